Source: an optimization exercise on an open RTL-to-GDS flow (aim: small area). Production flows keep margins and buffers that such runs may drop.
Function was checked by simulation only, so behaviour that the tests miss may differ from the original.
Runs are listed by start time; runs that overlapped did not see each other's results, and the first one shown may already differ from the original design.
The series may have gaps, and a smaller design here may also do less where the tests do not look.
No activity file was given, so power comes from the tool's default toggle rates.

===== flow/run.sh =====
#!/bin/bash
# synth_recipe.tcl (not shown) runs the flow's synth.tcl, then flattens the netlist and writes it again
# the make line also repeats each setting of config.mk as NAME=value (left out here)
make -C /OpenROAD-flow-scripts/flow DESIGN_CONFIG=/design/flow/config.mk WORK_HOME=/design/flow/orfs CLKGATE_MAP_FILE= SYNTH_SCRIPT=/design/flow/synth_recipe.tcl finish

===== flow/config.mk =====
export PLATFORM = sky130hd
export DESIGN_NAME = b14
export DESIGN_NICKNAME = b14
export VERILOG_FILES = /design/flow/design.v
export SDC_FILE = /design/flow/constraint.sdc
export NUM_CORES = 4
export LEC_CHECK = 0
export CAP_MARGIN = 20
export CORE_MARGIN = 2
export CORE_UTILIZATION = 40
export SLEW_MARGIN = 20

===== flow/constraint.sdc =====
create_clock -name core_clock -period 11.0 [get_ports {clock}]
set_input_delay 2.2000 -clock core_clock [delete_from_list [all_inputs] [get_ports {clock}]]
set_output_delay 2.2000 -clock core_clock [all_outputs]
set_load 0.01 [all_outputs]

===== flow/design.v =====
`timescale 1 ns / 1 ns  
module b14 (
   clock,
   reset,
   addr,
   datai,
   datao,
   rd,
   wr);
input   clock; 
input   reset; 
output   [31:0] addr; 
input   [31:0] datai; 
output   [31:0] datao; 
output   rd; 
output   wr; 
reg     [31:0] addr; 
reg     [31:0] datao; 
reg     rd; 
reg     wr; 
parameter FETCH = 0; 
parameter EXEC = 1; 
integer  reg0; 
integer  reg1; 
integer  reg2; 
integer  reg3; 
reg      B; 
reg     [31:0]  MAR; 
integer  MBR; 
reg     [1:0]  mf; 
reg     [2:0]  df; 
reg      cf; 
reg     [3:0]  ff; 
reg     [31:0]  tail; 
integer  IR; 
reg      state; 
integer  r; 
integer  m; 
integer  t; 
integer  d; 
integer  temp; 
reg     [1:0]  s; 
always @ (posedge clock)
   begin : process_1
   if (reset == 1'b 1)
      begin
      MAR = 0;   
      MBR = 0;   
      IR = 0;   
      d = 0;   
      r = 0;   
      m = 0;   
      s = 0;   
      temp = 0;   
      mf = 0;   
      df = 0;   
      ff = 0;   
      cf = 0;   
      tail = 0;   
      B = 1'b 0;   
      reg0 = 0;   
      reg1 = 0;   
      reg2 = 0;   
      reg3 = 0;   
      addr <= 0;   
      rd <= 1'b0;   
      wr <= 1'b0;   
      datao <= 0;   
      state = FETCH;   
      end
   else
      begin
      rd <= 1'b0;   
      wr <= 1'b0;   
      case (state)
      FETCH:
         begin
         MAR = reg3 %    2**20;   
         addr <= MAR;   
         rd <= 1'b1;   
         MBR = datai;   
         IR = MBR;   
         state = EXEC;   
         end
      EXEC:
         begin
         if (IR < 0)
            begin
            IR = -IR;   
            end
		/*verilator lint_off WIDTH*/
         mf = IR / (2**27) % 4;   
         df = IR / (2**24) % (2**3);
         ff = IR / (2**19) % (2**4);   
         cf = IR / (2**23) % 2;   
         tail = IR % 2**20;   
         reg3 = reg3 % (2**29) + 8;   
         s = IR / (2**29) % 4;   
		 /*verilator lint_off WIDTH*/
         case (s)
         0:
            begin
            r = reg0;   
            end
         1:
            begin
            r = reg1;   
            end
         2:
            begin
            r = reg2;   
            end
         3:
            begin
            r = reg3;   
            end
         endcase
         case (cf)
         1:
            begin
            case (mf)
            0:
               begin
               m = tail;   
               end
            1:
               begin
               m = datai;   
               addr <= tail;   
               rd <= 1'b1;   
               end
            2:
               begin
               addr <= (tail + reg1) % 2**20;   
               rd <= 1'b1;   
               m = datai;   
               end
            3:
               begin
               addr <= (tail + reg2) % 2**20;   
               rd <= 1'b1;   
               m = datai;   
               end
            endcase
            case (ff)
            0:
               begin
               if (r < m)
                  begin
                  B = 1'b 1;   
                  end
               else
                  begin
                  B = 1'b 0;   
                  end
               end
            1:
               begin
               if (~(r < m))
                  begin
                  B = 1'b 1;   
                  end
               else
                  begin
                  B = 1'b 0;   
                  end
               end
            2:
               begin
               if (r === m)
                  begin
                  B = 1'b 1;   
                  end
               else
                  begin
                  B = 1'b 0;   
                  end
               end
            3:
               begin
               if (~(r === m))
                  begin
                  B = 1'b 1;   
                  end
               else
                  begin
                  B = 1'b 0;   
                  end
               end
            4:
               begin
               if (~(r > m))
                  begin
                  B = 1'b 1;   
                  end
               else
                  begin
                  B = 1'b 0;   
                  end
               end
            5:
               begin
               if (r > m)
                  begin
                  B = 1'b 1;   
                  end
               else
                  begin
                  B = 1'b 0;   
                  end
               end
            6:
               begin
               if (r > (2**30) - 1)
                  begin
                  r = r - (2**30);   
                  end
               if (r < m)
                  begin
                  B = 1'b 1;   
                  end
               else
                  begin
                  B = 1'b 0;   
                  end
               end
            7:
               begin
               if (r > (2**30) - 1)
                  begin
                  r = r - (2**30);   
                  end
               if (~(r < m))
                  begin
                  B = 1'b 1;   
                  end
               else
                  begin
                  B = 1'b 0;   
                  end
               end
            8:
               begin
               if (r < m | B === 1'b 1)
                  begin
                  B = 1'b 1;   
                  end
               else
                  begin
                  B = 1'b 0;   
                  end
               end
            9:
               begin
               if (~(r < m) | B === 1'b 1)
                  begin
                  B = 1'b 1;   
                  end
               else
                  begin
                  B = 1'b 0;   
                  end
               end
            10:
               begin
               if (r === m | B === 1'b 1)
                  begin
                  B = 1'b 1;   
                  end
               else
                  begin
                  B = 1'b 0;   
                  end
               end
            11:
               begin
               if (~(r === m) | B === 1'b 1)
                  begin
                  B = 1'b 1;   
                  end
               else
                  begin
                  B = 1'b 0;   
                  end
               end
            12:
               begin
               if (~(r > m) | B === 1'b 1)
                  begin
                  B = 1'b 1;   
                  end
               else
                  begin
                  B = 1'b 0;   
                  end
               end
            13:
               begin
               if (r > m | B === 1'b 1)
                  begin
                  B = 1'b 1;   
                  end
               else
                  begin
                  B = 1'b 0;   
                  end
               end
            14:
               begin
               if (r > (2**30) - 1)
                  begin
                  r = r - (2**30);   
                  end
               if (r < m | B === 1'b 1)
                  begin
                  B = 1'b 1;   
                  end
               else
                  begin
                  B = 1'b 0;   
                  end
               end
            15:
               begin
               if (r > (2**30) - 1)
                  begin
                  r = r - (2**30);   
                  end
               if (~(r < m) | B === 1'b 1)
                  begin
                  B = 1'b 1;   
                  end
               else
                  begin
                  B = 1'b 0;   
                  end
               end
            endcase
            end
         0:
            begin
            if (~(df === 7))
               begin
               if (df === 5)
                  begin
                  if (~B === 1'b 1)
                     begin
                     d = 3;   
                     end
                  end
               else if (df === 4 )
                  begin
                  if (B === 1'b 1)
                     begin
                     d = 3;   
                     end
                  end
               else if (df === 3 )
                  begin
                  d = 3;   
                  end
               else if (df === 2 )
                  begin
                  d = 2;   
                  end
               else if (df === 1 )
                  begin
                  d = 1;   
                  end
               else if (df === 0 )
                  begin
                  d = 0;   
                  end
               case (ff)
               0:
                  begin
                  case (mf)
                  0:
                     begin
                     m = tail;   
                     end
                  1:
                     begin
                     m = datai;   
                     addr <= tail;   
                     rd <= 1'b 1;   
                     end
                  2:
                     begin
                     addr <= (tail + reg1) % 2**20;   
                     rd <= 1'b 1;   
                     m = datai;   
                     end
                  3:
                     begin
                     addr <= (tail + reg2) %  2**20;   
                     rd <= 1'b 1;   
                     m = datai;   
                     end
                  endcase
                  t = 0;   
                  case (d)
                  0:
                     begin
                     reg0 = t - m;   
                     end
                  1:
                     begin
                     reg1 = t - m;   
                     end
                  2:
                     begin
                     reg2 = t - m;   
                     end
                  3:
                     begin
                     reg3 = t - m;   
                     end
                  default:
                     ;
                  endcase
                  end
               1:
                  begin
                  case (mf)
                  0:
                     begin
                     m = tail;   
                     end
                  1:
                     begin
                     m = datai;   
                     addr <= tail;   
                     rd <= 1'b 1;   
                     end
                  2:
                     begin
                     addr <= (tail + reg1) %  2**20;   
                     rd <= 1'b 1;   
                     m = datai;   
                     end
                  3:
                     begin
                     addr <= (tail + reg2) %  2**20;   
                     rd <= 1'b 1;   
                     m = datai;   
                     end
                  endcase
                  reg2 = reg3;   
                  reg3 = m;   
                  end
               2:
                  begin
                  case (mf)
                  0:
                     begin
                     m = tail;   
                     end
                  1:
                     begin
                     m = datai;   
                     addr <= tail;   
                     rd <= 1'b 1;   
                     end
                  2:
                     begin
                     addr <= (tail + reg1) % 2**20;   
                     rd <= 1'b 1;   
                     m = datai;   
                     end
                  3:
                     begin
                     addr <= (tail + reg2) % 2**20;   
                     rd <= 1'b 1;   
                     m = datai;   
                     end
                  endcase
                  case (d)
                  0:
                     begin
                     reg0 = m;   
                     end
                  1:
                     begin
                     reg1 = m;   
                     end
                  2:
                     begin
                     reg2 = m;   
                     end
                  3:
                     begin
                     reg3 = m;   
                     end
                  default:
                     ;
                  endcase
                  end
               3:
                  begin
                  case (mf)
                  0:
                     begin
                     m = tail;   
                     end
                  1:
                     begin
                     m = datai;   
                     addr <= tail;   
                     rd <= 1'b 1;   
                     end
                  2:
                     begin
                     addr <= (tail + reg1) % 2**20;   
                     rd <= 1'b 1;   
                     m = datai;   
                     end
                  3:
                     begin
                     addr <= (tail + reg2) % 2**20;   
                     rd <= 1'b 1;   
                     m = datai;   
                     end
                  endcase
                  case (d)
                  0:
                     begin
                     reg0 = m;   
                     end
                  1:
                     begin
                     reg1 = m;   
                     end
                  2:
                     begin
                     reg2 = m;   
                     end
                  3:
                     begin
                     reg3 = m;   
                     end
                  default:
                     ;
                  endcase
                  end
               4:
                  begin
                  case (mf)
                  0:
                     begin
                     m = tail;   
                     end
                  1:
                     begin
                     m = datai;   
                     addr <= tail;   
                     rd <= 1'b 1;   
                     end
                  2:
                     begin
                     addr <= (tail + reg1) % 2**20;   
                     rd <= 1'b 1;   
                     m = datai;   
                     end
                  3:
                     begin
                     addr <= (tail + reg2) % 2**20;   
                     rd <= 1'b 1;   
                     m = datai;   
                     end
                  endcase
                  case (d)
                  0:
                     begin
                     reg0 = (r + m) % (2**30);   
                     end
                  1:
                     begin
                     reg1 = (r + m) % (2**30);   
                     end
                  2:
                     begin
                     reg2 = (r + m) % (2**30);   
                     end
                  3:
                     begin
                     reg3 = (r + m) % (2**30);   
                     end
                  default:
                     ;
                  endcase
                  end
               5:
                  begin
                  case (mf)
                  0:
                     begin
                     m = tail;   
                     end
                  1:
                     begin
                     m = datai;   
                     addr <= tail;   
                     rd <= 1'b 1;   
                     end
                  2:
                     begin
                     addr <= (tail + reg1) % 2**20;   
                     rd <= 1'b 1;   
                     m = datai;   
                     end
                  3:
                     begin
                     addr <= (tail + reg2) % 2**20;   
                     rd <= 1'b 1;   
                     m = datai;   
                     end
                  endcase
                  case (d)
                  0:
                     begin
                     reg0 = (r + m) % (2**30);   
                     end
                  1:
                     begin
                     reg1 = (r + m) % (2**30);   
                     end
                  2:
                     begin
                     reg2 = (r + m) %    (2**30);   
                     end
                  3:
                     begin
                     reg3 = (r + m) %    (2**30);   
                     end
                  default:
                     ;
                  endcase
                  end
               6:
                  begin
                  case (mf)
                  0:
                     begin
                     m = tail;   
                     end
                  1:
                     begin
                     m = datai;   
                     addr <= tail;   
                     rd <= 1'b 1;   
                     end
                  2:
                     begin
                     addr <= (tail + reg1) %    2**20;   
                     rd <= 1'b 1;   
                     m = datai;   
                     end
                  3:
                     begin
                     addr <= (tail + reg2) %    2**20;   
                     rd <= 1'b 1;   
                     m = datai;   
                     end
                  endcase
                  case (d)
                  0:
                     begin
                     reg0 = (r - m) %    (2**30);   
                     end
                  1:
                     begin
                     reg1 = (r - m) %    (2**30);   
                     end
                  2:
                     begin
                     reg2 = (r - m) %    (2**30);   
                     end
                  3:
                     begin
                     reg3 = (r - m) %    (2**30);   
                     end
                  default:
                     ;
                  endcase
                  end
               7:
                  begin
                  case (mf)
                  0:
                     begin
                     m = tail;   
                     end
                  1:
                     begin
                     m = datai;   
                     addr <= tail;   
                     rd <= 1'b 1;   
                     end
                  2:
                     begin
                     addr <= (tail + reg1) %    2**20;   
                     rd <= 1'b 1;   
                     m = datai;   
                     end
                  3:
                     begin
                     addr <= (tail + reg2) %    2**20;   
                     rd <= 1'b 1;   
                     m = datai;   
                     end
                  endcase
                  case (d)
                  0:
                     begin
                     reg0 = (r - m) %    (2**30);   
                     end
                  1:
                     begin
                     reg1 = (r - m) %    (2**30);   
                     end
                  2:
                     begin
                     reg2 = (r - m) %    (2**30);   
                     end
                  3:
                     begin
                     reg3 = (r - m) %    (2**30);   
                     end
                  default:
                     ;
                  endcase
                  end
               8:
                  begin
                  case (mf)
                  0:
                     begin
                     m = tail;   
                     end
                  1:
                     begin
                     m = datai;   
                     addr <= tail;   
                     rd <= 1'b 1;   
                     end
                  2:
                     begin
                     addr <= (tail + reg1) %    2**20;   
                     rd <= 1'b 1;   
                     m = datai;   
                     end
                  3:
                     begin
                     addr <= (tail + reg2) %    2**20;   
                     rd <= 1'b 1;   
                     m = datai;   
                     end
                  endcase
                  case (d)
                  0:
                     begin
                     reg0 = (r + m) %    (2**30);   
                     end
                  1:
                     begin
                     reg1 = (r + m) %    (2**30);   
                     end
                  2:
                     begin
                     reg2 = (r + m) %    (2**30);   
                     end
                  3:
                     begin
                     reg3 = (r + m) %    (2**30);   
                     end
                  default:
                     ;
                  endcase
                  end
               9:
                  begin
                  case (mf)
                  0:
                     begin
                     m = tail;   
                     end
                  1:
                     begin
                     m = datai;   
                     addr <= tail;   
                     rd <= 1'b 1;   
                     end
                  2:
                     begin
                     addr <= (tail + reg1) %    2**20;   
                     rd <= 1'b 1;   
                     m = datai;   
                     end
                  3:
                     begin
                     addr <= (tail + reg2) %    2**20;   
                     rd <= 1'b 1;   
                     m = datai;   
                     end
                  endcase
                  case (d)
                  0:
                     begin
                     reg0 = (r - m) %    (2**30);   
                     end
                  1:
                     begin
                     reg1 = (r - m) %    (2**30);   
                     end
                  2:
                     begin
                     reg2 = (r - m) %    (2**30);   
                     end
                  3:
                     begin
                     reg3 = (r - m) %    (2**30);   
                     end
                  default:
                     ;
                  endcase
                  end
               10:
                  begin
                  case (mf)
                  0:
                     begin
                     m = tail;   
                     end
                  1:
                     begin
                     m = datai;   
                     addr <= tail;   
                     rd <= 1'b 1;   
                     end
                  2:
                     begin
                     addr <= (tail + reg1) %    2**20;   
                     rd <= 1'b 1;   
                     m = datai;   
                     end
                  3:
                     begin
                     addr <= (tail + reg2) %    2**20;   
                     rd <= 1'b 1;   
                     m = datai;   
                     end
                  endcase
                  case (d)
                  0:
                     begin
                     reg0 = (r + m) %    (2**30);   
                     end
                  1:
                     begin
                     reg1 = (r + m) %    (2**30);   
                     end
                  2:
                     begin
                     reg2 = (r + m) %    (2**30);   
                     end
                  3:
                     begin
                     reg3 = (r + m) %    (2**30);   
                     end
                  default:
                     ;
                  endcase
                  end
               11:
                  begin
                  case (mf)
                  0:
                     begin
                     m = tail;   
                     end
                  1:
                     begin
                     m = datai;   
                     addr <= tail;   
                     rd <= 1'b 1;   
                     end
                  2:
                     begin
                     addr <= (tail + reg1) %    2**20;   
                     rd <= 1'b 1;   
                     m = datai;   
                     end
                  3:
                     begin
                     addr <= (tail + reg2) %    2**20;   
                     rd <= 1'b 1;   
                     m = datai;   
                     end
                  endcase
                  case (d)
                  0:
                     begin
                     reg0 = (r - m) %    (2**30);   
                     end
                  1:
                     begin
                     reg1 = (r - m) %    (2**30);   
                     end
                  2:
                     begin
                     reg2 = (r - m) %    (2**30);   
                     end
                  3:
                     begin
                     reg3 = (r - m) %    (2**30);   
                     end
                  default:
                     ;
                  endcase
                  end
               12:
                  begin
                  case (mf)
                  0:
                     begin
                     t = r / 2;   
                     end
                  1:
                     begin
                     t = r / 2;   
                     if (B === 1'b 1)
                        begin
                        t = t %    (2**29);   
                        end
                     end
                  2:
                     begin
                     t = r %    (2**29) * 2;   
                     end
                  3:
                     begin
                     t = r %    (2**29) * 2;   
                     if (t >    (2**30) - 1)
                        begin
                        B = 1'b 1;   
                        end
                     else
                        begin
                        B = 1'b 0;   
                        end
                     end
                  default:
                     ;
                  endcase
                  case (d)
                  0:
                     begin
                     reg0 = t;   
                     end
                  1:
                     begin
                     reg1 = t;   
                     end
                  2:
                     begin
                     reg2 = t;   
                     end
                  3:
                     begin
                     reg3 = t;   
                     end
                  default:
                     ;
                  endcase
                  end
               13,
               14,
               15:
                  ;
               endcase
               end
            else if (df === 7 )
               begin
               case (mf)
               0:
                  begin
                  m = tail;   
                  end
               1:
                  begin
                  m = tail;   
                  end
               2:
                  begin
                  m = (reg1 % 2**20) + (tail % 2**20);   
                  end
               3:
                  begin
                  m = (reg2 % 2**20) + (tail % 2**20);   
                  end
               endcase
               addr <= m % 2**20;   
               wr <= 1'b 1;   
               datao <= r;   
               end
            end
         endcase
         state = FETCH;   
         end
      endcase
      end
   end
endmodule  

==> results of run 1 <==
-- final cells by class --
cell class	count	area [um^2]
sequential	258	5166
fill	5731	30400
inverter	139	521.8
clock buffer	46	967.2
clock inverter	14	197.7
multi-input combinational	2528	16150
tap	756	945.9
timing repair buffer	210	1823
-- worst min-delay path by stage --
stage                         start   endpoint  slack (ns)  cells past startpoint
after global routing       datao[8]   datao[8]        0.48                      2
after CTS                  reg1[20]   reg1[20]        0.46                      2
after global placement     reg1[21]   reg1[21]        0.44                      2
after floorplan            reg2[28]   reg2[28]        0.43                      2
final                     datao[15]  datao[15]        0.45                      2
after detailed placement       d[9]       d[9]        0.45                      1
-- per-layer routing --
metal	share of wire	track usage
met3	0.11	0.07766
met1	0.41	0.4859
met4	0.061	0.1855
met2	0.42	0.5402
met5	0.00015	0
-- synth_stat cells, types with 42 or more instances --
library cell,count,area share
nand3_1,85,0.019
a21oi_1,238,0.053
nor3_1,124,0.027
xnor2_1,111,0.043
clkbuf_1,182,0.030
and2_1,44,0.012
o21ai_0,175,0.039
nor2_1,392,0.065
inv_1,132,0.022
dfxtp_1,258,0.23
a211oi_1,89,0.029
ha_1,97,0.054
nand2_1,319,0.053
mux2i_1,42,0.019
xor2_1,50,0.019
-- logic make-up after synthesis --
logic type,after synthesis
AND/OR/NAND/NOR,1240
AO/OA/AOI/OAI,937
XOR/XNOR,161
adder cells (fa/ha/maj),100
buffers and inverters,364
multiplexers,90
flip-flops,258
-- placed cells by master, fill, tap and decap left out, drive strengths merged, types with 97 or more instances in the layout --
| cell type | synthesis | layout |
|---|---|---|
| buf | 43 | 112 |
| inv | 137 | 139 |
| clkdlybuf4s50 | 0 | 98 |
| nor3 | 125 | 125 |
| nand2 | 320 | 320 |
| dfxtp | 258 | 258 |
| a21oi | 241 | 241 |
| o21ai | 195 | 195 |
| nor2 | 395 | 395 |
| ha | 97 | 97 |
| xnor2 | 111 | 111 |
-- registers in the layout (all words and copies together), names as in the netlist --
| signal | flops |
|---|---|
| IR | 32 |
| addr | 32 |
| d | 32 |
| datao | 32 |
| reg0 | 32 |
| reg1 | 32 |
| reg2 | 32 |
| reg3 | 30 |
| B | 1 |
| rd | 1 |
| state | 1 |
| wr | 1 |
-- worst register-to-register path: cells and delay by family (launching register included) --
family	cells	cell delay, ns
simple gates	11	4.01
compound gates	13	4.00
fa+ha+maj	2	0.92
mux	2	0.92
flops	1	0.39
buf+inv	1	0.08
-- stage by stage --
step           instance area, um^2  utilization  std cells  power [mW]  setup slack [ns]
2_1_floorplan                22680            -       3150       2.313             2.046
3_3_place_gp                 24570       0.4375       3890       3.027            0.7053
3_5_place_dp                 24570       0.4375       3890       3.030            0.4389
4_1_cts                      25740       0.4582       3950       4.225            0.3737
5_1_grt                      25770       0.4588       3951       4.468           0.01725
6_report                     25770       0.4588       3951       4.318            0.5068
-- power breakdown --
part           leakage, nW  switching, mW  internal (mW)
logic                 7.03           1.39          0.650
clock network        0.569          0.485          0.715
registers             2.10         0.0732          0.999
-- repair_timing --
action,in CTS,in global routing
hold endpoints to repair,0,0
hold buffers,0,0
gates resized for setup,0,4
endpoints found under the setup margin,0,27
==> run_results.csv, run 1 <==
group,metric,value,unit
logic_synthesis,seq_area_frac_synth,0.2278,
worst_setup_path,cp_common_cell,"or4_1",
routing,num_vias,26200,
sta,slew_violations,0,
logic_synthesis,postSynthCellCount,3150,
global_route,grt_pass1_wl,160.5,mm
power,leakagePower,9.695,nW
global_route,antenna_found_initial,0,
worst_setup_path,end_kind,"register",
global_route,grtUsageTotal,0.3606,
logic_synthesis,yosysWarnings,1,
sta,max_freq,95.30,MHz
global_route,grt_overflow,0,
layout,drive_gt1_frac,0.09077,
place,post-dp-hpwl,84.29,mm
power,vdd_drop_max,0.1134,mV
floorplanning,die_height,242.1,um
sta,relSlewSlack,0.1930,
clock_network,cts_buffers,34,
place,place.gp.congestion,1.031,
logic_synthesis,synth-xor-area-share,0.06218,
global_route,grt_pass1_vias,23880,
clock_network,worstSkewPairLatency,0.57,ns
worst_setup_path,path_buf_inv,1,
global_route,grt_max_degree,94,
hold_path,worstHoldPathType,"reg2reg",
sta,whs,0.4540,ns
routing,vias_per_cell,6.630,
sta,fin_crit,10.49,ns
clock_network,clkTransAtPathRegs,0.06,ns
logic_synthesis,synth_simple_gate_area_frac,0.2628,
worst_setup_path,critPathLaunch,"IR[18]",
sta,fin_crit_sh,0.9539,
logic_synthesis,yosys_register_bits,258,
worst_setup_path,r2r_end,"reg1[31]",
sta,finalSetupTns,0,ns
worst_setup_path,rrSetupSlack,0.51,ns
layout,layout.nets,3305,
job,drv_cap,0,
logic_synthesis,synth_top_family_by_area,"compound AO/OA/AOI/OAI gates",
clock_network,htree_levels,2,
clock_network,cts_sinks,258,
floorplanning,fp-row-count,87,
worst_setup_path,rr_startpoint,"IR[18]",
floorplanning,die_x,242.1,um
routing,ant_nets,0,
routing,wl,110.7,mm
worst_setup_path,start_kind,"register",
clock_network,cts_tree,"done",
clock_network,cts_buffer_depth,3,
routing,wire_per_inst,28.03,um
routing,dr.pass1.iters,7,
logic_synthesis,syn_avg_cell_area,7.199,um^2
worst_setup_path,worst-setup-path-type,"reg2reg",
worst_setup_path,critical_path_arrival,10.88,ns
logic_synthesis,synth-edff-count,0,
clock_network,postCtsSetupRepairBufs,0,
worst_setup_path,critPathTopFamily,"simple AND/OR/NAND/NOR gates",
logic_synthesis,synthFlopType,"dfxtp_1",
sta,tightest_slew,1.210,ns
sta,hold_viol,0,
status,run_status,"complete, no violations",
worst_setup_path,reg2regPathDepth,29,
routing,drc_errors,0,
sta,rsz0062_at_grt,"false",
worst_setup_path,crit_slowest_cell,"or4_1",
logic_synthesis,netlist_area,22680,um^2
floorplanning,core,56170,um^2
layout,synthToLayoutAreaGrowth,13.63,%
logic_synthesis,synthesis.nets,3284,
logic_synthesis,synth_compound_area_frac,0.2730,
floorplanning,pin_count,100,
logic_synthesis,ys_async_sr_fraction,0,
logic_synthesis,synth_mux_area_frac,0.05429,
power,powerDensity,167.6,nW/um^2
sta,skew,0.03602,ns
floorplanning,initial_core_util,0.4037,
routing,drt-initial-drc-count,3931,
logic_synthesis,synth_fa_ha_area_frac,0.05617,
clock_network,root_buffer,"clkbuf_16",
sta,setup_viol,0,
worst_setup_path,max_stage_delay,0.70,ns
worst_setup_path,required,11.39,ns
worst_setup_path,crit_fanout,21,
floorplanning,dieArea,58610,um^2
logic_synthesis,synth_cell_types,103,
worst_setup_path,endpoint,"reg1[31]",
layout,insertedDiodeCount,0,
place,port-buffer-count,99,
worst_setup_path,critical_path_depth,29,
==> run 2: changes to the inputs <==
==> flow/design.v (replaced) <==
module b14 (clock, reset, addr, datai, datao, rd, wr);
input         clock;
input         reset;
output [31:0] addr;
input  [31:0] datai;
output [31:0] datao;
output        rd;
output        wr;
reg  [31:0] datao;
reg         rd;
reg         wr;
reg  [31:0] reg0, reg1, reg2, reg3;
reg         B;
reg  [1:0]  d;
reg         state;           
reg  [30:0] ir;              
reg  [19:0] addr_lo;
reg         addr_hi;         
assign addr = {{12{addr_hi}}, addr_lo};
wire [1:0]  s    = ir[30:29];
wire [1:0]  mf   = ir[28:27];
wire [2:0]  df   = ir[26:24];
wire        cf   = ir[23];
wire [3:0]  ff   = ir[22:19];
wire [19:0] tail = ir[19:0];
wire fetch = ~state;
wire exec  = state;
wire [30:0] absd = datai[31] ? (~datai[30:0] + 31'd1) : datai[30:0];
wire [1:0]  rsel = s | {2{fetch}};
reg  [31:0] r;
always @* begin
  case (rsel)
    2'd0: r = reg0;
    2'd1: r = reg1;
    2'd2: r = reg2;
    default: r = reg3;
  endcase
end
wire [31:0] m = (mf == 2'd0) ? {12'd0, tail} : datai;
wire alu_w   = ~cf & (df != 3'd7);            
wire st      = ~cf & (df == 3'd7);            
wire ff12    = (ff == 4'd12);
wire alu     = exec & alu_w;
wire f_neg   = alu & (ff == 4'd0);
wire f_mov   = alu & (ff[3:2] == 2'b00) & (ff[1:0] != 2'b00);    
wire f_arith = alu & ((ff[3:2] == 2'b01) | (ff[3:2] == 2'b10));  
wire f_sub   = ff[3] ? ff[0] : ff[1];
wire f_shr   = alu & ff12 & ~mf[1];
wire f_shl   = alu & ff12 & mf[1];
wire adj     = exec & cf & (ff[2:1] == 2'b11);   
wire        mask29 = fetch | f_shl;
wire        nz29   = |r[28:0];
wire        sx29   = r[31] & nz29;
wire [31:0] a_r;
assign a_r[28:0]  = r[28:0];
assign a_r[29]    = mask29 ? sx29 : r[29];
assign a_r[30]    = mask29 ? sx29 : (r[30] & ~(adj & ~r[31]));
assign a_r[31]    = mask29 ? sx29 : r[31];
wire        zero_a = exec & (f_neg | f_mov);
wire [31:0] a      = zero_a ? 32'd0 : a_r;
wire        use_m  = exec & ~(f_shr | f_shl);
wire        inv_b  = (exec & cf) | f_neg | (f_arith & f_sub);
wire [31:0] b      = ({32{use_m}} & m) ^ {32{inv_b}} | {28'd0, fetch, 3'd0};
wire        cin    = inv_b | (f_shr & r[31]);
wire [32:0] sum    = {a[31], a} + {b[31], b} + {32'd0, cin};
wire lt = sum[32];
wire eq = (sum[31:0] == 32'd0);
wire cmp = (ff[2:1] == 2'b01) ? eq : (ff[2:1] == 2'b10) ? (lt | eq) : lt;
wire b_cmp = (cmp ^ ff[0]) | (ff[3] & B);
wire [31:0] sh_r = {sum[31], sum[31:1]};
wire        sx29t = sh_r[31] & (|sh_r[28:0]);
wire [31:0] t_r  = (mf[0] & B) ? {{3{sx29t}}, sh_r[28:0]} : sh_r;
wire        sx30 = sum[31] & (|sum[29:0]);
reg  [31:0] w;
always @* begin
  if (f_shl)        w = {sum[30:0], 1'b0};
  else if (f_shr)   w = t_r;
  else if (f_arith) w = {{2{sx30}}, sum[29:0]};
  else              w = sum[31:0];
end
reg [1:0] dn;
always @* begin
  dn = d;
  if (alu) begin
    case (df)
      3'd4: if (B)  dn = 2'd3;
      3'd5: if (~B) dn = 2'd3;
      3'd6: ;
      default: dn = df[1:0];
    endcase
  end
end
wire wr_d   = alu & ~(ff == 4'd1) & ~(ff[3:2] == 2'b11 & ff[1:0] != 2'b00);
wire mv23   = alu & (ff == 4'd1);
wire we0 = wr_d & (dn == 2'd0);
wire we1 = wr_d & (dn == 2'd1);
wire we2 = wr_d & (dn == 2'd2);
wire we3 = (wr_d & (dn == 2'd3)) | mv23 | fetch;
wire memop = cf | (alu_w & ~(ff[3:2] == 2'b11));
wire ld    = memop & (mf != 2'd0);
wire [19:0] xoff = mf[1] ? (mf[0] ? reg2[19:0] : reg1[19:0]) : 20'd0;
wire [19:0] ea   = tail + xoff;
always @(posedge clock) begin
  if (reset) begin
    reg0 <= 32'd0; reg1 <= 32'd0; reg2 <= 32'd0; reg3 <= 32'd0;
    B <= 1'b0; d <= 2'd0; state <= 1'b0;
    addr_lo <= 20'd0; addr_hi <= 1'b0;
    datao <= 32'd0; rd <= 1'b0; wr <= 1'b0;
  end else begin
    state <= ~state;
    d <= dn;
    if (we0) reg0 <= w;
    if (we1) reg1 <= w;
    if (mv23) reg2 <= reg3;
    else if (we2) reg2 <= w;
    if (we3) reg3 <= w;
    if (exec & cf) B <= b_cmp;
    else if (f_shl & mf[0]) B <= 1'b0;
    if (fetch) begin
      addr_lo <= reg3[19:0];
      addr_hi <= reg3[31] & (|reg3[19:0]);
    end else if (ld | st) begin
      addr_lo <= ea;
      addr_hi <= 1'b0;
    end
    if (exec & st) datao <= r;
    rd <= fetch | (exec & ld);
    wr <= exec & st;
  end
end
always @(posedge clock) ir <= absd;
endmodule
==> run_results.csv, run 2 <==
group,metric,value,unit
clock_network,worstSkewPairLatency,0.55,ns
power,p_total,3.216,mW
clock_network,postCtsHoldBufs,0,
floorplanning,die_height,192.3,um
floorplanning,core,34710,um^2
routing,ant_nets,0,
floorplanning,die_x,192.3,um
logic_synthesis,yosysWarnings,1,
layout,final_util,0.4683,
logic_synthesis,postSynthCellCount,1918,
routing,drt-initial-drc-count,1372,
worst_setup_path,critical_path_arrival,7.10,ns
logic_synthesis,yosysTopAreaCell,"dfxtp_1",
global_route,antenna_found_initial,1,
worst_setup_path,crit_chain,"nand2b_1 -> nor2b_1 -> nand2_1 -> o211ai_1 -> buf_4 -> xor2_1 -> fa_1 -> fa_1 -> a21o_1 -> a21oi_1 -> xnor2_1 -> or4_1 -> nor3_1 -> nor4bb_1 -> nand4_1 -> nor4b_4 -> nand2_1 -> o211ai_2 -> o22ai_1",
logic_synthesis,ys_async_sr_fraction,0,
sta,fin_crit_sh,0.6113,
clock_network,postCtsSetupRepairBufs,0,
clock_network,post_cts_resized,0,
layout,drive_gt1_frac,0.07015,
layout,fin_area,16260,um^2
worst_setup_path,critPathTopFamily,"simple AND/OR/NAND/NOR gates",
sta,hold_viol,0,
place,post-dp-hpwl,36.90,mm
place,port-buffer-count,99,
sta,setup_viol,0,
clock_network,cts_tree,"done",
logic_synthesis,syn_avg_cell_area,7.393,um^2
worst_setup_path,crit_fanout,29,
logic_synthesis,synth_cell_types,76,
sta,max_freq,148.7,MHz
logic_synthesis,synthFlopType,"dfxtp_1",
logic_synthesis,synth-edff-count,0,
clock_network,htree_levels,1,
power,powerDensity,197.8,nW/um^2
sta,slew_violations,0,
sta,relSlewSlack,0.1341,
logic_synthesis,yosys_register_bits,218,
logic_synthesis,netlist.area_leader.share,0.3078,
sta,fin_crit,6.725,ns
routing,vias_per_cell,5.936,
hold_path,worstHoldPathType,"reg2reg",
clock_network,cts_sinks,218,
sta,finalSetupTns,0,ns
logic_synthesis,seq_area_frac_synth,0.3078,
clock_network,cts_buffer_depth,3,
routing,topRoutingLayerUsed,"met4",
place,place.gp.congestion,0.9619,
worst_setup_path,crit_slowest_cell,"dfxtp_2",
worst_setup_path,end_kind,"register",
layout,synthToLayoutAreaGrowth,14.64,%
floorplanning,pin_count,100,
clock_network,clkTransAtPathRegs,0.06,ns
sta,setup_ws,4.275,ns
routing,wl_met2,22.82,mm
logic_synthesis,synthesis.nets,2008,
worst_setup_path,path_buf_inv,1,
place,dp_slack,4.005,ns
layout,final_common_cell,"nand2_1",
global_route,grt_pass1_vias,13300,
place,place_area,15430,um^2
routing,dr.pass1.iters,6,
routing,wl,52.63,mm
clock_network,cts_buffers,26,
global_route,grt_overflow,0,
logic_synthesis,synthTopCellsByArea,"dfxtp_1 31%, a21oi_1 8.4%, nand2_1 8.3%, nor2_1 6.0%, ha_1 4.7%",
routing,wl_met1,22.70,mm
worst_setup_path,start_kind,"register",
sta,tightest_slew,1.285,ns
layout,layout.nets,2026,
logic_synthesis,netlist_area,14180,um^2
floorplanning,fp-row-count,68,
routing,routed-wl-met3,4.035,mm
layout,layout_common_cells,"312 x nand2_1, 236 x a21oi_1, 226 x nor2_1, 217 x dfxtp_1, 98 x clkdlybuf4s50_1",
floorplanning,initial_core_util,0.4085,
floorplanning,dieArea,36970,um^2
global_route,grtUsageTotal,0.2808,
worst_setup_path,worst-setup-path-type,"reg2reg",
sta,rsz0062_at_grt,"false",
power,leakagePower,6.246,nW
clock_network,root_buffer,"clkbuf_16",
worst_setup_path,max_stage_delay,0.67,ns
sta,skew,0.02866,ns
global_route,grt_max_degree,98,
logic_synthesis,synth_most_common_cell,"nand2_1",
routing,wire_per_inst,21.85,um
worst_setup_path,required,11.38,ns
power,vdd_drop_max,0.1165,mV
routing,num_vias,14300,
global_route,grt_pass1_wl,79.11,mm
routing,drc_errors,0,
logic_synthesis,synth.top_cells.by_count,"312 x nand2_1, 237 x a21oi_1, 227 x nor2_1",
job,drv_cap,0,
status,run_status,"complete, no violations",
==> run 2: layer usage <==
metal	global-route usage	vias up
met1	0.3847	6753
met3	0.03655	134
met2	0.4287	604
met5	0	-
li1	-	6809
met4	0.1503	0
==> run 2: worst min-delay path: cells and delay by family (launching register included) <==
kind,cells,cell delay (ns)
AO/OA/AOI/OAI,1,0.05
flip-flops,1,0.30
AND/OR/NAND/NOR,1,0.05
==> run 2: worst paths after layout <==
kind	start	endpoint	slack [ns]	depth (start not counted)
setup / recovery	state	reg2[30]	4.28	19
hold / removal	reg0[23]	reg0[23]	0.45	2
setup reg to reg	state	reg2[30]	4.28	19
hold reg to reg	reg0[23]	reg0[23]	0.45	2
==> run 2: layout make-up <==
| class | count | area (um^2) |
|---|---|---|
| Sequential cell | 218 | 4365 |
| Clock inverter | 8 | 71.32 |
| Clock buffer | 37 | 753.2 |
| Antenna cell | 1 | 2.502 |
| Tap cell | 455 | 569.3 |
| Fill cell | 3539 | 18460 |
| Inverter | 34 | 127.6 |
| Timing Repair Buffer | 133 | 1247 |
| Multi-Input combinational cell | 1523 | 9119 |
==> run 2: report_power, final <==
part | total, mW | internal [mW] | switching [mW]
Clock | 0.847 | 0.497 | 0.351
Combinational | 1.40 | 0.472 | 0.927
Sequential | 0.969 | 0.871 | 0.0982
==> run 2: cell families after synthesis <==
kind of cell	after synthesis	synth area share
AO/OA/AOI/OAI	564	0.2474
XOR/XNOR	98	0.06053
buffers and inverters	177	0.05091
AND/OR/NAND/NOR	726	0.2236
flip-flops	218	0.3078
adder cells (fa/ha/maj)	56	0.05100
multiplexers	79	0.05877
==> run 2: metrics by stage <==
| stage | std cells | hold slack [ns] |
|---|---|---|
| after detailed placement | 2363 | 0.4464 |
| after floorplan | 1918 | 0.4338 |
| after CTS | 2408 | 0.4546 |
| final | 2409 | 0.4532 |
| after global routing | 2408 | 0.4669 |
| after global placement | 2363 | 0.4409 |
==> run 3: changes to the inputs <==
==> flow/flow/run.sh (new file) <==
#!/bin/bash
set -euo pipefail
bash standard.sh BUFFER_PORTS_ARGS="-buffer_cell sky130_fd_sc_hd__buf_1" finish > flow_make.log 2>&1
==> flow/standard.sh (new file) <==
#!/bin/bash
# synth_recipe.tcl (not shown) runs the flow's synth.tcl, then flattens the netlist and writes it again
# the make line also repeats each setting of config.mk as NAME=value (left out here)
make -C /OpenROAD-flow-scripts/flow DESIGN_CONFIG=/design/flow/config.mk WORK_HOME=/design/flow/orfs CLKGATE_MAP_FILE= SYNTH_SCRIPT=/design/flow/synth_recipe.tcl "${@:-finish}"
--- a/flow/config.mk
+++ b/flow/config.mk
@@ -10,2 +10,3 @@
 export CORE_UTILIZATION = 40
+export CTS_BUF_LIST = sky130_fd_sc_hd__clkbuf_2 sky130_fd_sc_hd__clkbuf_4
 export SLEW_MARGIN = 20
removed: flow/run.sh
==> run_results.csv, run 3 <==
group,metric,value,unit
layout,fill_cells,3615,
global_route,grtUsageTotal,0.2830,
worst_setup_path,rrSetupSlack,4.36,ns
logic_synthesis,synth_most_common_cell,"nand2_1",
layout,layout.nets,2059,
floorplanning,core,34710,um^2
clock_network,postCtsSetupRepairBufs,0,
global_route,grt_pass1_vias,13220,
sta,setup_ws,4.358,ns
clock_network,htree_levels,2,
logic_synthesis,synthFlopType,"dfxtp_1",
clock_network,root_buffer,"clkbuf_4",
global_route,met3_usage,0.04619,
routing,drc_errors,0,
routing,dr.pass1.iters,5,
floorplanning,die_x,192.3,um
logic_synthesis,yosysWarnings,1,
global_route,grt_overflow,0,
floorplanning,initial_core_util,0.4085,
sta,hold_viol,0,
status,run_status,"complete, no violations",
hold_path,worstHoldPathType,"reg2reg",
sta,finalSetupTns,0,ns
clock_network,worstSkewPairLatency,0.79,ns
floorplanning,fp-row-count,68,
sta,max_freq,150.6,MHz
worst_setup_path,worst-setup-path-type,"reg2reg",
routing,wire_per_inst,21.45,um
layout,layout_common_cells,"311 x nand2_1, 236 x a21oi_1, 226 x nor2_1, 217 x dfxtp_1, 98 x buf_1",
worst_setup_path,critical_path_arrival,7.32,ns
logic_synthesis,yosys_register_bits,218,
floorplanning,dieArea,36970,um^2
place,place.gp.congestion,0.9659,
layout,regArea,4365,um^2
floorplanning,pin_count,100,
logic_synthesis,synthesis.nets,2008,
clock_network,clkTransAtPathRegs,0.06,ns
logic_synthesis,netlist_area,14180,um^2
global_route,grtUsageMet1,0.3882,
routing,drt-initial-drc-count,1496,
logic_synthesis,syn_avg_cell_area,7.393,um^2
layout,drive_gt1_frac,0.09633,
routing,vias_per_cell,5.908,
place,dp_slack,4.375,ns
clock_network,cts_sinks,218,
logic_synthesis,synth_cell_types,76,
global_route,antenna_found_initial,2,
worst_setup_path,end_kind,"register",
global_route,grt_pass1_wl,79.27,mm
sta,slew_violations,0,
layout,multi_input_area,9121,um^2
clock_network,post_cts_resized,0,
layout,synthToLayoutAreaGrowth,9.926,%
logic_synthesis,synth-edff-count,0,
job,drv_cap,0,
power,vdd_drop_max,0.08485,mV
worst_setup_path,crit_fanout,32,
global_route,grt_busiest_layer,"met2",
sta,relSlewSlack,0.1323,
layout,fin_area,15590,um^2
clock_network,cts_buffer_depth,3,
sta,fin_crit,6.642,ns
logic_synthesis,yosysTopAreaCell,"dfxtp_1",
logic_synthesis,postSynthCellCount,1918,
clock_network,postCtsHoldBufs,0,
floorplanning,die_height,192.3,um
sta,setup_viol,0,
global_route,grt_max_degree,92,
logic_synthesis,ys_async_sr_fraction,0,
routing,num_vias,14590,
logic_synthesis,seq_area_frac_synth,0.3078,
power,powerDensity,198.7,nW/um^2
power,p_total,3.097,mW
worst_setup_path,required,11.67,ns
routing,ant_nets,0,
power,leakagePower,6.058,nW
place,place_area,14810,um^2
worst_setup_path,start_kind,"register",
logic_synthesis,synth.top_cells.by_count,"312 x nand2_1, 237 x a21oi_1, 227 x nor2_1",
routing,wl,52.99,mm
sta,tightest_slew,1.288,ns
place,port-buffer-count,99,
sta,fin_crit_sh,0.6038,
layout,final_common_cell,"nand2_1",
clock_network,cts_tree,"done",
logic_synthesis,netlist.area_leader.share,0.3078,
sta,skew,0.06683,ns
place,post-dp-hpwl,36.96,mm
global_route,grtUsageMet2,0.4199,
logic_synthesis,synthTopCellsByArea,"dfxtp_1 31%, a21oi_1 8.4%, nand2_1 8.3%, nor2_1 6.0%, ha_1 4.7%",
sta,rsz0062_at_grt,"false",
clock_network,cts_buffers,60,
[run 3: cell types whose count changed in the layout (fill, tap and decap cells not counted), moves of 4 or more]
cell / delta
clkdlybuf4s50_1: -98
clkbuf_8: -4
clkinv_1: +11
buf_1: +98
clkinv_2: -4
clkbuf_4: +93
clkbuf_1: -6
clkbuf_16: -27
[run 3: final timing paths]
kind | from | end | cells past startpoint
hold reg to reg | reg0[5] | reg0[5] | 2
setup / recovery | state | reg1[28] | 20
setup reg to reg | state | reg1[28] | 20
hold / removal | reg0[5] | reg0[5] | 2
[run 3: cell families (layout without fill, tap and decap cells)]
| logic type | count (synthesis) | in the layout | share of synthesized area |
|---|---|---|---|
| AND/OR/NAND/NOR | 726 | 726 | 0.2236 |
| flip-flops | 218 | 218 | 0.3078 |
| adder cells (fa/ha/maj) | 56 | 56 | 0.05100 |
| multiplexers | 79 | 79 | 0.05877 |
| AO/OA/AOI/OAI | 564 | 564 | 0.2474 |
| XOR/XNOR | 98 | 98 | 0.06053 |
| other | 0 | 1 | 0 |
| buffers and inverters | 177 | 273 | 0.05091 |
[run 3: per-layer routing]
layer	vias to the layer above	wire [um]	part of all wire
li1	6912	-	-
met1	6923	23240	0.44
met2	633	22660	0.43
met3	125	4177	0.079
met4	0	2916	0.055
met5	-	0	0
[run 3: layout make-up]
class                      instances  area share
clock inverter                    15    0.005619
multi-input combinational       1523      0.5852
antenna                            1   0.0001605
sequential                       218      0.2801
inverter                          34    0.008188
timing repair buffer             132     0.03997
clock buffer                      92     0.04431
tap                              455     0.03652
[run 3: where the power goes]
| group | total (mW) | leakage (nW) | switching [mW] | internal [mW] |
|---|---|---|---|---|
| clock | 0.758 | 0.463 | 0.358 | 0.400 |
| combinational | 1.37 | 3.81 | 0.935 | 0.439 |
| sequential | 0.965 | 1.78 | 0.0938 | 0.871 |
[run 3: through the flow]
stage	utilization	cells	hold WS, ns
2_1_floorplan	-	1918	0.4338
3_3_place_gp	0.4265	2362	0.4426
3_5_place_dp	0.4265	2362	0.4466
4_1_cts	0.4490	2469	0.4551
5_1_grt	0.4490	2470	0.4736
6_report	0.4490	2470	0.4543
[run 3: worst max-delay path, cell delays in order, from the launching register on]
cell and delay [ns]:
dfxtp_2 0.31, buf_4 0.38, nand2b_1 0.16, nor2b_1 0.43
and2_1 0.79, nand2_1 0.10, o211ai_1 0.18, buf_4 0.50
xor2_1 0.30, ha_1 0.30, a211oi_1 0.26, o21ai_1 0.20
a31o_2 0.27, o21ai_0 0.34, nand2_1 0.18, a311o_1 0.42
xor2_1 0.35, mux2i_1 0.12, o21ai_0 0.63, nand2_1 0.14
a21oi_1 0.17
==> run 4: changes to the inputs <==
==> flow/design.v (replaced) <==
module b14 (clock, reset, addr, datai, datao, rd, wr);
input         clock;
input         reset;
output [31:0] addr;
input  [31:0] datai;
output [31:0] datao;
output        rd;
output        wr;
reg  [31:0] datao;
reg         rd;
reg         wr;
reg  [31:0] reg0, reg1, reg2, reg3;
reg  [3:0]  vld;
reg         swp;
reg         B;
reg  [1:0]  d;
reg         state;           
reg  [30:0] ir;              
reg  [19:0] addr_lo;
reg         addr_hi;         
assign addr = {{12{addr_hi}}, addr_lo};
wire [1:0]  s    = ir[30:29];
wire [1:0]  mf   = ir[28:27];
wire [2:0]  df   = ir[26:24];
wire        cf   = ir[23];
wire [3:0]  ff   = ir[22:19];
wire [19:0] tail = ir[19:0];
wire fetch = ~state;
wire exec  = state;
wire [30:0] absd;
wire [31:0] lo_nz;                           
assign lo_nz[0] = 1'b0;
genvar gi;
generate for (gi = 0; gi < 31; gi = gi + 1) begin : g_abs
  assign lo_nz[gi+1] = lo_nz[gi] | datai[gi];
  assign absd[gi]    = datai[gi] ^ (datai[31] & lo_nz[gi]);
end endgenerate
wire [1:0]  rsel = s | {2{fetch}};
wire [1:0]  psel = {rsel[1], rsel[0] ^ (rsel[1] & swp)};
wire [3:0]  rs   = {psel == 2'd3, psel == 2'd2, psel == 2'd1, psel == 2'd0} & vld & {4{~reset}};
wire [31:0] r    = ({32{rs[0]}} & reg0) | ({32{rs[1]}} & reg1)
                 | ({32{rs[2]}} & reg2) | ({32{rs[3]}} & reg3);
wire [2:0]  xs   = {mf[1] & mf[0] & swp, mf[1] & mf[0] & ~swp, mf[1] & ~mf[0]} & vld[3:1];
wire [19:0] xoff = ({20{xs[0]}} & reg1[19:0]) | ({20{xs[1]}} & reg2[19:0])
                 | ({20{xs[2]}} & reg3[19:0]);
wire [31:0] m = (mf == 2'd0) ? {12'd0, tail} : datai;
wire alu_w   = ~cf & (df != 3'd7);            
wire st      = ~cf & (df == 3'd7);            
wire ff12    = (ff == 4'd12);
wire alu     = exec & alu_w;
wire cmpop   = exec & cf;
wire f_neg   = alu & (ff == 4'd0);
wire f_mov   = alu & (ff[3:2] == 2'b00) & (ff[1:0] != 2'b00);    
wire f_arith = alu & ((ff[3:2] == 2'b01) | (ff[3:2] == 2'b10));  
wire f_sub   = ff[3] ? ff[0] : ff[1];
wire f_shr   = alu & ff12 & ~mf[1];
wire f_shl   = alu & ff12 & mf[1];
wire adj     = cmpop & (ff[2:1] == 2'b11);    
wire        sx29   = r[31] & (|r[28:0]);     
wire [31:0] r29    = {{3{sx29}}, r[28:0]};    
wire [31:0] radj   = {r[31], r[30] & ~(adj & ~r[31]), r[29:0]};
wire        sel_r   = (exec & ~(f_neg | f_mov | f_shr | f_shl));
wire [31:0] a = ({32{sel_r}} & radj)
              | ({32{fetch}} & r29)
              | ({32{f_shr}} & {r[31], r[31:1]})
              | ({32{f_shl}} & {r29[30:0], 1'b0});
wire        use_m  = exec & ~(f_shr | f_shl);
wire        inv_b  = cmpop | f_neg | (f_arith & f_sub);
wire [31:0] b      = (({32{use_m}} & m) ^ {32{inv_b}}) | {28'd0, fetch, 3'd0};
wire        cin    = inv_b | (f_shr & r[31] & r[0]);
wire [31:0] sum;
wire        c32;
rca #(32) u_add (.a(a), .b(b), .ci(cin), .s(sum), .co(c32));
wire lt  = a[31] ^ b[31] ^ c32;
wire eq  = (sum == 32'd0);
wire cmp = (ff[2:1] == 2'b01) ? eq : (ff[2:1] == 2'b10) ? (lt | eq) : lt;
wire b_cmp = (cmp ^ ff[0]) | (ff[3] & B);
wire        sx30 = sum[31] & (|sum[29:0]);
wire        sx29t = sum[31] & (|sum[28:0]);
wire        t29  = f_shr & mf[0] & B;         
wire [31:0] w;
assign w[28:0] = sum[28:0];
assign w[29]   = t29 ? sx29t : sum[29];
assign w[31:30] = t29 ? {2{sx29t}} : f_arith ? {2{sx30}} : sum[31:30];
reg [1:0] dn;
always @* begin
  dn = d;
  if (alu) begin
    case (df)
      3'd4: if (B)  dn = 2'd3;
      3'd5: if (~B) dn = 2'd3;
      3'd6: ;
      default: dn = df[1:0];
    endcase
  end
end
wire wr_d   = alu & ~(ff == 4'd1) & ~(ff[3:2] == 2'b11 & ff[1:0] != 2'b00);
wire mv23   = alu & (ff == 4'd1);
wire [1:0] ldst = fetch ? 2'd3 : mv23 ? 2'd2 : dn;
wire [1:0] pdst = {ldst[1], ldst[0] ^ (ldst[1] & swp)};
wire       wany = wr_d | mv23 | fetch;
wire we0 = wany & (pdst == 2'd0);
wire we1 = wany & (pdst == 2'd1);
wire we2 = wany & (pdst == 2'd2);
wire we3 = wany & (pdst == 2'd3);
wire memop = cf | (alu_w & ~(ff[3:2] == 2'b11));
wire ld    = memop & (mf != 2'd0);
wire [19:0] ea;
wire        ea_co;
rca #(20) u_ea (.a(tail), .b(xoff), .ci(1'b0), .s(ea), .co(ea_co));
always @(posedge clock) begin
  if (we0) reg0 <= w;
  if (we1) reg1 <= w;
  if (we2) reg2 <= w;
  if (we3) reg3 <= w;
  ir <= absd;
  if (reset | (exec & st)) datao <= r;
end
always @(posedge clock) begin
  if (reset) begin
    vld <= 4'd0;
    swp <= 1'b0;
    B <= 1'b0; d <= 2'd0; state <= 1'b0;
    addr_lo <= 20'd0; addr_hi <= 1'b0;
    rd <= 1'b0; wr <= 1'b0;
  end else begin
    state <= ~state;
    d <= dn;
    if (we0) vld[0] <= 1'b1;
    if (we1) vld[1] <= 1'b1;
    if (we2) vld[2] <= 1'b1;
    if (mv23) swp <= ~swp;
    if (we3) vld[3] <= 1'b1;
    if (cmpop) B <= b_cmp;
    else if (f_shl & mf[0]) B <= 1'b0;
    if (fetch) begin
      addr_lo <= r[19:0];
      addr_hi <= r[31] & (|r[19:0]);
    end else if (ld | st) begin
      addr_lo <= ea;
      addr_hi <= 1'b0;
    end
    rd <= fetch | (exec & ld);
    wr <= exec & st;
  end
end
endmodule
module rca #(parameter W = 32) (a, b, ci, s, co);
input  [W-1:0] a, b;
input          ci;
output [W-1:0] s;
output         co;
wire [W:0] c;
assign c[0] = ci;
genvar i;
generate for (i = 0; i < W; i = i + 1) begin : g
  assign s[i]   = a[i] ^ b[i] ^ c[i];
  assign c[i+1] = (a[i] & b[i]) | (a[i] & c[i]) | (b[i] & c[i]);
end endgenerate
assign co = c[W];
endmodule
==> flow/flow/run.sh (replaced) <==
#!/bin/bash
# The standard layout (standard.sh), with two changes to what it inserts:
#  - port buffers are buf_1 instead of the default delay cells;
#  - a smaller clock tree: clkbuf_4 only, sinks clustered 10 at a time, no dummy loads.
set -euo pipefail
bash standard.sh \
  BUFFER_PORTS_ARGS="-buffer_cell sky130_fd_sc_hd__buf_1" \
  CTS_ARGS="-sink_clustering_enable -repair_clock_nets -buf_list sky130_fd_sc_hd__clkbuf_4 -sink_clustering_size 10 -sink_clustering_max_diameter 50 -dont_use_dummy_load" \
  finish > flow_make.log 2>&1
--- a/flow/config.mk
+++ b/flow/config.mk
@@ -10,3 +10,2 @@
 export CORE_UTILIZATION = 40
-export CTS_BUF_LIST = sky130_fd_sc_hd__clkbuf_2 sky130_fd_sc_hd__clkbuf_4
 export SLEW_MARGIN = 20
==> run_results.csv, run 4 <==
group,metric,value,unit
logic_synthesis,syn_avg_cell_area,11.15,um^2
global_route,grt_pass1_wl,51.67,mm
place,port-buffer-count,99,
logic_synthesis,yosys_register_bits,223,
layout,final_common_cell,"nand2_1",
job,drv_cap,0,
logic_synthesis,synthFlopType,"edfxtp_1",
global_route,grt_busiest_layer,"met2",
sta,skew,0.06655,ns
logic_synthesis,synthTopCellsByArea,"edfxtp_1 42%, dfxtp_1 11%, fa_1 8.7%, nand2_1 5.7%, a222oi_1 3.6%",
worst_setup_path,cp_common_cell,"fa_2",
logic_synthesis,synth_most_common_cell,"nand2_1",
worst_setup_path,crit_fanout,4,
logic_synthesis,synth_cell_types,69,
clock_network,cts_tree,"done",
clock_network,htree_levels,1,
sta,tightest_slew,0.7486,ns
place,place_area,13110,um^2
routing,vias_per_cell,5.617,
logic_synthesis,synth-edff-count,160,
worst_setup_path,max_stage_delay,0.44,ns
global_route,antenna_found_initial,1,
logic_synthesis,postSynthCellCount,1028,
power,leakagePower,5.014,nW
logic_synthesis,synth.top_cells.by_count,"174 x nand2_1, 160 x edfxtp_1, 72 x a21oi_1",
clock_network,cts_buffer_depth,3,
power,powerDensity,147.6,nW/um^2
worst_setup_path,crit_slowest_cell,"fa_1",
routing,wl,33.83,mm
routing,ant_nets,0,
worst_setup_path,critical_path_arrival,13.96,ns
logic_synthesis,yosysWarnings,1,
routing,dr.pass1.iters,8,
worst_setup_path,required,11.66,ns
floorplanning,pin_count,100,
layout,layout.nets,1308,
sta,max_freq,75.22,MHz
sta,fin_crit,13.29,ns
global_route,grtUsageMet1,0.2953,
routing,num_vias,8976,
layout,fill_cells,2638,
clock_network,cts_buffers,31,
sta,rsz0062_at_grt,"true",
worst_setup_path,worst-setup-path-type,"in2reg",
layout,synthToLayoutAreaGrowth,18.33,%
sta,fin_crit_sh,1.209,
status,so_faults,"negative setup slack",
layout,drive_gt1_frac,0.2100,
clock_network,cts_sinks,223,
clock_network,clkTransAtPathRegs,0.11,ns
layout,layout_common_cells,"174 x nand2_1, 160 x edfxtp_1, 127 x buf_4, 98 x buf_1, 67 x a21oi_1",
power,vdd_drop_max,0.08517,mV
layout,fin_cells,1598,
sta,hold_viol,0,
power,p_total,2.002,mW
floorplanning,die_x,173.3,um
global_route,grt_max_degree,52,
global_route,grt_overflow,0,
routing,drt-initial-drc-count,1123,
logic_synthesis,netlist.area_leader.share,0.4192,
floorplanning,core,28010,um^2
hold_path,worstHoldPathType,"reg2reg",
sta,slew_violations,0,
logic_synthesis,synthesis.nets,1115,
status,run_status,"finished with violations",
clock_network,postCtsHoldBufs,0,
logic_synthesis,netlist_area,11460,um^2
logic_synthesis,seq_area_frac_synth,0.5293,
clock_network,worstSkewPairLatency,0.72,ns
worst_setup_path,end_kind,"register",
floorplanning,initial_core_util,0.4092,
sta,finalSetupTns,-44.83,ns
floorplanning,fp-row-count,61,
clock_network,root_buffer,"clkbuf_4",
floorplanning,die_height,173.3,um
sta,setup_viol,41,
logic_synthesis,yosysTopAreaCell,"edfxtp_1",
routing,drc_errors,0,
global_route,met3_usage,0.03268,
place,place.gp.congestion,0.9128,
global_route,grtUsageMet2,0.3653,
place,post-dp-hpwl,24.03,mm
global_route,grtUsageTotal,0.2215,
place,placed_cells,1560,
logic_synthesis,ys_async_sr_fraction,0,
global_route,grt_pass1_vias,8860,
worst_setup_path,start_kind,"primary input",
sta,setup_ws,-2.295,ns
layout,fin_area,13560,um^2
floorplanning,dieArea,30020,um^2
layout,final_util,0.4842,
sta,relSlewSlack,0.4991,
routing,wire_per_inst,21.17,um
==> run 4: changes by cell type after synthesis, sizes merged, moves of 32 or more <==
cell,previous run,this run
mux2i,45,8
a21oi,240,72
edfxtp,0,160
clkbuf,108,52
a211oi,54,5
a222oi,0,41
ha,53,3
dfxtp,218,63
fa,3,50
mux2,34,2
nor2,228,35
nand2,312,174
o21ai,80,41
==> run 4: power breakdown <==
part	internal (mW)	total, mW	switching, mW	leakage, nW
sequential	1.04	1.09	0.0508	2.07
combinational	0.206	0.514	0.308	2.81
clock	0.128	0.398	0.270	0.143
==> run 4: metrics by stage <==
stage	setup slack, ns	hold WS (ns)
6_report	-2.295	0.4491
5_1_grt	-2.671	0.4601
4_1_cts	-2.305	0.4526
3_5_place_dp	-3.227	0.4426
3_3_place_gp	-3.010	0.4394
2_1_floorplan	-2.747	0.4510
==> run 4: final cells by class <==
| type | count | area (um^2) | share of cell area |
|---|---|---|---|
| multi-input combinational | 676 | 5085 | 0.3749 |
| timing repair buffer | 238 | 1491 | 0.1100 |
| sequential | 223 | 6068 | 0.4475 |
| inverter | 51 | 209.0 | 0.01541 |
| tap | 378 | 473.0 | 0.03487 |
| antenna | 1 | 2.502 | 0.0001845 |
| clock buffer | 31 | 232.7 | 0.01716 |
==> run 4: critical path, delay by kind of cell <==
| kind | cells | cell delay (ns) |
|---|---|---|
| AND/OR/NAND/NOR | 5 | 0.80 |
| AO/OA/AOI/OAI | 5 | 0.90 |
| adder cells (fa/ha/maj) | 32 | 9.50 |
| buffers and inverters | 6 | 0.42 |
| XOR/XNOR | 1 | 0.13 |
==> run 4: routing by layer <==
metal / vias up / wire, um
met3: 80 / 2452
met5: - / 0
met2: 405 / 15910
li1: 4125 / -
met1: 4366 / 14070
met4: 0 / 1391
==> run 4: what timing repair did <==
action / CTS / global route
buffers inserted: 6 / 4
pin swaps: 2 / 1
hold endpoints to repair: 0 / 0
endpoints found under the setup margin: 45 / 46
resized for setup: 26 / 12
==> run 4: final timing paths <==
kind	to	depth (start not counted)	slack, ns	startpoint
hold / removal	addr_lo[16]	2	0.45	addr_lo[16]
hold reg to reg	addr_lo[16]	2	0.45	addr_lo[16]
setup reg to reg	B	49	-1.31	state
setup / recovery	B	49	-2.29	reset
==> run 4: cell families after synthesis <==
logic type / after synthesis / share of synthesized area
fa+ha+maj: 53 / 0.09061
compound gates: 247 / 0.1500
flops: 223 / 0.5293
mux: 10 / 0.008952
simple gates: 297 / 0.1215
xor+xnor: 69 / 0.05273
buf+inv: 129 / 0.04694
==> run 5: changes to the inputs <==
--- a/flow/design.v
+++ b/flow/design.v
@@ -11,28 +11,39 @@
 reg         wr;
-reg  [31:0] reg0, reg1, reg2, reg3;
+reg  [31:0] reg0, reg1, reg2, reg3;    
 reg  [3:0]  vld;
-reg         swp;
+reg         swp;                       
 reg         B;
 reg  [1:0]  d;
-reg         state;           
-reg  [30:0] ir;              
+reg         state;                     
+reg  [11:0] irf;                       
+reg  [19:0] ea;                        
 reg  [19:0] addr_lo;
-reg         addr_hi;         
+reg         addr_hi;                   
 assign addr = {{12{addr_hi}}, addr_lo};
-wire [1:0]  s    = ir[30:29];
-wire [1:0]  mf   = ir[28:27];
-wire [2:0]  df   = ir[26:24];
-wire        cf   = ir[23];
-wire [3:0]  ff   = ir[22:19];
-wire [19:0] tail = ir[19:0];
 wire fetch = ~state;
 wire exec  = state;
-wire [30:0] absd;
-wire [31:0] lo_nz;                           
+wire        neg = datai[31];
+wire [31:0] lo_nz;                     
 assign lo_nz[0] = 1'b0;
 genvar gi;
-generate for (gi = 0; gi < 31; gi = gi + 1) begin : g_abs
+generate for (gi = 0; gi < 31; gi = gi + 1) begin : g_nz
   assign lo_nz[gi+1] = lo_nz[gi] | datai[gi];
-  assign absd[gi]    = datai[gi] ^ (datai[31] & lo_nz[gi]);
 end endgenerate
+wire [11:0] absf;
+generate for (gi = 19; gi < 31; gi = gi + 1) begin : g_abs
+  assign absf[gi-19] = datai[gi] ^ (neg & lo_nz[gi]);
+end endgenerate
+wire [1:0]  mf_f = absf[9:8];          
+wire [2:0]  xs   = {mf_f[1] & mf_f[0] & swp, mf_f[1] & mf_f[0] & ~swp, mf_f[1] & ~mf_f[0]}
+                 & vld[3:1];
+wire [19:0] xoff = ({20{xs[0]}} & reg1[19:0]) | ({20{xs[1]}} & reg2[19:0])
+                 | ({20{xs[2]}} & reg3[19:0]);
+wire [19:0] ea_n;
+wire        ea_co;
+rca #(20) u_ea (.a(datai[19:0] ^ {20{neg}}), .b(xoff), .ci(neg), .s(ea_n), .co(ea_co));
+wire [1:0]  s    = irf[11:10];
+wire [1:0]  mf   = irf[9:8];
+wire [2:0]  df   = irf[7:5];
+wire        cf   = irf[4];
+wire [3:0]  ff   = irf[3:0];
 wire [1:0]  rsel = s | {2{fetch}};
@@ -42,6 +53,3 @@
                  | ({32{rs[2]}} & reg2) | ({32{rs[3]}} & reg3);
-wire [2:0]  xs   = {mf[1] & mf[0] & swp, mf[1] & mf[0] & ~swp, mf[1] & ~mf[0]} & vld[3:1];
-wire [19:0] xoff = ({20{xs[0]}} & reg1[19:0]) | ({20{xs[1]}} & reg2[19:0])
-                 | ({20{xs[2]}} & reg3[19:0]);
-wire [31:0] m = (mf == 2'd0) ? {12'd0, tail} : datai;
+wire [31:0] m = (mf == 2'd0) ? {12'd0, ea} : datai;
 wire alu_w   = ~cf & (df != 3'd7);            
@@ -61,3 +69,3 @@
 wire [31:0] radj   = {r[31], r[30] & ~(adj & ~r[31]), r[29:0]};
-wire        sel_r   = (exec & ~(f_neg | f_mov | f_shr | f_shl));
+wire        sel_r  = exec & ~(f_neg | f_mov | f_shr | f_shl);
 wire [31:0] a = ({32{sel_r}} & radj)
@@ -72,3 +80,3 @@
 wire        c32;
-rca #(32) u_add (.a(a), .b(b), .ci(cin), .s(sum), .co(c32));
+add_ci #(32, 12) u_add (.a(a), .b(b), .ci(cin), .s(sum), .co(c32));
 wire lt  = a[31] ^ b[31] ^ c32;
@@ -77,8 +85,8 @@
 wire b_cmp = (cmp ^ ff[0]) | (ff[3] & B);
-wire        sx30 = sum[31] & (|sum[29:0]);
+wire        sx30  = sum[31] & (|sum[29:0]);
 wire        sx29t = sum[31] & (|sum[28:0]);
-wire        t29  = f_shr & mf[0] & B;         
+wire        t29   = f_shr & mf[0] & B;        
 wire [31:0] w;
-assign w[28:0] = sum[28:0];
-assign w[29]   = t29 ? sx29t : sum[29];
+assign w[28:0]  = sum[28:0];
+assign w[29]    = t29 ? sx29t : sum[29];
 assign w[31:30] = t29 ? {2{sx29t}} : f_arith ? {2{sx30}} : sum[31:30];
@@ -96,4 +104,4 @@
 end
-wire wr_d   = alu & ~(ff == 4'd1) & ~(ff[3:2] == 2'b11 & ff[1:0] != 2'b00);
-wire mv23   = alu & (ff == 4'd1);
+wire wr_d = alu & ~(ff == 4'd1) & ~(ff[3:2] == 2'b11 & ff[1:0] != 2'b00);
+wire mv23 = alu & (ff == 4'd1);
 wire [1:0] ldst = fetch ? 2'd3 : mv23 ? 2'd2 : dn;
@@ -107,5 +115,2 @@
 wire ld    = memop & (mf != 2'd0);
-wire [19:0] ea;
-wire        ea_co;
-rca #(20) u_ea (.a(tail), .b(xoff), .ci(1'b0), .s(ea), .co(ea_co));
 always @(posedge clock) begin
@@ -115,3 +120,4 @@
   if (we3) reg3 <= w;
-  ir <= absd;
+  irf <= absf;
+  ea  <= ea_n;
   if (reset | (exec & st)) datao <= r;
@@ -131,4 +137,4 @@
     if (we2) vld[2] <= 1'b1;
+    if (we3) vld[3] <= 1'b1;
     if (mv23) swp <= ~swp;
-    if (we3) vld[3] <= 1'b1;
     if (cmpop) B <= b_cmp;
@@ -161 +167,19 @@
 endmodule
+module add_ci #(parameter W = 32, parameter K = 12) (a, b, ci, s, co);
+input  [W-1:0] a, b;
+input          ci;
+output [W-1:0] s;
+output         co;
+wire         c_lo, c_hi;
+wire [K-1:0] s_hi;
+rca #(W-K) u_lo (.a(a[W-K-1:0]), .b(b[W-K-1:0]), .ci(ci), .s(s[W-K-1:0]), .co(c_lo));
+rca #(K) u_hi (.a(a[W-1:W-K]), .b(b[W-1:W-K]), .ci(1'b0), .s(s_hi), .co(c_hi));
+wire [K:0] p;                           
+assign p[0] = 1'b1;
+genvar i;
+generate for (i = 0; i < K; i = i + 1) begin : g
+  assign p[i+1]     = p[i] & s_hi[i];
+  assign s[W-K+i]   = s_hi[i] ^ (c_lo & p[i]);
+end endgenerate
+assign co = c_hi | (c_lo & p[K]);
+endmodule
==> flow/flow/run.sh (replaced) <==
#!/bin/bash
# The standard layout (standard.sh) with these changes:
#  - synthesis maps logic with an area-oriented ABC script (flow/area.abc);
#    registers, flattening and renaming are as in the standard flow's synthesis;
#  - port buffers are buf_1 instead of the default delay cells;
#  - a smaller clock tree: clkbuf_4 only, sinks clustered 10 at a time,
#    no dummy loads.
set -euo pipefail
W=$PWD
export FLOW_WORK=$W
export AREA_ABC_SCRIPT=$W/flow/area.abc
bash standard.sh \
  SYNTH_SCRIPT=$W/flow/area_synth.tcl \
  BUFFER_PORTS_ARGS="-buffer_cell sky130_fd_sc_hd__buf_1" \
  CTS_ARGS="-sink_clustering_enable -repair_clock_nets -buf_list sky130_fd_sc_hd__clkbuf_4 -sink_clustering_size 10 -sink_clustering_max_diameter 50 -dont_use_dummy_load" \
  finish > flow_make.log 2>&1
==> flow/flow/area.abc (new file) <==
strash
dc2
&get -n
&deepsyn -T 30
&put
dch -f
amap
topo
==> flow/flow/area_synth.tcl (new file) <==
# The standard flow's synthesis (synth_recipe.tcl in the run's folder), with one change:
# ABC maps the logic with the area-oriented script flow/area.abc.
proc abc {args} {
  set i [lsearch -exact $args -script]
  if {$i >= 0} {
    set args [lreplace $args [expr {$i + 1}] [expr {$i + 1}] $::env(AREA_ABC_SCRIPT)]
  }
  yosys abc {*}$args
}
source $::env(FLOW_WORK)/synth_recipe.tcl
==> run_results.csv, run 5 <==
group,metric,value,unit
sta,fin_crit_sh,1.204,
logic_synthesis,netlist_area,10630,um^2
clock_network,clkTransAtPathRegs,0.11,ns
job,drv_cap,0,
logic_synthesis,seq_area_frac_synth,0.5726,
place,post-dp-hpwl,23.57,mm
worst_setup_path,end_kind,"register",
routing,drc_errors,0,
floorplanning,die_height,167.0,um
logic_synthesis,yosys_register_bits,224,
logic_synthesis,yosysTopAreaCell,"edfxtp_1",
logic_synthesis,synth-edff-count,160,
floorplanning,initial_core_util,0.4079,
worst_setup_path,critPathTopFamily,"adder cells",
sta,hold_viol,0,
global_route,grt_max_degree,34,
place,dp_slack,-3.126,ns
routing,ant_nets,0,
global_route,grt_pass1_wl,50.34,mm
sta,relSlewSlack,0.2937,
floorplanning,die_x,167.0,um
logic_synthesis,postSynthCellCount,922,
global_route,antenna_found_initial,1,
clock_network,cts_sinks,224,
logic_synthesis,synthTopCellsByArea,"edfxtp_1 45%, dfxtp_1 12%, fa_1 9.2%, o21ai_0 6.5%, clkinv_1 3.6%",
sta,setup_ws,-2.239,ns
sta,slew_violations,0,
power,p_total,1.928,mW
worst_setup_path,required,11.43,ns
floorplanning,pin_count,100,
place,port-buffer-count,99,
hold_path,worstHoldPathType,"reg2reg",
sta,fin_crit,13.24,ns
sta,skew,0.08114,ns
routing,wire_per_inst,21.08,um
routing,num_vias,8959,
layout,synthToLayoutAreaGrowth,28.16,%
logic_synthesis,synth_most_common_cell,"edfxtp_1",
routing,vias_per_cell,5.638,
logic_synthesis,synth_cell_types,39,
layout,fin_area,13620,um^2
worst_setup_path,worst-setup-path-type,"in2reg",
floorplanning,core,26060,um^2
sta,whs,0.4656,ns
routing,dr.pass1.iters,7,
clock_network,worstSkewPairLatency,0.72,ns
routing,drt-initial-drc-count,838,
layout,layout.nets,1343,
logic_synthesis,synthesis.nets,1010,
logic_synthesis,yosysWarnings,1,
place,place_area,13050,um^2
power,powerDensity,141.5,nW/um^2
floorplanning,fp-row-count,59,
layout,multi_input_area,4504,um^2
routing,wl,33.50,mm
clock_network,cts_tree,"done",
status,run_status,"finished with violations",
layout,fill_cells,2348,
sta,rsz0062_at_grt,"true",
worst_setup_path,max_stage_delay,0.48,ns
global_route,grt_pass1_vias,8789,
global_route,grt_overflow,0,
logic_synthesis,syn_avg_cell_area,11.53,um^2
clock_network,cts_buffer_depth,3,
layout,layout_common_cells,"213 x buf_4, 160 x edfxtp_1, 131 x o21ai_0, 98 x buf_1, 90 x clkinv_1",
worst_setup_path,start_kind,"primary input",
power,leakagePower,4.934,nW
clock_network,postCtsHoldBufs,0,
global_route,grtUsageTotal,0.2354,
power,vdd_drop_max,0.09190,mV
logic_synthesis,synthFlopType,"edfxtp_1",
worst_setup_path,rrSetupSlack,-1.24,ns
worst_setup_path,cp_common_cell,"fa_2",
place,place.gp.congestion,0.8762,
logic_synthesis,ys_async_sr_fraction,0,
status,so_faults,"negative setup slack",
sta,tightest_slew,1.048,ns
worst_setup_path,critical_path_arrival,13.67,ns
layout,regArea,6086,um^2
layout,final_common_cell,"buf_4",
worst_setup_path,path_buf_inv,5,
sta,max_freq,75.53,MHz
sta,setup_viol,33,
worst_setup_path,crit_slowest_cell,"or4_1",
logic_synthesis,netlist.area_leader.share,0.4520,
layout,drive_gt1_frac,0.2745,
worst_setup_path,crit_fanout,4,
logic_synthesis,synth.top_cells.by_count,"160 x edfxtp_1, 139 x o21ai_0, 101 x clkinv_1",
clock_network,cts_buffers,30,
clock_network,htree_levels,1,
floorplanning,dieArea,27890,um^2
clock_network,root_buffer,"clkbuf_4",
==> run 5: changes by cell type after synthesis, sizes merged, moves of 47 or more <==
| cell | before | now |
|---|---|---|
| clkbuf | 52 | 0 |
| clkinv | 0 | 101 |
| inv | 51 | 0 |
| nand2 | 174 | 72 |
| nor2 | 35 | 82 |
| o21ai | 41 | 139 |
==> run 5: where the power goes <==
part / internal [mW] / total [mW] / switching [mW]
Clock: 0.124 / 0.389 / 0.265
Sequential: 1.03 / 1.07 / 0.0396
Combinational: 0.188 / 0.467 / 0.278
==> run 5: repair_timing <==
action,CTS,global route
gates resized for setup,13,26
pin swaps,13,24
setup buffers,20,4
gates cloned,0,0
setup endpoints to repair,34,39
==> run 5: worst min-delay path, cell delays in order, from the launching register on <==
cell	delay [ns]
dfxtp_1	0.34
a22oi_1	0.06
o21ai_0	0.06
==> run 5: final timing paths <==
kind	start	cells after the start	endpoint
hold reg to reg	ea[0]	2	addr_lo[0]
setup / recovery	reset	43	reg0[30]
setup reg to reg	state	43	reg0[30]
hold / removal	ea[0]	2	addr_lo[0]
==> run 5: final cells by class <==
| type | count | area share |
|---|---|---|
| repair buffers | 313 | 0.1463 |
| well taps | 335 | 0.03077 |
| inverters | 101 | 0.02875 |
| diodes | 1 | 0.0001837 |
| clock buffers | 30 | 0.01653 |
| multi-input cells | 585 | 0.3307 |
| flip-flops and latches | 224 | 0.4468 |
==> run 5: per-stage QoR <==
step	cells	TNS, ns	utilization
final	1589	-34.80	0.5227
after global routing	1589	-46.07	0.5227
after CTS	1584	-33.99	0.5175
after detailed placement	1534	-72.52	0.5009
after global placement	1534	-62.58	0.5009
after floorplan	922	-45.00	-
==> run 5: per-layer routing <==
metal	up-vias	wire length, um	GRT usage
li1	4174	-	-
met1	4269	14010	0.3196
met2	443	15740	0.3915
met3	73	2677	0.03422
met4	0	1074	0.07459
met5	-	0	0
==> run 5: cell families (layout without fill, tap and decap cells) <==
family,count (synthesis),count (layout),share of synthesized area
buffers and inverters,113,444,0.04414
AOI/OAI and AO/OA,325,325,0.1999
adders and majority gates,54,54,0.09818
DFF,224,224,0.5726
other,0,1,0
and+or+nand+nor,206,206,0.08523
==> run 6: changes to the inputs <==
==> flow/flow/run.sh (replaced) <==
#!/bin/bash
# The standard layout (standard.sh), with two changes to what it inserts:
#  - port buffers are buf_1 instead of the default delay cells;
#  - a smaller clock tree: clkbuf_4 only, sinks clustered 10 at a time, no dummy loads.
set -euo pipefail
bash standard.sh \
  BUFFER_PORTS_ARGS="-buffer_cell sky130_fd_sc_hd__buf_1" \
  CTS_ARGS="-sink_clustering_enable -repair_clock_nets -buf_list sky130_fd_sc_hd__clkbuf_4 -sink_clustering_size 10 -sink_clustering_max_diameter 50 -dont_use_dummy_load" \
  finish > flow_make.log 2>&1
removed: flow/flow/area.abc
removed: flow/flow/area_synth.tcl
==> run_results.csv, run 6 <==
group,metric,value,unit
status,run_status,"finished with violations",
status,so_faults,"negative setup slack",
hold_path,worstHoldPathType,"reg2reg",
worst_setup_path,start_kind,"primary input",
logic_synthesis,synth-xor-area-share,0.05720,
global_route,grtUsageTotal,0.2314,
global_route,grt_pass1_wl,55.57,mm
routing,dr.pass1.iters,8,
worst_setup_path,cp_common_cell,"fa_2",
place,place.gp.congestion,0.9106,
logic_synthesis,synthFlopType,"edfxtp_1",
hold_path,hold_path_startpoint,"addr_lo[7]",
clock_network,htree_levels,1,
power,pwr-share-clk,0.187,
worst_setup_path,max_stage_delay,0.40,ns
logic_synthesis,netlist.area_leader.share,0.3922,
logic_synthesis,synthTopCellsByArea,"edfxtp_1 39%, dfxtp_1 10%, fa_1 8.0%, nand2_1 5.3%, xor2_1 3.4%",
sta,skew,0.09176,ns
routing,ant_nets,0,
place,post-dp-hpwl,27.27,mm
clock_network,root_buffer,"clkbuf_4",
power,leakagePower,5.465,nW
worst_setup_path,rrSetupSlack,0.27,ns
clock_network,cts_buffer_depth,3,
power,sw_frac_of_total,0.3249,
clock_network,cts_tree,"done",
clock_network,cts_sinks,224,
logic_synthesis,synthesis.nets,1224,
logic_synthesis,syn_avg_cell_area,10.78,um^2
clock_network,worstSkewPairLatency,0.71,ns
power,p_total,2.041,mW
power,vdd_drop_max,0.07535,mV
sta,setup_viol,14,
floorplanning,pin_count,100,
global_route,antenna_found_initial,3,
layout,final_common_cell,"nand2_1",
sta,rsz0062_at_grt,"true",
logic_synthesis,synth_top_family_by_area,"compound AO/OA/AOI/OAI gates",
floorplanning,dieArea,32040,um^2
floorplanning,core,30350,um^2
global_route,grt_pass1_vias,9161,
hold_path,whs_endpoint,"addr_lo[7]",
sta,hold_viol,0,
clock_network,postCtsHoldBufs,0,
logic_synthesis,postSynthCellCount,1136,
logic_synthesis,synth_most_common_cell,"nand2_1",
place,port-buffer-count,99,
global_route,grt_overflow,0,
routing,drt-initial-drc-count,1070,
layout,layout.nets,1416,
worst_setup_path,reg2regPathDepth,36,
sta,setup_ws,-0.5715,ns
worst_setup_path,rr_startpoint,"irf[10]",
floorplanning,die_x,179.0,um
power,combPwrFrac,0.271,
clock_network,clkTransAtPathRegs,0.10,ns
sta,whs,0.4562,ns
logic_synthesis,ys_async_sr_fraction,0,
clock_network,cts_buffers,29,
worst_setup_path,end_kind,"register",
sta,max_freq,86.42,MHz
layout,synthToLayoutAreaGrowth,17.30,%
routing,num_vias,9660,
power,pwr-share-seq,0.542,
job,drv_cap,0,
floorplanning,fp-row-count,64,
logic_synthesis,synth_fa_ha_area_frac,0.08518,
power,powerDensity,142.0,nW/um^2
global_route,grt_max_degree,42,
logic_synthesis,synth_simple_gate_area_frac,0.1428,
logic_synthesis,netlist_area,12250,um^2
worst_setup_path,worst-setup-path-type,"in2reg",
logic_synthesis,synth.top_cells.by_count,"173 x nand2_1, 160 x edfxtp_1, 81 x a21oi_1",
floorplanning,die_height,179.0,um
routing,wl,37.03,mm
logic_synthesis,synth_mux_area_frac,0.002451,
sta,tightest_slew,1.081,ns
routing,drc_errors,0,
logic_synthesis,synth_compound_area_frac,0.1625,
worst_setup_path,required,11.43,ns
logic_synthesis,yosysTopAreaCell,"edfxtp_1",
worst_setup_path,crit_fanout,4,
floorplanning,initial_core_util,0.4037,
layout,drive_gt1_frac,0.2097,
logic_synthesis,synth_cell_types,85,
worst_setup_path,critical_path_arrival,12.00,ns
sta,fin_crit,11.57,ns
logic_synthesis,yosys_register_bits,224,
logic_synthesis,synth-edff-count,160,
place,placed_cells,1686,
layout,layout_common_cells,"171 x nand2_1, 160 x edfxtp_1, 143 x buf_4, 97 x buf_1, 79 x a21oi_1",
worst_setup_path,r2r_end,"reg3[31]",
logic_synthesis,seq_area_frac_synth,0.4968,
sta,slew_violations,0,
worst_setup_path,crit_slowest_cell,"a2111oi_4",
sta,relSlewSlack,0.2793,
power,p_int,1.378,mW
power,p_switching,0.6630,mW
routing,vias_per_cell,5.607,
routing,wire_per_inst,21.49,um
layout,fin_cells,1723,
hold_path,min_path_cells,2,
sta,fin_crit_sh,1.052,
logic_synthesis,yosysWarnings,1,
run 6: changes by cell type in the layout (fill, tap and decap cells not counted), sizes merged, moves of 19 or more:
cell | previous run | this run
a21oi | 37 | 82
a22oi | 39 | 8
buf | 313 | 246
clkinv | 95 | 0
inv | 6 | 52
nand2 | 72 | 173
nand3 | 7 | 36
nor2 | 82 | 49
o21ai | 139 | 57
o221ai | 20 | 1
o22a | 22 | 3
xnor2 | 0 | 33
xor2 | 0 | 47
run 6: cells by family (layout without fill, tap and decap cells):
group	Yosys count	count (layout)
and+or+nand+nor	359	359
AOI/OAI and AO/OA	278	278
DFF	224	224
buffers and inverters	138	328
xor gates and xnor gates	80	80
adders and majority gates	54	54
muxes	3	3
other	0	1
run 6: power by group through the flow:
stage | Clock, mW | Combinational, mW | Sequential, mW
6_report | 0.381 | 0.554 | 1.11
5_1_grt | 0.425 | 0.604 | 1.12
4_1_cts | 0.396 | 0.540 | 1.10
3_5_place_dp | 0 | 0.533 | 1.12
3_3_place_gp | 0 | 0.526 | 1.12
2_1_floorplan | 0 | 0.318 | 1.11
run 6: critical path: cells and delay by family:
kind,cells,cell delay [ns]
and+or+nand+nor,4,0.46
AOI/OAI and AO/OA,6,1.65
buffers and inverters,5,0.39
adders and majority gates,21,7.12
xor gates and xnor gates,1,0.18
run 6: layout make-up:
type / instances / area [um^2]
diodes: 1 / 2.502
clock buffers: 29 / 217.7
fillers: 2764 / 15980
inverters: 52 / 195.2
multi-input cells: 774 / 5826
flip-flops and latches: 224 / 6087
well taps: 396 / 495.5
repair buffers: 247 / 1546
run 6: worst max path at each step:
stage                     cells past startpoint       end  start  slack (ns)
after global routing                         37  reg3[31]  reset       -0.82
after CTS                                    37  reg3[31]  reset       -0.52
after floorplan                              40  reg0[31]  reset       -1.33
final                                        37  reg3[31]  reset       -0.57
after global placement                       38  reg2[31]  reset       -1.38
after detailed placement                     38  reg3[31]  reset       -1.54
run 6: metal layers:
metal	track usage	vias up	wire length [um]
met3	0.05110	73	3290
met1	0.3228	4655	16090
met5	0	-	18
li1	-	4500	-
met4	0.07588	4	1246
met2	0.3572	428	16390
run 6: repair_timing:
item,in CTS,in global routing
pin swaps,11,7
resized for setup,11,17
buffers inserted,5,2
setup endpoints to repair,14,16
run 6: per-stage QoR:
step | setup WS, ns | area (um^2) | TNS (ns) | utilization
2_1_floorplan | -1.334 | 12430 | -18.25 | -
3_3_place_gp | -1.375 | 13920 | -26.58 | 0.4586
3_5_place_dp | -1.540 | 13950 | -33.43 | 0.4596
4_1_cts | -0.5196 | 14250 | -4.848 | 0.4697
5_1_grt | -0.8185 | 14370 | -8.789 | 0.4735
6_report | -0.5715 | 14370 | -5.534 | 0.4735
==> run 7: changes to the inputs <==
--- a/flow/design.v
+++ b/flow/design.v
@@ -50,3 +50,3 @@
 wire [1:0]  psel = {rsel[1], rsel[0] ^ (rsel[1] & swp)};
-wire [3:0]  rs   = {psel == 2'd3, psel == 2'd2, psel == 2'd1, psel == 2'd0} & vld & {4{~reset}};
+wire [3:0]  rs   = {psel == 2'd3, psel == 2'd2, psel == 2'd1, psel == 2'd0} & vld;
 wire [31:0] r    = ({32{rs[0]}} & reg0) | ({32{rs[1]}} & reg1)
@@ -80,3 +80,3 @@
 wire        c32;
-add_ci #(32, 12) u_add (.a(a), .b(b), .ci(cin), .s(sum), .co(c32));
+add_ci #(32, 14) u_add (.a(a), .b(b), .ci(cin), .s(sum), .co(c32));
 wire lt  = a[31] ^ b[31] ^ c32;
@@ -122,3 +122,2 @@
   ea  <= ea_n;
-  if (reset | (exec & st)) datao <= r;
 end
@@ -131,2 +130,3 @@
     rd <= 1'b0; wr <= 1'b0;
+    datao <= 32'd0;
   end else begin
@@ -148,2 +148,3 @@
     end
+    if (exec & st) datao <= r;
     rd <= fetch | (exec & ld);
==> run_results.csv, run 7 <==
group,metric,value,unit
worst_setup_path,critPathTopFamily,"adder cells",
layout,layout.nets,1333,
layout,fill_cells,2696,
layout,fin_area,13540,um^2
logic_synthesis,synth_mux_area_frac,0.03952,
clock_network,cts_buffers,27,
logic_synthesis,synth_most_common_cell,"nand2_1",
clock_network,cts_tree,"done",
clock_network,worstSkewPairLatency,0.68,ns
clock_network,htree_levels,1,
floorplanning,die_x,175.6,um
place,place_area,13240,um^2
worst_setup_path,rrSetupSlack,0.37,ns
logic_synthesis,synth-xor-area-share,0.06098,
sta,setup_viol,0,
layout,final_util,0.4691,
floorplanning,die_height,175.6,um
logic_synthesis,netlist_area,11780,um^2
sta,setup_ws,0.2239,ns
floorplanning,dieArea,30830,um^2
layout,regArea,5767,um^2
logic_synthesis,synthFlopType,"edfxtp_1",
global_route,grt_pass1_wl,51.90,mm
clock_network,cts_buffer_depth,3,
power,p_int,1.408,mW
power,sw_frac_of_total,0.3265,
worst_setup_path,rr_startpoint,"state",
hold_path,whs_endpoint,"vld[0]",
logic_synthesis,ys_async_sr_fraction,0,
worst_setup_path,worst-setup-path-type,"in2reg",
job,drv_cap,0,
worst_setup_path,path_buf_inv,2,
sta,fin_crit_sh,0.9796,
floorplanning,fp-row-count,62,
global_route,antenna_found_initial,1,
routing,wl,33.67,mm
power,powerDensity,154.5,nW/um^2
worst_setup_path,reg2regPathDepth,34,
logic_synthesis,seq_area_frac_synth,0.4895,
power,p_switching,0.6828,mW
global_route,grt_max_degree,66,
sta,skew,0.03605,ns
logic_synthesis,synth_top_family_by_area,"compound AO/OA/AOI/OAI gates",
place,port-buffer-count,99,
place,post-dp-hpwl,24.42,mm
worst_setup_path,crit_fanout,2,
global_route,grt_overflow,0,
logic_synthesis,yosys_register_bits,224,
layout,drive_gt1_frac,0.1770,
floorplanning,pin_count,100,
layout,final_common_cell,"nand2_1",
layout,layout_common_cells,"153 x nand2_1, 128 x edfxtp_1, 111 x buf_4, 96 x buf_1, 95 x dfxtp_1",
sta,slew_violations,0,
logic_synthesis,synth.top_cells.by_count,"153 x nand2_1, 128 x edfxtp_1, 96 x dfxtp_1",
clock_network,root_buffer,"clkbuf_4",
routing,vias_per_cell,5.595,
worst_setup_path,start_kind,"primary input",
sta,tightest_slew,1.063,ns
layout,multi_input_area,5789,um^2
global_route,grtUsageTotal,0.2184,
logic_synthesis,synth_fa_ha_area_frac,0.08860,
sta,fin_crit,10.78,ns
sta,rsz0062_at_grt,"false",
power,pwr-share-clk,0.175,
worst_setup_path,required,11.56,ns
sta,hold_viol,0,
worst_setup_path,crit_slowest_cell,"fa_1",
worst_setup_path,cp_common_cell,"fa_1",
logic_synthesis,synth_cell_types,69,
clock_network,cts_sinks,224,
logic_synthesis,yosysWarnings,1,
status,run_status,"complete, no violations",
logic_synthesis,synth-edff-count,128,
hold_path,worstHoldPathType,"reg2reg",
worst_setup_path,r2r_end,"B",
logic_synthesis,synthTopCellsByArea,"edfxtp_1 33%, dfxtp_1 16%, fa_1 8.3%, nand2_1 4.9%, xor2_1 3.3%",
place,dp_slack,-0.7731,ns
power,vdd_drop_max,0.06537,mV
routing,drc_errors,0,
routing,ant_nets,0,
logic_synthesis,yosysTopAreaCell,"edfxtp_1",
layout,synthToLayoutAreaGrowth,14.94,%
hold_path,min_path_cells,2,
worst_setup_path,critical_path_arrival,11.34,ns
sta,max_freq,92.80,MHz
floorplanning,core,28860,um^2
logic_synthesis,synth_simple_gate_area_frac,0.1273,
global_route,grt_pass1_vias,8786,
clock_network,clkTransAtPathRegs,0.11,ns
worst_setup_path,max_stage_delay,0.42,ns
routing,wire_per_inst,20.68,um
power,leakagePower,5.062,nW
place,place.gp.congestion,0.9629,
worst_setup_path,critPathLaunch,"datai[17]",
hold_path,hold_path_startpoint,"vld[0]",
sta,relSlewSlack,0.2914,
clock_network,postCtsHoldBufs,0,
logic_synthesis,netlist.area_leader.share,0.3264,
logic_synthesis,synth_compound_area_frac,0.1583,
power,combPwrFrac,0.301,
power,p_total,2.091,mW
routing,dr.pass1.iters,5,
floorplanning,initial_core_util,0.4081,
logic_synthesis,syn_avg_cell_area,10.84,um^2
routing,drt-initial-drc-count,751,
worst_setup_path,end_kind,"register",
logic_synthesis,synthesis.nets,1174,
power,pwr-share-seq,0.524,
routing,num_vias,9108,
logic_synthesis,postSynthCellCount,1086,
run 7: metrics by stage:
step                      instances  hold slack (ns)  setup TNS, ns
final                          1628           0.4760              0
after global routing           1628           0.5215              0
after floorplan                1086           0.4321              0
after detailed placement       1598           0.4601         -10.91
after global placement         1598           0.4501         -6.864
after CTS                      1625           0.4840              0
run 7: worst max-delay path by stage:
stage,end,slack (ns),cells past startpoint
final,ea[19],0.22,30
after global routing,ea[19],0.03,30
after CTS,ea[19],0.04,30
after detailed placement,B,-0.77,33
after global placement,ea[19],-0.58,30
after floorplan,B,0.02,31
run 7: power groups by stage:
| stage | Clock (mW) | Combinational [mW] | Sequential, mW |
|---|---|---|---|
| after global routing | 0.409 | 0.684 | 1.11 |
| after floorplan | 0 | 0.376 | 1.11 |
| after CTS | 0.380 | 0.612 | 1.10 |
| after global placement | 0 | 0.601 | 1.11 |
| final | 0.365 | 0.630 | 1.10 |
| after detailed placement | 0 | 0.607 | 1.11 |
run 7: routing by layer:
metal | global-route usage | wire length (um) | vias up
li1 | - | - | 4276
met1 | 0.3314 | 15600 | 4381
met2 | 0.3246 | 14330 | 397
met3 | 0.02987 | 2837 | 54
met4 | 0.06474 | 905 | 0
met5 | 0 | 0 | -
run 7: worst min-delay path, delay by kind of cell, from the launching register on:
| family | cells | cell delay (ns) |
|---|---|---|
| and+or+nand+nor | 2 | 0.12 |
| DFF | 1 | 0.34 |
run 7: what timing repair did:
action                                  in CTS  in global routing
buffers inserted                             0                  1
endpoints found under the setup margin       1                 11
resized for setup                            1                 16
gates cloned                                 0                  0
pin swaps                                    1                 17
run 7: kinds of logic after synthesis:
family | count (synthesis)
AOI/OAI and AO/OA | 261
xor gates and xnor gates | 82
adders and majority gates | 54
buffers and inverters | 94
DFF | 224
muxes | 44
and+or+nand+nor | 327
run 7: cell type report:
type,instances,area share
well taps,384,0.03549
diodes,1,0.0001849
flip-flops and latches,224,0.4260
clock buffers,27,0.01497
repair buffers,213,0.09261
inverters,11,0.003050
multi-input cells,768,0.4277
==> run 8: changes to the inputs <==
==> flow/flow/run.sh (replaced) <==
#!/bin/bash
# The standard layout (standard.sh) with these changes:
#  - synthesis maps logic with an area-oriented ABC script (flow/area.abc);
#    registers, flattening and renaming are as in the standard flow's synthesis;
#  - port buffers are buf_1 instead of the default delay cells;
#  - a smaller clock tree: clkbuf_4 only, sinks clustered 10 at a time,
#    no dummy loads.
set -euo pipefail
W=$PWD
export FLOW_WORK=$W
export AREA_ABC_SCRIPT=$W/flow/area.abc
bash standard.sh \
  SYNTH_SCRIPT=$W/flow/area_synth.tcl \
  BUFFER_PORTS_ARGS="-buffer_cell sky130_fd_sc_hd__buf_1" \
  CTS_ARGS="-sink_clustering_enable -repair_clock_nets -buf_list sky130_fd_sc_hd__clkbuf_4 -sink_clustering_size 10 -sink_clustering_max_diameter 50 -dont_use_dummy_load" \
  finish > flow_make.log 2>&1
==> flow/flow/area.abc (new file) <==
strash
dc2
&get -n
&deepsyn -T 30
&put
dch -f
amap
topo
==> flow/flow/area_synth.tcl (new file) <==
# The standard flow's synthesis (synth_recipe.tcl in the run's folder), with one change:
# ABC maps the logic with the area-oriented script flow/area.abc.
proc abc {args} {
  set i [lsearch -exact $args -script]
  if {$i >= 0} {
    set args [lreplace $args [expr {$i + 1}] [expr {$i + 1}] $::env(AREA_ABC_SCRIPT)]
  }
  yosys abc {*}$args
}
source $::env(FLOW_WORK)/synth_recipe.tcl
==> run_results.csv, run 8 <==
group,metric,value,unit
worst_setup_path,crit_fanout,3,
logic_synthesis,yosys_register_bits,224,
place,placed_cells,1561,
power,p_total,2.047,mW
layout,drive_gt1_frac,0.2808,
logic_synthesis,ys_async_sr_fraction,0,
clock_network,cts_buffers,30,
clock_network,cts_sinks,224,
logic_synthesis,synthTopCellsByArea,"edfxtp_1 36%, dfxtp_1 18%, fa_1 9.2%, a222oi_1 4.8%, clkinv_1 4.7%",
logic_synthesis,syn_avg_cell_area,11.21,um^2
floorplanning,fp-row-count,59,
sta,fin_crit,12.17,ns
logic_synthesis,synth-edff-count,128,
worst_setup_path,rrSetupSlack,-0.90,ns
layout,multi_input_area,4707,um^2
logic_synthesis,seq_area_frac_synth,0.5403,
routing,ant_nets,0,
routing,num_vias,9295,
clock_network,htree_levels,1,
layout,fin_cells,1611,
worst_setup_path,start_kind,"primary input",
worst_setup_path,max_stage_delay,0.40,ns
power,vdd_drop_max,0.07432,mV
sta,hold_viol,0,
power,p_int,1.395,mW
layout,fill_cells,2423,
sta,rsz0062_at_grt,"true",
sta,max_freq,82.17,MHz
place,post-dp-hpwl,24.49,mm
floorplanning,pin_count,100,
sta,slew_violations,0,
power,sw_frac_of_total,0.3183,
worst_setup_path,end_kind,"register",
clock_network,worstSkewPairLatency,0.73,ns
logic_synthesis,synthFlopType,"edfxtp_1",
layout,layout.nets,1365,
hold_path,worstHoldPathType,"reg2reg",
global_route,grt_max_degree,34,
logic_synthesis,synthesis.nets,1040,
routing,wl,35.29,mm
floorplanning,initial_core_util,0.4084,
logic_synthesis,synth_most_common_cell,"clkinv_1",
routing,drt-initial-drc-count,1023,
layout,final_util,0.5238,
global_route,grt_overflow,0,
power,leakagePower,4.953,nW
place,place.gp.congestion,0.9094,
floorplanning,die_x,167.3,um
sta,tightest_slew,0.9853,ns
layout,final_common_cell,"buf_4",
sta,fin_crit_sh,1.106,
power,combPwrFrac,0.285,
clock_network,cts_tree,"done",
logic_synthesis,netlist_area,10670,um^2
global_route,grt_pass1_wl,53.40,mm
worst_setup_path,required,11.58,ns
logic_synthesis,yosysWarnings,1,
sta,setup_viol,17,
logic_synthesis,yosysTopAreaCell,"edfxtp_1",
routing,dr.pass1.iters,17,
job,drv_cap,0,
sta,setup_ws,-1.169,ns
sta,skew,0.07125,ns
status,so_faults,"negative setup slack",
power,p_switching,0.6514,mW
worst_setup_path,crit_slowest_cell,"fa_2",
power,pwr-share-clk,0.190,
floorplanning,die_height,167.3,um
sta,whs,0.4629,ns
status,run_status,"finished with violations",
routing,drc_errors,0,
global_route,antenna_found_initial,1,
power,pwr-share-seq,0.525,
worst_setup_path,worst-setup-path-type,"in2reg",
floorplanning,dieArea,28000,um^2
layout,synthToLayoutAreaGrowth,28.27,%
logic_synthesis,synth_cell_types,39,
worst_setup_path,critical_path_arrival,12.75,ns
routing,wire_per_inst,21.91,um
worst_setup_path,cp_common_cell,"fa_2",
place,port-buffer-count,99,
logic_synthesis,postSynthCellCount,952,
routing,vias_per_cell,5.770,
logic_synthesis,synth.top_cells.by_count,"134 x clkinv_1, 128 x edfxtp_1, 96 x dfxtp_1",
clock_network,cts_buffer_depth,3,
logic_synthesis,netlist.area_leader.share,0.3602,
floorplanning,core,26130,um^2
clock_network,clkTransAtPathRegs,0.10,ns
global_route,grtUsageTotal,0.2495,
layout,regArea,5771,um^2
global_route,grt_pass1_vias,9228,
layout,layout_common_cells,"203 x buf_4, 128 x edfxtp_1, 111 x clkinv_1, 94 x dfxtp_1, 90 x buf_1",
sta,relSlewSlack,0.3372,
power,powerDensity,149.5,nW/um^2
clock_network,root_buffer,"clkbuf_4",
==> run 8: changes by cell type after synthesis, sizes merged, moves of 44 or more <==
cell	change
clkbuf	-55
a222oi	+48
o22ai	+44
nand2	-124
clkinv	+134
xor2	-45
==> run 8: layout make-up <==
type	instances	share of cell area
diodes	1	0.0001828
clock buffers	30	0.01645
inverters	134	0.04141
multi-input cells	582	0.3439
flip-flops and latches	224	0.4216
well taps	335	0.03062
repair buffers	305	0.1459
==> run 8: final timing paths <==
check | startpoint | end | cells after the start
setup / recovery | datai[10] | ea[19] | 52
hold / removal | datao[11] | datao[11] | 2
setup reg to reg | irf[11] | B | 41
hold reg to reg | datao[11] | datao[11] | 2
==> run 8: repair_timing <==
action                     in CTS  in global routing
setup endpoints to repair      17                 19
gates cloned                    0                  0
pin swaps                      20                 24
hold buffers                    0                  0
resized for setup              28                 53
buffers inserted                7                 12
==> run 8: layer usage <==
metal / track usage / share of wire
met5: 0 / 0
met3: 0.03923 / 0.065
met2: 0.4332 / 0.49
met1: 0.3217 / 0.42
met4: 0.07826 / 0.031
==> run 8: power by group through the flow <==
stage	Combinational (mW)	Sequential, mW	Clock, mW
5_1_grt	0.635	1.08	0.428
6_report	0.584	1.07	0.389
3_5_place_dp	0.553	1.09	0
2_1_floorplan	0.289	1.08	0
4_1_cts	0.566	1.07	0.401
3_3_place_gp	0.546	1.09	0
==> run 8: stage by stage <==
| step | setup WS [ns] | TNS [ns] | instance area [um^2] |
|---|---|---|---|
| floorplan | -1.083 | -14.16 | 10940 |
| global placement | -1.919 | -30.23 | 13090 |
| detailed placement | -1.976 | -31.92 | 13090 |
| CTS | -1.030 | -14.27 | 13460 |
| global route | -1.525 | -19.01 | 13690 |
| finish | -1.169 | -15.01 | 13690 |
==> run 8: critical path: cells and delay by family <==
family,cells,cell delay [ns]
fa+ha+maj,18,6.43
compound gates,12,1.88
simple gates,13,1.54
buf+inv,9,0.69
==> run 8: cells by family after synthesis <==
kind of cell	after synthesis	share of synthesized area
adder cells (fa/ha/maj)	54	0.09778
flip-flops	224	0.5403
AO/OA/AOI/OAI	354	0.2324
AND/OR/NAND/NOR	174	0.07398
buffers and inverters	146	0.05558
==> run 9: changes to the inputs <==
--- a/flow/design.v
+++ b/flow/design.v
@@ -18,3 +18,3 @@
 reg  [11:0] irf;                       
-reg  [19:0] ea;                        
+reg  [19:0] tail;                      
 reg  [19:0] addr_lo;
@@ -27,18 +27,8 @@
 assign lo_nz[0] = 1'b0;
+wire [30:0] absd;
 genvar gi;
-generate for (gi = 0; gi < 31; gi = gi + 1) begin : g_nz
+generate for (gi = 0; gi < 31; gi = gi + 1) begin : g_abs
   assign lo_nz[gi+1] = lo_nz[gi] | datai[gi];
-end endgenerate
-wire [11:0] absf;
-generate for (gi = 19; gi < 31; gi = gi + 1) begin : g_abs
-  assign absf[gi-19] = datai[gi] ^ (neg & lo_nz[gi]);
-end endgenerate
-wire [1:0]  mf_f = absf[9:8];          
-wire [2:0]  xs   = {mf_f[1] & mf_f[0] & swp, mf_f[1] & mf_f[0] & ~swp, mf_f[1] & ~mf_f[0]}
-                 & vld[3:1];
-wire [19:0] xoff = ({20{xs[0]}} & reg1[19:0]) | ({20{xs[1]}} & reg2[19:0])
-                 | ({20{xs[2]}} & reg3[19:0]);
-wire [19:0] ea_n;
-wire        ea_co;
-rca #(20) u_ea (.a(datai[19:0] ^ {20{neg}}), .b(xoff), .ci(neg), .s(ea_n), .co(ea_co));
+  assign absd[gi]    = datai[gi] ^ (neg & lo_nz[gi]);
+end endgenerate
 wire [1:0]  s    = irf[11:10];
@@ -53,3 +43,9 @@
                  | ({32{rs[2]}} & reg2) | ({32{rs[3]}} & reg3);
-wire [31:0] m = (mf == 2'd0) ? {12'd0, ea} : datai;
+wire [31:0] m = (mf == 2'd0) ? {12'd0, tail} : datai;
+wire [2:0]  xs   = {mf[1] & mf[0] & swp, mf[1] & mf[0] & ~swp, mf[1] & ~mf[0]} & vld[3:1];
+wire [19:0] xoff = ({20{xs[0]}} & reg1[19:0]) | ({20{xs[1]}} & reg2[19:0])
+                 | ({20{xs[2]}} & reg3[19:0]);
+wire [19:0] ea;
+wire        ea_co;
+rca #(20) u_ea (.a(tail), .b(xoff), .ci(1'b0), .s(ea), .co(ea_co));
 wire alu_w   = ~cf & (df != 3'd7);            
@@ -79,10 +75,34 @@
 wire [31:0] sum;
-wire        c32;
-add_ci #(32, 14) u_add (.a(a), .b(b), .ci(cin), .s(sum), .co(c32));
+wire [10:0] s_b0;
+wire [10:0] s0_1;
+wire [9:0]  s0_2;
+wire        c1, c0_1, c0_2;
+rca #(11) u_b0 (.a(a[10:0]),  .b(b[10:0]),  .ci(cin),  .s(s_b0), .co(c1));
+rca #(11) u_b1 (.a(a[21:11]), .b(b[21:11]), .ci(1'b0), .s(s0_1), .co(c0_1));
+rca #(10) u_b2 (.a(a[31:22]), .b(b[31:22]), .ci(1'b0), .s(s0_2), .co(c0_2));
+wire [11:0] p1;                         
+wire [10:0] p2;                         
+pfx11 u_p1 (.x(s0_1), .p(p1));
+pfx10 u_p2 (.x(s0_2), .p(p2));
+wire        c2  = c0_1 | (c1 & p1[11]);
+wire        c32 = c0_2 | (c2 & p2[10]);
+assign sum[10:0]  = s_b0;
+assign sum[21:11] = s0_1 ^ ({11{c1}} & p1[10:0]);
+assign sum[31:22] = s0_2 ^ ({10{c2}} & p2[9:0]);
+wire        any0, any1, any2_7, any2_8, any2_10;
+or11  u_z0 (.x(s_b0), .y(any0));
+or11  u_z1 (.x(s0_1), .y(any1));
+orp10 u_z2 (.x(s0_2), .y7(any2_7), .y8(any2_8), .y10(any2_10));
+wire        nz1    = c1 ? ~p1[11] : any1;
+wire        nz2_7  = c2 ? ~p2[7]  : any2_7;
+wire        nz2_8  = c2 ? ~p2[8]  : any2_8;
+wire        nz2_10 = c2 ? ~p2[10] : any2_10;
+wire        nz29   = any0 | nz1 | nz2_7;       
+wire        nz30   = any0 | nz1 | nz2_8;       
 wire lt  = a[31] ^ b[31] ^ c32;
-wire eq  = (sum == 32'd0);
+wire eq  = ~(any0 | nz1 | nz2_10);
 wire cmp = (ff[2:1] == 2'b01) ? eq : (ff[2:1] == 2'b10) ? (lt | eq) : lt;
 wire b_cmp = (cmp ^ ff[0]) | (ff[3] & B);
-wire        sx30  = sum[31] & (|sum[29:0]);
-wire        sx29t = sum[31] & (|sum[28:0]);
+wire        sx30  = sum[31] & nz30;
+wire        sx29t = sum[31] & nz29;
 wire        t29   = f_shr & mf[0] & B;        
@@ -120,4 +140,4 @@
   if (we3) reg3 <= w;
-  irf <= absf;
-  ea  <= ea_n;
+  irf  <= absd[30:19];
+  tail <= absd[19:0];
 end
@@ -168,19 +188,31 @@
 endmodule
-module add_ci #(parameter W = 32, parameter K = 12) (a, b, ci, s, co);
-input  [W-1:0] a, b;
-input          ci;
-output [W-1:0] s;
-output         co;
-wire         c_lo, c_hi;
-wire [K-1:0] s_hi;
-rca #(W-K) u_lo (.a(a[W-K-1:0]), .b(b[W-K-1:0]), .ci(ci), .s(s[W-K-1:0]), .co(c_lo));
-rca #(K) u_hi (.a(a[W-1:W-K]), .b(b[W-1:W-K]), .ci(1'b0), .s(s_hi), .co(c_hi));
-wire [K:0] p;                           
+module pfx11 (x, p);
+input  [10:0] x;
+output [11:0] p;
+genvar i;
 assign p[0] = 1'b1;
+generate for (i = 0; i < 11; i = i + 1) begin : g
+  assign p[i+1] = p[i] & x[i];
+end endgenerate
+endmodule
+module pfx10 (x, p);
+input  [9:0]  x;
+output [10:0] p;
 genvar i;
-generate for (i = 0; i < K; i = i + 1) begin : g
-  assign p[i+1]     = p[i] & s_hi[i];
-  assign s[W-K+i]   = s_hi[i] ^ (c_lo & p[i]);
-end endgenerate
-assign co = c_hi | (c_lo & p[K]);
-endmodule
+assign p[0] = 1'b1;
+generate for (i = 0; i < 10; i = i + 1) begin : g
+  assign p[i+1] = p[i] & x[i];
+end endgenerate
+endmodule
+module or11 (x, y);
+input  [10:0] x;
+output        y;
+assign y = |x;
+endmodule
+module orp10 (x, y7, y8, y10);
+input  [9:0] x;
+output       y7, y8, y10;
+assign y7  = |x[6:0];
+assign y8  = y7 | x[7];
+assign y10 = y8 | x[8] | x[9];
+endmodule
==> flow/flow/run.sh (replaced) <==
#!/bin/bash
# The standard layout (standard.sh) with these changes:
#  - synthesis maps logic with an area-oriented ABC script (flow/area.abc);
#    registers, flattening and renaming are as in the standard flow's synthesis; the
#    small adder-tail modules (pfx11 pfx10 or11 orp10) are mapped on their
#    own, so that their structure follows the order the sum bits arrive in;
#  - port buffers are buf_1 instead of the default delay cells;
#  - a smaller clock tree: clkbuf_4 only, small sink clusters, no dummy loads.
set -euo pipefail
W=$PWD
export FLOW_WORK=$W
export AREA_ABC_SCRIPT=$W/flow/area.abc
bash standard.sh \
  SYNTH_SCRIPT=$W/flow/area_synth.tcl \
  SYNTH_KEEP_MODULES="pfx11 pfx10 or11 orp10" \
  BUFFER_PORTS_ARGS="-buffer_cell sky130_fd_sc_hd__buf_1" \
  CTS_ARGS="-sink_clustering_enable -repair_clock_nets -buf_list sky130_fd_sc_hd__clkbuf_4 -sink_clustering_size 8 -sink_clustering_max_diameter 40 -dont_use_dummy_load" \
  finish > flow_make.log 2>&1
--- a/flow/config.mk
+++ b/flow/config.mk
@@ -10,2 +10,3 @@
 export CORE_UTILIZATION = 40
+export GPL_TIMING_DRIVEN = 0
 export SLEW_MARGIN = 20
==> run_results.csv, run 9 <==
group,metric,value,unit
logic_synthesis,synth-edff-count,128,
routing,ant_nets,0,
place,port-buffer-count,99,
clock_network,postCtsHoldBufs,0,
layout,fin_cells,1556,
sta,fin_crit,10.53,ns
place,place_area,12240,um^2
floorplanning,dieArea,28840,um^2
routing,num_vias,9303,
logic_synthesis,syn_avg_cell_area,10.47,um^2
sta,whs,0.4596,ns
logic_synthesis,yosysWarnings,1,
layout,fin_area,12590,um^2
worst_setup_path,crit_fanout,20,
logic_synthesis,synth_cell_types,39,
layout,multi_input_area,4818,um^2
worst_setup_path,required,11.51,ns
clock_network,cts_sinks,223,
layout,synthToLayoutAreaGrowth,14.48,%
clock_network,cts_buffers,40,
clock_network,cts_buffer_depth,3,
hold_path,worstHoldPathType,"reg2reg",
worst_setup_path,end_kind,"register",
global_route,antenna_found_initial,2,
sta,setup_viol,0,
sta,max_freq,94.96,MHz
layout,fill_cells,2590,
worst_setup_path,worst-setup-path-type,"reg2reg",
logic_synthesis,yosysTopAreaCell,"edfxtp_1",
clock_network,clkTransAtPathRegs,0.08,ns
clock_network,worstSkewPairLatency,0.68,ns
floorplanning,die_x,169.8,um
layout,drive_gt1_frac,0.08656,
floorplanning,initial_core_util,0.4081,
place,placed_cells,1511,
floorplanning,fp-row-count,60,
floorplanning,pin_count,100,
layout,layout_common_cells,"152 x nor2_1, 128 x edfxtp_1, 111 x clkinv_1, 99 x buf_1, 95 x dfxtp_1",
sta,rsz0062_at_grt,"false",
clock_network,htree_levels,2,
global_route,grtUsageTotal,0.2377,
sta,setup_ws,0.4696,ns
place,post-dp-hpwl,23.40,mm
status,run_status,"complete, no violations",
worst_setup_path,rrSetupSlack,0.47,ns
place,dp_slack,-0.06406,ns
routing,dr.pass1.iters,8,
logic_synthesis,synthFlopType,"edfxtp_1",
logic_synthesis,synthTopCellsByArea,"edfxtp_1 35%, dfxtp_1 17%, fa_1 8.7%, nor2_1 5.6%, clkinv_1 3.9%",
sta,relSlewSlack,0.2203,
global_route,grt_pass1_vias,8928,
routing,vias_per_cell,5.979,
logic_synthesis,yosys_register_bits,223,
layout,final_common_cell,"nor2_1",
floorplanning,die_height,169.8,um
logic_synthesis,seq_area_frac_synth,0.5224,
logic_synthesis,synth.top_cells.by_count,"163 x nor2_1, 128 x edfxtp_1, 115 x clkinv_1",
global_route,grt_overflow,0,
logic_synthesis,netlist.area_leader.share,0.3494,
job,drv_cap,0,
logic_synthesis,synth_most_common_cell,"nor2_1",
power,vdd_drop_max,0.05735,mV
sta,hold_viol,0,
worst_setup_path,reg2regPathDepth,27,
floorplanning,core,26950,um^2
sta,slew_violations,0,
worst_setup_path,start_kind,"register",
routing,wire_per_inst,22.06,um
sta,tightest_slew,1.170,ns
worst_setup_path,critical_path_arrival,11.04,ns
global_route,grt_max_degree,51,
sta,finalSetupTns,0,ns
routing,drt-initial-drc-count,873,
sta,skew,0.1058,ns
routing,drc_errors,0,
hold_path,min_path_cells,2,
place,place.gp.congestion,0.8601,
power,powerDensity,154.4,nW/um^2
sta,fin_crit_sh,0.9573,
layout,regArea,5746,um^2
global_route,grt_pass1_wl,51.90,mm
clock_network,cts_tree,"done",
logic_synthesis,postSynthCellCount,1051,
logic_synthesis,synthesis.nets,1139,
logic_synthesis,netlist_area,11000,um^2
clock_network,root_buffer,"clkbuf_4",
power,leakagePower,4.184,nW
layout,layout.nets,1303,
routing,wl,34.33,mm
logic_synthesis,ys_async_sr_fraction,0,
==> run 9: critical path: stages, from the launching register on <==
cell and delay [ns]:
dfxtp_1 0.52, nand2_1 0.23, nor2_4 0.69, a222oi_1 0.25, clkinv_1 0.09, ha_1 0.16, clkinv_1 0.09, fa_1 0.42
fa_1 0.44, fa_1 0.44, fa_1 0.45, fa_1 0.45, fa_1 0.45, fa_1 0.43, fa_1 0.44, fa_1 0.43
fa_1 0.44, fa_1 0.44, fa_1 0.43, fa_1 0.43, fa_1 0.45, fa_1 0.44, fa_1 0.45, fa_1 0.44
fa_1 0.46, nor2_1 0.12, a211oi_1 0.05, a2111oi_0 0.30
==> run 9: path summary, 6_finish.rpt <==
check                end       from
max reg2reg  addr_lo[19]     irf[9]
min            datao[21]  datao[21]
min reg2reg    datao[21]  datao[21]
max          addr_lo[19]     irf[9]
==> run 9: kinds of logic (layout without fill, tap and decap cells) <==
| kind of cell | Yosys count | count (layout) | synth area share |
|---|---|---|---|
| flops | 223 | 223 | 0.5224 |
| other cells | 2 | 4 | 0.0006828 |
| buf+inv | 131 | 293 | 0.05017 |
| simple gates | 300 | 300 | 0.1184 |
| compound gates | 341 | 341 | 0.2142 |
| fa+ha+maj | 54 | 54 | 0.09419 |
==> run 9: cell type report <==
class,instances,share of cell area
sequential,223,0.4563
multi-input combinational,697,0.3827
timing repair buffer,121,0.05793
inverter,115,0.03508
tap,341,0.03388
clock buffer,40,0.02385
buffer,16,0.009539
timing repair inverter,1,0.0003975
antenna,2,0.0003975
==> run 9: per-module statistics from Yosys, one instance, submodules excluded <==
module  times used  cells inside
pfx10            1            12
or11             2             4
b14              1          1013
pfx11            1            13
orp10            1             5
==> run 9: report_power, final <==
part           switching, mW  internal [mW]
clock                  0.285          0.167
combinational          0.300          0.146
sequential            0.0375           1.01
total                  0.622           1.32
==> run 9: metal layers <==
metal | track usage | wire (um) | up-vias | part of all wire
met1 | 0.3228 | 14760 | 4513 | 0.43
li1 | - | - | 4309 | -
met2 | 0.3831 | 15810 | 417 | 0.46
met5 | 0 | 0 | - | 0
met3 | 0.04907 | 2872 | 64 | 0.084
met4 | 0.07581 | 881 | 0 | 0.026
==> run 9: stage by stage <==
stage / power, mW / utilization
floorplan: 1.338 / -
global route: 2.048 / 0.4672
finish: 1.944 / 0.4672
detailed placement: 1.503 / 0.4540
CTS: 1.948 / 0.4652
global placement: 1.476 / 0.4377
==> run 9: what timing repair did <==
action | CTS | global route
buffers inserted | 0 | 0
endpoints found under the hold margin | 0 | 0
endpoints found under the setup margin | 4 | 13
resized for setup | 1 | 5
cloned | 0 | 1
==> run 10: changes to the inputs <==
==> flow/design.v: back to that of run 7 <==
==> flow/flow/run.sh (replaced) <==
#!/bin/bash
# The standard layout (standard.sh), with two changes to what it inserts:
#  - port buffers are buf_1 instead of the default delay cells;
#  - a smaller clock tree: clkbuf_4 only, sinks clustered 10 at a time, no dummy loads.
set -euo pipefail
bash standard.sh \
  BUFFER_PORTS_ARGS="-buffer_cell sky130_fd_sc_hd__buf_1" \
  CTS_ARGS="-sink_clustering_enable -repair_clock_nets -buf_list sky130_fd_sc_hd__clkbuf_4 -sink_clustering_size 8 -sink_clustering_max_diameter 40 -dont_use_dummy_load" \
  finish > flow_make.log 2>&1
removed: flow/flow/area.abc
removed: flow/flow/area_synth.tcl
==> run_results.csv, run 10 <==
group,metric,value,unit
logic_synthesis,seq_area_frac_synth,0.4895,
routing,vias_per_cell,5.809,
hold_path,worstHoldPathType,"reg2reg",
worst_setup_path,start_kind,"primary input",
layout,multi_input_area,5923,um^2
floorplanning,fp-row-count,62,
floorplanning,pin_count,100,
sta,whs,0.4756,ns
logic_synthesis,synth.top_cells.by_count,"153 x nand2_1, 128 x edfxtp_1, 96 x dfxtp_1",
logic_synthesis,synth-xor-area-share,0.06098,
sta,hold_viol,0,
sta,relSlewSlack,0.1896,
clock_network,worstSkewPairLatency,0.67,ns
sta,skew,0.1083,ns
place,place.gp.congestion,0.9289,
worst_setup_path,crit_fanout,5,
worst_setup_path,end_kind,"register",
worst_setup_path,critPathLaunch,"datai[0]",
worst_setup_path,max_stage_delay,0.46,ns
sta,max_freq,92.55,MHz
job,drv_cap,0,
logic_synthesis,synth_simple_gate_area_frac,0.1273,
logic_synthesis,syn_avg_cell_area,10.84,um^2
global_route,grt_max_degree,20,
power,leakagePower,4.947,nW
clock_network,cts_tree,"done",
routing,num_vias,9468,
place,post-dp-hpwl,28.13,mm
routing,dr.pass1.iters,5,
layout,fill_cells,2728,
layout,layout.nets,1335,
routing,wl,36.82,mm
sta,fin_crit_sh,0.9822,
logic_synthesis,yosys_register_bits,224,
sta,setup_viol,0,
clock_network,clkTransAtPathRegs,0.08,ns
power,vdd_drop_max,0.04434,mV
logic_synthesis,netlist_area,11780,um^2
worst_setup_path,reg2regPathDepth,35,
layout,layout_common_cells,"153 x nand2_1, 128 x edfxtp_1, 99 x buf_1, 92 x dfxtp_1, 78 x nor2_1",
place,dp_slack,-1.436,ns
global_route,antenna_found_initial,1,
clock_network,htree_levels,2,
clock_network,cts_buffer_depth,3,
place,place_area,12890,um^2
floorplanning,dieArea,30830,um^2
worst_setup_path,required,11.35,ns
logic_synthesis,synth_most_common_cell,"nand2_1",
place,port-buffer-count,95,
global_route,grtUsageTotal,0.2388,
logic_synthesis,ys_async_sr_fraction,0,
logic_synthesis,synth_mux_area_frac,0.03952,
logic_synthesis,yosysWarnings,1,
sta,setup_ws,0.1954,ns
logic_synthesis,synthesis.nets,1174,
worst_setup_path,cp_common_cell,"fa_2",
sta,tightest_slew,1.216,ns
worst_setup_path,worst-setup-path-type,"in2reg",
logic_synthesis,netlist.area_leader.share,0.3264,
sta,rsz0062_at_grt,"false",
layout,drive_gt1_frac,0.1598,
sta,fin_crit,10.80,ns
worst_setup_path,rrSetupSlack,0.30,ns
worst_setup_path,r2r_end,"reg3[30]",
clock_network,postCtsHoldBufs,0,
layout,synthToLayoutAreaGrowth,15.27,%
logic_synthesis,synth_top_family_by_area,"compound AO/OA/AOI/OAI gates",
routing,drt-initial-drc-count,875,
worst_setup_path,endpoint,"reg3[30]",
layout,regArea,5771,um^2
routing,wire_per_inst,22.59,um
logic_synthesis,synthTopCellsByArea,"edfxtp_1 33%, dfxtp_1 16%, fa_1 8.3%, nand2_1 4.9%, xor2_1 3.3%",
logic_synthesis,yosysTopAreaCell,"edfxtp_1",
status,run_status,"complete, no violations",
floorplanning,core,28860,um^2
worst_setup_path,critical_path_arrival,11.15,ns
routing,drc_errors,0,
routing,ant_nets,0,
logic_synthesis,synth_compound_area_frac,0.1583,
worst_setup_path,rr_startpoint,"swp",
power,powerDensity,159.6,nW/um^2
clock_network,cts_sinks,224,
clock_network,root_buffer,"clkbuf_4",
worst_setup_path,crit_slowest_cell,"or4_4",
floorplanning,die_x,175.6,um
logic_synthesis,synth-edff-count,128,
floorplanning,die_height,175.6,um
layout,final_common_cell,"nand2_1",
layout,fin_area,13580,um^2
global_route,grt_pass1_vias,9175,
global_route,grt_pass1_wl,55.81,mm
clock_network,cts_buffers,38,
logic_synthesis,synth_cell_types,69,
logic_synthesis,postSynthCellCount,1086,
logic_synthesis,synthFlopType,"edfxtp_1",
global_route,grt_overflow,0,
sta,slew_violations,0,
layout,final_util,0.4704,
floorplanning,initial_core_util,0.4081,
logic_synthesis,synth_fa_ha_area_frac,0.08860,
-- run 10: changes by cell type after synthesis, sizes merged, moves of 26 or more --
cell,change
clkinv,-115
nand2,+110
nor2,-83
clkbuf,+55
xor2,+45
xnor2,+37
o21ai,-35
a21oi,-30
a222oi,-26
-- run 10: how the worst min path moves through the flow --
stage / endpoint / slack [ns] / depth (start not counted) / startpoint
global route: vld[0] / 0.51 / 2 / vld[0]
detailed placement: vld[0] / 0.46 / 2 / vld[0]
CTS: vld[0] / 0.48 / 2 / vld[0]
global placement: vld[0] / 0.45 / 2 / vld[0]
finish: vld[0] / 0.48 / 2 / vld[0]
floorplan: vld[0] / 0.43 / 2 / vld[0]
-- run 10: timing repair --
action                                  in CTS  in global routing
cloned                                       0                  0
endpoints found under the setup margin      23                 14
gates resized for setup                     53                 24
pin swaps                                   18                 15
setup buffers                                9                  3
-- run 10: final cells by class --
class	instances	area share
flip-flops and latches	224	0.4251
repair buffers	127	0.04894
plain buffers	77	0.03005
multi-input cells	768	0.4363
clock buffers	38	0.02101
inverters	11	0.003041
diodes	1	0.0001843
well taps	384	0.03539
-- run 10: cells by family (layout without fill, tap and decap cells) --
group           Yosys count  in the layout
simple gates            327            327
mux                      44             44
fa+ha+maj                54             54
buf+inv                  94            253
flops                   224            224
xor+xnor                 82             82
other cells               0              1
compound gates          261            261
-- run 10: where the power goes --
| part | total (mW) | internal, mW | switching [mW] |
|---|---|---|---|
| sequential | 1.10 | 1.05 | 0.0531 |
| combinational | 0.629 | 0.235 | 0.394 |
| clock | 0.437 | 0.159 | 0.278 |
| total | 2.17 | 1.44 | 0.726 |
-- run 10: critical path: cells and delay by family --
family	cells	cell delay (ns)
AO/OA/AOI/OAI	4	0.72
XOR/XNOR	2	0.30
adder cells (fa/ha/maj)	19	6.67
buffers and inverters	3	0.26
AND/OR/NAND/NOR	4	0.99
-- run 10: through the flow --
stage / power (mW) / std cells / setup TNS, ns
3_5_place_dp: 1.695 / 1578 / -21.57
3_3_place_gp: 1.675 / 1565 / -33.82
5_1_grt: 2.270 / 1630 / 0
4_1_cts: 2.157 / 1620 / 0
2_1_floorplan: 1.482 / 1086 / 0
6_report: 2.167 / 1630 / 0
-- run 10: per-layer routing --
metal / vias to the layer above / wire (um) / global-route usage
met5: - / 0 / 0
met4: 0 / 1306 / 0.09711
met2: 456 / 16690 / 0.3748
met3: 84 / 3041 / 0.04134
li1: 4283 / - / -
met1: 4645 / 15790 / 0.3287
==> run 11: changes to the inputs <==
==> flow/design.v: back to that of run 9 <==
==> flow/flow/run.sh (replaced) <==
#!/bin/bash
# The standard layout (standard.sh) with these changes:
#  - synthesis maps logic with an area-oriented ABC script (flow/area.abc);
#    registers, flattening and renaming are as in the standard flow's synthesis; the
#    small adder-tail modules (pfx11 pfx10 or11 orp10) are mapped on their
#    own, so that their structure follows the order the sum bits arrive in;
#  - port buffers are buf_1 instead of the default delay cells;
#  - a smaller clock tree: clkbuf_4 only, small sink clusters, no dummy loads.
set -euo pipefail
W=$PWD
export FLOW_WORK=$W
export AREA_ABC_SCRIPT=$W/flow/area.abc
bash standard.sh \
  SYNTH_SCRIPT=$W/flow/area_synth.tcl \
  SYNTH_KEEP_MODULES="pfx11 pfx10 or11 orp10" \
  BUFFER_PORTS_ARGS="-buffer_cell sky130_fd_sc_hd__buf_1" \
  CTS_ARGS="-sink_clustering_enable -repair_clock_nets -buf_list sky130_fd_sc_hd__clkbuf_4 -root_buf sky130_fd_sc_hd__clkbuf_8 -sink_clustering_size 10 -sink_clustering_max_diameter 45 -dont_use_dummy_load" \
  finish > flow_make.log 2>&1
==> flow/flow/area.abc (new file) <==
strash
dc2
&get -n
&deepsyn -T 30
&put
dch -f
amap
topo
==> flow/flow/area_synth.tcl (new file) <==
# The standard flow's synthesis (synth_recipe.tcl in the run's folder), with one change:
# ABC maps the logic with the area-oriented script flow/area.abc.
proc abc {args} {
  set i [lsearch -exact $args -script]
  if {$i >= 0} {
    set args [lreplace $args [expr {$i + 1}] [expr {$i + 1}] $::env(AREA_ABC_SCRIPT)]
  }
  yosys abc {*}$args
}
source $::env(FLOW_WORK)/synth_recipe.tcl
--- a/flow/config.mk
+++ b/flow/config.mk
@@ -7,3 +7,3 @@
 export LEC_CHECK = 0
-export CAP_MARGIN = 20
+export CAP_MARGIN = 5
 export CORE_MARGIN = 2
@@ -11,2 +11,2 @@
 export GPL_TIMING_DRIVEN = 0
-export SLEW_MARGIN = 20
+export SLEW_MARGIN = 5
==> run_results.csv, run 11 <==
group,metric,value,unit
status,run_status,"complete, no violations",
worst_setup_path,max_stage_delay,0.60,ns
power,powerDensity,154.0,nW/um^2
logic_synthesis,netlist_area,11000,um^2
worst_setup_path,rr_startpoint,"state",
place,post-dp-hpwl,23.32,mm
sta,hold_viol,0,
routing,dr.pass1.iters,8,
worst_setup_path,end_kind,"register",
hold_path,hold_path_startpoint,"datao[20]",
logic_synthesis,netlist.area_leader.share,0.3494,
worst_setup_path,reg2regPathDepth,30,
place,port-buffer-count,99,
layout,final_util,0.4645,
clock_network,postCtsHoldBufs,0,
logic_synthesis,synth_cell_types,39,
worst_setup_path,cp_common_cell,"fa_1",
floorplanning,core,26950,um^2
floorplanning,pin_count,100,
clock_network,htree_levels,2,
routing,vias_per_cell,5.958,
layout,synthToLayoutAreaGrowth,13.81,%
floorplanning,die_x,169.8,um
clock_network,cts_tree,"done",
worst_setup_path,crit_slowest_cell,"nor2_2",
clock_network,cts_sinks,223,
layout,regArea,5746,um^2
floorplanning,die_height,169.8,um
logic_synthesis,postSynthCellCount,1051,
power,vdd_drop_max,0.05531,mV
layout,multi_input_area,4798,um^2
worst_setup_path,crit_fanout,22,
sta,setup_viol,0,
floorplanning,initial_core_util,0.4081,
worst_setup_path,critPathTopFamily,"adder cells",
layout,fin_area,12520,um^2
routing,wire_per_inst,22.05,um
hold_path,worstHoldPathType,"reg2reg",
logic_synthesis,yosys_register_bits,223,
logic_synthesis,ys_async_sr_fraction,0,
clock_network,worstSkewPairLatency,0.54,ns
logic_synthesis,synth-edff-count,128,
sta,rsz0062_at_grt,"false",
floorplanning,dieArea,28840,um^2
power,p_total,1.928,mW
global_route,grt_max_degree,51,
global_route,antenna_found_initial,1,
hold_path,whs_endpoint,"datao[20]",
logic_synthesis,seq_area_frac_synth,0.5224,
worst_setup_path,required,11.29,ns
logic_synthesis,yosysWarnings,1,
worst_setup_path,start_kind,"register",
clock_network,clkTransAtPathRegs,0.10,ns
routing,wl,34.04,mm
sta,relSlewSlack,0.08620,
sta,slew_violations,0,
global_route,grt_pass1_vias,8647,
routing,num_vias,9199,
logic_synthesis,synthesis.nets,1139,
global_route,grt_overflow,0,
logic_synthesis,synthTopCellsByArea,"edfxtp_1 35%, dfxtp_1 17%, fa_1 8.7%, nor2_1 5.6%, clkinv_1 3.9%",
layout,layout_common_cells,"153 x nor2_1, 128 x edfxtp_1, 111 x clkinv_1, 99 x buf_1, 95 x dfxtp_1",
global_route,grt_pass1_wl,51.19,mm
routing,drt-initial-drc-count,859,
job,drv_cap,0,
place,place_area,12190,um^2
clock_network,root_buffer,"clkbuf_8",
clock_network,postCtsSetupRepairBufs,0,
sta,fin_crit,10.31,ns
logic_synthesis,synthFlopType,"edfxtp_1",
logic_synthesis,synth.top_cells.by_count,"163 x nor2_1, 128 x edfxtp_1, 115 x clkinv_1",
layout,fill_cells,2580,
power,leakagePower,4.149,nW
clock_network,cts_buffers,34,
worst_setup_path,critical_path_arrival,10.60,ns
hold_path,min_path_cells,2,
sta,tightest_slew,1.371,ns
sta,fin_crit_sh,0.9376,
layout,drive_gt1_frac,0.07571,
worst_setup_path,rrSetupSlack,0.69,ns
clock_network,cts_buffer_depth,3,
layout,final_common_cell,"nor2_1",
worst_setup_path,r2r_end,"reg3[30]",
routing,ant_nets,0,
sta,skew,0.08063,ns
logic_synthesis,yosysTopAreaCell,"edfxtp_1",
routing,drc_errors,0,
layout,layout.nets,1292,
worst_setup_path,worst-setup-path-type,"reg2reg",
worst_setup_path,path_buf_inv,5,
logic_synthesis,syn_avg_cell_area,10.47,um^2
global_route,grtUsageTotal,0.2349,
sta,max_freq,96.96,MHz
logic_synthesis,synth_most_common_cell,"nor2_1",
floorplanning,fp-row-count,60,
place,place.gp.congestion,0.8601,
==> run 11: how the worst max path moves through the flow <==
stage               end   from  slack [ns]  cells past startpoint
6_report       reg3[30]  state        0.69                     30
5_1_grt        reg2[30]  state        0.12                     32
4_1_cts        reg3[30]  state        0.05                     30
3_5_place_dp   reg3[30]  state       -0.78                     30
3_3_place_gp   reg2[30]  state       -3.49                     31
2_1_floorplan  reg0[30]  state        0.85                     31
==> run 11: report_power, final <==
part	internal (mW)	switching [mW]	total, mW
registers	1.01	0.0365	1.05
clock network	0.163	0.275	0.438
logic	0.144	0.300	0.444
==> run 11: metrics by stage <==
step	setup TNS (ns)	setup WS (ns)	hold WS, ns	instances
final	0	0.6864	0.4587	1544
after global routing	0	0.1197	0.4907	1544
after CTS	0	0.04580	0.4604	1542
after detailed placement	-6.282	-0.7833	0.4496	1508
after global placement	-224.80	-3.492	0.4439	1491
after floorplan	0	0.8550	0.4319	1051
==> run 11: worst min-delay path: cells and delay by family, from the launching register on <==
kind                   cells  cell delay, ns
DFF                        1            0.31
buffers and inverters      1            0.04
AOI/OAI and AO/OA          1            0.06
==> run 11: Yosys stat by module (local to each module, per instance) <==
module | cells | flip-flops and latches | times used | area (um^2)
pfx10 | 12 | 0 | 1 | 75.07
or11 | 4 | 0 | 2 | 22.52
orp10 | 5 | 0 | 1 | 27.53
pfx11 | 13 | 0 | 1 | 81.33
b14 | 1013 | 223 | 1 | 10770
==> run 11: final cells by class <==
cell class	instances	area share
Antenna cell	1	0.0001999
Buffer	16	0.009595
Clock buffer	34	0.02289
Inverter	115	0.03538
Multi-Input combinational cell	697	0.3833
Sequential cell	223	0.4590
Tap cell	341	0.03408
Timing Repair Buffer	116	0.05517
Timing Repair inverter	1	0.0003998
==> run 11: repair_timing <==
action | in CTS | in global routing
cloned | 0 | 1
resized for setup | 2 | 7
endpoints found under the setup margin | 13 | 14
==> run 11: per-layer routing <==
layer  vias up  GRT usage  share of wire
met1      4449     0.3222           0.42
met4         0    0.05946          0.019
met2       416     0.3828           0.47
li1       4284          -              -
met3        50    0.04767          0.090
met5         -          0              0
==> run 11: kinds of logic (layout without fill, tap and decap cells) <==
logic type / Yosys count / after routing / share of synthesized area
other cells: 2 / 3 / 0.0006828
flops: 223 / 223 / 0.5224
fa+ha+maj: 54 / 54 / 0.09419
buf+inv: 131 / 282 / 0.05017
simple gates: 300 / 300 / 0.1184
compound gates: 341 / 341 / 0.2142
==> run 12: changes to the inputs <==
--- a/flow/config.mk
+++ b/flow/config.mk
@@ -9,3 +9,3 @@
 export CORE_MARGIN = 2
-export CORE_UTILIZATION = 40
+export CORE_UTILIZATION = 65
 export GPL_TIMING_DRIVEN = 0
==> run_results.csv, run 12 <==
group,metric,value,unit
clock_network,cts_buffers,30,
sta,fin_crit_sh,0.9605,
logic_synthesis,netlist_area,11000,um^2
layout,final_common_cell,"nor2_1",
layout,insertedDiodeCount,0,
logic_synthesis,synth-edff-count,128,
logic_synthesis,ys_async_sr_fraction,0,
worst_setup_path,crit_slowest_cell,"and3_1",
sta,max_freq,94.65,MHz
sta,setup_ws,0.4349,ns
global_route,grt_pass1_vias,8802,
floorplanning,dieArea,17980,um^2
hold_path,whs_endpoint,"datao[20]",
place,place.gp.congestion,0.9177,
logic_synthesis,synthFlopType,"edfxtp_1",
sta,rsz0062_at_grt,"false",
worst_setup_path,rr_startpoint,"irf[9]",
floorplanning,core,16580,um^2
layout,layout_common_cells,"152 x nor2_1, 128 x edfxtp_1, 112 x clkinv_1, 99 x buf_1, 95 x dfxtp_1",
power,pwr-share-seq,0.556,
power,combPwrFrac,0.233,
place,dp_slack,-0.4390,ns
global_route,grt_pass1_wl,47.28,mm
routing,vias_per_cell,6.606,
logic_synthesis,synthTopCellsByArea,"edfxtp_1 35%, dfxtp_1 17%, fa_1 8.7%, nor2_1 5.6%, clkinv_1 3.9%",
power,pwr-share-clk,0.211,
power,leakagePower,4.098,nW
routing,drt-initial-drc-count,1137,
worst_setup_path,start_kind,"register",
sta,whs,0.4552,ns
routing,num_vias,9354,
clock_network,cts_buffer_depth,3,
worst_setup_path,required,11.45,ns
logic_synthesis,yosysWarnings,1,
logic_synthesis,seq_area_frac_synth,0.5224,
global_route,grtUsageTotal,0.3434,
floorplanning,die_height,134.1,um
sta,slew_violations,0,
sta,hold_viol,0,
worst_setup_path,max_stage_delay,1.00,ns
clock_network,cts_tree,"done",
hold_path,worstHoldPathType,"reg2reg",
worst_setup_path,r2r_end,"addr_lo[19]",
hold_path,min_path_cells,2,
logic_synthesis,netlist.area_leader.share,0.3494,
worst_setup_path,end_kind,"register",
power,vdd_drop_max,0.1073,mV
global_route,grt_max_degree,37,
routing,dr.pass1.iters,9,
logic_synthesis,syn_avg_cell_area,10.47,um^2
sta,setup_viol,0,
clock_network,postCtsHoldBufs,0,
worst_setup_path,cp_common_cell,"fa_1",
logic_synthesis,yosys_register_bits,223,
sta,tightest_slew,1.340,ns
floorplanning,pin_count,100,
logic_synthesis,synthesis.nets,1139,
job,drv_cap,0,
clock_network,htree_levels,1,
worst_setup_path,rrSetupSlack,0.43,ns
worst_setup_path,path_buf_inv,2,
sta,skew,0.05345,ns
worst_setup_path,worst-setup-path-type,"reg2reg",
worst_setup_path,reg2regPathDepth,26,
logic_synthesis,yosysTopAreaCell,"edfxtp_1",
routing,drc_errors,0,
clock_network,worstSkewPairLatency,0.56,ns
routing,wire_per_inst,21.89,um
global_route,antenna_found_initial,0,
logic_synthesis,synth.top_cells.by_count,"163 x nor2_1, 128 x edfxtp_1, 115 x clkinv_1",
sta,finalSetupTns,0,ns
sta,relSlewSlack,0.1068,
power,p_int,1.290,mW
place,port-buffer-count,99,
routing,wl,30.99,mm
global_route,grt_overflow,0,
sta,fin_crit,10.57,ns
logic_synthesis,postSynthCellCount,1051,
clock_network,root_buffer,"clkbuf_8",
routing,ant_nets,0,
power,sw_frac_of_total,0.3142,
layout,layout.nets,1286,
power,p_switching,0.5910,mW
worst_setup_path,critical_path_arrival,11.02,ns
floorplanning,die_x,134.1,um
clock_network,postCtsSetupRepairBufs,0,
floorplanning,fp-row-count,47,
logic_synthesis,synth_cell_types,39,
logic_synthesis,synth_most_common_cell,"nor2_1",
hold_path,hold_path_startpoint,"datao[20]",
status,run_status,"complete, no violations",
layout,synthToLayoutAreaGrowth,11.38,%
power,powerDensity,153.5,nW/um^2
floorplanning,initial_core_util,0.6633,
worst_setup_path,critPathTopFamily,"adder cells",
layout,drive_gt1_frac,0.07023,
clock_network,clkTransAtPathRegs,0.11,ns
clock_network,cts_sinks,223,
place,post-dp-hpwl,21.38,mm
worst_setup_path,crit_fanout,20,
run 12: worst register-to-register path: cells and delay by family, from the launching register on:
kind | cells | cell delay (ns)
simple gates | 2 | 1.12
buf+inv | 2 | 0.20
fa+ha+maj | 19 | 8.10
flops | 1 | 0.47
compound gates | 3 | 0.57
run 12: per-module statistics from Yosys (local to each module, per instance):
module  flip-flops and latches  cells inside
b14                        223          1013
pfx11                        0            13
pfx10                        0            12
orp10                        0             5
or11                         0             4
run 12: layout make-up:
class,count,area [um^2]
Buffer,16,120.1
Clock buffer,30,244.0
Fill cell,1239,4333
Inverter,115,441.7
Multi-Input combinational cell,697,4791
Sequential cell,223,5746
Tap cell,220,275.3
Timing Repair Buffer,114,628.1
Timing Repair inverter,1,5.005
run 12: cells by family (layout without fill, tap and decap cells):
group | Yosys count | in the layout | share of synthesized area
flops | 223 | 223 | 0.5224
buf+inv | 131 | 276 | 0.05017
compound gates | 341 | 341 | 0.2142
simple gates | 300 | 300 | 0.1184
fa+ha+maj | 54 | 54 | 0.09419
other cells | 2 | 2 | 0.0006828
run 12: power groups by stage:
| stage | combinational (mW) | sequential (mW) | clock (mW) |
|---|---|---|---|
| 2_1_floorplan | 0.280 | 1.06 | 0 |
| 3_3_place_gp | 0.399 | 1.06 | 0 |
| 3_5_place_dp | 0.426 | 1.06 | 0 |
| 4_1_cts | 0.429 | 1.04 | 0.399 |
| 5_1_grt | 0.480 | 1.05 | 0.427 |
| 6_report | 0.439 | 1.05 | 0.396 |
run 12: through the flow:
| stage | power (mW) | cells | instance area (um^2) | util |
|---|---|---|---|---|
| after floorplan | 1.338 | 1051 | 11000 | - |
| after global placement | 1.461 | 1370 | 11650 | 0.7023 |
| after detailed placement | 1.488 | 1385 | 11970 | 0.7217 |
| after CTS | 1.871 | 1415 | 12220 | 0.7367 |
| after global routing | 1.960 | 1416 | 12250 | 0.7387 |
| final | 1.881 | 1416 | 12250 | 0.7387 |
run 12: worst max path at each step:
stage,startpoint,endpoint,cells past startpoint
2_1_floorplan,state,reg0[30],31
3_3_place_gp,state,reg2[30],31
3_5_place_dp,state,reg3[30],30
4_1_cts,state,reg3[30],30
5_1_grt,state,reg3[30],32
6_report,irf[9],addr_lo[19],26
run 12: repair_timing:
item,CTS,global route
resized for setup,2,6
gates cloned,0,1
endpoints found under the setup margin,13,5
pin swaps,0,0
run 12: per-layer routing:
layer	track usage	share of wire	vias up	routed length, um
met3	0.07181	0.11	100	3482
met2	0.5476	0.46	595	14140
met4	0.1257	0.036	0	1108
met5	0	0	-	0
li1	-	-	4267	-
met1	0.4719	0.40	4392	12270
==> run 13: changes to the inputs <==
--- a/flow/config.mk
+++ b/flow/config.mk
@@ -9,4 +9,5 @@
 export CORE_MARGIN = 2
-export CORE_UTILIZATION = 65
+export CORE_UTILIZATION = 75
 export GPL_TIMING_DRIVEN = 0
+export PLACE_DENSITY = 0.8
 export SLEW_MARGIN = 5
==> run_results.csv, run 13 <==
group,metric,value,unit
clock_network,htree_levels,1,
hold_path,hold_path_startpoint,"datao[20]",
worst_setup_path,required,11.38,ns
logic_synthesis,synth_fa_ha_area_frac,0.09419,
routing,num_vias,9646,
clock_network,root_buffer,"clkbuf_8",
sta,fin_crit_sh,0.9744,
worst_setup_path,max_stage_delay,0.60,ns
layout,insertedDiodeCount,0,
routing,vias_per_cell,7.005,
worst_setup_path,rrSetupSlack,0.28,ns
floorplanning,die_x,125.1,um
worst_setup_path,reg2regPathDepth,28,
worst_setup_path,worst-setup-path-type,"reg2reg",
clock_network,cts_buffer_depth,3,
logic_synthesis,synth-xor-area-share,0,
logic_synthesis,seq_area_frac_synth,0.5224,
power,p_total,1.875,mW
global_route,grt_pass1_vias,9233,
global_route,grt_max_degree,37,
power,powerDensity,154.2,nW/um^2
logic_synthesis,synth_cell_types,39,
global_route,grtUsageTotal,0.3920,
global_route,grt_overflow,0,
sta,rsz0062_at_grt,"false",
layout,synthToLayoutAreaGrowth,10.58,%
layout,layout.nets,1283,
sta,whs,0.4669,ns
logic_synthesis,synth_most_common_cell,"nor2_1",
clock_network,cts_sinks,223,
sta,setup_viol,0,
floorplanning,fp-row-count,44,
clock_network,cts_tree,"done",
clock_network,worstSkewPairLatency,0.56,ns
place,post-dp-hpwl,21.75,mm
logic_synthesis,netlist.area_leader.share,0.3494,
global_route,antenna_found_initial,0,
logic_synthesis,syn_avg_cell_area,10.47,um^2
sta,fin_crit,10.72,ns
floorplanning,die_height,125.1,um
logic_synthesis,synthFlopType,"edfxtp_1",
logic_synthesis,synth-edff-count,128,
worst_setup_path,r2r_end,"addr_lo[19]",
floorplanning,pin_count,100,
logic_synthesis,postSynthCellCount,1051,
logic_synthesis,synth.top_cells.by_count,"163 x nor2_1, 128 x edfxtp_1, 115 x clkinv_1",
sta,skew,0.04449,ns
sta,tightest_slew,1.373,ns
worst_setup_path,crit_slowest_cell,"nor2_2",
job,drv_cap,0,
routing,wire_per_inst,22.81,um
routing,ant_nets,0,
layout,final_util,0.8433,
clock_network,clkTransAtPathRegs,0.11,ns
worst_setup_path,critical_path_arrival,11.10,ns
hold_path,min_path_cells,2,
global_route,grt_pass1_wl,47.98,mm
layout,fill_cells,860,
floorplanning,core,14420,um^2
layout,drive_gt1_frac,0.06706,
logic_synthesis,synth_top_family_by_area,"compound AO/OA/AOI/OAI gates",
floorplanning,dieArea,15650,um^2
logic_synthesis,synth_mux_area_frac,0,
sta,relSlewSlack,0.08133,
logic_synthesis,yosys_register_bits,223,
sta,hold_viol,0,
logic_synthesis,synth_simple_gate_area_frac,0.1184,
worst_setup_path,crit_fanout,11,
logic_synthesis,netlist_area,11000,um^2
place,port-buffer-count,99,
worst_setup_path,start_kind,"register",
routing,dr.pass1.iters,6,
clock_network,cts_buffers,28,
worst_setup_path,critPathLaunch,"irf[9]",
worst_setup_path,rr_startpoint,"irf[9]",
sta,finalSetupTns,0,ns
worst_setup_path,end_kind,"register",
routing,drt-initial-drc-count,1480,
hold_path,worstHoldPathType,"reg2reg",
floorplanning,initial_core_util,0.7626,
logic_synthesis,synthTopCellsByArea,"edfxtp_1 35%, dfxtp_1 17%, fa_1 8.7%, nor2_1 5.6%, clkinv_1 3.9%",
power,vdd_drop_max,0.1258,mV
logic_synthesis,synthesis.nets,1139,
hold_path,whs_endpoint,"datao[20]",
place,place.gp.congestion,0.9512,
logic_synthesis,synth_compound_area_frac,0.2142,
worst_setup_path,cp_common_cell,"fa_1",
power,leakagePower,4.077,nW
sta,slew_violations,0,
layout,final_common_cell,"nor2_1",
layout,layout_common_cells,"154 x nor2_1, 128 x edfxtp_1, 112 x clkinv_1, 99 x buf_1, 95 x dfxtp_1",
logic_synthesis,yosysTopAreaCell,"edfxtp_1",
status,run_status,"complete, no violations",
routing,wl,31.41,mm
routing,drc_errors,0,
logic_synthesis,ys_async_sr_fraction,0,
logic_synthesis,yosysWarnings,1,
sta,max_freq,93.30,MHz
[run 13: power breakdown]
part / total [mW] / internal, mW / switching, mW
clock network: 0.385 / 0.130 / 0.255
logic: 0.442 / 0.142 / 0.300
registers: 1.05 / 1.01 / 0.0389
total: 1.87 / 1.28 / 0.593
[run 13: cell type report]
| type | instances | area, um^2 | area share |
|---|---|---|---|
| Clock buffer | 28 | 229.0 | 0.01883 |
| Buffer | 16 | 120.1 | 0.009876 |
| Multi-Input combinational cell | 697 | 4787 | 0.3936 |
| Sequential cell | 223 | 5746 | 0.4724 |
| Inverter | 115 | 441.7 | 0.03631 |
| Timing Repair inverter | 1 | 5.005 | 0.0004115 |
| Timing Repair Buffer | 113 | 604.3 | 0.04969 |
| Tap cell | 184 | 230.2 | 0.01893 |
[run 13: layer usage]
layer  up-vias  track usage  wire length, um
li1       4258            -                -
met1      4431       0.5166            11390
met2       809       0.6349            14700
met3       148      0.09071             3950
met4         0       0.1667             1378
met5         -            0                0
[run 13: worst max-delay path: cells and delay by family, from the launching register on]
kind	cells	cell delay (ns)
AOI/OAI and AO/OA	3	0.68
adders and majority gates	19	8.10
buffers and inverters	3	0.42
and+or+nand+nor	3	0.86
DFF	1	0.48
[run 13: stage by stage]
| stage | instance area [um^2] | std cells | setup slack, ns |
|---|---|---|---|
| 2_1_floorplan | 11000 | 1051 | 0.8550 |
| 3_3_place_gp | 11600 | 1334 | -2.781 |
| 3_5_place_dp | 11900 | 1348 | -0.2440 |
| 4_1_cts | 12130 | 1376 | 0.2879 |
| 5_1_grt | 12160 | 1377 | 0.02019 |
| 6_report | 12160 | 1377 | 0.2814 |
[run 13: logic make-up (layout without fill, tap and decap cells)]
| family | after synthesis | after routing |
|---|---|---|
| simple gates | 300 | 300 |
| buf+inv | 131 | 273 |
| fa+ha+maj | 54 | 54 |
| flops | 223 | 223 |
| compound gates | 341 | 341 |
| other cells | 2 | 2 |
[run 13: modules after synthesis (local to each module, per instance)]
module | cells inside | times used
b14 | 1013 | 1
or11 | 4 | 2
pfx10 | 12 | 1
pfx11 | 13 | 1
orp10 | 5 | 1
[run 13: timing repair]
item	4_1_cts	5_1_grt
pin swaps	0	0
endpoints found under the setup margin	4	6
hold buffers	0	0
gates cloned	0	1
resized for setup	1	8
buffers inserted	0	0
[run 13: worst max-delay path by stage]
| stage | slack (ns) | cells past startpoint | to |
|---|---|---|---|
| 3_3_place_gp | -2.78 | 31 | reg2[30] |
| 6_report | 0.28 | 28 | addr_lo[19] |
| 5_1_grt | 0.02 | 28 | addr_lo[19] |
| 3_5_place_dp | -0.24 | 30 | reg2[30] |
| 4_1_cts | 0.29 | 30 | reg2[30] |
| 2_1_floorplan | 0.85 | 31 | reg0[30] |
==> run 14: changes to the inputs <==
--- a/flow/config.mk
+++ b/flow/config.mk
@@ -9,5 +9,5 @@
 export CORE_MARGIN = 2
-export CORE_UTILIZATION = 75
+export CORE_UTILIZATION = 85
 export GPL_TIMING_DRIVEN = 0
-export PLACE_DENSITY = 0.8
+export PLACE_DENSITY = 0.9
 export SLEW_MARGIN = 5
==> run_results.csv, run 14 <==
group,metric,value,unit
clock_network,htree_levels,1,
logic_synthesis,syn_avg_cell_area,10.47,um^2
place,place.gp.congestion,0.9745,
clock_network,cts_buffer_depth,3,
clock_network,cts_buffers,27,
place,placed_cells,1335,
clock_network,post_cts_resized,6,
logic_synthesis,yosysWarnings,1,
floorplanning,die_x,117.8,um
logic_synthesis,synth-edff-count,128,
logic_synthesis,synth_simple_gate_area_frac,0.1184,
place,port-buffer-count,99,
logic_synthesis,netlist_area,11000,um^2
logic_synthesis,synth_mux_area_frac,0,
floorplanning,initial_core_util,0.8716,
place,post-dp-hpwl,25.34,mm
global_route,grt_max_degree,37,
logic_synthesis,postSynthCellCount,1051,
logic_synthesis,ys_async_sr_fraction,0,
place,dp_slack,-0.6308,ns
logic_synthesis,synthTopCellsByArea,"edfxtp_1 35%, dfxtp_1 17%, fa_1 8.7%, nor2_1 5.6%, clkinv_1 3.9%",
global_route,grt_overflow,88,
logic_synthesis,synth_top_family_by_area,"compound AO/OA/AOI/OAI gates",
clock_network,root_buffer,"clkbuf_8",
logic_synthesis,synth_fa_ha_area_frac,0.09419,
logic_synthesis,netlist.area_leader.share,0.3494,
floorplanning,fp-row-count,41,
status,lastStage,"global routing (5_1_grt)",
logic_synthesis,synthFlopType,"edfxtp_1",
clock_network,cts_sinks,223,
status,firstError,"[ERROR GRT-0232] Routing congestion too high. Check the congestion heatmap in the GUI.",
logic_synthesis,synth-xor-area-share,0,
global_route,grtUsageTotal,0.8506,
logic_synthesis,synth_cell_types,39,
floorplanning,pin_count,100,
status,run_status,"aborted with a tool error",
logic_synthesis,seq_area_frac_synth,0.5224,
place,place_area,11870,um^2
logic_synthesis,synth.top_cells.by_count,"163 x nor2_1, 128 x edfxtp_1, 115 x clkinv_1",
logic_synthesis,synth_compound_area_frac,0.2142,
logic_synthesis,yosysTopAreaCell,"edfxtp_1",
clock_network,postCtsHoldBufs,0,
logic_synthesis,synthesis.nets,1139,
logic_synthesis,synth_most_common_cell,"nor2_1",
logic_synthesis,yosys_register_bits,223,
floorplanning,die_height,117.8,um
clock_network,postCtsSetupRepairBufs,0,
==> run 14: cell counts after synthesis <==
No cell type changed its count.
==> run 14: cells by family after synthesis <==
| kind of cell | Yosys count |
|---|---|
| compound gates | 341 |
| fa+ha+maj | 54 |
| buf+inv | 131 |
| flops | 223 |
| other cells | 2 |
| simple gates | 300 |
==> run 14: power groups by stage <==
stage,clock [mW],sequential [mW],combinational (mW)
detailed placement,0,1.07,0.439
floorplan,0,1.06,0.280
global placement,0,1.06,0.386
CTS,0.385,1.05,0.470
==> run 14: per-module statistics from Yosys, one instance, submodules excluded <==
module	flops+latches	times used	area, um^2
b14	223	1	10770
or11	0	2	22.52
orp10	0	1	27.53
pfx10	0	1	75.07
pfx11	0	1	81.33
==> run 14: worst min path at each step <==
stage,from,endpoint,slack (ns),cells after the start
after CTS,datao[20],datao[20],0.47,2
after detailed placement,datao[30],datao[30],0.46,2
after global placement,vld[0],vld[0],0.44,2
after floorplan,vld[0],vld[0],0.43,2
==> run 14: metal layers <==
layer	overflow	GRT usage
met4	47	0.8645
met3	6	0.7447
met2	32	0.9622
met5	1	0.3309
met1	2	0.8625
==> run 15: changes to the inputs <==
==> flow/flow/area.abc (replaced) <==
strash
dc2
&get -n
&deepsyn -T 60
&put
dch -f
amap
topo
--- a/flow/config.mk
+++ b/flow/config.mk
@@ -9,5 +9,5 @@
 export CORE_MARGIN = 2
-export CORE_UTILIZATION = 85
+export CORE_UTILIZATION = 75
 export GPL_TIMING_DRIVEN = 0
-export PLACE_DENSITY = 0.9
+export PLACE_DENSITY = 0.8
 export SLEW_MARGIN = 5
==> run_results.csv, run 15 <==
group,metric,value,unit
worst_setup_path,worst-setup-path-type,"reg2reg",
layout,insertedDiodeCount,0,
logic_synthesis,synth_cell_types,39,
place,port-buffer-count,99,
global_route,grt_pass1_wl,49.98,mm
sta,setup_ws,0.2752,ns
logic_synthesis,yosysWarnings,1,
clock_network,cts_buffers,29,
routing,num_vias,9955,
logic_synthesis,synth.top_cells.by_count,"158 x clkinv_1, 128 x edfxtp_1, 118 x nor2_1",
sta,fin_crit,10.72,ns
logic_synthesis,synth-edff-count,128,
floorplanning,die_height,126.1,um
worst_setup_path,rrSetupSlack,0.28,ns
clock_network,root_buffer,"clkbuf_8",
layout,final_util,0.8640,
layout,layout_common_cells,"155 x clkinv_1, 128 x edfxtp_1, 110 x nor2_1, 97 x buf_1, 94 x dfxtp_1",
layout,final_common_cell,"clkinv_1",
place,post-dp-hpwl,21.78,mm
routing,ant_nets,0,
worst_setup_path,crit_slowest_cell,"nor3_2",
worst_setup_path,critical_path_arrival,11.16,ns
power,powerDensity,148.3,nW/um^2
worst_setup_path,cp_common_cell,"fa_1",
worst_setup_path,crit_fanout,8,
clock_network,cts_tree,"done",
sta,slew_violations,0,
power,p_total,1.862,mW
global_route,grt_max_degree,33,
floorplanning,core,14530,um^2
hold_path,worstHoldPathType,"reg2reg",
sta,finalSetupTns,0,ns
clock_network,postCtsHoldBufs,0,
power,leakagePower,4.250,nW
logic_synthesis,netlist_area,11180,um^2
power,vdd_drop_max,0.1502,mV
layout,synthToLayoutAreaGrowth,12.35,%
clock_network,clkTransAtPathRegs,0.10,ns
clock_network,worstSkewPairLatency,0.57,ns
global_route,antenna_found_initial,0,
logic_synthesis,netlist.area_leader.share,0.3439,
global_route,grtUsageTotal,0.4051,
worst_setup_path,end_kind,"register",
place,placed_cells,1367,
logic_synthesis,yosysTopAreaCell,"edfxtp_1",
sta,max_freq,93.24,MHz
routing,dr.pass1.iters,6,
sta,tightest_slew,1.245,ns
worst_setup_path,max_stage_delay,0.69,ns
routing,wl,32.49,mm
place,place.gp.congestion,0.9622,
clock_network,htree_levels,1,
layout,drive_gt1_frac,0.09398,
routing,drc_errors,0,
floorplanning,pin_count,100,
logic_synthesis,syn_avg_cell_area,10.48,um^2
logic_synthesis,yosys_register_bits,223,
layout,fin_cells,1397,
routing,drt-initial-drc-count,1491,
routing,wire_per_inst,23.26,um
floorplanning,initial_core_util,0.7690,
floorplanning,die_x,126.1,um
place,dp_slack,-2.944,ns
clock_network,cts_sinks,223,
global_route,grt_overflow,0,
sta,relSlewSlack,0.1702,
sta,hold_viol,0,
floorplanning,dieArea,15890,um^2
worst_setup_path,required,11.43,ns
logic_synthesis,synthFlopType,"edfxtp_1",
logic_synthesis,synthesis.nets,1154,
sta,skew,0.06056,ns
sta,fin_crit_sh,0.9750,
routing,vias_per_cell,7.126,
job,drv_cap,0,
status,run_status,"complete, no violations",
clock_network,cts_buffer_depth,3,
logic_synthesis,ys_async_sr_fraction,0,
global_route,grt_pass1_vias,9681,
sta,setup_viol,0,
floorplanning,fp-row-count,44,
worst_setup_path,start_kind,"register",
logic_synthesis,postSynthCellCount,1066,
logic_synthesis,seq_area_frac_synth,0.5140,
layout,layout.nets,1303,
logic_synthesis,synthTopCellsByArea,"edfxtp_1 34%, dfxtp_1 17%, fa_1 8.6%, clkinv_1 5.3%, nor2_1 4.0%",
logic_synthesis,synth_most_common_cell,"clkinv_1",
==> run 15: worst paths after layout <==
check / startpoint / end / cells past startpoint
worst max-delay path: swp / addr_lo[19] / 28
worst min-delay path: datao[29] / datao[29] / 2
worst max register to register: swp / addr_lo[19] / 28
worst min register to register: datao[29] / datao[29] / 2
==> run 15: through the flow <==
step,hold WS (ns),instance area (um^2)
after floorplan,0.4316,11180
after global placement,0.4438,11790
after detailed placement,0.4474,12180
after CTS,0.4629,12460
after global routing,0.4868,12560
final,0.4579,12560
==> run 15: kinds of logic (layout without fill, tap and decap cells) <==
| kind of cell | count (synthesis) | after routing | synth area share |
|---|---|---|---|
| and+or+nand+nor | 274 | 274 | 0.1098 |
| AOI/OAI and AO/OA | 338 | 338 | 0.2182 |
| DFF | 223 | 223 | 0.5140 |
| adders and majority gates | 54 | 54 | 0.09269 |
| xor gates and xnor gates | 1 | 1 | 0.0007838 |
| buffers and inverters | 174 | 321 | 0.06381 |
| other | 2 | 2 | 0.0006719 |
==> run 15: where the power goes <==
part / switching [mW] / internal (mW) / total [mW]
combinational: 0.291 / 0.140 / 0.431
sequential: 0.0389 / 0.997 / 1.04
clock: 0.261 / 0.134 / 0.395
==> run 15: Yosys stat by module, one instance, submodules excluded <==
module	area [um^2]	cells
or11	22.52	4
pfx10	75.07	12
pfx11	81.33	13
b14	10950	1028
orp10	27.53	5
==> run 15: critical path: cells and delay by family (launching register included) <==
family / cells / cell delay (ns)
XOR/XNOR: 1 / 0.14
AO/OA/AOI/OAI: 3 / 0.71
buffers and inverters: 3 / 0.44
adder cells (fa/ha/maj): 19 / 8.21
flip-flops: 1 / 0.36
AND/OR/NAND/NOR: 2 / 0.75
==> run 15: area by class of cell <==
type                            count  area [um^2]
Fill cell                         776         1977
Tap cell                          184        230.2
Sequential cell                   223         5749
Timing Repair Buffer              118        678.2
Multi-Input combinational cell    669         4942
Clock buffer                       29        236.5
Inverter                          158        600.6
Buffer                             16        120.1
==> run 15: timing repair <==
item / in CTS / in global routing
setup endpoints to repair: 97 / 47
gates resized for setup: 34 / 33
pin swaps: 1 / 1
setup buffers: 1 / 0
==> run 15: layer usage <==
metal / GRT usage / share of wire
met1: 0.5310 / 0.34
met2: 0.6483 / 0.47
met3: 0.08879 / 0.13
met4: 0.1991 / 0.052
met5: 0 / 0

## what the ideal ports hide
Ports are ideal in the flow. The routed layouts listed here were re-timed in OpenROAD.
Step 1, drivers: a clkbuf_16 drives clock and a buf_2 each remaining input, both assumed.
Step 2, shift: input delay + t, output delay - t, t = (earliest + latest rising clock arrival at the registers) / 2. This alone moves slack from input paths to output paths.
Slacks: ideal / step 1 / step 2; pairs: ideal / step 1.
| run | t, ns | setup slack, ns | worst setup path at the end | worst slew at a driven data input, ns | pins driven straight from the clock port |
|---|---|---|---|---|---|
| run 1 | 0.617 | 0.507 / 0.507 / 0.507 | register to register | 0.06 | 1 |
| run 2 | 0.587 | 4.275 / 4.275 / 3.948 | input to register | 0.04 | 1 |
| run 3 | 0.805 | 4.358 / 4.358 / 4.287 | input to register | 0.04 | 1 |
| run 4 | 0.730 | -2.295 / -2.346 / -3.076 | input to register | 0.09 | 1 |
| run 5 | 0.713 | -2.239 / -2.242 / -2.955 | input to register | 0.05 | 1 |
| run 6 | 0.709 | -0.572 / -0.581 / -1.290 | input to register | 0.06 | 1 |
| run 7 | 0.710 | 0.224 / 0.229 / -0.481 | input to register | 0.05 | 1 |
| run 8 | 0.740 | -1.169 / -1.161 / -1.900 | input to register | 0.09 | 1 |
| run 9 | 0.669 | 0.470 / 0.470 / 0.470 | register to register | 0.08 | 1 |
| run 10 | 0.661 | 0.195 / 0.207 / -0.454 | input to register | 0.07 | 1 |
| run 11 | 0.540 | 0.686 / 0.686 / 0.686 | register to register | 0.07 | 1 |
| run 12 | 0.578 | 0.435 / 0.435 / 0.435 | register to register | 0.06 | 1 |
| run 13 | 0.574 | 0.281 / 0.281 / 0.281 | register to register | 0.06 | 1 |
| run 15 | 0.583 | 0.275 / 0.275 / 0.251 | input to register | 0.06 | 1 |
Met with ideal ports but missed after step 2: setup timing in run 7 and run 10. The setup slack of run 4, which loses most, moves by -0.051 ns with the drivers and by -0.781 ns with both steps.
